Source: an optimization exercise on an open RTL-to-GDS flow (aim: small area). Production flows keep margins and buffers that such runs may drop.
At most, simulation tests tie the RTL to the original design; equivalence was not proved.
The runs stand in the order in which they began. Some may have run side by side, so a run need not build on the results above it, and the first need not be the original design.
Not every run is shown, and edits may drop behaviour that the tests do not exercise.
Function not checked in runs 5 and 6: the RTL went through the layout flow alone.
Power is estimated from default activity; no workload was simulated.

==> design.v <==
module Decoder_7seg (output wire [6:0] out, input [3:0] in );
assign out = (in == 4'h0) ? 7'b1000000 :
				 (in == 4'h1) ? 7'b1111001 :
				 (in == 4'h2) ? 7'b0100100 :
				 (in == 4'h3) ? 7'b0110000 :
				 (in == 4'h4) ? 7'b0011001 :
				 (in == 4'h5) ? 7'b0010010 :
				 (in == 4'h6) ? 7'b0000010 :
				 (in == 4'h7) ? 7'b1111000 :
				 (in == 4'h8) ? 7'b0000000 :
				 (in == 4'h9) ? 7'b0010000 :
				 (in == 4'hA) ? 7'b0001000 :
				 (in == 4'hB) ? 7'b0000011 :
				 (in == 4'hC) ? 7'b1000110 :
				 (in == 4'hD) ? 7'b0100001 :
				 (in == 4'hE) ? 7'b0000110 :
				 (in == 4'hF) ? 7'b0001110 :
				 8'bXXXX_XXXX;
endmodule
module I2C_Master (
	input Clk,
	input Reset,				 
	input Start,				 
	input Write,				 
	input [1:0] Num_Bytes,	 
	input [6:0] Address,		 
	input [7:0] Register,	 
	output reg Buff_Next,	 
	output reg DV,				 
	output reg Busy,			 
	output reg I2C_SDA_OEn,	 
	output I2C_SDA_O,			 
	input I2C_SDA_I,			 
	output reg I2C_SCL_OEn,	 
	output I2C_SCL_O,			 
	input I2C_SCL_I,			 
	input [7:0] Data_Tx,		 
	output reg [7:0] Data_Rx		 
);
localparam STATE_IDLE 				= 8'd0;
localparam STATE_START 				= 8'd1;
localparam STATE_ADDRESS 			= 8'd2;
localparam STATE_RW 					= 8'd3;
localparam STATE_ACK_ADDR	 		= 8'd4;
localparam STATE_REGISTER		 	= 8'd5;
localparam STATE_ACK_REG	 		= 8'd6;
localparam STATE_WRITE		 		= 8'd7;
localparam STATE_ACK_WR		 		= 8'd8;
localparam STATE_READ				= 8'd9;
localparam STATE_ACK_R		 		= 8'd10;
localparam STATE_NACK	 			= 8'd11;
localparam STATE_STOP		 		= 8'd12;
reg [7:0] state;
reg [7:0] next_state;
reg ack;
reg write_reg;
reg [6:0] address_reg;
reg [7:0] register_reg;
reg [7:0] data_TX_reg;
reg [16:0] clock_count;
reg drive_pulse;
reg start_stop_pulse;
reg poll_pulse;
reg case_pulse;
reg [2:0] c_start;
reg [7:0] c_bit;
reg [7:0] c_byte;
assign I2C_SDA_O = 0;
assign I2C_SCL_O = 0;
always @ (posedge Clk) begin
	if(Reset)
		state <= STATE_IDLE;
	else if(case_pulse)
		state <= next_state;  
end
always @ (*) begin	
	case(state)  
		STATE_IDLE:
		begin	
			if(Start == 1)
				next_state = STATE_START;
			else
				next_state = STATE_IDLE;
		end
		STATE_START:
		begin
			next_state = STATE_ADDRESS;
		end
		STATE_ADDRESS:
		begin
			if (c_bit == 0)
				next_state = STATE_RW;
			else
				next_state = STATE_ADDRESS;
		end
		STATE_RW:
		begin
			next_state = STATE_ACK_ADDR;
		end
		STATE_ACK_ADDR:
		begin
			if (write_reg == 0 & c_start == 2)
				next_state = STATE_READ;
			else
				next_state = STATE_REGISTER;
		end
		STATE_REGISTER:
		begin
			if (c_bit == 0)
				next_state = STATE_ACK_REG;
			else
				next_state = STATE_REGISTER;
		end
		STATE_ACK_REG:
		begin
			if(write_reg == 0)
				next_state = STATE_START;
			else
				next_state = STATE_WRITE;
		end
		STATE_WRITE:
		begin
			if (c_bit == 0)
				next_state = STATE_ACK_WR;
			else 
				next_state = STATE_WRITE;
		end
		STATE_ACK_WR:
		begin
			if (c_byte == 0)
				next_state = STATE_STOP;
			else
				next_state = STATE_WRITE;
		end
		STATE_READ:
		begin
			if (c_bit == 0) begin
				if (c_byte == 1)  
					next_state = STATE_NACK;
				else
					next_state = STATE_ACK_R;
			end
			else
				next_state = STATE_READ;
		end
		STATE_ACK_R:
		begin
			next_state = STATE_READ;
		end
		STATE_NACK:
		begin
			next_state = STATE_STOP;
		end
		STATE_STOP:
		begin
			next_state = STATE_IDLE;
		end
		default: next_state = STATE_IDLE;
	endcase
end
always @ (posedge Clk) begin
	if(Reset) begin
		ack <= 0;
		Busy <= 0;
		DV <= 0;
		Buff_Next <= 0;
		c_start <= 0;
		c_bit <= 0;
		c_byte <= 0;
		write_reg <= 0;
		address_reg <= 0;
		register_reg <= 0;
		data_TX_reg <= 0;
		I2C_SDA_OEn <= 0;
	end
	else
	case(state)
		STATE_IDLE:
		begin
			ack <= 0;
			Busy <= 0;
			c_start <= 0;
			c_byte <= Num_Bytes;
			write_reg <= Write;
			address_reg <= Address;
			register_reg <= Register;	
			I2C_SDA_OEn <= 0; 
		end
		STATE_START:
		begin
			if(start_stop_pulse) begin	
				c_bit <= 7;
				c_start <= c_start + 1;
				I2C_SDA_OEn <= 1;
				Busy <= 1;
				ack <= 0;
			end
		end
		STATE_ADDRESS:
		begin
			if(drive_pulse) begin
				if(address_reg[c_bit-1])  
					I2C_SDA_OEn <= 0;  
				else
					I2C_SDA_OEn <= 1;  
				c_bit <= c_bit - 1;
			end
		end
		STATE_RW:
		begin
			if(drive_pulse) begin
				if(write_reg) begin
					I2C_SDA_OEn <= 1;  
					Buff_Next <= 1;
					data_TX_reg <= Data_Tx;
				end
				else begin
					if(c_start == 1)
						I2C_SDA_OEn <= 1;
					else
						I2C_SDA_OEn <= 0;  
				end
			end
		end
		STATE_ACK_ADDR:
		begin
			if(drive_pulse) begin
				I2C_SDA_OEn <= 0;  
				c_bit <= 8;
			end
			if(poll_pulse) begin
				ack <= I2C_SDA_I;  
			end
		end
		STATE_REGISTER:
		begin
			if(drive_pulse) begin
				if (register_reg[c_bit-1])  
					I2C_SDA_OEn <= 0;  
				else
					I2C_SDA_OEn <= 1;  
				c_bit <= c_bit - 1;
				ack <= 0;
			end
		end
		STATE_ACK_REG:
		begin
			if(drive_pulse) begin
				I2C_SDA_OEn <= 0;  
				c_bit <= 8;
			end
			if(poll_pulse) begin
				ack <= I2C_SDA_I;  
			end
		end
		STATE_WRITE:
		begin
			if(drive_pulse) begin
				if (data_TX_reg[c_bit-1])  
					I2C_SDA_OEn <= 0;  
				else
					I2C_SDA_OEn <= 1;  
				c_bit <= c_bit - 1;
				Buff_Next <= 0;
				ack <= 0;
			end
		end
		STATE_ACK_WR:
		begin
			if(drive_pulse) begin
				if(c_byte != 0) begin
					c_byte <= c_byte - 1;
					Buff_Next <= 1;
					data_TX_reg <= Data_Tx;
				end
				I2C_SDA_OEn <= 0;  
				c_bit <= 8;
			end
			if(poll_pulse) begin
				ack <= I2C_SDA_I;  
			end
		end
		STATE_READ:
		begin
			if(drive_pulse) begin
				I2C_SDA_OEn <= 0;  
				DV <= 0;  
			end
			if(poll_pulse) begin
				Data_Rx[c_bit-1] <= I2C_SDA_I;  
				c_bit <= c_bit - 1;
			end
		end
		STATE_ACK_R:
		begin
			if(drive_pulse) begin
				DV <= 1;
				I2C_SDA_OEn <= 1;
				c_bit <= 8;
				c_byte <= c_byte - 1;
			end
		end
		STATE_NACK:
		begin
			if(drive_pulse) begin
				DV <= 1;
				I2C_SDA_OEn <= 0;
				c_byte <= c_byte - 1;
			end
		end
		STATE_STOP:
		begin
			if(drive_pulse) begin
				Buff_Next <= 0;
				DV <= 0;
				I2C_SDA_OEn <= 1;
			end
			if(start_stop_pulse)
				I2C_SDA_OEn <= 0;
		end
	endcase
end
always @ (posedge Clk) begin
	if(Reset) begin
		clock_count <= 0;
		drive_pulse <= 0;
		poll_pulse <= 0;
		start_stop_pulse <= 0;
		case_pulse <= 0;
		I2C_SCL_OEn <= 0;
	end
	else begin
	if(clock_count == 500)
		clock_count <= 1;
	else
		clock_count <= clock_count+1;
	if(clock_count == 125) begin
		drive_pulse <= 1;
	end
	else if(clock_count == 250) begin
		poll_pulse <=1;
		I2C_SCL_OEn <= 0;
	end
	else if(clock_count == 375) begin
		start_stop_pulse <= 1;
	end
	else if(clock_count == 500) begin
		case_pulse <= 1;
		I2C_SCL_OEn <= 1;
	end
	else begin
		drive_pulse <= 0;
		poll_pulse <= 0;
		start_stop_pulse <= 0;
		case_pulse <= 0;
	end	
	end
end
endmodule
module I2C_Master_Top(
	input 		          		MAX10_CLK1_50,
	input 		          		RESET,
	output		     [6:0]		HEX0,
	output		     [6:0]		HEX1,
	output		     [6:0]		HEX2,
	output		     [6:0]		HEX3,
	output		     [6:0]		HEX4,
	output		          		SDA_OEN,
	input 		          		SDA_IN,
	output		          		SCL_OEN
);
reg start;
reg write;
reg [1:0] num_bytes;
reg [6:0] address;
reg [7:0] register;
wire fifo_read;
wire dv;
wire busy;
wire sda_oen;
wire sda_o;
wire sda_i;
wire scl_oen;
wire scl_o;
wire scl_i;
reg [7:0] data_tx;
wire [7:0] data_rx;
reg [15:0] data_rx_buffer;
reg [7:0] quotient_10k, quotient_1k, quotient_100, quotient_10;
reg [15:0] remainder_10k, remainder_1k;
reg [7:0] remainder_100, remainder_10;
reg [3:0] BCD_State;
reg [19:0] BCD;
reg [7:0] state;	
reg [31:0] count;
reg [1:0] fifo_read_posedge;
reg [1:0] dv_posedge;
assign SDA_OEN = sda_oen;
assign sda_i = SDA_IN;
assign SCL_OEN = scl_oen;
assign scl_i = 1'b1;
I2C_Master i2c_controller (.Clk(MAX10_CLK1_50), .Reset(RESET), .Start(start), .Write(write), .Num_Bytes(num_bytes), .Address(address), .Register(register), .Buff_Next(fifo_read), .DV(dv), .Busy(busy), 
					 .I2C_SDA_OEn(sda_oen), .I2C_SDA_O(sda_o), .I2C_SDA_I(sda_i), .I2C_SCL_OEn(scl_oen), .I2C_SCL_O(scl_o), .I2C_SCL_I(scl_i),
					 .Data_Tx(data_tx), .Data_Rx(data_rx));
Decoder_7seg decoder_1(.out(HEX0[6:0]), .in(BCD[3:0]));
Decoder_7seg decoder_2(.out(HEX1[6:0]), .in(BCD[7:4]));
Decoder_7seg decoder_3(.out(HEX2[6:0]), .in(BCD[11:8]));
Decoder_7seg decoder_4(.out(HEX3[6:0]), .in(BCD[15:12]));
Decoder_7seg decoder_5(.out(HEX4[6:0]), .in(BCD[19:16]));
localparam STATE_INIT_WRITE		= 8'd0;
localparam STATE_WRITE 				= 8'd1;
localparam STATE_INIT_READ			= 8'd2;
localparam STATE_READ 				= 8'd3;
localparam STATE_OUTPUT				= 8'd4;
localparam STATE_DELAY 				= 8'd5;
always @ (posedge MAX10_CLK1_50) begin
	if(RESET) begin
		start <= 0;
		write <= 1;
		num_bytes <= 2;
		address <= 7'h10;
		register <= 8'h0;
		data_tx <= 8'h0;
		data_rx_buffer <= 16'd0;
		BCD_State <= 0;
		BCD <= 20'd0;
		state <= STATE_INIT_WRITE;
		count <= 0;
	end
	else
	case(state)
		STATE_INIT_WRITE: begin
			start <= 1;
			address <= 7'h10;
			register <= 8'h0;
			num_bytes <= 2;
			BCD_State <= 1;
			if(busy)
				state <= STATE_WRITE;
		end
		STATE_WRITE: begin
			start <= 0;
			BCD_State <= 2;
			if(!fifo_read_posedge[1] && fifo_read_posedge[0])
				data_tx <= 8'h13;
			if(!busy)
				state <= STATE_INIT_READ;
		end
		STATE_INIT_READ: begin
			start <= 1;
			address <= 7'h10;
			register <= 8'h4;
			num_bytes <= 2;
			BCD_State <= 3;
			write <= 0;
			if(busy)
				state <= STATE_READ;
			count <= 4;
		end
		STATE_READ: begin
			start <= 0;
			BCD_State <= 4;
			if(!dv_posedge[1] && dv_posedge[0]) begin
				data_rx_buffer[15:8] <= data_rx;
				data_rx_buffer[7:0] <= data_rx_buffer[15:8];
			end
			if(!busy)
				state <= STATE_OUTPUT;
		end	
		STATE_OUTPUT: begin
			BCD_State <= 5;
			if (count == 0) begin
				BCD[19:16] <= quotient_10k; 
				BCD[15:12] <= quotient_1k;	
				BCD[11:8] <= quotient_100;
				BCD[7:4] <= quotient_10;
				BCD[3:0] <= remainder_10;
				state <= STATE_DELAY;
			end
			else begin
				quotient_10k <= data_rx_buffer/'d10000;  
				remainder_10k <= data_rx_buffer%'d10000;
				quotient_1k <= remainder_10k/'d1000;  
				remainder_1k <= remainder_10k%'d1000;
				quotient_100 <= remainder_1k/'d100;  
				remainder_100 <= remainder_1k%'d100;
				quotient_10 <= remainder_100/'d10; 
				remainder_10 <= remainder_100%'d10;
				count <= count-1;
			end
		end
		STATE_DELAY: begin
			BCD_State <= 6;
			if(count == 25000)
				state <= STATE_INIT_READ;
			else
				count <= count+1;
		end
		default: state <= STATE_INIT_WRITE;
	endcase
end
always @ (posedge MAX10_CLK1_50) begin
	if(RESET) begin
		fifo_read_posedge <= 2'b00;
		dv_posedge <= 2'b00;
	end
	else begin
	fifo_read_posedge[1] <= fifo_read_posedge[0];
	fifo_read_posedge[0] <= fifo_read;
	dv_posedge[1] <= dv_posedge[0];
	dv_posedge[0] <= dv;
	end
end
endmodule
==> run.sh <==
#!/bin/bash
# synth_recipe.tcl (not shown) runs the flow's synth.tcl, then flattens the netlist and writes it again
# the make line also repeats each setting of config.mk as NAME=value (left out here)
make -C /OpenROAD-flow-scripts/flow DESIGN_CONFIG=/design/flow/config.mk WORK_HOME=/design/flow/orfs CLKGATE_MAP_FILE= SYNTH_SCRIPT=/design/flow/synth_recipe.tcl finish
==> config.mk <==
export PLATFORM = sky130hd
export DESIGN_NAME = I2C_Master_Top
export DESIGN_NICKNAME = I2C_Master_Top
export VERILOG_FILES = /design/flow/design.v
export SDC_FILE = /design/flow/constraint.sdc
export NUM_CORES = 4
export LEC_CHECK = 0
export CAP_MARGIN = 20
export CORE_MARGIN = 2
export CORE_UTILIZATION = 45
export SLEW_MARGIN = 20
==> constraint.sdc <==
create_clock -name core_clock -period 20.0 [get_ports {MAX10_CLK1_50}]
set_input_delay 4.0000 -clock core_clock [delete_from_list [all_inputs] [get_ports {MAX10_CLK1_50}]]
set_output_delay 4.0000 -clock core_clock [all_outputs]
set_load 0.01 [all_outputs]
==> results_dict.tcl, run 1 <==
set metrics [dict create \
    status "complete, no violations" \
    synthArstFlopShare_pct 0 \
    nFillCells 3239 \
    slew_headroom_pct 43.44 \
    cp_data_arrival_time_ns 8.73 \
    globalRouteOverflowTotal 0 \
    grt_util_met1_pct 25.63 \
    hpwlAfterDp_um 24740 \
    regMostFlops "count" \
    drive_gt1_share_pct 5.949 \
    die_area_um2 35420 \
    num_antenna_cells 0 \
    final-setup-viol-count 0 \
    post-place-ws_ns 11.60 \
    critPathMaxStageDelay_ns 0.58 \
    clockBufferDepth 2 \
    initial_core_util_pct 45.65 \
    hold_path.class "reg -> reg" \
    gp_congestion 0.8416 \
    ios 40 \
    cts_root_buffer "clkbuf_16" \
    slowest_stage "edfxtp_1" \
    yosys_register_bits 198 \
    yosysSeqAreaShare_pct 30.35 \
    skew_ns 0.01175 \
    post_synth_instance_area_um2 15270 \
    rsz0062_at_grt "no" \
    insertion_delay_ns 0.44 \
    antenna_left 0 \
    cts_buffers 17 \
    worst_pin_slew_ns 0.8464 \
    cts_hold_buffers 0 \
    fin_crit_sh_pct 42.68 \
    met2_usage_pct 33.34 \
    cts_sinks 198 \
    final_common_cell "nor2_1" \
    crit_path_end_kind "flop" \
    synth_warnings 2 \
    drtIter0Drc 828 \
    grt_pass1_wl_um 58970 \
    cp.required_ns 20.19 \
    timing.final.ws_setup_ns 11.46 \
    viasPerCell 5.799 \
    fin_nets 1982 \
    drt_first_pass_iters 5 \
    setup_tns_ns 0 \
    critPathTopFamily "compound AO/OA/AOI/OAI gates" \
    synth.avg_cell_area_um2 7.822 \
    crit_type "reg -> reg" \
    mostFrequentLayoutCells "nor2_1, nand2_1, a21oi_1" \
    cts_resized 0 \
    reg_top3 "count (32), BCD (19), i2c_controller.clock_count (17)" \
    finalMaxSlewViolations 0 \
    worstSetupStartpointType "flop" \
    routed_wl_um 34540 \
    crit_fanout 14 \
    grt_pass1_vias 12540 \
    vias 13810 \
    hold_viol 0 \
    die_h_um 188.2 \
    synth.distinct_cells 98 \
    post_cts_buffers 0 \
    wire_per_inst_um 14.51 \
    htreeDepth 4 \
    synth-edff-count 67 \
    rows 67 \
    clock.fmax_ghz 0.1171 \
    grt_max_degree 69 \
    grt.busiest_layer "met2" \
    drc 0 \
    critPathBufInv 2 \
    netlist_instances 1952 \
    cts_tree "done" \
    die_w_um 188.2 \
    largest_reg_flops 32 \
    track_usage_pct 19.37 \
    period_minus_slack_ns 8.536 \
    synthFlopType "dfxtp_1" \
    antenna_found_initial 0 \
    drv_cap 0 \
    grtUsageMet3_pct 2.570 \
    io_buffers 39 \
    design.core.area_um2 33450 \
    clkTransAtPathRegs_ns 0.07 \
    syn_to_final_growth_pct 8.244 \
]
==> layer usage <==
metal	part of all wire (%)	up-vias
met2	48	253
met5	0	-
met4	1.0	0
met1	48	6455
li1	-	7073
met3	3.0	26
==> worst reg2reg max path, delay by kind of cell, from the launching register on <==
kind	cells	cell delay, ns
buf+inv	2	0.27
simple gates	7	1.98
flops	1	0.58
compound gates	9	3.08
xor+xnor	2	0.47
fa+ha+maj	2	0.66
mux	3	1.25
==> cell families after synthesis <==
group                      count (synthesis)  synth area share [%]
and+or+nand+nor                          788                 25.15
AOI/OAI and AO/OA                        532                 23.13
DFF                                      198                 30.35
buffers and inverters                    183                 4.614
xor gates and xnor gates                 114                 6.589
adders and majority gates                 70                 5.613
muxes                                     66                 4.532
other                                      1               0.02456
==> stage by stage <==
stage          utilization, %  instances  hold WS (ns)  area, um2
2_1_floorplan               -       1954        0.4003      15280
3_3_place_gp            47.65       2349        0.4074      15940
3_5_place_dp            47.65       2349        0.4173      15940
4_1_cts                 49.41       2381        0.4253      16530
5_1_grt                 49.41       2381        0.4296      16530
6_report                49.41       2381        0.4163      16530
==> cell type report <==
type | count | area (um2) | area share [%]
Clock inverter | 13 | 136.4 | 0.8252
Multi-Input combinational cell | 1573 | 9963 | 60.28
Sequential cell | 198 | 4634 | 28.04
Clock buffer | 19 | 454.2 | 2.748
Inverter | 78 | 292.8 | 1.772
Timing Repair Buffer | 52 | 485.5 | 2.937
Tap cell | 448 | 560.5 | 3.392
==> path summary, 6_finish.rpt <==
path | slack (ns) | end | from | depth (start not counted)
worst max register to register | 11.46 | remainder_100[6] | remainder_1k[12] | 25
worst max-delay path | 11.46 | remainder_100[6] | remainder_1k[12] | 25
worst min-delay path | 0.42 | remainder_1k[0] | remainder_10k[0] | 0
worst min register to register | 0.42 | remainder_1k[0] | remainder_10k[0] | 0
==> Yosys cell counts (all sizes together), types with 8 or more instances <==
library cell | count | share of area [%]
nor2 | 214 | 5.3
nand2 | 193 | 4.7
a21oi | 163 | 5.3
dfxtp | 131 | 17
o21ai | 107 | 3.5
clkbuf | 92 | 2.3
nand3 | 91 | 3.0
inv | 78 | 1.9
xnor2 | 76 | 4.4
edfxtp | 67 | 13
nor3 | 67 | 2.4
ha | 58 | 4.8
mux2i | 47 | 3.1
xor2 | 38 | 2.2
a31oi | 36 | 1.5
nand2b | 30 | 1.2
nor4 | 27 | 1.1
and3 | 26 | 1.1
and2 | 25 | 1.1
or3 | 23 | 0.98
a211oi | 22 | 1.3
nor2b | 22 | 0.90
nand4 | 20 | 0.82
a21o | 19 | 0.93
mux2 | 19 | 1.4
o211ai | 17 | 0.96
o31ai | 17 | 0.87
a21boi | 16 | 0.79
buf | 13 | 0.43
o21bai | 13 | 0.64
o21a | 12 | 0.59
a31o | 11 | 0.63
maj3 | 11 | 0.73
nand4b | 10 | 0.57
or2 | 10 | 0.41
o32ai | 9 | 0.52
a311oi | 8 | 0.61
o31a | 8 | 0.46
Power of run 1 is not shown: the default activity estimate is doubtful for this run.
==> run 2, diff against run 1 <==
==> design.v (replaced) <==
module Decoder_7seg (output wire [6:0] out, input [3:0] in);
wire x3 = in[3], x2 = in[2], x1 = in[1], x0 = in[0];
assign out[0] = ~x3 & ~x1 & (x2 ^ x0);                  
assign out[1] = x2 & (x1 ^ x0);                         
assign out[2] = ~x2 & x1 & ~x0;                         
assign out[3] = x2 ? ~(x1 ^ x0) : (~x3 & ~x1 & x0);     
assign out[4] = x0 | (x2 & ~x1);                        
assign out[5] = (x1 & (x0 | ~x2)) | (~x3 & ~x2 & x0);   
assign out[6] = x2 ? (x1 & x0) : (~x3 & ~x1);           
endmodule
module I2C_Master (
	input            Clk,
	input            Reset,
	output reg       I2C_SDA_OEn,
	output           I2C_SCL_OEn,
	output           z,
	output reg [1:0] q,
	output reg [6:0] c,
	output reg       W,
	output           upd_time        
);
reg [6:0] u;
assign z = (u == 7'd21);
assign upd_time = (u == 7'd126) & (q == 2'd0);
always @(posedge Clk) begin
	if (Reset)
		u <= 7'd42;
	else
		u <= {u[5:0], u[6] ^ u[5] ^ z};
end
wire       inc = z & (q == 2'd3);
wire [7:0] cn  = {1'b0, c} + {7'd0, inc};
always @(posedge Clk) begin
	if (Reset) begin
		q <= 2'd0;
		c <= 7'd88;
		W <= 1'b1;
	end
	else begin
		q <= q + {1'b0, z};
		c <= cn[6:0] | {2'b00, cn[7], cn[7], cn[7], 1'b0, cn[7]};    
		W <= W & ~cn[7];
	end
end
reg sda_d, sda_a;
always @(*) begin
	sda_d = 1'b0;
	sda_a = 1'b0;
	if (W) begin
		case (c)
			7'd89:  sda_a = 1'b1;                                               
			7'd90, 7'd91, 7'd93, 7'd94, 7'd95, 7'd96, 7'd97,                   
			7'd99, 7'd100, 7'd101, 7'd102, 7'd103, 7'd104, 7'd105, 7'd106,     
			7'd108, 7'd109, 7'd110, 7'd111, 7'd112, 7'd113, 7'd114, 7'd115,    
			7'd117, 7'd118, 7'd119, 7'd121, 7'd122:                            
				begin sda_d = 1'b1; sda_a = 1'b1; end
			7'd126: sda_d = 1'b1;                                               
			default: ;
		endcase
	end
	else begin
		case (c)
			7'd29, 7'd48: sda_a = 1'b1;                                         
			7'd30, 7'd31, 7'd33, 7'd34, 7'd35, 7'd36, 7'd37,                   
			7'd39, 7'd40, 7'd41, 7'd42, 7'd43, 7'd45, 7'd46,                   
			7'd49, 7'd50, 7'd52, 7'd53, 7'd54, 7'd55,                          
			7'd66:                                                              
				begin sda_d = 1'b1; sda_a = 1'b1; end
			7'd76: sda_d = 1'b1;                                                
			default: ;
		endcase
	end
end
always @(posedge Clk) begin
	if (Reset)
		I2C_SDA_OEn <= 1'b0;
	else if (z & ~q[0])
		I2C_SDA_OEn <= q[1] ? sda_a : sda_d;
end
wire scl = ~q[1] & ~(q[0] & z);
assign I2C_SCL_OEn = (scl & ~(W & (c == 7'd88))) | ((q == 2'd3) & z);
endmodule
module I2C_Master_Top(
	input        MAX10_CLK1_50,
	input        RESET,
	output [6:0] HEX0,
	output [6:0] HEX1,
	output [6:0] HEX2,
	output [6:0] HEX3,
	output [6:0] HEX4,
	output       SDA_OEN,
	input        SDA_IN,
	output       SCL_OEN
);
wire       z;
wire [1:0] q;
wire [6:0] c;
wire       W;
wire       upd_time;
I2C_Master i2c_controller (
	.Clk(MAX10_CLK1_50), .Reset(RESET),
	.I2C_SDA_OEn(SDA_OEN), .I2C_SCL_OEn(SCL_OEN),
	.z(z), .q(q), .c(c), .W(W), .upd_time(upd_time));
wire poll   = z & (q == 2'd1) & ~W;
reg in_l, in_h;
always @(*) begin
	in_l = 1'b0;
	in_h = 1'b0;
	case (c)
		7'd58, 7'd59, 7'd60, 7'd61, 7'd62, 7'd63, 7'd64, 7'd65: in_l = 1'b1;    
		7'd67, 7'd68, 7'd69, 7'd70, 7'd71, 7'd72, 7'd73, 7'd74: in_h = 1'b1;    
		default: ;
	endcase
end
wire samp_l = poll & in_l;
wire samp_h = poll & in_h;
wire fstep  = z & ~W & ((c == 7'd75) | (c == 7'd76));  
wire upd    = upd_time & ~W & (c == 7'd77);
wire k2 = fstep & ~(c[0] & (q == 2'd0));
wire k3 = fstep & ~c[0] & (q != 2'd0);
reg [18:0] R;
reg [18:0] BCD;
function [3:0] dd;
	input [3:0] d;
	input       k;
	reg g;
	begin
		g = k & (d[3] | (d[2] & (d[1] | d[0])));
		dd[3] = d[3] | g;
		dd[2] = g ? (d[3] & d[0]) : d[2];
		dd[1] = g ? ((d[1] & d[0]) | (d[3] & ~d[0])) : d[1];
		dd[0] = d[0] ^ g;
	end
endfunction
wire [18:0] X = {R[18:16], dd(R[15:12], k3), dd(R[11:8], k2), dd(R[7:4], 1'b1), dd(R[3:0], 1'b1)};
always @(posedge MAX10_CLK1_50) begin
	if (samp_l | samp_h | fstep)
		R[10:0] <= samp_l ? 11'd0 : {X[9:0], samp_h ? SDA_IN : R[18]};
	if (samp_l | fstep)
		R[18:11] <= {X[17:11], samp_l ? SDA_IN : X[10]};
end
always @(posedge MAX10_CLK1_50) begin
	if (RESET | upd)
		BCD <= RESET ? 19'd0 : R;
end
Decoder_7seg decoder_1(.out(HEX0), .in(BCD[3:0]));
Decoder_7seg decoder_2(.out(HEX1), .in(BCD[7:4]));
Decoder_7seg decoder_3(.out(HEX2), .in(BCD[11:8]));
Decoder_7seg decoder_4(.out(HEX3), .in(BCD[15:12]));
Decoder_7seg decoder_5(.out(HEX4), .in({1'b0, BCD[18:16]}));
endmodule
==> run 2 against run 1 <==
  * Final area is 75% lower
  * Clock skew increased by 0.00070 ns
  * Utilization up 4.9 points
  * Synthesized area decreased by 77%
  * Die area shrank 76%
  * Highest routed layer unchanged
  * Wire length down 80%
==> results_dict.tcl, run 2 <==
set metrics [dict create \
    wire_per_inst_um 13.74 \
    crit_start "i2c_controller.u[1]" \
    yosysMostFrequentCell "edfxtp_1" \
    worstSetupPathDepth 8 \
    grt_pass1_wl_um 11740 \
    crit_fanout 9 \
    netlist_top_cells_area "edfxtp_1, dfxtp_1, ha_1" \
    yosys_register_bits 58 \
    critPathMaxStageDelay_ns 0.56 \
    synthArstFlopShare_pct 0 \
    cts_tree "done" \
    slew_headroom_pct 46.66 \
    synth_largest_area_cell "edfxtp_1" \
    clkTransAtPathRegs_ns 0.07 \
    insertion_delay_ns 0.33 \
    hold_path.class "reg -> reg" \
    skew_ns 0.01244 \
    netlist_instances 370 \
    crit_type "reg -> out" \
    cts_hold_buffers 0 \
    seq_power_share_pct 51.7 \
    die_w_um 92.09 \
    routed_wl_um 6995 \
    syn_to_final_growth_pct 18.27 \
    worstSetupStartpointType "flop" \
    cts_sinks 58 \
    dp.cells 493 \
    grt_max_degree 45 \
    fin_nets 427 \
    drive_gt1_share_pct 8.600 \
    clock.fmax_ghz 0.1516 \
    synth_warnings 2 \
    post_synth_instance_area_um2 3492 \
    grt_pass1_vias 2567 \
    post-place-ws_ns 13.66 \
    worstReg2RegStart "i2c_controller.u[1]" \
    finalMaxSlewViolations 0 \
    yosys.area.top_type_share_pct 32.68 \
    synth-edff-count 38 \
    vdd_ir_drop_max_mv 0.02768 \
    drtIter0Drc 91 \
    antenna_left 0 \
    cts_resized 0 \
    htreeDepth 3 \
    setup_tns_ns 0 \
    drt_first_pass_iters 4 \
    crit_path_end_kind "output port" \
    worst_pin_slew_ns 0.7990 \
    path_common_cell "ha_1" \
    io_buffers 39 \
    cts_buffers 9 \
    hold_viol 0 \
    synthFlopType "edfxtp_1" \
    powerDensity_nw_per_um2 62.28 \
    track_usage_pct 17.17 \
    initial_core_util_pct 45.90 \
    rsz0062_at_grt "no" \
    clkPwrFrac_pct 40.3 \
    yosysSeqAreaShare_pct 44.14 \
    cts_root_buffer "clkbuf_8" \
    r2r_slack_ns 15.98 \
    critPathTopFamily "simple AND/OR/NAND/NOR gates" \
    status "complete, no violations" \
    globalRouteOverflowTotal 0 \
    layoutNonFillerInstCount 509 \
    cp_cell_sequence "or4b_4 -> nor3_4 -> ha_1 -> inv_1 -> ha_1 -> o41ai_1 -> nand2b_1 -> clkdlybuf4s50_1" \
    drv_cap 0 \
    final_util_pct 54.29 \
    timing.final.ws_setup_ns 13.40 \
    rows 32 \
    hpwlAfterDp_um 4837 \
    design.core.area_um2 7607 \
    vias 2745 \
    viasPerCell 5.393 \
    final-setup-viol-count 0 \
    sw_frac_of_total_pct 22.85 \
    power_switching_mw 0.05878 \
    die_area_um2 8481 \
    mostFrequentLayoutCells "clkdlybuf4s50_1, edfxtp_1, nor2_1" \
    ios 40 \
    reg2regPathDepth 14 \
    comb_power_share_pct 8.0 \
    die_h_um 92.09 \
    p_int_mw 0.1984 \
    drc 0 \
    post_cts_buffers 0 \
    num_antenna_cells 0 \
    synth.distinct_cells 59 \
    synthTopCellsByCount "edfxtp_1, nor2_1, inv_1, nand2_1, nor2b_1" \
    fin_crit_sh_pct 32.98 \
    critPathBufInv 2 \
    gp_congestion 0.7803 \
    cp-endpoint "SCL_OEN" \
    slowest_stage "or4b_4" \
    antenna_found_initial 0 \
    cp_data_arrival_time_ns 2.60 \
    power.leakage_nw 1.573 \
    clockBufferDepth 2 \
    period_minus_slack_ns 6.595 \
    final_common_cell "clkdlybuf4s50_1" \
    synth.avg_cell_area_um2 9.438 \
    cp.required_ns 16.00 \
    reg_top3 "BCD (19), R (19)" \
]
-- run 2: worst min-delay path by stage --
stage,from,endpoint,slack [ns],depth (start not counted)
6_report,i2c_controller.u[4],i2c_controller.u[5],0.44,1
3_3_place_gp,i2c_controller.u[4],i2c_controller.u[5],0.42,1
3_5_place_dp,i2c_controller.u[4],i2c_controller.u[5],0.43,1
2_1_floorplan,i2c_controller.u[2],i2c_controller.u[3],0.41,1
5_1_grt,R[16],R[17],0.46,0
4_1_cts,i2c_controller.u[4],i2c_controller.u[5],0.44,1
-- run 2: cell families (layout without fill, tap and decap cells) --
family | count (synthesis) | count (layout) | synth area share (%)
muxes | 8 | 8 | 2.401
xor gates and xnor gates | 6 | 6 | 1.505
and+or+nand+nor | 152 | 152 | 24.44
AOI/OAI and AO/OA | 77 | 77 | 14.48
DFF | 58 | 58 | 44.14
adders and majority gates | 22 | 22 | 7.882
buffers and inverters | 47 | 84 | 5.159
-- run 2: worst register-to-register path, stage by stage (launching register included) --
cell       delay (ns)
dfxtp_1          0.33
or4b_4           0.56
nor3_4           0.31
and3_1           0.26
ha_1             0.25
nand2_1          0.12
or3_1            0.53
a21oi_1          0.26
inv_1            0.11
ha_1             0.32
o22a_1           0.12
nor2_1           0.04
a2111oi_0        0.44
a211o_1          0.20
o32ai_1          0.07
-- run 2: power groups by stage --
| stage | clock network (mW) | logic (mW) | registers (mW) |
|---|---|---|---|
| after detailed placement | 0 | 0.0208 | 0.135 |
| after CTS | 0.106 | 0.0209 | 0.133 |
| after floorplan | 0 | 0.0107 | 0.135 |
| after global placement | 0 | 0.0205 | 0.135 |
| after global routing | 0.112 | 0.0228 | 0.133 |
| final | 0.104 | 0.0206 | 0.133 |
-- run 2: metrics by stage --
step                hold WS [ns]  total power [mW]  cell area, um2
floorplan                 0.4141            0.1454            3492
global placement          0.4221            0.1558            3943
detailed placement        0.4286            0.1563            3943
CTS                       0.4448            0.2593            4130
global route              0.4602            0.2681            4130
finish                    0.4437            0.2572            4130
-- run 2: layer usage --
metal,vias up,share of wire [%],GRT usage (%)
met5,-,0,0
met4,0,0.71,5.473
met3,5,4.0,4.355
met2,58,47,28.43
met1,1278,48,22.07
li1,1404,-,-
-- run 2: area by class of cell --
cell class	instances	area [um2]
clock buffers	11	131.4
clock inverters	5	56.30
fillers	673	3477
inverters	28	105.1
multi-input cells	265	1770
flip-flops and latches	58	1541
well taps	102	127.6
repair buffers	40	397.9
==> run 3, diff against run 2 <==
--- a/config.mk
+++ b/config.mk
@@ -8,4 +8,6 @@
 export CAP_MARGIN = 20
 export CORE_MARGIN = 2
 export CORE_UTILIZATION = 45
+export CTS_BUF_LIST = sky130_fd_sc_hd__clkbuf_4
+export CTS_CLUSTER_SIZE = 20
 export SLEW_MARGIN = 20
==> run 3 against run 2 <==
  * Die area did not move
  * Global-route usage fell by 0.088 points
  * Clock power fell by 18%
  * Final cell count did not move
  * Still clean
  * Sequential cell count did not move
  * Register-to-register slack barely moved
==> results_dict.tcl, run 3 <==
set metrics [dict create \
    track_usage_pct 17.09 \
    ios 40 \
    final_util_pct 53.65 \
    grt_pass1_vias 2562 \
    cts_hold_buffers 0 \
    skew_ns 0.01683 \
    htreeDepth 3 \
    cts_tree "done" \
    synthArstFlopShare_pct 0 \
    sw_frac_of_total_pct 23.86 \
    die_area_um2 8481 \
    post_cts_buffers 0 \
    num_antenna_cells 0 \
    setup_tns_ns 0 \
    insertion_delay_ns 0.40 \
    path_common_cell "ha_1" \
    synth.distinct_cells 59 \
    syn_to_final_growth_pct 16.88 \
    crit_path_end_kind "output port" \
    worstSetupPathDepth 8 \
    die_h_um 92.09 \
    post_synth_instance_area_um2 3492 \
    drv_cap 0 \
    drt_first_pass_iters 4 \
    netlist_top_cells_area "edfxtp_1, dfxtp_1, ha_1" \
    yosysMostFrequentCell "edfxtp_1" \
    drc 0 \
    synthTopCellsByCount "edfxtp_1, nor2_1, inv_1, nand2_1, nor2b_1" \
    cts_root_buffer "clkbuf_4" \
    cts_sinks 58 \
    crit_fanout 9 \
    antenna_found_initial 0 \
    reg_top3 "BCD (19), R (19)" \
    seq_power_share_pct 55.6 \
    cp.required_ns 16.00 \
    post-place-ws_ns 13.66 \
    rsz0062_at_grt "no" \
    synth_top_family_by_area "simple AND/OR/NAND/NOR gates" \
    synth_mux_area_share_pct 2.401 \
    timing.final.ws_setup_ns 13.32 \
    critPathTopFamily "simple AND/OR/NAND/NOR gates" \
    synth_compound_area_share_pct 14.48 \
    cp_data_arrival_time_ns 2.68 \
    rows 32 \
    finalMaxSlewViolations 0 \
    wire_per_inst_um 13.78 \
    synth_xor_area_share_pct 1.505 \
    globalRouteOverflowTotal 0 \
    synth_warnings 2 \
    final_common_cell "clkdlybuf4s50_1" \
    grt_max_degree 45 \
    fin_nets 427 \
    reg2regPathDepth 14 \
    grt_pass1_wl_um 11650 \
    synth-edff-count 38 \
    total_power_mw 0.2386 \
    comb_power_share_pct 8.6 \
    regArea_um2 1541 \
    vias 2762 \
    cts_resized 0 \
    period_minus_slack_ns 6.678 \
    nFillCells 676 \
    crit_type "reg -> out" \
    hold_depth 1 \
    gp_congestion 0.7803 \
    power_switching_mw 0.05693 \
    hold_ws_ns 0.4525 \
    netlist_instances 370 \
    synth_largest_area_cell "edfxtp_1" \
    final-setup-viol-count 0 \
    worst_pin_slew_ns 0.8200 \
    clockBufferDepth 2 \
    synthSimpleGateAreaFrac_pct 24.44 \
    status "complete, no violations" \
    routed_wl_um 7013 \
    hold_viol 0 \
    critPathMaxStageDelay_ns 0.56 \
    drtIter0Drc 90 \
    clkTransAtPathRegs_ns 0.10 \
    clkPwrFrac_pct 35.7 \
    clock.fmax_ghz 0.1497 \
    antenna_left 0 \
    multi_input_area_um2 1770 \
    cts_buffers 9 \
    vdd_ir_drop_max_mv 0.03079 \
    power.leakage_nw 1.556 \
    hold_path.class "reg -> reg" \
    yosys.area.top_type_share_pct 32.68 \
    io_buffers 39 \
    yosysSeqAreaShare_pct 44.14 \
    yosys_register_bits 58 \
    initial_core_util_pct 45.90 \
    slew_headroom_pct 45.26 \
    synth_fa_ha_area_share_pct 7.882 \
    slowest_stage "or4b_4" \
    hpwlAfterDp_um 4837 \
    worstSetupStartpointType "flop" \
    mostFrequentLayoutCells "clkdlybuf4s50_1, edfxtp_1, nor2_1" \
    p_int_mw 0.1817 \
    viasPerCell 5.426 \
    powerDensity_nw_per_um2 58.46 \
    critPathBufInv 2 \
    cp_cell_sequence "or4b_4 -> nor3_4 -> ha_1 -> inv_1 -> ha_1 -> o41ai_1 -> nand2b_1 -> clkdlybuf4s50_1" \
    synthFlopType "edfxtp_1" \
    die_w_um 92.09 \
    fin_crit_sh_pct 33.39 \
    drive_gt1_share_pct 9.091 \
    synth.avg_cell_area_um2 9.438 \
    design.core.area_um2 7607 \
]
==> run 3: cell counts after synthesis <==
No cell type changed its count.
==> run 3: through the flow <==
stage | instances | area [um2]
floorplan | 370 | 3492
global placement | 493 | 3943
detailed placement | 493 | 3943
CTS | 509 | 4081
global route | 509 | 4081
finish | 509 | 4081
==> run 3: layout make-up <==
type	count	share of cell area [%]
Clock buffer	11	2.023
Clock inverter	5	1.380
Multi-Input combinational cell	265	43.38
Sequential cell	58	37.77
Tap cell	102	3.127
Timing Repair Buffer	40	9.749
Inverter	28	2.575
==> run 3: cells by family after synthesis <==
kind of cell / count (synthesis)
multiplexers: 8
adder cells (fa/ha/maj): 22
XOR/XNOR: 6
flip-flops: 58
AO/OA/AOI/OAI: 77
AND/OR/NAND/NOR: 152
buffers and inverters: 47
==> run 3: routing by layer <==
metal,track usage (%),vias to the layer above,part of all wire (%)
li1,-,1408,-
met1,21.86,1266,48
met2,28.55,76,46
met3,3.040,12,4.6
met4,7.090,0,1.9
met5,0,-,0
==> run 3: power groups by stage <==
stage                     logic [mW]  clock network [mW]  registers [mW]
after floorplan               0.0107                   0           0.135
after global placement        0.0205                   0           0.135
final                         0.0206              0.0852           0.133
after CTS                     0.0209              0.0859           0.133
after detailed placement      0.0208                   0           0.135
after global routing          0.0228              0.0917           0.133
==> run 3: worst register-to-register path, stage by stage (launching register included) <==
cell	delay, ns
dfxtp_1	0.34
or4b_4	0.56
nor3_4	0.31
and3_1	0.26
ha_1	0.25
nand2_1	0.12
or3_1	0.52
a21oi_1	0.26
inv_1	0.11
ha_1	0.32
o22a_1	0.12
nor2_1	0.04
a2111oi_0	0.44
a211o_1	0.19
o32ai_1	0.07
==> run 3: worst paths after layout <==
path / slack, ns / to / startpoint
worst max register to register: 15.98 / flop / i2c_controller.u[1]
worst max-delay path: 13.32 / SCL_OEN / i2c_controller.u[1]
worst min register to register: 0.45 / i2c_controller.u[5] / i2c_controller.u[4]
worst min-delay path: 0.45 / i2c_controller.u[5] / i2c_controller.u[4]
==> run 4, diff against run 3 <==
--- a/config.mk
+++ b/config.mk
@@ -8,6 +8,7 @@
 export CAP_MARGIN = 20
 export CORE_MARGIN = 2
 export CORE_UTILIZATION = 45
-export CTS_BUF_LIST = sky130_fd_sc_hd__clkbuf_4
-export CTS_CLUSTER_SIZE = 20
+export CTS_BUF_LIST = sky130_fd_sc_hd__clkbuf_8
+export CTS_CLUSTER_DIAMETER = 100
+export CTS_CLUSTER_SIZE = 30
 export SLEW_MARGIN = 20
==> run 4 against run 3 <==
  * Still clean
  * Synthesized area is the same
  * Highest routed layer unchanged
  * Sequential cell count is the same
  * Utilization grew 0.64 points
  * Maximum frequency grew 1.2%
  * Largest cell class unchanged
==> results_dict.tcl, run 4 <==
set metrics [dict create \
    die_h_um 92.09 \
    fin_crit_sh_pct 32.98 \
    synth.distinct_cells 59 \
    r2r_slack_ns 15.97 \
    drt_first_pass_iters 4 \
    worstSetupPathDepth 8 \
    slew_headroom_pct 46.61 \
    reg_top3 "BCD (19), R (19)" \
    htreeDepth 3 \
    num_antenna_cells 0 \
    mostFrequentLayoutCells "clkdlybuf4s50_1, edfxtp_1, nor2_1" \
    finalMaxSlewViolations 0 \
    vias 2744 \
    synthFlopType "edfxtp_1" \
    fin_nets 427 \
    hpwlAfterDp_um 4837 \
    cp_data_arrival_time_ns 2.60 \
    skew_ns 0.01201 \
    hold_ws_ns 0.4436 \
    yosys_register_bits 58 \
    track_usage_pct 17.17 \
    crit_fanout 9 \
    antenna_left 0 \
    design.core.area_um2 7607 \
    crit_type "reg -> out" \
    crit_path_end_kind "output port" \
    synth_warnings 2 \
    cts_resized 0 \
    powerDensity_nw_per_um2 62.04 \
    synth_largest_area_cell "edfxtp_1" \
    io_buffers 39 \
    yosysMostFrequentCell "edfxtp_1" \
    path_common_cell "ha_1" \
    hold_path.class "reg -> reg" \
    slowest_stage "or4b_4" \
    period_minus_slack_ns 6.596 \
    regArea_um2 1541 \
    critPathBufInv 2 \
    rsz0062_at_grt "no" \
    nFillCells 673 \
    drtIter0Drc 89 \
    post_synth_instance_area_um2 3492 \
    cp.required_ns 16.00 \
    critPathTopFamily "simple AND/OR/NAND/NOR gates" \
    multi_input_area_um2 1770 \
    rows 32 \
    die_w_um 92.09 \
    initial_core_util_pct 45.90 \
    drive_gt1_share_pct 8.600 \
    final_common_cell "clkdlybuf4s50_1" \
    viasPerCell 5.391 \
    clockBufferDepth 2 \
    die_area_um2 8481 \
    insertion_delay_ns 0.33 \
    wire_per_inst_um 13.77 \
    grt_pass1_wl_um 11740 \
    reg2regPathDepth 14 \
    antenna_found_initial 0 \
    cts_root_buffer "clkbuf_8" \
    cts_tree "done" \
    cts_sinks 58 \
    yosysSeqAreaShare_pct 44.14 \
    crit_start "i2c_controller.u[1]" \
    grt_max_degree 45 \
    setup_tns_ns 0 \
    netlist_instances 370 \
    critPathMaxStageDelay_ns 0.56 \
    synthArstFlopShare_pct 0 \
    cts_buffers 9 \
    syn_to_final_growth_pct 18.27 \
    grt_pass1_vias 2567 \
    globalRouteOverflowTotal 0 \
    netlist_top_cells_area "edfxtp_1, dfxtp_1, ha_1" \
    status "complete, no violations" \
    yosys.area.top_type_share_pct 32.68 \
    worst_pin_slew_ns 0.7998 \
    cp-endpoint "SCL_OEN" \
    worstReg2RegStart "i2c_controller.u[1]" \
    ios 40 \
    post_cts_buffers 0 \
    cts_hold_buffers 0 \
    power.leakage_nw 1.581 \
    final-setup-viol-count 0 \
    synthTopCellsByCount "edfxtp_1, nor2_1, inv_1, nand2_1, nor2b_1" \
    synth-edff-count 38 \
    vdd_ir_drop_max_mv 0.02769 \
    hold_viol 0 \
    cp_cell_sequence "or4b_4 -> nor3_4 -> ha_1 -> inv_1 -> ha_1 -> o41ai_1 -> nand2b_1 -> clkdlybuf4s50_1" \
    clock.fmax_ghz 0.1516 \
    drc 0 \
    gp_congestion 0.7803 \
    synth.avg_cell_area_um2 9.438 \
    routed_wl_um 7009 \
    drv_cap 0 \
    clkTransAtPathRegs_ns 0.07 \
    worstSetupStartpointType "flop" \
]
[run 4: cell counts after synthesis]
Identical to the previous run, type by type.
[run 4: kinds of logic (layout without fill, tap and decap cells)]
| family | after synthesis | count (layout) | share of synthesized area [%] |
|---|---|---|---|
| AND/OR/NAND/NOR | 152 | 152 | 24.44 |
| AO/OA/AOI/OAI | 77 | 77 | 14.48 |
| flip-flops | 58 | 58 | 44.14 |
| buffers and inverters | 47 | 84 | 5.159 |
| adder cells (fa/ha/maj) | 22 | 22 | 7.882 |
| multiplexers | 8 | 8 | 2.401 |
| XOR/XNOR | 6 | 6 | 1.505 |
[run 4: area by class of cell]
class / count / share of cell area, %
well taps: 102 / 3.090
clock buffers: 9 / 2.999
flip-flops and latches: 58 / 37.32
inverters: 28 / 2.545
repair buffers: 40 / 9.633
multi-input cells: 265 / 42.87
clock inverters: 7 / 1.545
[run 4: per-stage QoR]
stage | utilization (%) | total power [mW] | setup slack [ns] | area [um2] | std cells
2_1_floorplan | - | 0.1454 | 14.26 | 3492 | 370
6_report | 54.29 | 0.2562 | 13.40 | 4130 | 509
5_1_grt | 54.29 | 0.2672 | 13.24 | 4130 | 509
4_1_cts | 54.29 | 0.2583 | 13.37 | 4130 | 509
3_3_place_gp | 51.83 | 0.1558 | 13.70 | 3943 | 493
3_5_place_dp | 51.83 | 0.1563 | 13.66 | 3943 | 493
[run 4: report_power, final]
group | internal [mW] | switching (mW)
clock network | 0.0564 | 0.0464
logic | 0.0113 | 0.00938
registers | 0.130 | 0.00305
[run 4: per-layer routing]
metal	GRT usage, %	vias up	part of all wire, %
met4	5.473	0	0.71
met5	0	-	0
met1	22.07	1280	48
met3	4.355	5	3.8
li1	-	1406	-
met2	28.43	53	47
[run 4: how the worst min path moves through the flow]
stage,cells past startpoint,slack [ns],endpoint,start
6_report,0,0.44,R[17],R[16]
4_1_cts,1,0.44,i2c_controller.u[5],i2c_controller.u[4]
3_3_place_gp,1,0.42,i2c_controller.u[5],i2c_controller.u[4]
5_1_grt,0,0.46,R[17],R[16]
2_1_floorplan,1,0.41,i2c_controller.u[3],i2c_controller.u[2]
3_5_place_dp,1,0.43,i2c_controller.u[5],i2c_controller.u[4]
==> run 5, diff against run 4 <==
==> design.v (replaced) <==
module Decoder_7seg (output [6:0] out, input [3:0] in);
assign out[0] = (in == 4'd1) | (in == 4'd4);
assign out[1] = (in == 4'd5) | (in == 4'd6) | (in == 4'd13) | (in == 4'd14);
assign out[2] = (in == 4'd2) | (in == 4'd10) | (in == 4'd11) | (in == 4'd14) | (in == 4'd15);
assign out[3] = (in == 4'd1) | (in == 4'd4) | (in == 4'd7);
assign out[4] = (in == 4'd1) | (in == 4'd3) | (in == 4'd4) | (in == 4'd5) | (in == 4'd7) | (in == 4'd9) | (in == 4'd11) | (in == 4'd12) | (in == 4'd13) | (in == 4'd15);
assign out[5] = (in == 4'd1) | (in == 4'd2) | (in == 4'd3) | (in == 4'd7) | (in == 4'd11) | (in == 4'd15);
assign out[6] = (in == 4'd0) | (in == 4'd1) | (in == 4'd7) | (in == 4'd15);
endmodule
module Decoder_7seg_top (output [6:0] out, input [2:0] in);
assign out[0] = (in == 3'd1) | (in == 3'd4);
assign out[1] = (in == 3'd5) | (in == 3'd6) | (in == 3'd7);
assign out[2] = (in == 3'd2);
assign out[3] = (in == 3'd1) | (in == 3'd4);
assign out[4] = (in == 3'd1) | (in == 3'd3) | (in == 3'd4) | (in == 3'd5) | (in == 3'd7);
assign out[5] = (in == 3'd1) | (in == 3'd2) | (in == 3'd3);
assign out[6] = (in == 3'd0) | (in == 3'd1);
endmodule
module I2C_Master (
	input            Clk,
	input            Reset,
	output           I2C_SDA_OEn,
	output           I2C_SCL_OEn,
	output           z,
	output reg [1:0] q,
	output reg [6:0] c,
	output reg       W,
	output           upd_time        
);
reg [6:0] u;
assign z = (u == 7'd21);
assign upd_time = (u == 7'd126) & (q == 2'd0);
always @(posedge Clk) begin
	if (Reset)
		u <= 7'd42;
	else
		u <= {u[5:0], u[6] ^ u[5] ^ z};
end
wire       inc = z & (q == 2'd0);
wire [7:0] cn  = {1'b0, c} + {7'd0, inc};
always @(posedge Clk) begin
	if (Reset) begin
		q <= 2'd0;
		c <= 7'd87;
		W <= 1'b1;
	end
	else begin
		q <= q + {1'b0, z};
		c <= cn[6:0] | {2'b00, cn[7], cn[7], cn[7], 1'b0, cn[7]};    
		W <= W & ~cn[7];
	end
end
wire sda_bits = W ? ((c == 7'd90) | (c == 7'd91) | (c == 7'd93) | (c == 7'd94) | (c == 7'd95) | (c == 7'd96) | (c == 7'd97) | (c == 7'd99) | (c == 7'd100) | (c == 7'd101) | (c == 7'd102) | (c == 7'd103) | (c == 7'd104) | (c == 7'd105) | (c == 7'd106) | (c == 7'd108) | (c == 7'd109) | (c == 7'd110) | (c == 7'd111) | (c == 7'd112) | (c == 7'd113) | (c == 7'd114) | (c == 7'd115) | (c == 7'd117) | (c == 7'd118) | (c == 7'd119) | (c == 7'd121) | (c == 7'd122))
                  : ((c == 7'd30) | (c == 7'd31) | (c == 7'd33) | (c == 7'd34) | (c == 7'd35) | (c == 7'd36) | (c == 7'd37) | (c == 7'd39) | (c == 7'd40) | (c == 7'd41) | (c == 7'd42) | (c == 7'd43) | (c == 7'd45) | (c == 7'd46) | (c == 7'd49) | (c == 7'd50) | (c == 7'd52) | (c == 7'd53) | (c == 7'd54) | (c == 7'd55) | (c == 7'd66));
wire sda_d = sda_bits | (W ? (c == 7'd126) : (c == 7'd76));
wire sda_a = sda_bits | (c == 7'd29) | (~W & (c == 7'd48)) | (W & (c == 7'd89));
assign I2C_SDA_OEn = (q[0] ^ q[1]) ? sda_d : sda_a;
wire scl = ~q[1] & ~(q[0] & z);
assign I2C_SCL_OEn = (scl & ~(W & ((c == 7'd87) | ((c == 7'd88) & q[0])))) | ((q == 2'd3) & z);
endmodule
module I2C_Master_Top(
	input        MAX10_CLK1_50,
	input        RESET,
	output [6:0] HEX0,
	output [6:0] HEX1,
	output [6:0] HEX2,
	output [6:0] HEX3,
	output [6:0] HEX4,
	output       SDA_OEN,
	input        SDA_IN,
	output       SCL_OEN
);
wire       z;
wire [1:0] q;
wire [6:0] c;
wire       W;
wire       upd_time;
I2C_Master i2c_controller (
	.Clk(MAX10_CLK1_50), .Reset(RESET),
	.I2C_SDA_OEn(SDA_OEN), .I2C_SCL_OEn(SCL_OEN),
	.z(z), .q(q), .c(c), .W(W), .upd_time(upd_time));
wire poll   = z & (q == 2'd1) & ~W;
wire in_l = (c == 7'd58) | (c == 7'd59) | (c == 7'd60) | (c == 7'd61) | (c == 7'd62) | (c == 7'd63) | (c == 7'd64) | (c == 7'd65);    
wire in_h = (c == 7'd67) | (c == 7'd68) | (c == 7'd69) | (c == 7'd70) | (c == 7'd71) | (c == 7'd72) | (c == 7'd73) | (c == 7'd74);    
wire samp_l = poll & in_l;
wire samp_h = poll & in_h;
wire fstep  = z & ~W & (((c == 7'd74) & (q != 2'd1)) | (c == 7'd75) | ((c == 7'd76) & (q == 2'd1)));
wire upd    = upd_time & ~W & (c == 7'd76);
wire k2 = fstep & ~((c == 7'd74) & (q == 2'd2));
wire k3 = fstep & ((c == 7'd76) | ((c == 7'd75) & q[1] & q[0]) | ((c == 7'd75) & (q == 2'd0)));
reg [18:0] R;
reg [18:0] BCD;
function [3:0] dd;
	input [3:0] d;
	input       k;
	reg g;
	begin
		g = k & (d[3] | (d[2] & (d[1] | d[0])));
		dd[3] = d[3] | g;
		dd[2] = g ? (d[3] & d[0]) : d[2];
		dd[1] = g ? ((d[1] & d[0]) | (d[3] & ~d[0])) : d[1];
		dd[0] = d[0] ^ g;
	end
endfunction
wire [18:0] X = {R[18:16], dd(R[15:12], k3), dd(R[11:8], k2), dd(R[7:4], 1'b1), dd(R[3:0], 1'b1)};
always @(posedge MAX10_CLK1_50) begin
	if (samp_l | samp_h | fstep)
		R[10:0] <= samp_l ? 11'd0 : {X[9:0], samp_h ? SDA_IN : R[18]};
	if (samp_l | fstep)
		R[18:11] <= {X[17:11], samp_l ? SDA_IN : X[10]};
end
always @(posedge MAX10_CLK1_50) begin
	if (RESET | upd)
		BCD <= RESET ? 19'd0 : R;
end
Decoder_7seg decoder_1(.out(HEX0), .in(BCD[3:0]));
Decoder_7seg decoder_2(.out(HEX1), .in(BCD[7:4]));
Decoder_7seg decoder_3(.out(HEX2), .in(BCD[11:8]));
Decoder_7seg decoder_4(.out(HEX3), .in(BCD[15:12]));
Decoder_7seg_top decoder_5(.out(HEX4), .in(BCD[18:16]));
endmodule
--- a/config.mk
+++ b/config.mk
@@ -8,7 +8,4 @@
 export CAP_MARGIN = 20
 export CORE_MARGIN = 2
 export CORE_UTILIZATION = 45
-export CTS_BUF_LIST = sky130_fd_sc_hd__clkbuf_8
-export CTS_CLUSTER_DIAMETER = 100
-export CTS_CLUSTER_SIZE = 30
 export SLEW_MARGIN = 20
==> run 5 against run 4 <==
  * Die area decreased by 4.1%
  * Synthesized area down 4.3%
  * Setup slack gained 0.15 ns
  * Sequential cell count fell by 3
  * Via count fell by 8.0%
  * First-iteration DRC count decreased by 2.2%
  * Utilization decreased by 0.91 points
  * Global-route usage down 1.8 points
  * Maximum frequency rose by 2.3%
  * Final cell count fell by 5.7%
  * Total power fell by 16%
  * Sequential share of layout area increased by 1.1 points
  * Largest cell class unchanged
==> results_dict.tcl, run 5 <==
set metrics [dict create \
    final_util_pct 53.38 \
    timing.final.ws_setup_ns 13.55 \
    drtIter0Drc 87 \
    nFillCells 686 \
    cts_root_buffer "clkbuf_8" \
    final-setup-viol-count 0 \
    synth_largest_area_cell "edfxtp_1" \
    skew_ns 0.005767 \
    grt_pass1_wl_um 10540 \
    cts_resized 0 \
    final_common_cell "nor2_1" \
    slowest_stage "clkdlybuf4s50_1" \
    power.leakage_nw 1.385 \
    post-place-ws_ns 13.92 \
    crit_type "reg -> out" \
    period_minus_slack_ns 6.449 \
    timing.rr.end "R[6]" \
    synth.avg_cell_area_um2 9.261 \
    fin_nets 391 \
    yosys_register_bits 55 \
    crit_fanout 11 \
    synthFlopType "edfxtp_1" \
    initial_core_util_pct 46.34 \
    cp_cell_sequence "inv_1 -> or3_1 -> nor3_1 -> a21oi_1 -> o221ai_1 -> clkdlybuf4s50_1" \
    gp_congestion 0.9332 \
    vdd_ir_drop_max_mv 0.02560 \
    drt_first_pass_iters 4 \
    die_h_um 90.20 \
    critPathTopFamily "buffers and inverters" \
    synthTopCellsByCount "nor2_1, edfxtp_1, nor2b_1" \
    yosysMostFrequentCell "nor2_1" \
    netlist_top_cells_area "edfxtp_1, dfxtp_1, nor2b_1" \
    cts_tree "done" \
    min-delay-start "R[16]" \
    regArea_um2 1481 \
    die_area_um2 8135 \
    wire_per_inst_um 12.69 \
    synth-edff-count 38 \
    slew_headroom_pct 50.96 \
    cts_hold_buffers 0 \
    status "complete, no violations" \
    worst_pin_slew_ns 0.7256 \
    cts_sinks 55 \
    cp_data_arrival_time_ns 2.45 \
    drc 0 \
    routed_wl_um 6093 \
    syn_to_final_growth_pct 15.19 \
    globalRouteOverflowTotal 0 \
    post_synth_instance_area_um2 3343 \
    fin_crit_sh_pct 32.25 \
    critPathBufInv 2 \
    hold_path.class "reg -> reg" \
    track_usage_pct 15.37 \
    powerDensity_nw_per_um2 55.62 \
    antenna_found_initial 0 \
    hpwlAfterDp_um 4529 \
    crit_path_end_kind "output port" \
    dp.cells 472 \
    netlist_instances 361 \
    viasPerCell 5.258 \
    clockBufferDepth 2 \
    mostFrequentLayoutCells "nor2_1, clkdlybuf4s50_1, edfxtp_1" \
    reg_top3 "BCD (19), R (19)" \
    hold_viol 0 \
    r2r_slack_ns 17.02 \
    finalMaxSlewViolations 0 \
    drv_cap 0 \
    worstSetupStartpointType "flop" \
    clock.fmax_ghz 0.1551 \
    cts_buffers 5 \
    io_buffers 39 \
    reg2regPathDepth 5 \
    synth.distinct_cells 60 \
    vias 2524 \
    yosys.area.top_type_share_pct 34.13 \
    yosysSeqAreaShare_pct 44.31 \
    num_antenna_cells 0 \
    grt_max_degree 32 \
    hold_depth 0 \
    design.core.area_um2 7214 \
    post_cts_buffers 0 \
    critPathMaxStageDelay_ns 0.57 \
    die_w_um 90.20 \
    synthArstFlopShare_pct 0 \
    drive_gt1_share_pct 5.512 \
    insertion_delay_ns 0.30 \
    ios 40 \
    multi_input_area_um2 1693 \
    worstReg2RegStart "i2c_controller.u[5]" \
    setup_tns_ns 0 \
    clkTransAtPathRegs_ns 0.10 \
    layoutNonFillerInstCount 480 \
    antenna_left 0 \
    cp.required_ns 16.00 \
    rows 31 \
    grt_pass1_vias 2314 \
    holdPathEnd "R[17]" \
    rsz0062_at_grt "no" \
    htreeDepth 2 \
    synth_warnings 2 \
]
## run 5: cell count changes after synthesis, moves of 6 or more
cell      before  now
inv_1         28   13
nand2_1       28   13
ha_1          22    8
nor2_1        32   45
nand2b_1       7   19
clkbuf_1      12   21
xnor2_1        4   13
o21ai_0       20   12
o32ai_1        7    1
xor2_1         2    8
## run 5: cells by family (layout without fill, tap and decap cells)
group           Yosys count  in the layout  share of synthesized area [%]
xor+xnor                 21             21                          5.502
mux                       1              1                         0.2994
buf+inv                  42             62                          5.053
flops                    55             55                          44.31
simple gates            163            163                          27.43
compound gates           67             67                          13.21
fa+ha+maj                12             12                          4.192
## run 5: layout make-up
| cell class | count | area share [%] |
|---|---|---|
| inverter | 13 | 1.267 |
| sequential | 55 | 38.47 |
| clock inverter | 1 | 0.2274 |
| multi-input combinational | 264 | 43.96 |
| timing repair buffer | 41 | 10.53 |
| clock buffer | 7 | 2.339 |
| tap | 99 | 3.216 |
## run 5: how the worst max path moves through the flow
stage	from	end	slack, ns	cells past startpoint
3_3_place_gp	i2c_controller.c[3]	SDA_OEN	13.92	6
5_1_grt	i2c_controller.c[1]	SDA_OEN	13.32	6
4_1_cts	i2c_controller.c[2]	SDA_OEN	13.56	6
3_5_place_dp	i2c_controller.c[2]	SDA_OEN	13.92	6
2_1_floorplan	i2c_controller.c[3]	SDA_OEN	14.48	7
6_report	i2c_controller.c[3]	SDA_OEN	13.55	6
## run 5: where the power goes
| group | internal, mW | switching [mW] |
|---|---|---|
| registers | 0.124 | 0.00429 |
| logic | 0.0128 | 0.00883 |
| clock network | 0.0298 | 0.0347 |
## run 5: layer usage
metal,track usage [%],vias to the layer above,part of all wire (%)
met1,19.21,1150,47
met5,0,-,0
met3,2.263,13,3.5
met2,27.07,58,47
li1,-,1303,-
met4,5.385,0,2.3
## run 5: metrics by stage
| stage | area [um2] | hold slack (ns) | total power [mW] |
|---|---|---|---|
| global route | 3851 | 0.4701 | 0.2229 |
| floorplan | 3343 | 0.4180 | 0.1420 |
| global placement | 3752 | 0.4332 | 0.1523 |
| detailed placement | 3752 | 0.4318 | 0.1527 |
| CTS | 3851 | 0.4555 | 0.2166 |
| finish | 3851 | 0.4506 | 0.2142 |
==> run 6, diff against run 5 <==
==> flow/run.sh (new file) <==
#!/bin/bash
# The standard layout (standard.sh: ORFS with the standard synthesis),
# with two placement/CTS arguments changed:
#  - port buffers use the smallest buffer cell instead of the resizer's pick
#  - clock tree buffers are clkbuf_2 and CTS inserts no dummy loads
# Each ORFS step's full output is in orfs/logs/; make's own output is in
# flow_make.log.
set -euo pipefail
cd "$(dirname "$0")/.."
export BUFFER_PORTS_ARGS="-buffer_cell sky130_fd_sc_hd__buf_1"
export CTS_ARGS="-sink_clustering_enable -repair_clock_nets -dont_use_dummy_load -buf_list sky130_fd_sc_hd__clkbuf_8"
bash standard.sh > flow_make.log 2>&1
==> standard.sh (new file) <==
#!/bin/bash
# synth_recipe.tcl (not shown) runs the flow's synth.tcl, then flattens the netlist and writes it again
# the make line also repeats each setting of config.mk as NAME=value (left out here)
make -C /OpenROAD-flow-scripts/flow DESIGN_CONFIG=/design/flow/config.mk WORK_HOME=/design/flow/orfs CLKGATE_MAP_FILE= SYNTH_SCRIPT=/design/flow/synth_recipe.tcl "${@:-finish}"
removed: run.sh
==> run 6 against run 5 <==
  * Final area down 7.1%
  * Clock power fell by 16%
  * Final cell count decreased by 0.63%
  * Maximum frequency grew 6.0%
  * Register-to-register slack got worse by 0.03 ns
==> results_dict.tcl, run 6 <==
set metrics [dict create \
    grt_max_degree 25 \
    slew_headroom_pct 48.52 \
    cts_tree "done" \
    die_w_um 90.20 \
    status "complete, no violations" \
    worstSetupStartpointType "flop" \
    drt_first_pass_iters 4 \
    yosysMostFrequentCell "nor2_1" \
    synth_warnings 2 \
    synth_fa_ha_area_share_pct 4.192 \
    netlist_top_cells_area "edfxtp_1, dfxtp_1, nor2b_1" \
    cp_data_arrival_time_ns 2.08 \
    skew_ns 0.02030 \
    hold_ws_ns 0.4412 \
    final-setup-viol-count 0 \
    worst_pin_slew_ns 0.7619 \
    die_area_um2 8135 \
    synth_mux_area_share_pct 0.2994 \
    cts_root_buffer "clkbuf_8" \
    hold_depth 0 \
    reg_top3 "BCD (19), R (19)" \
    synth.avg_cell_area_um2 9.261 \
    cp.required_ns 16.00 \
    synth_xor_area_share_pct 5.501 \
    htreeDepth 2 \
    antenna_left 0 \
    post-place-ws_ns 14.26 \
    vias 2473 \
    nFillCells 714 \
    netlist_instances 361 \
    clkTransAtPathRegs_ns 0.09 \
    rows 31 \
    post_synth_instance_area_um2 3343 \
    io_buffers 39 \
    fin_crit_sh_pct 30.42 \
    crit_fanout 21 \
    crit_path_end_kind "output port" \
    power.leakage_nw 1.272 \
    reg2regPathDepth 5 \
    grt_pass1_vias 2215 \
    insertion_delay_ns 0.30 \
    yosys_register_bits 55 \
    hpwlAfterDp_um 4403 \
    regArea_um2 1481 \
    synth.distinct_cells 60 \
    design.core.area_um2 7214 \
    ios 40 \
    powerDensity_nw_per_um2 55.30 \
    synth_compound_area_share_pct 13.21 \
    cts_resized 0 \
    synth_largest_area_cell "edfxtp_1" \
    viasPerCell 5.184 \
    synth_top_family_by_area "simple AND/OR/NAND/NOR gates" \
    final_util_pct 49.58 \
    globalRouteOverflowTotal 0 \
    drc 0 \
    num_antenna_cells 0 \
    track_usage_pct 15.05 \
    crit_type "reg -> out" \
    postPlaceCellArea_um2 3508 \
    mostFrequentLayoutCells "nor2_1, buf_1, edfxtp_1" \
    synthFlopType "edfxtp_1" \
    cts_buffers 5 \
    fin_nets 391 \
    routed_wl_um 6093 \
    finalMaxSlewViolations 0 \
    syn_to_final_growth_pct 6.998 \
    multi_input_area_um2 1693 \
    drive_gt1_share_pct 4.762 \
    antenna_found_initial 0 \
    rsz0062_at_grt "no" \
    synth-edff-count 38 \
    gp_congestion 0.8764 \
    grt_pass1_wl_um 10320 \
    synthTopCellsByCount "nor2_1, edfxtp_1, nor2b_1" \
    yosysSeqAreaShare_pct 44.31 \
    wire_per_inst_um 12.77 \
    drtIter0Drc 75 \
    clockBufferDepth 2 \
    cts_hold_buffers 0 \
    final_common_cell "nor2_1" \
    synthArstFlopShare_pct 0 \
    vdd_ir_drop_max_mv 0.02687 \
    clock.fmax_ghz 0.1644 \
    die_h_um 90.20 \
    synthSimpleGateAreaFrac_pct 27.43 \
    timing.final.ws_setup_ns 13.92 \
    post_cts_buffers 0 \
    drv_cap 0 \
    cts_sinks 55 \
    hold_path.class "reg -> reg" \
    setup_tns_ns 0 \
    hold_viol 0 \
    period_minus_slack_ns 6.083 \
    fin_area_um2 3577 \
    yosys.area.top_type_share_pct 34.13 \
    initial_core_util_pct 46.34 \
]
## run 6: cell counts after synthesis
Identical to the previous run, type by type.
## run 6: stage by stage
step | power [mW] | std cells
floorplan | 0.1420 | 361
CTS | 0.2017 | 477
detailed placement | 0.1469 | 472
global route | 0.2068 | 477
global placement | 0.1465 | 472
finish | 0.1978 | 477
## run 6: metal layers
layer	share of wire, %	wire [um]	GRT usage [%]	vias up
met5	0	0	0	-
met4	1.2	76	3.974	0
met3	4.1	251	2.347	8
met2	47	2844	26.07	59
met1	48	2920	19.68	1111
li1	-	-	-	1295
## run 6: cell type report
type / instances / share of cell area, %
Multi-Input combinational cell: 264 / 47.32
Sequential cell: 55 / 41.41
Inverter: 13 / 1.364
Clock buffer: 5 / 1.924
Tap cell: 99 / 3.463
Timing Repair Buffer: 41 / 4.512
## run 6: where the power goes
group	leakage (nW)	internal, mW	switching (mW)	total [mW]
clock network	0.0359	0.0227	0.0312	0.0539
registers	0.503	0.124	0.00426	0.128
logic	0.733	0.00709	0.00874	0.0158
total	1.27	0.154	0.0442	0.198
## run 6: worst max-delay path: stages (launching register included)
cell,delay (ns)
dfxtp_1,0.76
nor2b_1,0.29
xnor2_1,0.14
a21oi_1,0.08
a311oi_1,0.25
o221ai_1,0.14
buf_1,0.15
## run 6: cell families after synthesis
logic type	Yosys count
xor+xnor	21
mux	1
fa+ha+maj	12
flops	55
compound gates	67
buf+inv	42
simple gates	163
## run 6: final timing paths
path,to,slack (ns),start
worst min register to register,R[17],0.44,R[16]
worst max-delay path,SDA_OEN,13.92,i2c_controller.c[1]
worst min-delay path,R[17],0.44,R[16]
worst max register to register,R[7],16.99,i2c_controller.c[1]
==> run 7, diff against run 6 <==
--- a/design.v
+++ b/design.v
@@ -1,20 +1,22 @@
-module Decoder_7seg (output [6:0] out, input [3:0] in);
-assign out[0] = (in == 4'd1) | (in == 4'd4);
-assign out[1] = (in == 4'd5) | (in == 4'd6) | (in == 4'd13) | (in == 4'd14);
-assign out[2] = (in == 4'd2) | (in == 4'd10) | (in == 4'd11) | (in == 4'd14) | (in == 4'd15);
-assign out[3] = (in == 4'd1) | (in == 4'd4) | (in == 4'd7);
-assign out[4] = (in == 4'd1) | (in == 4'd3) | (in == 4'd4) | (in == 4'd5) | (in == 4'd7) | (in == 4'd9) | (in == 4'd11) | (in == 4'd12) | (in == 4'd13) | (in == 4'd15);
-assign out[5] = (in == 4'd1) | (in == 4'd2) | (in == 4'd3) | (in == 4'd7) | (in == 4'd11) | (in == 4'd15);
-assign out[6] = (in == 4'd0) | (in == 4'd1) | (in == 4'd7) | (in == 4'd15);
+module Decoder_7seg (output wire [6:0] out, input [3:0] in);
+wire x3 = in[3], x2 = in[2], x1 = in[1], x0 = in[0];
+assign out[0] = ~x3 & ~x1 & (x2 ^ x0);                  
+assign out[1] = x2 & (x1 ^ x0);                         
+assign out[2] = ~x2 & x1 & ~x0;                         
+assign out[3] = x2 ? ~(x1 ^ x0) : (~x3 & ~x1 & x0);     
+assign out[4] = x0 | (x2 & ~x1);                        
+assign out[5] = (x1 & (x0 | ~x2)) | (~x3 & ~x2 & x0);   
+assign out[6] = x2 ? (x1 & x0) : (~x3 & ~x1);           
 endmodule
-module Decoder_7seg_top (output [6:0] out, input [2:0] in);
-assign out[0] = (in == 3'd1) | (in == 3'd4);
-assign out[1] = (in == 3'd5) | (in == 3'd6) | (in == 3'd7);
-assign out[2] = (in == 3'd2);
-assign out[3] = (in == 3'd1) | (in == 3'd4);
-assign out[4] = (in == 3'd1) | (in == 3'd3) | (in == 3'd4) | (in == 3'd5) | (in == 3'd7);
-assign out[5] = (in == 3'd1) | (in == 3'd2) | (in == 3'd3);
-assign out[6] = (in == 3'd0) | (in == 3'd1);
+module Decoder_7seg_top (output wire [6:0] out, input [2:0] in);
+wire x2 = in[2], x1 = in[1], x0 = in[0];
+assign out[0] = ~x1 & (x2 ^ x0);                        
+assign out[1] = x2 & (x1 | x0);                         
+assign out[2] = ~x2 & x1 & ~x0;                         
+assign out[3] = out[0];                                 
+assign out[4] = x0 | (x2 & ~x1);                        
+assign out[5] = ~x2 & (x1 | x0);                        
+assign out[6] = ~x2 & ~x1;                              
 endmodule
 module I2C_Master (
 	input            Clk,
@@ -86,10 +88,12 @@
 wire samp_h = poll & in_h;
 wire fstep  = z & ~W & (((c == 7'd74) & (q != 2'd1)) | (c == 7'd75) | ((c == 7'd76) & (q == 2'd1)));
 wire upd    = upd_time & ~W & (c == 7'd76);
-wire k2 = fstep & ~((c == 7'd74) & (q == 2'd2));
-wire k3 = fstep & ((c == 7'd76) | ((c == 7'd75) & q[1] & q[0]) | ((c == 7'd75) & (q == 2'd0)));
-reg [18:0] R;
-reg [18:0] BCD;
+wire k01 = ~samp_l;
+wire k2  = fstep & ~((c == 7'd74) & (q == 2'd2));
+wire k3  = fstep & ((c == 7'd76) | ((c == 7'd75) & q[1] & q[0]) | ((c == 7'd75) & (q == 2'd0)));
+reg  [18:0] Rn;
+wire [18:0] R = ~Rn;
+reg  [18:0] BCD;
 function [3:0] dd;
 	input [3:0] d;
 	input       k;
@@ -102,12 +106,12 @@
 		dd[0] = d[0] ^ g;
 	end
 endfunction
-wire [18:0] X = {R[18:16], dd(R[15:12], k3), dd(R[11:8], k2), dd(R[7:4], 1'b1), dd(R[3:0], 1'b1)};
+wire [18:0] X = {R[18:16], dd(R[15:12], k3), dd(R[11:8], k2), dd(R[7:4], k01), dd(R[3:0], k01)};
 always @(posedge MAX10_CLK1_50) begin
 	if (samp_l | samp_h | fstep)
-		R[10:0] <= samp_l ? 11'd0 : {X[9:0], samp_h ? SDA_IN : R[18]};
+		Rn[10:0] <= ~{X[9:0], samp_h ? SDA_IN : (fstep & R[18])};
 	if (samp_l | fstep)
-		R[18:11] <= {X[17:11], samp_l ? SDA_IN : X[10]};
+		Rn[18:11] <= ~{X[17:11], samp_l ? SDA_IN : X[10]};
 end
 always @(posedge MAX10_CLK1_50) begin
 	if (RESET | upd)
==> flow/run.sh (replaced) <==
#!/bin/bash
# Layout flow: the standard layout (standard.sh, ORFS), with these changes:
#  - synthesis: flow/synth.tcl, the standard synthesis with an area-oriented
#    ABC script, and without Yosys's adder extraction (ADDER_MAP_FILE empty),
#    which otherwise fixes XOR gates as half-adder cells before ABC runs;
#  - port buffers use the smallest buffer cell (buf_1);
#  - clock tree: CTS inserts no dummy loads.
# Each ORFS step's full output is in orfs/logs/; make's own output is in
# flow_make.log.
set -euo pipefail
cd "$(dirname "$0")/.."
work=$(pwd)
sed -e "s|SYNTH_SCRIPT=[^ ]*|SYNTH_SCRIPT=$work/flow/synth.tcl ADDER_MAP_FILE=|" standard.sh > flow_standard.sh
export BUFFER_PORTS_ARGS="-buffer_cell sky130_fd_sc_hd__buf_1"
export CTS_ARGS="-sink_clustering_enable -repair_clock_nets -dont_use_dummy_load -buf_list sky130_fd_sc_hd__clkbuf_8"
bash flow_standard.sh > flow_make.log 2>&1
==> flow/abc_area.script (new file) <==
&get -n
&st
&dch
&nf
&st
&syn2
&if -g -K 6
&synch2
&nf
&st
&syn2
&if -g -K 6
&synch2
&nf
&put
==> flow/synth.tcl (new file) <==
# The standard synthesis (synth_recipe.tcl in the work folder, which sources
# ORFS's synth.tcl), with one change: ABC maps the logic with abc_area.script
# (the mapping passes of ORFS's abc_speed.script without its buffering and
# gate up-sizing, which only add area at this clock period).
# Registers are mapped before ABC runs, so they are the standard synthesis's.
set ::my_flow_dir [file dirname [file normalize [info script]]]
proc ::use_area_abc_script {name1 name2 op} {
	set i [lsearch -exact $::abc_args -script]
	if {$i >= 0} {
		lset ::abc_args [expr {$i + 1}] [file join $::my_flow_dir abc_area.script]
	}
}
trace add variable ::abc_args write ::use_area_abc_script
source [file join [file dirname $::my_flow_dir] synth_recipe.tcl]
==> run 7 against run 6 <==
  * Still clean
  * Die area fell by 7.4%
  * Via count up 3.0%
  * Wire length rose by 1.9%
  * Global-route usage rose by 1.9 points
  * Maximum frequency shrank 4.0%
  * Largest cell class unchanged
  * Largest power group unchanged
  * Highest routed layer unchanged
==> results_dict.tcl, run 7 <==
set metrics [dict create \
    synthTopCellsByCount "edfxtp_1, nor2_1, nand2_1" \
    fin_area_um2 3416 \
    worst_pin_slew_ns 0.8087 \
    initial_core_util_pct 45.92 \
    critPathTopFamily "compound AO/OA/AOI/OAI gates" \
    design.core.area_um2 6719 \
    sw_frac_of_total_pct 22.80 \
    fin_nets 378 \
    vdd_ir_drop_max_mv 0.02752 \
    syn_to_final_growth_pct 10.71 \
    yosys_register_bits 55 \
    synth.distinct_cells 51 \
    die_area_um2 7535 \
    yosys.area.top_type_share_pct 36.98 \
    comb_power_share_pct 8.3 \
    slowest_stage "dfxtp_1" \
    grt.busiest_layer "met2" \
    insertion_delay_ns 0.30 \
    min-delay-start "Rn[17]" \
    rsz0062_at_grt "no" \
    reg2regPathDepth 5 \
    post_cts_buffers 0 \
    routed_wl_um 6206 \
    cp_data_arrival_time_ns 2.34 \
    final-setup-viol-count 0 \
    drc 0 \
    yosysMostFrequentCell "edfxtp_1" \
    yosysSeqAreaShare_pct 48.01 \
    hold_path.class "reg -> reg" \
    drt_first_pass_iters 4 \
    period_minus_slack_ns 6.337 \
    netlist_instances 327 \
    crit_type "reg -> out" \
    vias 2548 \
    dp.cells 448 \
    synth.avg_cell_area_um2 9.436 \
    io_buffers 39 \
    antenna_found_initial 0 \
    track_usage_pct 16.97 \
    grtUsageMet3_pct 2.667 \
    timing.final.ws_setup_ns 13.66 \
    rows 30 \
    htreeDepth 2 \
    cts_sinks 55 \
    final_common_cell "buf_1" \
    clkTransAtPathRegs_ns 0.09 \
    grt_util_met1_pct 23.00 \
    drtIter0Drc 202 \
    gp_congestion 0.9171 \
    ios 40 \
    critPathMaxStageDelay_ns 0.78 \
    crit_fanout 21 \
    cts_tree "done" \
    cp.required_ns 16.00 \
    power.leakage_nw 1.155 \
    reg_top3 "BCD (19), Rn (19)" \
    r2r_slack_ns 16.30 \
    grt_pass1_vias 2233 \
    crit_path_end_kind "output port" \
    mostFrequentLayoutCells "buf_1, edfxtp_1, nor2_1" \
    clkPwrFrac_pct 27.3 \
    cts_hold_buffers 0 \
    grt_max_degree 38 \
    cp_cell_sequence "clkinv_1 -> o41a_1 -> a32oi_1 -> a221o_1 -> buf_1" \
    drive_gt1_share_pct 2.145 \
    num_antenna_cells 0 \
    cts_root_buffer "clkbuf_8" \
    viasPerCell 5.625 \
    slew_headroom_pct 46.09 \
    grt_pass1_wl_um 10360 \
    synth-edff-count 38 \
    fin_crit_sh_pct 31.69 \
    powerDensity_nw_per_um2 58.24 \
    holdPathEnd "Rn[18]" \
    clockBufferDepth 2 \
    synthFlopType "edfxtp_1" \
    timing.rr.end "Rn[3]" \
    power_switching_mw 0.04535 \
    wire_per_inst_um 13.70 \
    drv_cap 0 \
    status "complete, no violations" \
    total_power_mw 0.1989 \
    cts_buffers 5 \
    hold_viol 0 \
    die_w_um 86.81 \
    die_h_um 86.81 \
    synth_warnings 2 \
    worstReg2RegStart "i2c_controller.c[3]" \
    globalRouteOverflowTotal 0 \
    post-place-ws_ns 14.00 \
    postPlaceCellArea_um2 3347 \
    hold_ws_ns 0.4705 \
    p_int_mw 0.1536 \
    setup_tns_ns 0 \
    seq_power_share_pct 64.3 \
    post_synth_instance_area_um2 3085 \
    worstSetupStartpointType "flop" \
    met2_usage_pct 28.04 \
    netlist_top_cells_area "edfxtp_1, dfxtp_1, nor2_1" \
    layoutNonFillerInstCount 453 \
    synthArstFlopShare_pct 0 \
    final_util_pct 50.84 \
    skew_ns 0.01380 \
    finalMaxSlewViolations 0 \
    clock.fmax_ghz 0.1578 \
    antenna_left 0 \
    hpwlAfterDp_um 4317 \
    cts_resized 0 \
    hold_depth 0 \
    critPathBufInv 2 \
    synth_largest_area_cell "edfxtp_1" \
]
==> run 7: cell types whose count changed after synthesis, moves of 7 or more <==
cell | before | now
a21o_1 | 2 | 9
clkinv_1 | 0 | 14
clkbuf_1 | 21 | 0
inv_1 | 13 | 0
nand2_1 | 13 | 33
xnor2_1 | 13 | 5
ha_1 | 8 | 0
nor2_1 | 45 | 37
nor2b_1 | 28 | 7
==> run 7: final cells by class <==
type                            instances  area, um2
Clock buffer                            5      68.82
Tap cell                               80      100.1
Sequential cell                        55       1481
Inverter                               14      52.55
Fill cell                             645       3303
Timing Repair Buffer                   42      168.9
Multi-Input combinational cell        257       1544
==> run 7: cells by family (layout without fill, tap and decap cells) <==
family                     after synthesis  count (layout)  synth area share, %
xor gates and xnor gates                15              15                4.258
DFF                                     55              55                48.01
AOI/OAI and AO/OA                       82              82                18.09
muxes                                    4               4                1.379
adders and majority gates                1               1               0.3244
and+or+nand+nor                        155             155                25.99
buffers and inverters                   15              61                1.947
==> run 7: routing by layer <==
| layer | up-vias | part of all wire, % |
|---|---|---|
| met5 | - | 0 |
| met4 | 0 | 1.2 |
| met3 | 8 | 3.9 |
| met2 | 63 | 46 |
| met1 | 1155 | 49 |
| li1 | 1322 | - |
==> run 7: worst max-delay path by stage <==
stage	depth (start not counted)	slack (ns)	start	end
floorplan	5	14.34	i2c_controller.c[2]	SDA_OEN
global placement	6	14.04	i2c_controller.c[2]	SDA_OEN
detailed placement	5	14.00	i2c_controller.c[3]	SDA_OEN
CTS	5	13.66	i2c_controller.c[3]	SDA_OEN
global route	5	13.52	i2c_controller.c[3]	SDA_OEN
finish	5	13.66	i2c_controller.c[3]	SDA_OEN
==> run 7: power groups by stage <==
stage,sequential (mW),combinational [mW],clock (mW)
after CTS,0.128,0.0169,0.0554
final,0.128,0.0166,0.0544
after global placement,0.131,0.0164,0
after floorplan,0.130,0.0113,0
after detailed placement,0.131,0.0168,0
after global routing,0.129,0.0189,0.0598
==> run 8, diff against run 7 <==
==> flow/abc_area.script (replaced) <==
&get -n
&st
&dch -x
&nf -R 1000 -p
&st
&dch -x
&nf -R 1000 -p
&put
--- a/flow/synth.tcl
+++ b/flow/synth.tcl
@@ -1,7 +1,7 @@
 # The standard synthesis (synth_recipe.tcl in the work folder, which sources
 # ORFS's synth.tcl), with one change: ABC maps the logic with abc_area.script
-# (the mapping passes of ORFS's abc_speed.script without its buffering and
-# gate up-sizing, which only add area at this clock period).
+# (choice computation and area-recovering mapping, twice, without the buffering
+# and gate up-sizing of abc_speed.script, which only add area at this period).
 # Registers are mapped before ABC runs, so they are the standard synthesis's.
 set ::my_flow_dir [file dirname [file normalize [info script]]]
 proc ::use_area_abc_script {name1 name2 op} {
==> run 8 against run 7 <==
  * Still clean
  * Synthesized cell count decreased by 9.2%
  * Combinational power decreased by 7%
  * Synthesized area decreased by 7.8%
  * Die area decreased by 7.4%
  * Global-route usage decreased by 1.8 points
  * Critical path type unchanged
  * Highest routed layer unchanged
==> results_dict.tcl, run 8 <==
set metrics [dict create \
    slew_headroom_pct 43.39 \
    post-place-ws_ns 14.10 \
    finalMaxSlewViolations 0 \
    rows 28 \
    drv_cap 0 \
    seq_power_share_pct 64.9 \
    r2r_slack_ns 16.70 \
    vdd_ir_drop_max_mv 0.03378 \
    cp_data_arrival_time_ns 2.25 \
    vias 2254 \
    grt_pass1_wl_um 8811 \
    die_w_um 83.52 \
    drive_gt1_share_pct 2.047 \
    crit_fanout 6 \
    fin_crit_sh_pct 31.25 \
    ios 40 \
    die_area_um2 6975 \
    status "complete, no violations" \
    synth.distinct_cells 39 \
    htreeDepth 2 \
    cts_sinks 55 \
    crit_type "reg -> out" \
    yosys.area.top_type_share_pct 40.11 \
    synth.avg_cell_area_um2 9.580 \
    yosysSeqAreaShare_pct 52.07 \
    yosys_register_bits 55 \
    setup_tns_ns 0 \
    timing.final.ws_setup_ns 13.75 \
    globalRouteOverflowTotal 0 \
    drt_first_pass_iters 5 \
    cts_buffers 5 \
    wire_per_inst_um 12.35 \
    power.leakage_nw 1.071 \
    rsz0062_at_grt "no" \
    yosysMostFrequentCell "nor2_1" \
    post_cts_buffers 0 \
    worstSetupStartpointType "flop" \
    grtUsageMet3_pct 2.572 \
    synth_warnings 2 \
    initial_core_util_pct 47.22 \
    final-setup-viol-count 0 \
    sw_frac_of_total_pct 22.17 \
    grt_pass1_vias 1975 \
    drtIter0Drc 102 \
    clkPwrFrac_pct 27.2 \
    synth_largest_area_cell "edfxtp_1" \
    cts_resized 0 \
    antenna_found_initial 0 \
    final_common_cell "nor2_1" \
    synthFlopType "edfxtp_1" \
    design.core.area_um2 6026 \
    synthArstFlopShare_pct 0 \
    hold_viol 0 \
    drc 0 \
    period_minus_slack_ns 6.251 \
    cts_tree "done" \
    viasPerCell 5.405 \
    powerDensity_nw_per_um2 62.15 \
    hold_path.class "reg -> reg" \
    clkTransAtPathRegs_ns 0.09 \
    p_int_mw 0.1529 \
    io_buffers 39 \
    synthTopCellsByCount "nor2_1, edfxtp_1, nand2_1" \
    skew_ns 0.01128 \
    clock.fmax_ghz 0.1600 \
    hpwlAfterDp_um 3694 \
    grt.busiest_layer "met2" \
    total_power_mw 0.1965 \
    hold_ws_ns 0.4514 \
    reg_top3 "BCD (19), Rn (19)" \
    netlist_instances 297 \
    routed_wl_um 5151 \
    grt_max_degree 36 \
    synth-edff-count 38 \
    cts_root_buffer "clkbuf_8" \
    die_h_um 83.52 \
    clockBufferDepth 2 \
    netlist_top_cells_area "edfxtp_1, dfxtp_1, nor2_1" \
    power_switching_mw 0.04357 \
    postPlaceCellArea_um2 3093 \
    mostFrequentLayoutCells "nor2_1, buf_1, edfxtp_1" \
    insertion_delay_ns 0.29 \
    post_synth_instance_area_um2 2845 \
    fin_nets 347 \
    cts_hold_buffers 0 \
    gp_congestion 0.8462 \
    antenna_left 0 \
    comb_power_share_pct 7.9 \
    track_usage_pct 15.16 \
    grt_util_met1_pct 20.54 \
    met2_usage_pct 24.56 \
    num_antenna_cells 0 \
    crit_path_end_kind "output port" \
    cp.required_ns 16.00 \
    worst_pin_slew_ns 0.8378 \
    fin_area_um2 3162 \
    syn_to_final_growth_pct 11.13 \
]
run 8: power groups by stage:
| stage | Clock, mW | Combinational, mW | Sequential [mW] |
|---|---|---|---|
| 3_3_place_gp | 0 | 0.0155 | 0.130 |
| 2_1_floorplan | 0 | 0.0103 | 0.129 |
| 3_5_place_dp | 0 | 0.0157 | 0.130 |
| 6_report | 0.0535 | 0.0155 | 0.128 |
| 5_1_grt | 0.0600 | 0.0175 | 0.128 |
| 4_1_cts | 0.0569 | 0.0158 | 0.128 |
run 8: stage by stage:
step                utilization [%]  cells
floorplan                         -    297
global placement              51.33    412
detailed placement            51.33    412
CTS                           52.47    417
global route                  52.47    417
finish                        52.47    417
run 8: area by class of cell:
| type | instances | area (um2) |
|---|---|---|
| Fill cell | 575 | 2864 |
| Sequential cell | 55 | 1481 |
| Multi-Input combinational cell | 235 | 1334 |
| Timing Repair Buffer | 41 | 161.4 |
| Tap cell | 75 | 93.84 |
| Clock buffer | 5 | 68.82 |
| Inverter | 6 | 22.52 |
run 8: worst paths after layout:
path | to | startpoint | cells after the start
min reg2reg | i2c_controller.u[5] | i2c_controller.u[4] | 1
max | SCL_OEN | i2c_controller.u[5] | 6
max reg2reg | Rn[9] | i2c_controller.u[5] | 7
min | i2c_controller.u[5] | i2c_controller.u[4] | 1
run 8: logic make-up after synthesis:
kind of cell              Yosys count  synth area share (%)
AOI/OAI and AO/OA                  76                 16.45
xor gates and xnor gates           16                 4.925
DFF                                55                 52.07
and+or+nand+nor                   142                 25.11
buffers and inverters               7                 1.055
muxes                               1                0.3958
run 8: per-layer routing:
metal | up-vias | wire (um)
met5 | - | 0
met4 | 0 | 114
met3 | 11 | 257
met1 | 1013 | 2462
met2 | 60 | 2317
li1 | 1170 | -
run 8: critical path, stage by stage (launching register included):
cell and delay (ns):
dfxtp_1 0.34, nor3_1 0.16, nor4bb_1 0.75, nand2_1 0.19, xor2_1 0.21, o31a_1 0.15, buf_1 0.14
==> run 9, diff against run 8 <==
--- a/flow/run.sh
+++ b/flow/run.sh
@@ -12,5 +12,5 @@
 work=$(pwd)
 sed -e "s|SYNTH_SCRIPT=[^ ]*|SYNTH_SCRIPT=$work/flow/synth.tcl ADDER_MAP_FILE=|" standard.sh > flow_standard.sh
 export BUFFER_PORTS_ARGS="-buffer_cell sky130_fd_sc_hd__buf_1"
-export CTS_ARGS="-sink_clustering_enable -repair_clock_nets -dont_use_dummy_load -buf_list sky130_fd_sc_hd__clkbuf_8"
+export CTS_ARGS="-sink_clustering_enable -repair_clock_nets -dont_use_dummy_load -buf_list sky130_fd_sc_hd__clkbuf_16"
 bash flow_standard.sh > flow_make.log 2>&1
==> run 9 against run 8 <==
  * Count of clock-buffer cells in the layout unchanged
  * Critical path depth unchanged
  * Sequential share of layout area decreased by 0.82 points
  * Clock power increased by 45%
  * Sequential power about the same
  * Largest power group unchanged
  * Largest cell class unchanged
==> results_dict.tcl, run 9 <==
set metrics [dict create \
    cts_resized 0 \
    final-setup-viol-count 0 \
    synth-edff-count 38 \
    initial_core_util_pct 47.22 \
    worstSetupStartpointType "flop" \
    io_buffers 39 \
    antenna_found_initial 0 \
    viasPerCell 5.372 \
    htreeDepth 2 \
    track_usage_pct 15.24 \
    cp-endpoint "SCL_OEN" \
    final_common_cell "nor2_1" \
    wire_per_inst_um 12.27 \
    crit_start "i2c_controller.u[5]" \
    hold_path.class "reg -> reg" \
    drv_cap 0 \
    fin_nets 347 \
    netlist_instances 297 \
    drtIter0Drc 94 \
    slew_headroom_pct 42.98 \
    design.core.area_um2 6026 \
    r2r_slack_ns 16.68 \
    rows 28 \
    clock.fmax_ghz 0.1604 \
    gp_congestion 0.8462 \
    mostFrequentLayoutCells "nor2_1, buf_1, edfxtp_1" \
    antenna_left 0 \
    post_cts_buffers 0 \
    grt_pass1_wl_um 8804 \
    globalRouteOverflowTotal 0 \
    cts_hold_buffers 0 \
    synth_warnings 2 \
    status "complete, no violations" \
    setup_tns_ns 0 \
    finalMaxSlewViolations 0 \
    powerDensity_nw_per_um2 68.52 \
    cts_root_buffer "clkbuf_16" \
    grt_pass1_vias 1979 \
    num_antenna_cells 0 \
    synthTopCellsByCount "nor2_1, edfxtp_1, nand2_1" \
    clkTransAtPathRegs_ns 0.06 \
    die_w_um 83.52 \
    worstSetupPathDepth 6 \
    die_area_um2 6975 \
    vias 2240 \
    hold_viol 0 \
    vdd_ir_drop_max_mv 0.03974 \
    worstReg2RegStart "i2c_controller.u[5]" \
    post-place-ws_ns 14.10 \
    synth.avg_cell_area_um2 9.580 \
    power.leakage_nw 1.097 \
    synth_largest_area_cell "edfxtp_1" \
    cts_buffers 5 \
    grt_max_degree 36 \
    yosys_register_bits 55 \
    yosys.area.top_type_share_pct 40.11 \
    rsz0062_at_grt "no" \
    cts_tree "done" \
    synth.distinct_cells 39 \
    post_synth_instance_area_um2 2845 \
    reg_top3 "BCD (19), Rn (19)" \
    period_minus_slack_ns 6.236 \
    skew_ns 0.01075 \
    yosysSeqAreaShare_pct 52.07 \
    critPathMaxStageDelay_ns 0.76 \
    insertion_delay_ns 0.28 \
    crit_path_end_kind "output port" \
    cp_cell_sequence "nor3_1 -> nor4bb_1 -> nand2_1 -> xor2_1 -> o31a_1 -> buf_1" \
    synthArstFlopShare_pct 0 \
    drive_gt1_share_pct 2.047 \
    critPathTopFamily "simple AND/OR/NAND/NOR gates" \
    die_h_um 83.52 \
    timing.rr.end "Rn[9]" \
    netlist_top_cells_area "edfxtp_1, dfxtp_1, nor2_1" \
    cp_data_arrival_time_ns 2.24 \
    crit_fanout 6 \
    timing.final.ws_setup_ns 13.76 \
    reg2regPathDepth 7 \
    cp.required_ns 16.00 \
    drc 0 \
    drt_first_pass_iters 5 \
    worst_pin_slew_ns 0.8439 \
    syn_to_final_growth_pct 13.10 \
    slowest_stage "nor4bb_1" \
    critPathBufInv 1 \
    crit_type "reg -> out" \
    cts_sinks 55 \
    fin_crit_sh_pct 31.18 \
    synthFlopType "edfxtp_1" \
    ios 40 \
    routed_wl_um 5117 \
    yosysMostFrequentCell "nor2_1" \
    clockBufferDepth 2 \
    hpwlAfterDp_um 3694 \
]
## run 9: power by group
group          internal (mW)  switching (mW)  total [mW]
sequential             0.124         0.00360       0.128
clock                 0.0442          0.0331      0.0774
combinational        0.00637         0.00907      0.0154
## run 9: per-stage QoR
| step | hold WS, ns | cells | utilization, % | total power [mW] | cell area (um2) |
|---|---|---|---|---|---|
| 2_1_floorplan | 0.4183 | 297 | - | 0.1397 | 2845 |
| 3_3_place_gp | 0.4296 | 412 | 51.33 | 0.1455 | 3093 |
| 3_5_place_dp | 0.4314 | 412 | 51.33 | 0.1459 | 3093 |
| 4_1_cts | 0.4493 | 417 | 53.41 | 0.2242 | 3218 |
| 5_1_grt | 0.4666 | 417 | 53.41 | 0.2299 | 3218 |
| 6_report | 0.4470 | 417 | 53.41 | 0.2205 | 3218 |
## run 9: kinds of logic (layout without fill, tap and decap cells)
family | after synthesis | after routing | synth area share, %
AO/OA/AOI/OAI | 76 | 76 | 16.45
XOR/XNOR | 16 | 16 | 4.925
flip-flops | 55 | 55 | 52.07
buffers and inverters | 7 | 52 | 1.055
multiplexers | 1 | 1 | 0.3958
AND/OR/NAND/NOR | 142 | 142 | 25.11
## run 9: how the worst min path moves through the flow
stage                                   start                  end  slack (ns)  cells past startpoint
after floorplan           i2c_controller.u[2]  i2c_controller.u[3]        0.42                      1
after global placement    i2c_controller.u[2]  i2c_controller.u[3]        0.43                      1
after detailed placement  i2c_controller.u[2]  i2c_controller.u[3]        0.43                      1
after CTS                 i2c_controller.u[4]  i2c_controller.u[5]        0.45                      1
after global routing                   Rn[16]               Rn[17]        0.47                      0
final                     i2c_controller.u[4]  i2c_controller.u[5]        0.45                      1
## run 9: metal layers
layer	wire length, um	track usage [%]
met1	2478	20.15
met2	2312	24.85
met3	225	2.671
met4	100	6.305
met5	0	0
## run 9: final cells by class
type                    count  area (um2)
multi-input cells         235        1334
flip-flops and latches     55        1481
inverters                   6       22.52
clock buffers               5       125.1
repair buffers             41       161.4
fillers                   572        2808
well taps                  75       93.84
==> run 10, diff against run 9 <==
--- a/flow/run.sh
+++ b/flow/run.sh
@@ -12,5 +12,5 @@
 work=$(pwd)
 sed -e "s|SYNTH_SCRIPT=[^ ]*|SYNTH_SCRIPT=$work/flow/synth.tcl ADDER_MAP_FILE=|" standard.sh > flow_standard.sh
 export BUFFER_PORTS_ARGS="-buffer_cell sky130_fd_sc_hd__buf_1"
-export CTS_ARGS="-sink_clustering_enable -repair_clock_nets -dont_use_dummy_load -buf_list sky130_fd_sc_hd__clkbuf_16"
+export CTS_ARGS="-sink_clustering_enable -repair_clock_nets -dont_use_dummy_load -buf_list sky130_fd_sc_hd__clkbuf_8 -sink_buffer_max_cap_derate 3.0"
 bash flow_standard.sh > flow_make.log 2>&1
==> run 10 against run 9 <==
  * The run now fails in 4_1_cts
  * Synthesized cell count stayed put
  * Synthesized area stayed put
==> results_dict.tcl, run 10 <==
set metrics [dict create \
    status "aborted with a tool error" \
    lastStage "4_1_cts" \
    error_line "[ERROR CTS-0109] sink_buffer_max_cap_derate needs to be between 0 and 1.0." \
    rows 28 \
    netlist_instances 297 \
    synth_mux_area_share_pct 0.3958 \
    synth_largest_area_cell "edfxtp_1" \
    synth_compound_area_share_pct 16.45 \
    yosys.area.top_type_share_pct 40.11 \
    initial_core_util_pct 47.22 \
    hpwlAfterDp_um 3694 \
    synth_top_family_by_area "simple AND/OR/NAND/NOR gates" \
    yosysMostFrequentCell "nor2_1" \
    dp.cells 412 \
    io_buffers 39 \
    netlist_top_cells_area "edfxtp_1, dfxtp_1, nor2_1" \
    yosys_register_bits 55 \
    synthArstFlopShare_pct 0 \
    synth_xor_area_share_pct 4.925 \
    synth_warnings 2 \
    synth_fa_ha_area_share_pct 0 \
    die_w_um 83.52 \
    die_h_um 83.52 \
    synthFlopType "edfxtp_1" \
    synthSimpleGateAreaFrac_pct 25.11 \
    synth.distinct_cells 39 \
    post_synth_instance_area_um2 2845 \
    synth-edff-count 38 \
    gp_congestion 0.8462 \
    synthTopCellsByCount "nor2_1, edfxtp_1, nand2_1" \
    synth.avg_cell_area_um2 9.580 \
    ios 40 \
    yosysSeqAreaShare_pct 52.07 \
]
==> run 10: worst max-delay path by stage <==
stage | slack [ns] | startpoint | cells after the start | to
2_1_floorplan | 14.39 | i2c_controller.u[5] | 5 | SCL_OEN
3_3_place_gp | 14.17 | i2c_controller.u[5] | 6 | SCL_OEN
3_5_place_dp | 14.10 | i2c_controller.u[5] | 6 | SCL_OEN
==> run 10: power by group through the flow <==
stage / combinational [mW] / clock [mW] / sequential [mW]
floorplan: 0.0103 / 0 / 0.129
global placement: 0.0155 / 0 / 0.130
detailed placement: 0.0157 / 0 / 0.130
==> run 10: cell families after synthesis <==
group / after synthesis
AOI/OAI and AO/OA: 76
muxes: 1
and+or+nand+nor: 142
DFF: 55
buffers and inverters: 7
xor gates and xnor gates: 16
==> run 10: through the flow <==
| stage | util [%] | power, mW | setup WS (ns) | instance area (um2) | hold WS, ns |
|---|---|---|---|---|---|
| 2_1_floorplan | - | 0.1397 | 14.39 | 2845 | 0.4183 |
| 3_5_place_dp | 51.33 | 0.1459 | 14.10 | 3093 | 0.4314 |
| 3_3_place_gp | 51.33 | 0.1455 | 14.17 | 3093 | 0.4296 |
==> run 11, diff against run 10 <==
--- a/flow/run.sh
+++ b/flow/run.sh
@@ -12,5 +12,5 @@
 work=$(pwd)
 sed -e "s|SYNTH_SCRIPT=[^ ]*|SYNTH_SCRIPT=$work/flow/synth.tcl ADDER_MAP_FILE=|" standard.sh > flow_standard.sh
 export BUFFER_PORTS_ARGS="-buffer_cell sky130_fd_sc_hd__buf_1"
-export CTS_ARGS="-sink_clustering_enable -repair_clock_nets -dont_use_dummy_load -buf_list sky130_fd_sc_hd__clkbuf_8 -sink_buffer_max_cap_derate 3.0"
+export CTS_ARGS="-repair_clock_nets -dont_use_dummy_load -buf_list sky130_fd_sc_hd__clkbuf_8"
 bash flow_standard.sh > flow_make.log 2>&1
==> run 11 against run 10 <==
  * Now clean on timing, DRC and antenna
  * Synthesized cell count is the same
  * Synthesized area is the same
==> results_dict.tcl, run 11 <==
set metrics [dict create \
    rsz0062_at_grt "no" \
    post_cts_buffers 0 \
    initial_core_util_pct 47.22 \
    design.core.area_um2 6026 \
    clkTransAtPathRegs_ns 0.09 \
    slowest_stage "nor4bb_1" \
    yosys.area.top_type_share_pct 40.11 \
    io_buffers 39 \
    hold_viol 0 \
    die_w_um 83.52 \
    die_area_um2 6975 \
    netlist_instances 297 \
    cp_data_arrival_time_ns 2.25 \
    fin_nets 347 \
    power.leakage_nw 1.071 \
    routed_wl_um 5151 \
    regArea_um2 1481 \
    total_power_mw 0.1965 \
    vias 2254 \
    critPathMaxStageDelay_ns 0.75 \
    synth_largest_area_cell "edfxtp_1" \
    cts_tree "done" \
    skew_ns 0.01128 \
    synth-edff-count 38 \
    num_antenna_cells 0 \
    final_common_cell "nor2_1" \
    hold_path.class "reg -> reg" \
    final-setup-viol-count 0 \
    synthArstFlopShare_pct 0 \
    drc 0 \
    crit_path_end_kind "output port" \
    powerDensity_nw_per_um2 62.15 \
    final_util_pct 52.47 \
    htreeDepth 2 \
    period_minus_slack_ns 6.251 \
    hold_ws_ns 0.4514 \
    vdd_ir_drop_max_mv 0.03378 \
    worst_pin_slew_ns 0.8378 \
    yosys_register_bits 55 \
    viasPerCell 5.405 \
    nFillCells 575 \
    grt_pass1_vias 1975 \
    cts_root_buffer "clkbuf_8" \
    synth_warnings 2 \
    cts_buffers 5 \
    cp_cell_sequence "nor3_1 -> nor4bb_1 -> nand2_1 -> xor2_1 -> o31a_1 -> buf_1" \
    track_usage_pct 15.16 \
    grt_max_degree 36 \
    globalRouteOverflowTotal 0 \
    finalMaxSlewViolations 0 \
    drt_first_pass_iters 5 \
    grt_pass1_wl_um 8811 \
    layoutNonFillerInstCount 417 \
    cts_resized 0 \
    cts_hold_buffers 0 \
    slew_headroom_pct 43.39 \
    critPathBufInv 1 \
    netlist_top_cells_area "edfxtp_1, dfxtp_1, nor2_1" \
    drive_gt1_share_pct 2.047 \
    fin_crit_sh_pct 31.25 \
    synthFlopType "edfxtp_1" \
    syn_to_final_growth_pct 11.13 \
    mostFrequentLayoutCells "nor2_1, buf_1, edfxtp_1" \
    setup_tns_ns 0 \
    dp.cells 412 \
    cts_sinks 55 \
    post_synth_instance_area_um2 2845 \
    drv_cap 0 \
    clockBufferDepth 2 \
    insertion_delay_ns 0.29 \
    wire_per_inst_um 12.35 \
    ios 40 \
    worstSetupStartpointType "flop" \
    gp_congestion 0.8462 \
    reg_top3 "BCD (19), Rn (19)" \
    crit_type "reg -> out" \
    critPathTopFamily "simple AND/OR/NAND/NOR gates" \
    clock.fmax_ghz 0.1600 \
    die_h_um 83.52 \
    synth.avg_cell_area_um2 9.580 \
    rows 28 \
    status "complete, no violations" \
    crit_fanout 6 \
    hpwlAfterDp_um 3694 \
    synthTopCellsByCount "nor2_1, edfxtp_1, nand2_1" \
    multi_input_area_um2 1334 \
    drtIter0Drc 102 \
    antenna_found_initial 0 \
    antenna_left 0 \
    yosysSeqAreaShare_pct 52.07 \
    cp.required_ns 16.00 \
    synth.distinct_cells 39 \
    yosysMostFrequentCell "nor2_1" \
]
run 11: cell counts after synthesis:
Identical to the previous run, type by type.
run 11: cell families (layout without fill, tap and decap cells):
group / after synthesis / count (layout) / synth area share (%)
buf+inv: 7 / 52 / 1.055
simple gates: 142 / 142 / 25.11
xor+xnor: 16 / 16 / 4.925
flops: 55 / 55 / 52.07
compound gates: 76 / 76 / 16.45
mux: 1 / 1 / 0.3958
run 11: power breakdown:
part           internal [mW]  total, mW  switching (mW)
sequential             0.124      0.128         0.00361
clock                 0.0227     0.0535          0.0309
combinational        0.00637     0.0155         0.00910
run 11: layout make-up:
type                       count  share of cell area [%]
tap                           75                   2.968
multi-input combinational    235                   42.18
clock buffer                   5                   2.176
timing repair buffer          41                   5.105
sequential                    55                   46.85
inverter                       6                  0.7123
run 11: worst reg2reg max path, delay by kind of cell (launching register included):
kind             cells  cell delay [ns]
DFF                  1             0.34
and+or+nand+nor      7             2.60
run 11: final timing paths:
kind              cells after the start             endpoint           startpoint  slack, ns
hold / removal                        1  i2c_controller.u[5]  i2c_controller.u[4]       0.45
setup reg to reg                      7                Rn[9]  i2c_controller.u[5]      16.70
hold reg to reg                       1  i2c_controller.u[5]  i2c_controller.u[4]       0.45
setup / recovery                      6              SCL_OEN  i2c_controller.u[5]      13.75
run 11: per-layer routing:
metal  vias to the layer above  wire length, um  track usage (%)
met5                         -                0                0
met4                         0              114            5.572
met3                        11              257            2.572
met2                        60             2317            24.56
met1                      1013             2462            20.54
li1                       1170                -                -
run 11: per-stage QoR:
| step | cell area [um2] | setup WS, ns |
|---|---|---|
| 4_1_cts | 3162 | 13.76 |
| 2_1_floorplan | 2845 | 14.39 |
| 6_report | 3162 | 13.75 |
| 3_3_place_gp | 3093 | 14.17 |
| 3_5_place_dp | 3093 | 14.10 |
| 5_1_grt | 3162 | 13.50 |
==> run 12, diff against run 11 <==
--- a/design.v
+++ b/design.v
@@ -52,11 +52,8 @@
 		W <= W & ~cn[7];
 	end
 end
-wire sda_bits = W ? ((c == 7'd90) | (c == 7'd91) | (c == 7'd93) | (c == 7'd94) | (c == 7'd95) | (c == 7'd96) | (c == 7'd97) | (c == 7'd99) | (c == 7'd100) | (c == 7'd101) | (c == 7'd102) | (c == 7'd103) | (c == 7'd104) | (c == 7'd105) | (c == 7'd106) | (c == 7'd108) | (c == 7'd109) | (c == 7'd110) | (c == 7'd111) | (c == 7'd112) | (c == 7'd113) | (c == 7'd114) | (c == 7'd115) | (c == 7'd117) | (c == 7'd118) | (c == 7'd119) | (c == 7'd121) | (c == 7'd122))
-                  : ((c == 7'd30) | (c == 7'd31) | (c == 7'd33) | (c == 7'd34) | (c == 7'd35) | (c == 7'd36) | (c == 7'd37) | (c == 7'd39) | (c == 7'd40) | (c == 7'd41) | (c == 7'd42) | (c == 7'd43) | (c == 7'd45) | (c == 7'd46) | (c == 7'd49) | (c == 7'd50) | (c == 7'd52) | (c == 7'd53) | (c == 7'd54) | (c == 7'd55) | (c == 7'd66));
-wire sda_d = sda_bits | (W ? (c == 7'd126) : (c == 7'd76));
-wire sda_a = sda_bits | (c == 7'd29) | (~W & (c == 7'd48)) | (W & (c == 7'd89));
-assign I2C_SDA_OEn = (q[0] ^ q[1]) ? sda_d : sda_a;
+wire p = q[0] ^ q[1];
+assign I2C_SDA_OEn = (~c[6] & ~c[5] & ~p) | (~c[6] & ~c[5] & c[1]) | (~c[6] & ~c[3] & c[2] & ~c[1]) | (~c[6] & ~c[4] & c[3] & ~c[2]) | (~c[6] & ~c[4] & ~c[1] & c[0]) | (~c[6] & ~c[4] & c[3] & c[1] & ~c[0]) | (~c[5] & ~c[4] & ~c[3] & ~c[2] & c[1] & ~c[0]) | (~c[5] & ~c[4] & c[3] & c[2] & ~c[1] & ~c[0] & p) | (W & ~c[4] & c[2]) | (~c[6] & ~c[3] & ~c[1] & c[0]) | (W & c[5] & ~c[2] & ~c[1] & c[0]) | (W & ~c[5] & c[3] & c[1]) | (W & c[5] & ~c[3] & c[0]) | (W & ~c[4] & ~c[1]) | (~c[6] & ~c[3] & c[2] & c[0]) | (W & c[4] & ~c[3] & ~c[2]) | (~c[6] & ~c[4] & ~c[2] & c[1]) | (~c[6] & c[4] & ~c[3] & c[1] & ~c[0]) | (W & c[3] & ~c[2] & c[1] & ~c[0]) | (W & ~c[3] & c[2] & c[1] & ~c[0]) | (W & ~c[5] & ~c[1] & c[0] & ~p) | (~c[6] & c[4] & ~c[3] & ~c[1] & ~p) | (W & ~c[5] & c[3] & c[2] & c[0]) | (W & c[4] & c[1] & ~c[0] & p);
 wire scl = ~q[1] & ~(q[0] & z);
 assign I2C_SCL_OEn = (scl & ~(W & ((c == 7'd87) | ((c == 7'd88) & q[0])))) | ((q == 2'd3) & z);
 endmodule
@@ -81,16 +78,17 @@
 	.Clk(MAX10_CLK1_50), .Reset(RESET),
 	.I2C_SDA_OEn(SDA_OEN), .I2C_SCL_OEn(SCL_OEN),
 	.z(z), .q(q), .c(c), .W(W), .upd_time(upd_time));
-wire poll   = z & (q == 2'd1) & ~W;
-wire in_l = (c == 7'd58) | (c == 7'd59) | (c == 7'd60) | (c == 7'd61) | (c == 7'd62) | (c == 7'd63) | (c == 7'd64) | (c == 7'd65);    
-wire in_h = (c == 7'd67) | (c == 7'd68) | (c == 7'd69) | (c == 7'd70) | (c == 7'd71) | (c == 7'd72) | (c == 7'd73) | (c == 7'd74);    
+wire poll   = z & (q == 2'd1);
+wire in_l   = (~c[5] & ~c[4] & ~c[3] & ~c[2] & ~c[1]) | (~c[6] & c[5] & c[4] & c[3] & c[2]) | (~c[6] & c[5] & c[4] & c[3] & c[1]);    
+wire in_h   = (~c[5] & ~c[4] & ~c[3] & c[1] & c[0]) | (~c[5] & ~c[4] & ~c[3] & c[2]) | (~c[5] & ~c[4] & c[3] & ~c[2] & ~c[1]) | (~c[5] & ~c[4] & c[3] & ~c[2] & ~c[0]);    
 wire samp_l = poll & in_l;
 wire samp_h = poll & in_h;
-wire fstep  = z & ~W & (((c == 7'd74) & (q != 2'd1)) | (c == 7'd75) | ((c == 7'd76) & (q == 2'd1)));
-wire upd    = upd_time & ~W & (c == 7'd76);
+wire s45 = (~c[5] & ~c[4] & c[3] & ~c[2] & c[1] & ~c[0]), s46 = (~c[5] & ~c[4] & c[3] & ~c[2] & c[1] & c[0]), s47 = (~c[5] & ~c[4] & c[3] & c[2] & ~c[1] & ~c[0]);
+wire fstep  = z & ((s45 & (q != 2'd1)) | s46 | (s47 & (q == 2'd1)));
+wire upd    = upd_time & s47;
 wire k01 = ~samp_l;
-wire k2  = fstep & ~((c == 7'd74) & (q == 2'd2));
-wire k3  = fstep & ((c == 7'd76) | ((c == 7'd75) & q[1] & q[0]) | ((c == 7'd75) & (q == 2'd0)));
+wire k2  = fstep & ~(s45 & (q == 2'd2));
+wire k3  = fstep & (s47 | (s46 & q[1] & q[0]) | (s46 & (q == 2'd0)));
 reg  [18:0] Rn;
 wire [18:0] R = ~Rn;
 reg  [18:0] BCD;
==> flow/run.sh (replaced) <==
#!/bin/bash
# Layout flow: the standard layout (standard.sh, ORFS), with these changes:
#  - synthesis: flow/synth.tcl, the standard synthesis with an area-oriented
#    ABC script, and without Yosys's adder extraction (ADDER_MAP_FILE empty),
#    which otherwise fixes XOR gates as half-adder cells before ABC runs;
#  - port buffers use the smallest buffer cell (buf_1);
#  - clock tree: clkbuf_8 buffers only, and CTS inserts no dummy loads.
# Each ORFS step's full output is in orfs/logs/; make's own output is in
# flow_make.log.
set -euo pipefail
cd "$(dirname "$0")/.."
work=$(pwd)
sed -e "s|SYNTH_SCRIPT=[^ ]*|SYNTH_SCRIPT=$work/flow/synth.tcl ADDER_MAP_FILE=|" standard.sh > flow_standard.sh
export BUFFER_PORTS_ARGS="-buffer_cell sky130_fd_sc_hd__buf_1"
export CTS_ARGS="-sink_clustering_enable -repair_clock_nets -dont_use_dummy_load -buf_list sky130_fd_sc_hd__clkbuf_8"
bash flow_standard.sh > flow_make.log 2>&1
==> flow/abc_area.script (replaced) <==
&get -n
&st
&dch -x -f
&nf -R 1000 -p -C 32 -F 8 -A 8
&st
&dch -x -f
&nf -R 1000 -p -C 32 -F 8 -A 8
&put
==> run 12 against run 11 <==
  * Hold slack better by 0.0071 ns
  * Combinational power is 12% lower
  * Final cell count is 3.1% lower
  * Final area is 2.2% lower
  * Non-clock buffer count stayed put
  * Critical endpoint unchanged
  * Largest power group unchanged
==> results_dict.tcl, run 12 <==
set metrics [dict create \
    grt_pass1_vias 1773 \
    worstSetupStartpointType "flop" \
    yosys_register_bits 55 \
    hold_viol 0 \
    synth-edff-count 38 \
    synthArstFlopShare_pct 0 \
    finalMaxSlewViolations 0 \
    wire_per_inst_um 12.23 \
    design.core.area_um2 5956 \
    io_buffers 39 \
    rows 28 \
    powerDensity_nw_per_um2 62.84 \
    clkTransAtPathRegs_ns 0.08 \
    antenna_found_initial 0 \
    yosysMostFrequentCell "nor2_1" \
    synth_fa_ha_area_share_pct 0 \
    mostFrequentLayoutCells "nor2_1, buf_1, edfxtp_1" \
    synth.distinct_cells 36 \
    post_cts_buffers 0 \
    drv_cap 0 \
    post-place-ws_ns 14.28 \
    hold_path.class "reg -> reg" \
    post_synth_instance_area_um2 2775 \
    vias 2164 \
    rsz0062_at_grt "no" \
    synth_largest_area_cell "edfxtp_1" \
    critPathTopFamily "simple AND/OR/NAND/NOR gates" \
    hpwlAfterDp_um 3381 \
    slowest_stage "nor3_1" \
    hold_ws_ns 0.4585 \
    cts_resized 0 \
    insertion_delay_ns 0.30 \
    synthFlopType "edfxtp_1" \
    netlist_top_cells_area "edfxtp_1, dfxtp_1, nor2_1" \
    viasPerCell 5.356 \
    die_area_um2 6811 \
    drt_first_pass_iters 4 \
    initial_core_util_pct 46.60 \
    htreeDepth 2 \
    track_usage_pct 14.71 \
    netlist_instances 284 \
    clock.fmax_ghz 0.1653 \
    critPathBufInv 1 \
    period_minus_slack_ns 6.048 \
    synth_mux_area_share_pct 0.8115 \
    final-setup-viol-count 0 \
    synth_top_family_by_area "simple AND/OR/NAND/NOR gates" \
    synth_compound_area_share_pct 16.46 \
    timing.final.ws_setup_ns 13.95 \
    ios 40 \
    clockBufferDepth 2 \
    synthTopCellsByCount "nor2_1, edfxtp_1, nand2_1" \
    num_antenna_cells 0 \
    globalRouteOverflowTotal 0 \
    routed_wl_um 4939 \
    cts_buffers 5 \
    dp.cells 399 \
    fin_area_um2 3092 \
    setup_tns_ns 0 \
    yosysSeqAreaShare_pct 53.38 \
    die_h_um 82.53 \
    cts_sinks 55 \
    fin_crit_sh_pct 30.24 \
    crit_path_end_kind "output port" \
    drive_gt1_share_pct 2.128 \
    grt_pass1_wl_um 7638 \
    vdd_ir_drop_max_mv 0.03619 \
    cp_cell_sequence "or2_0 -> nor3_1 -> nand2_1 -> xnor2_1 -> a21oi_1 -> buf_1" \
    postPlaceCellArea_um2 3023 \
    synth.avg_cell_area_um2 9.772 \
    crit_type "reg -> out" \
    crit_fanout 6 \
    cp_data_arrival_time_ns 2.05 \
    die_w_um 82.53 \
    power.leakage_nw 1.031 \
    syn_to_final_growth_pct 11.41 \
    cts_tree "done" \
    slew_headroom_pct 47.45 \
    final_common_cell "nor2_1" \
    critPathMaxStageDelay_ns 0.48 \
    drtIter0Drc 131 \
    cts_hold_buffers 0 \
    status "complete, no violations" \
    grt_max_degree 36 \
    reg_top3 "BCD (19), Rn (19)" \
    gp_congestion 0.8633 \
    worst_pin_slew_ns 0.7882 \
    layoutNonFillerInstCount 404 \
    antenna_left 0 \
    skew_ns 0.01725 \
    cts_root_buffer "clkbuf_8" \
    synthSimpleGateAreaFrac_pct 22.95 \
    fin_nets 334 \
    yosys.area.top_type_share_pct 41.12 \
    cp.required_ns 16.00 \
    synth_xor_area_share_pct 5.050 \
    synth_warnings 2 \
    drc 0 \
]
## run 12: cell types whose count changed after synthesis, sizes merged, moves of 4 or more
cell    change
a21oi       -4
nor3        +4
and3        -4
nand2b      -6
nand3       +6
o22ai       -5
nor2        -6
## run 12: power breakdown
group          leakage (nW)  internal, mW  total, mW  switching, mW
Combinational         0.491       0.00554     0.0137        0.00821
Clock                0.0359        0.0226     0.0538         0.0311
Sequential            0.504         0.124      0.127        0.00309
Total                  1.03         0.152      0.194         0.0424
## run 12: area by class of cell
| type | instances | area [um2] |
|---|---|---|
| flip-flops and latches | 55 | 1481 |
| clock buffers | 5 | 68.82 |
| fillers | 562 | 2864 |
| inverters | 8 | 30.03 |
| well taps | 75 | 93.84 |
| repair buffers | 41 | 161.4 |
| multi-input cells | 220 | 1256 |
## run 12: routing by layer
layer	global-route usage, %	up-vias	wire, um
met4	5.738	0	58
met1	18.14	974	2353
met2	25.08	58	2259
met5	0	-	0
met3	3.261	6	267
li1	-	1126	-
## run 12: worst register-to-register path: stages, from the launching register on
cell	delay, ns
dfxtp_1	0.32
or2_0	0.23
nor3_1	0.48
nand2_1	0.24
o32ai_1	0.62
or2_0	0.55
nand2b_1	0.55
## run 12: worst paths after layout
kind,from,end,slack [ns],cells after the start
setup / recovery,i2c_controller.u[5],SCL_OEN,13.95,6
hold / removal,Rn[16],Rn[17],0.46,0
setup reg to reg,i2c_controller.u[5],Rn[5],16.63,6
hold reg to reg,Rn[16],Rn[17],0.46,0
## run 12: kinds of logic after synthesis
logic type	Yosys count
simple gates	131
compound gates	71
flops	55
xor+xnor	16
buf+inv	9
mux	2
## run 12: through the flow
step                      utilization (%)  total power [mW]
after floorplan                         -            0.1380
after global placement              50.76            0.1432
after detailed placement            50.76            0.1433
after CTS                           51.91            0.1958
after global routing                51.91            0.2024
final                               51.91            0.1943
==> run 13, diff against run 12 <==
==> design.v: back to that of run 7 <==
==> flow/run.sh (replaced) <==
#!/bin/bash
# Layout flow: the standard layout (standard.sh, ORFS), with these changes:
#  - synthesis: flow/synth.tcl, the standard synthesis with an area-oriented
#    ABC script, and without Yosys's adder extraction (ADDER_MAP_FILE empty),
#    which otherwise fixes XOR gates as half-adder cells before ABC runs;
#  - port buffers use the smallest buffer cell (buf_1);
#  - clock tree: CTS inserts no dummy loads.
# Each ORFS step's full output is in orfs/logs/; make's own output is in
# flow_make.log.
set -euo pipefail
cd "$(dirname "$0")/.."
work=$(pwd)
sed -e "s|SYNTH_SCRIPT=[^ ]*|SYNTH_SCRIPT=$work/flow/synth.tcl ADDER_MAP_FILE=|" standard.sh > flow_standard.sh
export BUFFER_PORTS_ARGS="-buffer_cell sky130_fd_sc_hd__buf_1"
export CTS_ARGS="-sink_clustering_enable -sink_clustering_size 60 -sink_clustering_max_diameter 300 -repair_clock_nets -dont_use_dummy_load -buf_list sky130_fd_sc_hd__clkbuf_16"
bash flow_standard.sh > flow_make.log 2>&1
==> flow/abc_area.script (replaced) <==
&get -n
&st
&dch -x
&nf -R 1000 -p
&st
&dch -x
&nf -R 1000 -p
&put
==> run 13 against run 12 <==
  * Still clean
  * First-iteration DRC count down 28%
  * Total power up 13%
  * Sequential power about the same
  * Critical endpoint unchanged
  * Largest power group unchanged
  * Highest routed layer unchanged
==> results_dict.tcl, run 13 <==
set metrics [dict create \
    vias 2240 \
    cts_sinks 55 \
    grtUsageMet3_pct 2.671 \
    synth_warnings 2 \
    final_common_cell "nor2_1" \
    viasPerCell 5.372 \
    powerDensity_nw_per_um2 68.52 \
    die_h_um 83.52 \
    final_util_pct 53.41 \
    synth.avg_cell_area_um2 9.580 \
    ios 40 \
    cts_buffers 5 \
    yosysSeqAreaShare_pct 52.07 \
    crit_type "reg -> out" \
    gp_congestion 0.8462 \
    finalMaxSlewViolations 0 \
    yosysMostFrequentCell "nor2_1" \
    synth-edff-count 38 \
    hold_ws_ns 0.4470 \
    synthSimpleGateAreaFrac_pct 25.11 \
    mostFrequentLayoutCells "nor2_1, buf_1, edfxtp_1" \
    slew_headroom_pct 42.98 \
    fin_nets 347 \
    clockBufferDepth 2 \
    hpwlAfterDp_um 3694 \
    sw_frac_of_total_pct 20.77 \
    cts_root_buffer "clkbuf_16" \
    synth_largest_area_cell "edfxtp_1" \
    routed_wl_um 5117 \
    met2_usage_pct 24.85 \
    antenna_found_initial 0 \
    grt_util_met1_pct 20.15 \
    vdd_ir_drop_max_mv 0.03974 \
    hold_viol 0 \
    wire_per_inst_um 12.27 \
    rows 28 \
    crit_path_end_kind "output port" \
    yosys.area.top_type_share_pct 40.11 \
    comb_power_share_pct 7.0 \
    worstSetupStartpointType "flop" \
    power_switching_mw 0.04579 \
    status "complete, no violations" \
    synth_compound_area_share_pct 16.45 \
    insertion_delay_ns 0.28 \
    crit_fanout 6 \
    design.core.area_um2 6026 \
    hold_path.class "reg -> reg" \
    htreeDepth 2 \
    die_area_um2 6975 \
    die_w_um 83.52 \
    synth_top_family_by_area "simple AND/OR/NAND/NOR gates" \
    reg_top3 "BCD (19), Rn (19)" \
    synthArstFlopShare_pct 0 \
    p_int_mw 0.1747 \
    drive_gt1_share_pct 2.047 \
    cp_data_arrival_time_ns 2.24 \
    drc 0 \
    cts_tree "done" \
    post_cts_buffers 0 \
    antenna_left 0 \
    grt_pass1_vias 1979 \
    seq_power_share_pct 57.9 \
    grt_max_degree 36 \
    skew_ns 0.01075 \
    drtIter0Drc 94 \
    synth_fa_ha_area_share_pct 0 \
    period_minus_slack_ns 6.236 \
    rsz0062_at_grt "no" \
    power.leakage_nw 1.097 \
    yosys_register_bits 55 \
    drv_cap 0 \
    globalRouteOverflowTotal 0 \
    cts_resized 0 \
    initial_core_util_pct 47.22 \
    synth.distinct_cells 39 \
    grt_pass1_wl_um 8804 \
    netlist_top_cells_area "edfxtp_1, dfxtp_1, nor2_1" \
    cp.required_ns 16.00 \
    clock.fmax_ghz 0.1604 \
    num_antenna_cells 0 \
    synth_xor_area_share_pct 4.925 \
    io_buffers 39 \
    synth_mux_area_share_pct 0.3958 \
    fin_crit_sh_pct 31.18 \
    clkTransAtPathRegs_ns 0.06 \
    clkPwrFrac_pct 35.1 \
    final-setup-viol-count 0 \
    synthFlopType "edfxtp_1" \
    netlist_instances 297 \
    syn_to_final_growth_pct 13.10 \
    setup_tns_ns 0 \
    nFillCells 572 \
    total_power_mw 0.2205 \
    track_usage_pct 15.24 \
    worst_pin_slew_ns 0.8439 \
    grt.busiest_layer "met2" \
    cts_hold_buffers 0 \
    synthTopCellsByCount "nor2_1, edfxtp_1, nand2_1" \
    drt_first_pass_iters 5 \
    post_synth_instance_area_um2 2845 \
]
[run 13: changes by cell type in the layout (fill, tap and decap cells not counted), sizes merged, moves of 5 or more]
cell	delta
o22ai	+5
nand2b	+6
nor2	+6
nand3	-6
[run 13: critical path, cell delays in order (launching register included)]
cell and delay [ns]:
dfxtp_1 0.33, nor3_1 0.16, nor4bb_1 0.76, nand2_1 0.18, xor2_1 0.21, o31a_1 0.15, buf_1 0.14
[run 13: final timing paths]
check / startpoint / endpoint / slack (ns) / cells past startpoint
setup reg to reg: i2c_controller.u[5] / Rn[9] / 16.68 / 7
hold reg to reg: i2c_controller.u[4] / i2c_controller.u[5] / 0.45 / 1
setup / recovery: i2c_controller.u[5] / SCL_OEN / 13.76 / 6
hold / removal: i2c_controller.u[4] / i2c_controller.u[5] / 0.45 / 1
[run 13: cells by family (layout without fill, tap and decap cells)]
logic type / count (synthesis) / after routing
buf+inv: 7 / 52
mux: 1 / 1
simple gates: 142 / 142
flops: 55 / 55
compound gates: 76 / 76
xor+xnor: 16 / 16
[run 13: metrics by stage]
| stage | cell area (um2) | instances | setup WS [ns] |
|---|---|---|---|
| floorplan | 2845 | 297 | 14.39 |
| global placement | 3093 | 412 | 14.17 |
| detailed placement | 3093 | 412 | 14.10 |
| CTS | 3218 | 417 | 13.79 |
| global route | 3218 | 417 | 13.53 |
| finish | 3218 | 417 | 13.76 |
[run 13: routing by layer]
layer  wire length (um)  vias up
met2               2312       55
met1               2478     1002
met3                225        9
li1                   -     1174
met4                100        0
met5                  0        -
[run 13: power by group through the flow]
stage | Sequential (mW) | Clock [mW] | Combinational, mW
CTS | 0.128 | 0.0808 | 0.0158
global placement | 0.130 | 0 | 0.0155
finish | 0.128 | 0.0774 | 0.0154
global route | 0.128 | 0.0841 | 0.0175
detailed placement | 0.130 | 0 | 0.0157
floorplan | 0.129 | 0 | 0.0103
[run 13: layout make-up]
cell class | count | area, um2 | share of cell area (%)
tap | 75 | 93.84 | 2.916
multi-input combinational | 235 | 1334 | 41.45
inverter | 6 | 22.52 | 0.6998
sequential | 55 | 1481 | 46.03
clock buffer | 5 | 125.1 | 3.888
timing repair buffer | 41 | 161.4 | 5.016
==> run 14, diff against run 13 <==
==> design.v: back to that of run 12 <==
==> flow/run.sh (replaced) <==
#!/bin/bash
# Layout flow: the standard layout (standard.sh, ORFS), with these changes:
#  - synthesis: flow/synth.tcl, the standard synthesis with an area-oriented
#    ABC script, and without Yosys's adder extraction (ADDER_MAP_FILE empty),
#    which otherwise fixes XOR gates as half-adder cells before ABC runs;
#  - port buffers use the smallest buffer cell (buf_1);
#  - clock tree: clkbuf_8 buffers only, and CTS inserts no dummy loads.
# Each ORFS step's full output is in orfs/logs/; make's own output is in
# flow_make.log.
set -euo pipefail
cd "$(dirname "$0")/.."
work=$(pwd)
sed -e "s|SYNTH_SCRIPT=[^ ]*|SYNTH_SCRIPT=$work/flow/synth.tcl ADDER_MAP_FILE=|" standard.sh > flow_standard.sh
export BUFFER_PORTS_ARGS="-buffer_cell sky130_fd_sc_hd__buf_1"
export CTS_ARGS="-sink_clustering_enable -repair_clock_nets -dont_use_dummy_load -buf_list sky130_fd_sc_hd__clkbuf_8"
bash flow_standard.sh > flow_make.log 2>&1
==> flow/abc_area.script (replaced) <==
&get -n
&st
&dch -x -f
&nf -R 1000 -p -C 32 -F 8 -A 8
&st
&dch -x -f
&nf -R 1000 -p -C 32 -F 8 -A 8
&put
--- a/config.mk
+++ b/config.mk
@@ -7,5 +7,5 @@
 export LEC_CHECK = 0
 export CAP_MARGIN = 20
 export CORE_MARGIN = 2
-export CORE_UTILIZATION = 45
+export CORE_UTILIZATION = 65
 export SLEW_MARGIN = 20
==> run 14 against run 13 <==
  * Register-to-register slack got worse by 0.17 ns
  * Final area decreased by 5.1%
  * Via count decreased by 3.6%
  * Global-route usage increased by 4.8 points
  * Die area decreased by 31%
  * Count of clock-buffer cells in the layout unchanged
  * Critical endpoint unchanged
  * Clock skew increased by 0.0038 ns
  * Highest routed layer unchanged
  * Combinational power decreased by 11%
  * Utilization increased by 22 points
  * Hold slack improved by 0.017 ns
==> results_dict.tcl, run 14 <==
set metrics [dict create \
    final-setup-viol-count 0 \
    slew_headroom_pct 38.91 \
    cts_hold_buffers 0 \
    drtIter0Drc 60 \
    antenna_found_initial 0 \
    post_cts_buffers 0 \
    clkTransAtPathRegs_ns 0.09 \
    grt_pass1_vias 1852 \
    track_usage_pct 20.01 \
    setup_tns_ns 0 \
    crit_path_end_kind "output port" \
    status "complete, no violations" \
    dp.cells 373 \
    die_w_um 69.34 \
    min-delay-start "Rn[16]" \
    ios 40 \
    cts_resized 0 \
    syn_to_final_growth_pct 10.01 \
    drc 0 \
    routed_wl_um 4735 \
    io_buffers 39 \
    rows 23 \
    globalRouteOverflowTotal 0 \
    clockBufferDepth 2 \
    vias 2160 \
    hold_viol 0 \
    yosysSeqAreaShare_pct 53.38 \
    cts_tree "done" \
    rsz0062_at_grt "no" \
    crit_type "reg -> out" \
    antenna_left 0 \
    crit_start "i2c_controller.u[5]" \
    powerDensity_nw_per_um2 63.40 \
    insertion_delay_ns 0.30 \
    synth-edff-count 38 \
    period_minus_slack_ns 6.044 \
    die_area_um2 4808 \
    yosysMostFrequentCell "nor2_1" \
    synth.distinct_cells 36 \
    die_h_um 69.34 \
    fin_crit_sh_pct 30.22 \
    worstReg2RegStart "i2c_controller.u[5]" \
    drv_cap 0 \
    netlist_top_cells_area "edfxtp_1, dfxtp_1, nor2_1" \
    yosys_register_bits 55 \
    gp_congestion 0.8869 \
    synthTopCellsByCount "nor2_1, edfxtp_1, nand2_1" \
    yosys.area.top_type_share_pct 41.12 \
    synth.avg_cell_area_um2 9.772 \
    grt_max_degree 36 \
    synth_warnings 2 \
    reg_top3 "BCD (19), Rn (19)" \
    synth_largest_area_cell "edfxtp_1" \
    synthArstFlopShare_pct 0 \
    synthFlopType "edfxtp_1" \
    final_common_cell "nor2_1" \
    clock.fmax_ghz 0.1654 \
    hold_path.class "reg -> reg" \
    post_synth_instance_area_um2 2775 \
    nFillCells 311 \
    num_antenna_cells 0 \
    hpwlAfterDp_um 3381 \
    worstSetupStartpointType "flop" \
    mostFrequentLayoutCells "nor2_1, buf_1, edfxtp_1" \
    grt_pass1_wl_um 7900 \
    netlist_instances 284 \
    worst_pin_slew_ns 0.9094 \
    cts_root_buffer "clkbuf_8" \
    cp.required_ns 16.00 \
    cts_sinks 55 \
    layoutNonFillerInstCount 378 \
    postPlaceCellArea_um2 2984 \
    fin_nets 333 \
    crit_fanout 6 \
    finalMaxSlewViolations 0 \
    drt_first_pass_iters 4 \
    viasPerCell 5.714 \
    initial_core_util_pct 68.39 \
    power.leakage_nw 1.026 \
    htreeDepth 2 \
    design.core.area_um2 4058 \
    cts_buffers 5 \
    skew_ns 0.01455 \
    vdd_ir_drop_max_mv 0.05162 \
    fin_area_um2 3053 \
    final_util_pct 75.24 \
    drive_gt1_share_pct 1.829 \
    cp_data_arrival_time_ns 2.04 \
    wire_per_inst_um 12.53 \
]
-- run 14: changes by cell type in the layout (fill, tap and decap cells not counted), moves of 4 or more --
| cell | delta |
|---|---|
| and3_1 | -4 |
| nor2_1 | -6 |
| nor3_1 | +4 |
| o22ai_1 | -5 |
| clkbuf_8 | +5 |
| clkbuf_16 | -5 |
| nand2b_1 | -6 |
| nand3_1 | +6 |
| a21oi_1 | -4 |
-- run 14: cells by family (layout without fill, tap and decap cells) --
logic type / after synthesis / count (layout) / synth area share (%)
multiplexers: 2 / 2 / 0.8115
AND/OR/NAND/NOR: 131 / 131 / 22.95
XOR/XNOR: 16 / 16 / 5.050
buffers and inverters: 9 / 53 / 1.353
AO/OA/AOI/OAI: 71 / 71 / 16.46
flip-flops: 55 / 55 / 53.38
-- run 14: layout make-up --
| cell class | instances | area [um2] | area share [%] |
|---|---|---|---|
| Multi-Input combinational cell | 220 | 1256 | 41.15 |
| Sequential cell | 55 | 1481 | 48.52 |
| Inverter | 8 | 30.03 | 0.9836 |
| Timing Repair Buffer | 40 | 153.9 | 5.041 |
| Tap cell | 50 | 62.56 | 2.049 |
| Clock buffer | 5 | 68.82 | 2.254 |
-- run 14: worst max-delay path, stage by stage, from the launching register on --
cell     delay (ns)
dfxtp_1        0.32
or2_0          0.23
nor3_1         0.48
nand2_1        0.25
xnor2_1        0.19
a21oi_1        0.12
buf_1          0.16
-- run 14: power by group --
part | internal (mW) | total, mW | switching (mW)
logic | 0.00554 | 0.0137 | 0.00813
registers | 0.124 | 0.127 | 0.00313
clock network | 0.0226 | 0.0530 | 0.0304
-- run 14: worst paths after layout --
path	slack, ns	to	depth (start not counted)
worst max-delay path	13.96	SCL_OEN	6
worst min-delay path	0.46	Rn[17]	0
worst max register to register	16.51	Rn[6]	6
worst min register to register	0.46	Rn[17]	0
-- run 14: per-stage QoR --
| step | power [mW] | setup WS (ns) | hold slack (ns) |
|---|---|---|---|
| 2_1_floorplan | 0.1380 | 14.50 | 0.4272 |
| 3_3_place_gp | 0.1428 | 14.37 | 0.4443 |
| 3_5_place_dp | 0.1432 | 14.27 | 0.4383 |
| 4_1_cts | 0.1947 | 13.93 | 0.4665 |
| 5_1_grt | 0.2010 | 13.76 | 0.4754 |
| 6_report | 0.1936 | 13.96 | 0.4642 |
-- run 14: routing by layer --
metal,track usage [%],up-vias,routed length (um)
li1,-,1125,-
met1,26.02,968,2171
met2,33.44,61,2260
met3,3.779,6,236
met4,7.407,0,66
met5,0,-,0
==> run 15, diff against run 14 <==
--- a/config.mk
+++ b/config.mk
@@ -7,5 +7,5 @@
 export LEC_CHECK = 0
 export CAP_MARGIN = 20
 export CORE_MARGIN = 2
-export CORE_UTILIZATION = 65
+export CORE_UTILIZATION = 80
 export SLEW_MARGIN = 20
==> run 15 against run 14 <==
  * Synthesized area is the same
  * First-iteration DRC count grew to 4.0 times the previous value
  * Sequential share of layout area is essentially flat
  * Wire length grew 37%
  * Combinational power grew 8%
  * Non-clock buffer count grew 1
  * Die area shrank 18%
  * Sequential power is essentially flat
  * Register-to-register slack gained 0.15 ns
  * Final cell count shrank 0.79%
  * Critical path depth is the same
  * Setup slack lost 0.021 ns
  * Critical endpoint unchanged
==> results_dict.tcl, run 15 <==
set metrics [dict create \
    status "complete, no violations" \
    clock.fmax_ghz 0.1649 \
    track_usage_pct 35.48 \
    slowest_stage "nor3_1" \
    viasPerCell 6.517 \
    antenna_found_initial 0 \
    crit_type "reg -> out" \
    period_minus_slack_ns 6.065 \
    fin_nets 334 \
    synthTopCellsByCount "nor2_1, edfxtp_1, nand2_1" \
    clkTransAtPathRegs_ns 0.09 \
    routed_wl_um 6486 \
    io_buffers 39 \
    rsz0062_at_grt "no" \
    synthFlopType "edfxtp_1" \
    wire_per_inst_um 17.30 \
    crit_fanout 6 \
    cp.required_ns 16.00 \
    hold_viol 0 \
    cts_root_buffer "clkbuf_8" \
    gp_congestion 0.9243 \
    grt_pass1_wl_um 10830 \
    netlist_top_cells_area "edfxtp_1, dfxtp_1, nor2_1" \
    yosys.area.top_type_share_pct 41.12 \
    cp_cell_sequence "or2_0 -> nor3_1 -> nand2_1 -> xnor2_1 -> a21oi_1 -> buf_1" \
    finalMaxSlewViolations 0 \
    initial_core_util_pct 83.16 \
    skew_ns 0.01950 \
    regArea_um2 1481 \
    critPathBufInv 1 \
    drtIter0Drc 240 \
    vias 2444 \
    worst_pin_slew_ns 0.8564 \
    nFillCells 138 \
    htreeDepth 2 \
    cts_buffers 5 \
    clockBufferDepth 2 \
    powerDensity_nw_per_um2 64.47 \
    drc 0 \
    syn_to_final_growth_pct 10.10 \
    antenna_left 0 \
    die_area_um2 3956 \
    reg_top3 "BCD (19), Rn (19)" \
    die_h_um 62.90 \
    yosys_register_bits 55 \
    synth.distinct_cells 36 \
    synthArstFlopShare_pct 0 \
    cts_hold_buffers 0 \
    synth.avg_cell_area_um2 9.772 \
    synth-edff-count 38 \
    insertion_delay_ns 0.32 \
    crit_start "i2c_controller.u[5]" \
    total_power_mw 0.1970 \
    ios 40 \
    synth_warnings 2 \
    cts_tree "done" \
    cts_sinks 55 \
    vdd_ir_drop_max_mv 0.06844 \
    hpwlAfterDp_um 4268 \
    critPathMaxStageDelay_ns 0.49 \
    die_w_um 62.90 \
    multi_input_area_um2 1256 \
    yosysSeqAreaShare_pct 53.38 \
    setup_tns_ns 0 \
    post-place-ws_ns 14.28 \
    power.leakage_nw 1.031 \
    post_cts_buffers 0 \
    netlist_instances 284 \
    slew_headroom_pct 42.91 \
    final_util_pct 91.56 \
    cts_resized 0 \
    drt_first_pass_iters 5 \
    cp_data_arrival_time_ns 2.06 \
    min-delay-start "Rn[17]" \
    drv_cap 0 \
    crit_path_end_kind "output port" \
    critPathTopFamily "simple AND/OR/NAND/NOR gates" \
    mostFrequentLayoutCells "nor2_1, buf_1, edfxtp_1" \
    grt_pass1_vias 2217 \
    design.core.area_um2 3337 \
    grt_max_degree 36 \
    final_common_cell "nor2_1" \
    post_synth_instance_area_um2 2775 \
    synth_largest_area_cell "edfxtp_1" \
    worstSetupStartpointType "flop" \
    final-setup-viol-count 0 \
    yosysMostFrequentCell "nor2_1" \
    num_antenna_cells 0 \
    rows 21 \
    fin_crit_sh_pct 30.32 \
    drive_gt1_share_pct 2.128 \
    hold_path.class "reg -> reg" \
    worstReg2RegStart "i2c_controller.u[5]" \
    globalRouteOverflowTotal 0 \
    timing.final.ws_setup_ns 13.94 \
]
[run 15: changes by cell type in the layout (fill, tap and decap cells not counted)]
| cell | before | now |
|---|---|---|
| buf_4 | 1 | 2 |
[run 15: layout make-up]
| type | count | area share, % |
|---|---|---|
| Clock buffer | 5 | 2.252 |
| Tap cell | 46 | 1.884 |
| Sequential cell | 55 | 48.48 |
| Timing Repair Buffer | 41 | 5.283 |
| Multi-Input combinational cell | 220 | 41.11 |
| Inverter | 8 | 0.9828 |
[run 15: cell families after synthesis]
logic type	count (synthesis)	synth area share, %
compound gates	71	16.46
mux	2	0.8115
xor+xnor	16	5.050
flops	55	53.38
buf+inv	9	1.353
simple gates	131	22.95
[run 15: through the flow]
stage               hold slack (ns)  cells  instance area, um2
floorplan                    0.4272    284                2775
global placement             0.4420    370                2987
detailed placement           0.4456    370                2987
CTS                          0.4695    375                3055
global route                 0.4834    375                3055
finish                       0.4695    375                3055
[run 15: worst paths after layout]
check	endpoint	slack [ns]	depth (start not counted)
min reg2reg	Rn[18]	0.47	0
min	Rn[18]	0.47	0
max	SCL_OEN	13.94	6
max reg2reg	Rn[4]	16.66	6
[run 15: per-layer routing]
metal	GRT usage, %	up-vias	wire, um
li1	-	1125	-
met1	43.35	1108	2446
met2	61.30	185	3234
met3	7.748	26	601
met4	13.61	0	204
met5	0	-	0
[run 15: power by group]
group          internal, mW  switching, mW
registers             0.124        0.00374
logic               0.00554        0.00929
clock network        0.0226         0.0320
total                 0.152         0.0451
==> run 16, diff against run 15 <==
==> flow/abc_area.script (replaced) <==
&get -n
&st
&dc2
&dch -x
&nf -R 1000
&st
&b
&dch -x -f
&nf -R 1000 -p
&put
--- a/config.mk
+++ b/config.mk
@@ -7,5 +7,5 @@
 export LEC_CHECK = 0
 export CAP_MARGIN = 20
 export CORE_MARGIN = 2
-export CORE_UTILIZATION = 80
+export CORE_UTILIZATION = 65
 export SLEW_MARGIN = 20
==> run 16 against run 15 <==
  * Still clean on timing, DRC and antenna
  * Clock power decreased by 3%
  * Register-to-register slack got worse by 0.30 ns
  * Clock skew shrank 0.0039 ns
  * Sequential share of layout area is 0.26 points higher
  * Setup slack got worse by 0.22 ns
  * Critical path depth is the same
  * Via count shrank 11%
  * Non-clock buffer count is the same
  * Critical endpoint unchanged
  * Largest cell class unchanged
  * Largest power group unchanged
==> results_dict.tcl, run 16 <==
set metrics [dict create \
    crit_fanout 6 \
    io_buffers 39 \
    cts_resized 0 \
    drive_gt1_share_pct 2.128 \
    netlist_top_cells_area "edfxtp_1, dfxtp_1, nor2_1" \
    synth_warnings 2 \
    track_usage_pct 21.24 \
    synthTopCellsByCount "nor2_1, edfxtp_1, a21oi_1" \
    routed_wl_um 4868 \
    grtUsageMet3_pct 4.532 \
    critPathTopFamily "simple AND/OR/NAND/NOR gates" \
    cts_hold_buffers 0 \
    skew_ns 0.01565 \
    grt_pass1_vias 1964 \
    finalMaxSlewViolations 0 \
    yosys.area.top_type_share_pct 41.44 \
    synth.distinct_cells 37 \
    slowest_stage "nor4_1" \
    power_switching_mw 0.04196 \
    status "complete, no violations" \
    cp_cell_sequence "or2_0 -> nor4_1 -> nand2_1 -> xor2_1 -> o21a_1 -> buf_1" \
    cp.required_ns 16.00 \
    met2_usage_pct 37.61 \
    grt_max_degree 36 \
    grt.busiest_layer "met2" \
    worstSetupPathDepth 6 \
    post_cts_buffers 0 \
    insertion_delay_ns 0.31 \
    num_antenna_cells 0 \
    vdd_ir_drop_max_mv 0.06163 \
    drc 0 \
    antenna_found_initial 0 \
    critPathMaxStageDelay_ns 0.61 \
    fin_crit_sh_pct 31.41 \
    clkPwrFrac_pct 27.5 \
    seq_power_share_pct 64.9 \
    final-setup-viol-count 0 \
    drtIter0Drc 98 \
    ios 40 \
    p_int_mw 0.1521 \
    cts_sinks 55 \
    antenna_left 0 \
    yosysMostFrequentCell "nor2_1" \
    setup_tns_ns 0 \
    slew_headroom_pct 40.93 \
    die_h_um 69.09 \
    synth_largest_area_cell "edfxtp_1" \
    synthArstFlopShare_pct 0 \
    hold_depth 1 \
    globalRouteOverflowTotal 0 \
    powerDensity_nw_per_um2 63.84 \
    syn_to_final_growth_pct 10.36 \
    power.leakage_nw 1.046 \
    clockBufferDepth 2 \
    fin_nets 334 \
    cts_root_buffer "clkbuf_8" \
    final_common_cell "nor2_1" \
    comb_power_share_pct 7.6 \
    cp_data_arrival_time_ns 2.28 \
    yosysSeqAreaShare_pct 53.79 \
    grt_util_met1_pct 26.00 \
    gp_congestion 0.9032 \
    period_minus_slack_ns 6.283 \
    rsz0062_at_grt "no" \
    reg2regPathDepth 7 \
    netlist_instances 284 \
    sw_frac_of_total_pct 21.63 \
    drv_cap 0 \
    hold_path.class "reg -> reg" \
    reg_top3 "BCD (19), Rn (19)" \
    hpwlAfterDp_um 3454 \
    rows 23 \
    post_synth_instance_area_um2 2754 \
    synth-edff-count 38 \
    clock.fmax_ghz 0.1592 \
    grt_pass1_wl_um 8411 \
    viasPerCell 5.726 \
    clkTransAtPathRegs_ns 0.08 \
    drt_first_pass_iters 4 \
    cts_buffers 5 \
    total_power_mw 0.1940 \
    htreeDepth 2 \
    die_w_um 69.09 \
    synth.avg_cell_area_um2 9.697 \
    crit_path_end_kind "output port" \
    critPathBufInv 1 \
    worstSetupStartpointType "flop" \
    wire_per_inst_um 12.84 \
    design.core.area_um2 4029 \
    hold_viol 0 \
    yosys_register_bits 55 \
    mostFrequentLayoutCells "nor2_1, buf_1, edfxtp_1" \
    die_area_um2 4773 \
    cts_tree "done" \
    synthFlopType "edfxtp_1" \
    crit_type "reg -> out" \
    vias 2170 \
    worst_pin_slew_ns 0.8792 \
    initial_core_util_pct 68.35 \
]
run 16: power by group through the flow:
stage	Sequential, mW	Combinational [mW]	Clock [mW]
after floorplan	0.128	0.00987	0
after global placement	0.128	0.0146	0
after detailed placement	0.129	0.0148	0
after CTS	0.126	0.0149	0.0548
after global routing	0.126	0.0167	0.0583
final	0.126	0.0148	0.0533
run 16: final timing paths:
kind	startpoint	end	slack (ns)
setup / recovery	i2c_controller.u[5]	SCL_OEN	13.72
hold / removal	i2c_controller.u[4]	i2c_controller.u[5]	0.45
setup reg to reg	i2c_controller.u[5]	Rn[6]	16.36
hold reg to reg	i2c_controller.u[4]	i2c_controller.u[5]	0.45
run 16: metrics by stage:
step           setup WS, ns  cell area, um2  hold WS [ns]  instances  util (%)
2_1_floorplan         14.38            2754        0.4183        284         -
3_3_place_gp          14.17            2970        0.4250        374     73.73
3_5_place_dp          14.04            2970        0.4385        374     73.73
4_1_cts               13.69            3039        0.4575        379     75.43
5_1_grt               13.46            3039        0.4690        379     75.43
6_report              13.72            3039        0.4506        379     75.43
run 16: final cells by class:
type                    count  area [um2]
well taps                  50       62.56
flip-flops and latches     55        1481
fillers                   316       989.7
repair buffers             41       161.4
clock buffers               5       68.82
inverters                   4       15.01
multi-input cells         224        1250
run 16: cells by family (layout without fill, tap and decap cells):
group                     after synthesis  count (layout)  synth area share (%)
buffers and inverters                   5              50                0.8178
AOI/OAI and AO/OA                      79              79                 17.77
muxes                                   1               1                0.4089
and+or+nand+nor                       135             135                 24.35
xor gates and xnor gates                9               9                 2.862
DFF                                    55              55                 53.79
run 16: metal layers:
metal  share of wire (%)  vias up
li1                    -     1118
met3                 4.7        4
met1                  45      996
met4                0.82        0
met5                   0        -
met2                  50       52
==> run 17, diff against run 16 <==
--- a/design.v
+++ b/design.v
@@ -38,24 +38,25 @@
 	else
 		u <= {u[5:0], u[6] ^ u[5] ^ z};
 end
-wire       inc = z & (q == 2'd0);
-wire [7:0] cn  = {1'b0, c} + {7'd0, inc};
+wire inc = z & (q == 2'd0);
+wire jmp = (~c[6] & c[5] & c[3]) | (~c[6] & ~c[4] & c[3]) | (~c[6] & c[3] & c[0]) | (c[5] & c[4] & c[3] & c[2] & c[0]);
 always @(posedge Clk) begin
 	if (Reset) begin
 		q <= 2'd0;
-		c <= 7'd87;
+		c <= 7'd84;
 		W <= 1'b1;
 	end
 	else begin
 		q <= q + {1'b0, z};
-		c <= cn[6:0] | {2'b00, cn[7], cn[7], cn[7], 1'b0, cn[7]};    
-		W <= W & ~cn[7];
+		if (inc)
+			c <= (c | {3'b000, {4{jmp}}}) + 7'd1;
+		W <= W & ~((c[5] & c[4] & c[3] & c[2] & c[0]));
 	end
 end
 wire p = q[0] ^ q[1];
-assign I2C_SDA_OEn = (~c[6] & ~c[5] & ~p) | (~c[6] & ~c[5] & c[1]) | (~c[6] & ~c[3] & c[2] & ~c[1]) | (~c[6] & ~c[4] & c[3] & ~c[2]) | (~c[6] & ~c[4] & ~c[1] & c[0]) | (~c[6] & ~c[4] & c[3] & c[1] & ~c[0]) | (~c[5] & ~c[4] & ~c[3] & ~c[2] & c[1] & ~c[0]) | (~c[5] & ~c[4] & c[3] & c[2] & ~c[1] & ~c[0] & p) | (W & ~c[4] & c[2]) | (~c[6] & ~c[3] & ~c[1] & c[0]) | (W & c[5] & ~c[2] & ~c[1] & c[0]) | (W & ~c[5] & c[3] & c[1]) | (W & c[5] & ~c[3] & c[0]) | (W & ~c[4] & ~c[1]) | (~c[6] & ~c[3] & c[2] & c[0]) | (W & c[4] & ~c[3] & ~c[2]) | (~c[6] & ~c[4] & ~c[2] & c[1]) | (~c[6] & c[4] & ~c[3] & c[1] & ~c[0]) | (W & c[3] & ~c[2] & c[1] & ~c[0]) | (W & ~c[3] & c[2] & c[1] & ~c[0]) | (W & ~c[5] & ~c[1] & c[0] & ~p) | (~c[6] & c[4] & ~c[3] & ~c[1] & ~p) | (W & ~c[5] & c[3] & c[2] & c[0]) | (W & c[4] & c[1] & ~c[0] & p);
+assign I2C_SDA_OEn = (~c[6] & ~c[4] & ~c[3] & ~c[1]) | (~c[6] & ~c[4] & ~c[2] & c[0]) | (~c[6] & ~c[4] & c[2] & ~c[0]) | (~c[6] & c[5] & c[4] & c[3]) | (~c[5] & ~c[4] & c[3] & ~c[2] & ~c[1] & c[0] & p) | (c[5] & c[4] & c[3] & c[2] & c[0] & ~p) | (W & ~c[3] & c[1] & c[0]) | (W & ~c[5] & ~c[2] & c[1]) | (W & ~c[5] & c[3] & c[2] & ~c[1]) | (W & ~c[4] & c[0]) | (W & ~c[4] & c[1]) | (W & ~c[4] & c[2]) | (W & c[5] & ~c[3] & ~c[0]) | (~c[6] & ~c[5] & c[4] & c[1]) | (W & ~c[5] & c[3] & ~c[0]) | (~c[6] & ~c[5] & ~c[3] & ~c[2] & ~c[1]) | (~c[6] & ~c[5] & c[1] & c[0]) | (~c[6] & ~c[5] & c[2] & ~c[0]) | (~c[6] & c[3] & c[0] & ~p) | (W & ~c[3] & c[1] & ~p) | (W & ~c[2] & c[1] & c[0] & p);
 wire scl = ~q[1] & ~(q[0] & z);
-assign I2C_SCL_OEn = (scl & ~(W & ((c == 7'd87) | ((c == 7'd88) & q[0])))) | ((q == 2'd3) & z);
+assign I2C_SCL_OEn = (scl & ~(W & ((c == 7'd84) | ((c == 7'd85) & q[0])))) | ((q == 2'd3) & z);
 endmodule
 module I2C_Master_Top(
 	input        MAX10_CLK1_50,
@@ -79,16 +80,16 @@
 	.I2C_SDA_OEn(SDA_OEN), .I2C_SCL_OEn(SCL_OEN),
 	.z(z), .q(q), .c(c), .W(W), .upd_time(upd_time));
 wire poll   = z & (q == 2'd1);
-wire in_l   = (~c[5] & ~c[4] & ~c[3] & ~c[2] & ~c[1]) | (~c[6] & c[5] & c[4] & c[3] & c[2]) | (~c[6] & c[5] & c[4] & c[3] & c[1]);    
-wire in_h   = (~c[5] & ~c[4] & ~c[3] & c[1] & c[0]) | (~c[5] & ~c[4] & ~c[3] & c[2]) | (~c[5] & ~c[4] & c[3] & ~c[2] & ~c[1]) | (~c[5] & ~c[4] & c[3] & ~c[2] & ~c[0]);    
+wire in_l   = (~c[6] & c[5] & c[4] & ~c[3]);
+wire in_h   = (c[6] & ~c[5] & ~c[4] & ~c[3]);
 wire samp_l = poll & in_l;
 wire samp_h = poll & in_h;
-wire s45 = (~c[5] & ~c[4] & c[3] & ~c[2] & c[1] & ~c[0]), s46 = (~c[5] & ~c[4] & c[3] & ~c[2] & c[1] & c[0]), s47 = (~c[5] & ~c[4] & c[3] & c[2] & ~c[1] & ~c[0]);
-wire fstep  = z & ((s45 & (q != 2'd1)) | s46 | (s47 & (q == 2'd1)));
-wire upd    = upd_time & s47;
+wire s71 = (c[6] & ~c[5] & ~c[4] & ~c[3] & c[2] & c[1] & c[0]), s72 = (c[6] & ~c[5] & ~c[4] & c[3] & ~c[2] & ~c[1] & ~c[0]), s73 = (~c[5] & ~c[4] & c[3] & ~c[2] & ~c[1] & c[0]);
+wire fstep  = z & ((s71 & (q != 2'd1)) | s72 | (s73 & (q == 2'd1)));
+wire upd    = upd_time & s73;
 wire k01 = ~samp_l;
-wire k2  = fstep & ~(s45 & (q == 2'd2));
-wire k3  = fstep & (s47 | (s46 & q[1] & q[0]) | (s46 & (q == 2'd0)));
+wire k2  = fstep & ~(s71 & (q == 2'd2));
+wire k3  = fstep & (s73 | (s72 & q[1] & q[0]) | (s72 & (q == 2'd0)));
 reg  [18:0] Rn;
 wire [18:0] R = ~Rn;
 reg  [18:0] BCD;
==> run 17 against run 16 <==
  * Still clean
  * Hold slack gained 0.015 ns
  * Register-to-register slack better by 0.65 ns
  * Sequential power about the same
  * Utilization shrank 0.28 points
  * Global-route usage shrank 0.74 points
  * Count of clock-buffer cells in the layout did not move
  * Clock skew is 0.0044 ns lower
  * Synthesized cell count is 1.4% lower
  * Combinational power grew 7%
  * Maximum frequency rose by 4.0%
  * Critical path type unchanged
  * Largest power group unchanged
==> results_dict.tcl, run 17 <==
set metrics [dict create \
    status "complete, no violations" \
    slowest_stage "nor4_1" \
    num_antenna_cells 0 \
    period_minus_slack_ns 6.042 \
    cts_resized 0 \
    mostFrequentLayoutCells "nor2_1, buf_1, edfxtp_1" \
    grt_pass1_vias 1629 \
    reg_top3 "BCD (19), Rn (19)" \
    netlist_top_cells_area "edfxtp_1, dfxtp_1, nor2_1" \
    drv_cap 0 \
    yosys.area.top_type_share_pct 41.61 \
    final_common_cell "nor2_1" \
    power_switching_mw 0.04327 \
    met2_usage_pct 34.38 \
    grt_pass1_wl_um 7107 \
    grt_util_met1_pct 26.36 \
    multi_input_area_um2 1246 \
    synth.avg_cell_area_um2 9.795 \
    synth-edff-count 38 \
    insertion_delay_ns 0.30 \
    rows 23 \
    path_common_cell "nand2_1" \
    synth_largest_area_cell "edfxtp_1" \
    die_w_um 68.96 \
    cts_tree "done" \
    htreeDepth 2 \
    drc 0 \
    io_buffers 39 \
    regArea_um2 1481 \
    final-setup-viol-count 0 \
    cp_cell_sequence "nand4b_1 -> nor4_1 -> nand2_1 -> nand2_1 -> nand2_1 -> nor2_1 -> buf_1" \
    wire_per_inst_um 12.09 \
    cts_root_buffer "clkbuf_8" \
    total_power_mw 0.1962 \
    die_area_um2 4755 \
    gp_congestion 0.8342 \
    vdd_ir_drop_max_mv 0.04753 \
    synth_warnings 2 \
    critPathMaxStageDelay_ns 0.65 \
    grtUsageMet3_pct 4.870 \
    cts_buffers 5 \
    crit_fanout 6 \
    fin_crit_sh_pct 30.21 \
    drive_gt1_share_pct 2.154 \
    power.leakage_nw 1.100 \
    slew_headroom_pct 36.64 \
    design.core.area_um2 4029 \
    globalRouteOverflowTotal 0 \
    hold_viol 0 \
    clockBufferDepth 2 \
    setup_tns_ns 0 \
    drt_first_pass_iters 4 \
    p_int_mw 0.1530 \
    netlist_instances 280 \
    antenna_found_initial 0 \
    worstSetupStartpointType "flop" \
    clkPwrFrac_pct 27.2 \
    antenna_left 0 \
    sw_frac_of_total_pct 22.05 \
    routed_wl_um 4533 \
    drtIter0Drc 73 \
    vias 2094 \
    grt_max_degree 38 \
    cp.required_ns 16.00 \
    viasPerCell 5.584 \
    timing.final.ws_setup_ns 13.96 \
    syn_to_final_growth_pct 10.40 \
    grt.busiest_layer "met2" \
    initial_core_util_pct 68.07 \
    comb_power_share_pct 8.1 \
    synthArstFlopShare_pct 0 \
    powerDensity_nw_per_um2 64.81 \
    synthTopCellsByCount "nor2_1, edfxtp_1, nand2b_1" \
    skew_ns 0.01123 \
    die_h_um 68.96 \
    ios 40 \
    synthFlopType "edfxtp_1" \
    nFillCells 298 \
    hold_path.class "reg -> reg" \
    clock.fmax_ghz 0.1655 \
    post_cts_buffers 0 \
    cp_data_arrival_time_ns 2.04 \
    seq_power_share_pct 64.7 \
    final_util_pct 75.16 \
    yosysSeqAreaShare_pct 54.01 \
    fin_nets 330 \
    hpwlAfterDp_um 3274 \
    post-place-ws_ns 14.31 \
    worst_pin_slew_ns 0.9417 \
    yosys_register_bits 55 \
    track_usage_pct 20.50 \
    cts_hold_buffers 0 \
    crit_type "reg -> out" \
    rsz0062_at_grt "no" \
    clkTransAtPathRegs_ns 0.09 \
    yosysMostFrequentCell "nor2_1" \
    synth.distinct_cells 39 \
    post_synth_instance_area_um2 2743 \
    crit_path_end_kind "output port" \
    cts_sinks 55 \
    finalMaxSlewViolations 0 \
]
run 17: area by class of cell:
cell class	instances	share of cell area (%)
Clock buffer	5	2.273
Inverter	2	0.2479
Multi-Input combinational cell	222	41.16
Sequential cell	55	48.93
Tap cell	50	2.066
Timing Repair Buffer	41	5.331
run 17: logic make-up after synthesis:
family	synth area share, %
buffers and inverters	0.5476
AOI/OAI and AO/OA	14.42
and+or+nand+nor	27.97
xor gates and xnor gates	2.235
muxes	0.8211
DFF	54.01
run 17: metrics by stage:
step           cells  hold slack, ns  instance area (um2)
2_1_floorplan    280          0.4272                 2743
3_3_place_gp     370          0.4357                 2959
3_5_place_dp     370          0.4372                 2959
4_1_cts          375          0.4715                 3028
5_1_grt          375          0.4853                 3028
6_report         375          0.4653                 3028
run 17: power by group through the flow:
stage / logic [mW] / clock network (mW) / registers, mW
floorplan: 0.0105 / 0 / 0.129
global placement: 0.0157 / 0 / 0.129
detailed placement: 0.0160 / 0 / 0.130
CTS: 0.0161 / 0.0546 / 0.127
global route: 0.0187 / 0.0579 / 0.127
finish: 0.0159 / 0.0534 / 0.127
run 17: path summary, 6_finish.rpt:
check | start | end | slack (ns) | cells past startpoint
worst max-delay path | i2c_controller.u[1] | SCL_OEN | 13.96 | 7
worst min-delay path | Rn[16] | Rn[17] | 0.47 | 0
worst max register to register | i2c_controller.u[1] | i2c_controller.c[6] | 17.01 | 10
worst min register to register | Rn[16] | Rn[17] | 0.47 | 0
run 17: critical path, delay by kind of cell (launching register included):
kind | cells | cell delay [ns]
buffers and inverters | 1 | 0.15
DFF | 1 | 0.32
and+or+nand+nor | 6 | 1.27
run 17: metal layers:
metal,vias up,part of all wire (%)
met5,-,0
met4,0,1.1
met3,5,5.1
met2,56,45
met1,924,49
li1,1109,-
==> run 18, diff against run 17 <==
--- a/flow/synth.tcl
+++ b/flow/synth.tcl
@@ -1,7 +1,8 @@
 # The standard synthesis (synth_recipe.tcl in the work folder, which sources
 # ORFS's synth.tcl), with one change: ABC maps the logic with abc_area.script
-# (choice computation and area-recovering mapping, twice, without the buffering
-# and gate up-sizing of abc_speed.script, which only add area at this period).
+# (two rounds of AIG rewriting, choice computation and area-recovering
+# mapping, without the buffering and gate up-sizing of abc_speed.script,
+# which only add area at this clock period).
 # Registers are mapped before ABC runs, so they are the standard synthesis's.
 set ::my_flow_dir [file dirname [file normalize [info script]]]
 proc ::use_area_abc_script {name1 name2 op} {
==> run 18 against run 17 <==
  * Synthesized area did not move
  * Setup slack is the same
  * Clock power about the same
  * Total power is the same
  * Largest cell class unchanged
  * Sequential power about the same
  * Highest routed layer unchanged
==> results_dict.tcl, run 18 <==
set metrics [dict create \
    skew_ns 0.01123 \
    wire_per_inst_um 12.09 \
    post_synth_instance_area_um2 2743 \
    yosys.area.top_type_share_pct 41.61 \
    clock.fmax_ghz 0.1655 \
    final_common_cell "nor2_1" \
    routed_wl_um 4533 \
    antenna_found_initial 0 \
    drv_cap 0 \
    reg2regPathDepth 10 \
    total_power_mw 0.1962 \
    netlist_top_cells_area "edfxtp_1, dfxtp_1, nor2_1" \
    synthArstFlopShare_pct 0 \
    final-setup-viol-count 0 \
    timing.final.ws_setup_ns 13.96 \
    synthFlopType "edfxtp_1" \
    period_minus_slack_ns 6.042 \
    fin_nets 330 \
    synth-edff-count 38 \
    crit_fanout 6 \
    dp.cells 370 \
    drtIter0Drc 73 \
    design.core.area_um2 4029 \
    worst_pin_slew_ns 0.9417 \
    initial_core_util_pct 68.07 \
    setup_tns_ns 0 \
    worstSetupStartpointType "flop" \
    hold_depth 0 \
    powerDensity_nw_per_um2 64.81 \
    synth.avg_cell_area_um2 9.795 \
    reg_top3 "BCD (19), Rn (19)" \
    clockBufferDepth 2 \
    die_h_um 68.96 \
    track_usage_pct 20.50 \
    synth_warnings 2 \
    crit_path_end_kind "output port" \
    netlist_instances 280 \
    post-place-ws_ns 14.31 \
    cts_resized 0 \
    grt_pass1_wl_um 7107 \
    insertion_delay_ns 0.30 \
    hold_ws_ns 0.4653 \
    gp_congestion 0.8342 \
    fin_area_um2 3028 \
    hpwlAfterDp_um 3274 \
    antenna_left 0 \
    post_cts_buffers 0 \
    drc 0 \
    die_w_um 68.96 \
    vias 2094 \
    clkTransAtPathRegs_ns 0.09 \
    layoutNonFillerInstCount 375 \
    slowest_stage "nor4_1" \
    cts_root_buffer "clkbuf_8" \
    grt_pass1_vias 1629 \
    drt_first_pass_iters 4 \
    ios 40 \
    yosysSeqAreaShare_pct 54.01 \
    grt_max_degree 38 \
    htreeDepth 2 \
    viasPerCell 5.584 \
    rows 23 \
    path_common_cell "nand2_1" \
    crit_type "reg -> out" \
    finalMaxSlewViolations 0 \
    synthTopCellsByCount "nor2_1, edfxtp_1, nand2b_1" \
    cts_sinks 55 \
    critPathMaxStageDelay_ns 0.65 \
    io_buffers 39 \
    cts_buffers 5 \
    rsz0062_at_grt "no" \
    slew_headroom_pct 36.64 \
    cp_cell_sequence "nand4b_1 -> nor4_1 -> nand2_1 -> nand2_1 -> nand2_1 -> nor2_1 -> buf_1" \
    postPlaceCellArea_um2 2959 \
    fin_crit_sh_pct 30.21 \
    mostFrequentLayoutCells "nor2_1, buf_1, edfxtp_1" \
    final_util_pct 75.16 \
    cp.required_ns 16.00 \
    cp_data_arrival_time_ns 2.04 \
    power.leakage_nw 1.100 \
    num_antenna_cells 0 \
    cts_tree "done" \
    drive_gt1_share_pct 2.154 \
    hold_viol 0 \
    status "complete, no violations" \
    cts_hold_buffers 0 \
    syn_to_final_growth_pct 10.40 \
    vdd_ir_drop_max_mv 0.04753 \
    yosysMostFrequentCell "nor2_1" \
    hold_path.class "reg -> reg" \
    globalRouteOverflowTotal 0 \
    synth_largest_area_cell "edfxtp_1" \
    yosys_register_bits 55 \
    die_area_um2 4755 \
    synth.distinct_cells 39 \
]
## run 18: cell counts after synthesis
No cell type changed its count.
## run 18: path summary, 6_finish.rpt
check	start	to	slack (ns)
max	i2c_controller.u[1]	SCL_OEN	13.96
min reg2reg	Rn[16]	Rn[17]	0.47
max reg2reg	i2c_controller.u[1]	i2c_controller.c[6]	17.01
min	Rn[16]	Rn[17]	0.47
## run 18: cell families after synthesis
| family | count (synthesis) | synth area share (%) |
|---|---|---|
| buffers and inverters | 3 | 0.5476 |
| flip-flops | 55 | 54.01 |
| AO/OA/AOI/OAI | 63 | 14.42 |
| multiplexers | 2 | 0.8211 |
| AND/OR/NAND/NOR | 150 | 27.97 |
| XOR/XNOR | 7 | 2.235 |
## run 18: report_power, final
group	internal (mW)	switching [mW]
logic	0.00625	0.00966
clock network	0.0226	0.0308
registers	0.124	0.00283
## run 18: worst max-delay path: cells and delay by family, from the launching register on
kind	cells	cell delay (ns)
simple gates	6	1.27
flops	1	0.32
buf+inv	1	0.15
## run 18: layout make-up
cell class	count	area (um2)
Sequential cell	55	1481
Clock buffer	5	68.82
Inverter	2	7.507
Tap cell	50	62.56
Timing Repair Buffer	41	161.4
Multi-Input combinational cell	222	1246
Fill cell	298	1001
## run 18: layer usage
metal	track usage [%]	wire [um]	share of wire, %	vias to the layer above
met3	4.870	229	5.1	5
met1	26.36	2202	49	924
met4	6.618	49	1.1	0
met5	0	0	0	-
li1	-	-	-	1109
met2	34.38	2052	45	56

port drivers added, routing unchanged:
In the flow no input, the clock included, has a driving cell. The finished layouts below were timed again as built, in two steps.
Step 1 (the two cells are an assumption about what drives the block):
set clk [get_ports {MAX10_CLK1_50}]
set_driving_cell -lib_cell sky130_fd_sc_hd__clkbuf_16 $clk
set_driving_cell -lib_cell sky130_fd_sc_hd__buf_2 [delete_from_list [all_inputs] $clk]
Step 2 adds t to the input delays and takes it off the output delays; t is the mean of the earliest and latest rising clock arrival at the registers after step 1. Input paths then give back, and output paths get back, about the clock's delay inside the block.
Slacks: ideal / step 1 / step 2; pairs: ideal / step 1.
run	t (ns)	slack for setup (ns)	hold slack, ns	pins driven straight from the clock port
run 1	0.480	11.464 / 11.464 / 11.464	0.416 / 0.416 / 0.416	1
run 2	0.352	13.405 / 13.376 / 13.632	0.444 / 0.444 / 0.444	1
run 3	0.421	13.322 / 13.295 / 13.639	0.452 / 0.452 / 0.452	1
run 4	0.352	13.404 / 13.375 / 13.631	0.444 / 0.444 / 0.444	1
run 5	0.327	13.551 / 13.522 / 13.849	0.451 / 0.451 / 0.451	1
run 6	0.322	13.917 / 13.886 / 14.208	0.441 / 0.441 / 0.441	1
run 7	0.324	13.663 / 13.634 / 13.958	0.471 / 0.471 / 0.471	1
run 8	0.318	13.749 / 13.721 / 14.039	0.451 / 0.451 / 0.451	1
run 9	0.312	13.764 / 13.731 / 14.043	0.447 / 0.447 / 0.447	1
run 11	0.318	13.749 / 13.721 / 14.039	0.451 / 0.451 / 0.451	1
run 12	0.324	13.952 / 13.924 / 14.248	0.459 / 0.459 / 0.459	1
run 13	0.312	13.764 / 13.731 / 14.043	0.447 / 0.447 / 0.447	1
run 14	0.322	13.955 / 13.928 / 14.249	0.464 / 0.464 / 0.464	1
run 15	0.335	13.935 / 13.908 / 14.243	0.470 / 0.470 / 0.470	1
run 16	0.327	13.717 / 13.689 / 14.016	0.451 / 0.451 / 0.451	1
run 17	0.322	13.958 / 13.934 / 14.256	0.465 / 0.465 / 0.465	1
run 18	0.322	13.958 / 13.934 / 14.256	0.465 / 0.465 / 0.465	1
After both steps every run listed still meets setup and hold.
